What follows belongs to an exercise in optimizing a design on an open flow for small area, a short achievable clock period and few clock cycles per item; a production flow would make more cautious choices.
In this exercise RTL edits were held to simulation tests only and were not proved equivalent to the original.
Order is by start time. A run may have started before the one above it ended, and the first run may already hold edits.
The series may have gaps, and a smaller design here may also do less where the tests do not look.

## flow/design.v

```verilog
module Trans_filter #(
    parameter WIDTH = 16,
    parameter ROWS = 4,
    parameter COLS = 4,
    parameter FRAC_WIDTH = 8
) (
    input clk,
    input rst_n,
    input enable,
    input [0:ROWS-2][0:COLS-2][WIDTH-1:0] kernel,   
    output logic [0:ROWS-1][0:COLS-1][WIDTH-1:0] F   
);
    localparam INT_WIDTH = WIDTH - FRAC_WIDTH;
    logic [0:3][0:2][WIDTH-1:0] G;
    assign G = {
        {16'h0100, 16'h0000, 16'h0000},   
        {16'h0080, 16'h0080, 16'h0080},   
        {16'h0080, 16'hFF80, 16'h0080},   
        {16'h0000, 16'h0000, 16'h0100}    
    };
    logic [0:2][0:3][WIDTH-1:0] G_T;
    assign G_T = {
        {16'h0100, 16'h0080, 16'h0080, 16'h0000},   
        {16'h0000, 16'h0080, 16'hFF80, 16'h0000},   
        {16'h0000, 16'h0080, 16'h0080, 16'h0100}    
    };
    logic signed [WIDTH-1:0] W_reg [0:ROWS-1][0:COLS-2];   
    logic enable_stage2;                                    
    logic signed [2*WIDTH-1:0] temp_stage1 [0:ROWS-1][0:COLS-2];
    logic signed [2*WIDTH-1:0] temp_stage2 [0:ROWS-1][0:COLS-1];
    always @(posedge clk or negedge rst_n) begin
        if (!rst_n) begin
            for (int i = 0; i < ROWS; i++) begin
                for (int j = 0; j < COLS-1; j++) begin
                    W_reg[i][j] <= '0;
                end
            end
            enable_stage2 <= '0;
        end
        else begin
            enable_stage2 <= enable;
            if (enable) begin
                for (int i = 0; i < 4; i++) begin
                    for (int j = 0; j < 3; j++) begin
                        temp_stage1[i][j] = $signed(G[i][0]) * $signed(kernel[0][j]) + 
                                          $signed(G[i][1]) * $signed(kernel[1][j]) + 
                                          $signed(G[i][2]) * $signed(kernel[2][j]);
                        W_reg[i][j] <= temp_stage1[i][j][WIDTH+FRAC_WIDTH-1:FRAC_WIDTH];
                    end
                end
            end
        end
    end
    always @(posedge clk or negedge rst_n) begin
        if (!rst_n) begin
            for (int i = 0; i < ROWS; i++) begin
                for (int j = 0; j < COLS; j++) begin
                    F[i][j] <= '0;
                end
            end
        end
        else if (enable_stage2) begin
            for (int i = 0; i < 4; i++) begin
                for (int j = 0; j < 4; j++) begin
                    temp_stage2[i][j] = $signed(W_reg[i][0]) * $signed(G_T[0][j]) + 
                                      $signed(W_reg[i][1]) * $signed(G_T[1][j]) + 
                                      $signed(W_reg[i][2]) * $signed(G_T[2][j]);
                    F[i][j] <= temp_stage2[i][j][WIDTH+FRAC_WIDTH-1:FRAC_WIDTH];
                end
            end
        end
    end
endmodule
module Trans_tail#(
    parameter width = 16 , parameter rows = 4 , parameter cols = 4
) (clk,rst_n,data_in,I);
    input clk,rst_n;
    input [0: rows-1][0: cols-1][width - 1:0] data_in;
    output logic [0: rows -1][0: cols-1][width - 1:0] I;
        logic  [0:rows-1][0:cols-1][width-1:0] B_T;
    assign B_T = {
            {16'sd1,16'sd0,-16'sd1,16'sd0},
            {16'sd0,16'sd1,16'sd1,16'sd0},
            {16'sd0,-16'sd1,16'sd1,16'sd0},
            {16'sd0,16'sd1,16'sd0,-16'sd1}
            };
        logic  [0:rows-1][0:cols-1][width-1:0] B;
    assign B = {
            {16'sd1,16'sd0,16'sd0,16'sd0},
            {16'sd0,16'sd1,-16'sd1,16'sd1},
            {-16'sd1,16'sd1,16'sd1,16'sd0},
            {16'sd0,16'sd0,16'sd0,-16'sd1}
            };
    logic signed [width-1:0] D_T [0:rows-1][0:cols-1] ;
    always @(posedge clk or negedge rst_n) begin
        if (!rst_n) begin
            for (int i=0; i<rows; i++) begin
                for (int j=0; j<cols; j++) begin 
                    D_T[i][j] <= 0;
                    I[i][j] <= 0;
                end
            end
        end else begin
            for (int i=0; i<rows; i++) begin
                for (int j=0; j<cols; j++) begin
                    D_T[i][j] <= B_T[i][0] * data_in[0][j] + B_T[i][1] * data_in[1][j] + B_T[i][2] * data_in[2][j] + B_T[i][3] * data_in[3][j];
                end
            end
            for (int i=0; i<rows; i++) begin
                for (int j=0; j<cols; j++) begin
                    I[i][j] <= D_T[i][0] * B[0][j] + D_T[i][1] * B[1][j] + D_T[i][2] * B[2][j] + D_T[i][3] * B[3][j];
                end
            end
        end
    end
endmodule
module Element_wise_mult #(
    parameter WIDTH = 16,
    parameter ROWS = 4,
    parameter COLS = 4,
    parameter FRAC_WIDTH = 8
)(
    input  clk,
    input  rst_n,
    input [0: ROWS-1][0: COLS-1][WIDTH-1:0] I,   
    input [0: ROWS-1][0: COLS-1][WIDTH-1:0] F,   
    output logic [0: ROWS-1][0: COLS-1][WIDTH-1:0] IF    
);
    logic [31:0] product [0:3][0:3];   
    always @(posedge clk or negedge rst_n) begin
        if (!rst_n) begin
            for (int i = 0; i < ROWS; i = i + 1) begin
                for (int j = 0; j < COLS; j = j + 1) begin
                    IF[i][j] <= 0;
                    product[i][j] <= 0;
                end
            end
        end else begin
            for (int i = 0; i < ROWS; i = i + 1) begin
                for (int j = 0; j < COLS; j = j + 1) begin
                    product[i][j] <= $signed(I[i][j]) * $signed(F[i][j]);
                    IF[i][j] <= product[i][j][WIDTH+FRAC_WIDTH-1:FRAC_WIDTH];
                end
            end
        end
    end
endmodule
module Trans_Y #(
    parameter width = 16 , parameter rows = 4 , parameter cols = 4, parameter FRAC_WIDTH = 8
) (clk,rst_n,IF,Y);
    input clk,rst_n;
    input [0: rows-1][0: cols-1][width - 1:0] IF;
    output logic [0: rows/2 -1][0: cols/2-1][width - 1:0] Y;
        logic  [0:1][0:3][width-1:0] A_T;
    assign A_T = {
            {16'sd1,16'sd1,16'sd1,16'sd0},
            {16'sd0,16'sd1,-16'sd1,-16'sd1}
            };
        logic  [0:3][0:1][width-1:0] A;
    assign A = {
            {16'sd1,16'sd0},
            {16'sd1,16'sd1},
            {16'sd1,-16'sd1},
            {16'sd0,-16'sd1}
            };
    logic signed [2*width-1:0] temp_stage1 [0:1][0:3];
    logic signed [width-1:0] IF_T [0:1][0:3] ; 
    logic signed [2*width-1:0] temp_stage2 [0:1][0:1];
    always @(posedge clk or negedge rst_n) begin
        if (!rst_n) begin
            for (int i=0; i<rows/2; i++) begin
                for (int j=0; j<cols/2; j++) begin 
                    temp_stage2[i][j] <= 0;
                    Y[i][j] <= 0;
                end
            end
            for (int i=0; i<rows/2; i++) begin
                for (int j=0; j<cols; j++) begin 
                    temp_stage1[i][j] <= 0;
                    IF_T[i][j] <= 0;
                end
            end
        end else begin
            for (int i=0; i<rows/2; i++) begin
                for (int j=0; j<cols; j++) begin
                    temp_stage1[i][j] <= $signed(A_T[i][0]) * $signed(IF[0][j]) + 
                                         $signed(A_T[i][1]) * $signed(IF[1][j]) + 
                                         $signed(A_T[i][2]) * $signed(IF[2][j]) + 
                                         $signed(A_T[i][3]) * $signed(IF[3][j]);
                    IF_T[i][j] <= temp_stage1[i][j][width-1:0];
                end
            end
            for (int i=0; i<rows/2; i++) begin
                for (int j=0; j<cols/2; j++) begin
                    temp_stage2[i][j] <= IF_T[i][0] * $signed(A[0][j]) +
                                         IF_T[i][1] * $signed(A[1][j]) +
                                         IF_T[i][2] * $signed(A[2][j]) +
                                         IF_T[i][3] * $signed(A[3][j]);
                    Y[i][j] <= temp_stage2[i][j][width-1:0];
                end
            end
        end
    end
endmodule
module winograd_tile (
    input  logic         clk,
    input  logic         rst_n,
    input  logic         in_valid,
    input  logic [255:0] tile,     
    input  logic [143:0] kernel,   
    output logic         in_ready,
    output logic         out_valid,
    output logic [63:0]  y         
);
    localparam LATENCY = 8;
    logic [0:3][0:3][15:0] d_arr;
    logic [0:2][0:2][15:0] g_arr;
    logic [0:3][0:3][15:0] F_arr;
    logic [0:3][0:3][15:0] I_arr;
    logic [0:3][0:3][15:0] IF_arr;
    logic [0:1][0:1][15:0] Y_arr;
    genvar i, j;
    generate
        for (i = 0; i < 4; i++) begin : g_d_r
            for (j = 0; j < 4; j++) begin : g_d_c
                assign d_arr[i][j] = tile[(4*i+j)*16 +: 16];
            end
        end
        for (i = 0; i < 3; i++) begin : g_g_r
            for (j = 0; j < 3; j++) begin : g_g_c
                assign g_arr[i][j] = kernel[(3*i+j)*16 +: 16];
            end
        end
        for (i = 0; i < 2; i++) begin : g_y_r
            for (j = 0; j < 2; j++) begin : g_y_c
                assign y[(2*i+j)*16 +: 16] = Y_arr[i][j];
            end
        end
    endgenerate
    Trans_filter u_filter (
        .clk(clk),
        .rst_n(rst_n),
        .enable(1'b1),
        .kernel(g_arr),
        .F(F_arr)
    );
    Trans_tail u_tail (
        .clk(clk),
        .rst_n(rst_n),
        .data_in(d_arr),
        .I(I_arr)
    );
    Element_wise_mult u_mult (
        .clk(clk),
        .rst_n(rst_n),
        .I(I_arr),
        .F(F_arr),
        .IF(IF_arr)
    );
    Trans_Y u_y (
        .clk(clk),
        .rst_n(rst_n),
        .IF(IF_arr),
        .Y(Y_arr)
    );
    logic [LATENCY-1:0] valid_pipe;
    always_ff @(posedge clk or negedge rst_n) begin
        if (!rst_n)
            valid_pipe <= '0;
        else
            valid_pipe <= {valid_pipe[LATENCY-2:0], in_valid};
    end
    assign in_ready  = 1'b1;
    assign out_valid = valid_pipe[LATENCY-1];
endmodule
```

## flow/run.sh

```bash
#!/bin/bash
# synth_recipe.tcl (not shown) runs the flow's synth.tcl, then flattens the netlist and writes it again
# the make line also repeats each setting of config.mk as NAME=value (left out here)
make -C /OpenROAD-flow-scripts/flow DESIGN_CONFIG=/design/flow/config.mk WORK_HOME=/design/flow/orfs CLKGATE_MAP_FILE= SYNTH_SCRIPT=/design/flow/synth_recipe.tcl finish
```

## flow/config.mk

```make
export PLATFORM = sky130hd
export DESIGN_NAME = winograd_tile
export DESIGN_NICKNAME = winograd_tile
export VERILOG_FILES = /design/flow/design.v
export SDC_FILE = /design/flow/constraint.sdc
export NUM_CORES = 4
export LEC_CHECK = 0
export CAP_MARGIN = 20
export CORE_MARGIN = 2
export CORE_UTILIZATION = 40
export SLEW_MARGIN = 20
```

## flow/constraint.sdc

```tcl
create_clock -name core_clock -period 10.0 [get_ports {clk}]
set_input_delay 2.0000 -clock core_clock [delete_from_list [all_inputs] [get_ports {clk}]]
set_output_delay 2.0000 -clock core_clock [all_outputs]
set_load 0.01 [all_outputs]
```

==> results of run 1 <==
## worst max-delay path, cell delays in order, from the launching register on
cell,delay (ns)
sky130_fd_sc_hd__dfrtp_1,0.89
sky130_fd_sc_hd__and2_1,0.26
sky130_fd_sc_hd__fa_1,0.42
sky130_fd_sc_hd__inv_1,0.08
sky130_fd_sc_hd__fa_1,0.43
sky130_fd_sc_hd__fa_1,0.50
sky130_fd_sc_hd__fa_1,0.55
sky130_fd_sc_hd__inv_1,0.05
sky130_fd_sc_hd__fa_1,0.48
sky130_fd_sc_hd__inv_1,0.05
sky130_fd_sc_hd__fa_1,0.47
sky130_fd_sc_hd__inv_1,0.05
sky130_fd_sc_hd__ha_1,0.19
sky130_fd_sc_hd__or3_1,0.37
sky130_fd_sc_hd__or3_1,0.31
sky130_fd_sc_hd__a31oi_1,0.20
sky130_fd_sc_hd__o21ai_0,0.14
sky130_fd_sc_hd__o2111ai_1,0.14
sky130_fd_sc_hd__nand3_1,0.19
sky130_fd_sc_hd__o41ai_1,0.51
sky130_fd_sc_hd__o21bai_1,0.18
sky130_fd_sc_hd__a21oi_1,0.21
sky130_fd_sc_hd__xnor2_1,0.08
## routing by layer
metal,track usage (%),routed length [µm],vias to the layer above
met5,0,368,-
met4,12.54,41530,58
met3,4.405,45570,916
met2,38.68,302300,4213
met1,34.00,293600,76900
li1,-,-,68230
## per-stage QoR
step | instance area, µm² | std cells | util (%) | hold WS, ns
finish | 237800 | 30160 | 43.96 | 0.3372
global route | 237700 | 30130 | 43.95 | 0.3445
CTS | 237600 | 30100 | 43.93 | 0.3316
detailed placement | 229700 | 29690 | 42.47 | 0.3347
global placement | 229700 | 29690 | 42.47 | 0.3318
floorplan | 217200 | 22500 | - | 0.3312
## cells by family (layout without fill, tap and decap cells)
family,Yosys count,count (layout)
compound gates,1837,1837
flops,1854,1854
buf+inv,5935,6331
fa+ha+maj,5424,5424
xor+xnor,1342,1342
other cells,1,57
mux,199,199
simple gates,5904,5904
## cell usage in the layout (no fill, tap or decap), types with 25 or more instances in the layout
| cell type | count |
|---|---|
| sky130_fd_sc_hd__o41ai_1 | 51 |
| sky130_fd_sc_hd__ha_1 | 2006 |
| sky130_fd_sc_hd__nor4_1 | 48 |
| sky130_fd_sc_hd__a21o_1 | 115 |
| sky130_fd_sc_hd__bufinv_16 | 26 |
| sky130_fd_sc_hd__o31ai_1 | 41 |
| sky130_fd_sc_hd__nor2b_1 | 203 |
| sky130_fd_sc_hd__a21oi_1 | 522 |
| sky130_fd_sc_hd__a2111oi_0 | 44 |
| sky130_fd_sc_hd__o21a_1 | 95 |
| sky130_fd_sc_hd__a211oi_1 | 58 |
| sky130_fd_sc_hd__o211ai_1 | 58 |
| sky130_fd_sc_hd__or3_1 | 70 |
| sky130_fd_sc_hd__a21boi_0 | 94 |
| sky130_fd_sc_hd__a211o_1 | 28 |
| sky130_fd_sc_hd__nand2b_1 | 107 |
| sky130_fd_sc_hd__buf_4 | 112 |
| sky130_fd_sc_hd__mux2_2 | 187 |
| sky130_fd_sc_hd__o21bai_1 | 81 |
| sky130_fd_sc_hd__xor2_1 | 307 |
| sky130_fd_sc_hd__xnor2_1 | 1029 |
| sky130_fd_sc_hd__clkdlybuf4s50_1 | 466 |
| sky130_fd_sc_hd__fa_1 | 3418 |
| sky130_fd_sc_hd__dfrtp_1 | 1852 |
| sky130_fd_sc_hd__o21ai_0 | 432 |
| sky130_fd_sc_hd__nor2_1 | 904 |
| sky130_fd_sc_hd__clkinv_2 | 33 |
| sky130_fd_sc_hd__diode_2 | 55 |
| sky130_fd_sc_hd__nand4_1 | 32 |
| sky130_fd_sc_hd__and2_1 | 1753 |
| sky130_fd_sc_hd__nand2_1 | 2116 |
| sky130_fd_sc_hd__nor3_1 | 255 |
| sky130_fd_sc_hd__nand3b_1 | 30 |
| sky130_fd_sc_hd__a41o_1 | 28 |
| sky130_fd_sc_hd__nor3b_1 | 25 |
| sky130_fd_sc_hd__nand3_1 | 186 |
| sky130_fd_sc_hd__clkbuf_8 | 35 |
| sky130_fd_sc_hd__inv_1 | 5317 |
| sky130_fd_sc_hd__clkbuf_16 | 229 |
| sky130_fd_sc_hd__and3_1 | 87 |
## final cells by class
class	instances	area share, %
well taps	7208	3.793
flip-flops and latches	1854	19.51
clock buffers	286	2.647
repair buffers	591	2.424
diodes	55	0.05788
clock inverters	126	0.6751
multi-input cells	14710	62.48
inverters	5328	8.411
## worst max path at each step
stage                                            from                               to  slack (ns)  cells after the start
after floorplan           u_filter.F[225]$_DFFE_PN0P_  u_mult.product[1][23]$_DFF_PN0_        3.68                     21
after global placement        u_tail.I[135]$_DFF_PN0_  u_mult.product[7][23]$_DFF_PN0_        3.22                     22
after detailed placement      u_tail.I[134]$_DFF_PN0_  u_mult.product[7][23]$_DFF_PN0_        3.16                     22
after CTS                     u_tail.I[134]$_DFF_PN0_  u_mult.product[7][23]$_DFF_PN0_        3.15                     22
after global routing          u_tail.I[134]$_DFF_PN0_  u_mult.product[7][23]$_DFF_PN0_        2.77                     22
final                         u_tail.I[134]$_DFF_PN0_  u_mult.product[7][23]$_DFF_PN0_        3.13                     22
==> impl_metrics.yaml, run 1 <==
sta:
  totalNegativeSetupSlack_ns: 0
  clk_skew_ns: 0.08738
  max-slew-margin-rel_pct: 14.67
  final.setup.worst_slack_ns: 3.125
  report.final.slew_viol_count: 0
  peak_freq_mhz: 145.5
  hold_violations: 0
  grt_setup_unrepaired: "no"
  post-route-min-period_ns: 6.875
  setup-violations-final: 0
  fin_crit_sh_pct: 68.75
  worst_slew_pin_slew_ns: 1.271
worst_hold_path:
  number_of_cells_traversed_by_the_worst_hold_path: 0
  min_path_type: "register to register"
  hold_start: "u_mult.product[0][13]$_DFF_PN0_"
  holdPathEnd: "u_mult.IF[245]$_DFF_PN0_"
outcome:
  run_status: "complete, no violations"
clock_network:
  postCtsResizedCells: 0
  clock-root-buffer: "sky130_fd_sc_hd__clkbuf_16"
  path_clk_slew_ns: 0.07
  hold_buffers: 0
  clk-insertion-delay-late_ns: 0.96
  postCtsSetupBuffers: 0
  cts_num_sinks: 1854
  cts_tree: "done"
  clock_path_buffers: 4
  cts_buffers: 224
  cts.htree.levels: 4
synthesis:
  post_synthesis_mux_area_share_pct: 1.025
  number_of_enable_flip_flop_cells_after_synthesis: 0
  synth_most_common_cell: "sky130_fd_sc_hd__inv_1"
  post_synth_inst_count: 22500
  synth-adder-area-share_pct: 43.06
  synth_top_area_share_pct: 31.51
  ys_async_rst_share_pct: 100.0
  dominant_combinational_cell_family_by_area_after_synthesis: "adder cells"
  yosys-top-cells-count: "5318 x sky130_fd_sc_hd__inv_1, 3418 x sky130_fd_sc_hd__fa_1, 2116 x sky130_fd_sc_hd__nand2_1"
  synth_compound_area_share_pct: 5.497
  netlist-cell-type-count: 84
  ys_top_cells_by_area: "sky130_fd_sc_hd__fa_1 32%, sky130_fd_sc_hd__dfrtp_1 21%, sky130_fd_sc_hd__ha_1 12%"
  synth_seq_cells: 1854
  synth_seq_area_share_pct: 21.36
  synth.avg_cell_area_um2: 9.654
  synth.largest_area_cell: "sky130_fd_sc_hd__fa_1"
  synth-simple-area-share_pct: 13.38
  synth.cell_area_um2: 217200
  synth-xor-area-share_pct: 5.412
  ys_dominant_reg_cell: "sky130_fd_sc_hd__dfrtp_1"
  yosys_warnings: 13
finish:
  drive_gt1_share_pct: 3.394
  final_nets: 28530
  layout-area-overhead-vs-synth_pct: 9.485
  layout_top_registers: "u_filter.F (256), u_mult.IF (256), u_mult.product (256)"
  multiInputGateArea_um2: 148600
  layout.area.seq_um2: 46400
  filler_cell_count: 52030
floorplan:
  core-area_um2: 540900
  die_h_um: 740.9
  dieArea_um2: 548900
  design.portCount: 469
  row_cnt: 270
  start_util_pct: 40.16
  die_w_um: 740.9
worst_setup_path:
  timing_worst_setup_path_type: "register to register"
  rrSetupSlack_ns: 3.13
  r2r.worst_path.cells: 22
  startpoint_type: "register"
  rr_startpoint: "u_tail.I[134]$_DFF_PN0_"
  crit_arrival_ns: 7.71
  end_kind: "register"
  worstPathRequired_ns: 10.84
  critical_path.reg2reg.endpoint: "u_mult.product[7][23]$_DFF_PN0_"
  crit_path_max_fanout: 16
routing:
  number_of_drc_violations_after_detailed_routing_iteration_0: 10620
  dr_total_vias: 150300
  detail_route.drc_violations: 0
  drt_first_pass_iters: 6
  final_antenna_net_count: 0
  totalWireLength_mm: 683.4
  routed_length_per_instance_um: 22.66
  detail_route.vias_per_cell: 4.984
global_routing:
  grt_overflow_total: 0
  grt_pass1_vias: 156100
  global_route.usage.total_pct: 25.05
  grt_start_max_net_pins: 169
  initial_antenna_violation_count: 148
  global_route_wire_length_before_repair_mm: 1020
place:
  place_congestion: 0.9412
  dp_hpwl_mm: 577.9
  port_buffers: 467
  detailedPlace.worstSlack_ns: 3.157
job:
  max_cap_violations: 0
Testbench counts, summed over its fixed seeds: cycles 8,064, items 8,000.
Power of run 1 is not shown: default switching activity piles up to over one toggle a cycle in this logic, so the estimate is an artifact.
==> run 2: too many edits to list; what changed since run 1 <==
flow/design.v: 275 -> 4404 lines; modules unchanged: 0
  Trans_filter_w: new, 14 lines
  Trans_filter: edited, 73 -> 16 lines
  Trans_tail: edited, 43 -> 21 lines
  booth_mul_cs: new, 558 lines, not shown
  Trans_Y: edited, 57 -> 3723 lines, shown in part
  winograd_tile: edited, 71 -> 72 lines
  removed: Element_wise_mult
==> module Trans_filter_w as of run 2 <==
module Trans_filter_w (
    input  [0:2][0:2][15:0] g,
    output [0:1][0:2][15:0] w      
);
    genvar j;
    generate
        for (j = 0; j < 3; j++) begin : g_col
            wire signed [17:0] sp = $signed(g[0][j]) + $signed(g[1][j]) + $signed(g[2][j]);
            wire signed [17:0] sm = $signed(g[0][j]) - $signed(g[1][j]) + $signed(g[2][j]);
            assign w[0][j] = sp[16:1];
            assign w[1][j] = sm[16:1];
        end
    endgenerate
endmodule
==> module Trans_filter as of run 2 <==
module Trans_filter (
    input  [0:3][0:2][15:0] W,
    output [0:3][0:3][15:0] F
);
    genvar i;
    generate
        for (i = 0; i < 4; i++) begin : g_row
            wire signed [17:0] sp = $signed(W[i][0]) + $signed(W[i][1]) + $signed(W[i][2]);
            wire signed [17:0] sm = $signed(W[i][0]) - $signed(W[i][1]) + $signed(W[i][2]);
            assign F[i][0] = W[i][0];
            assign F[i][1] = sp[16:1];
            assign F[i][2] = sm[16:1];
            assign F[i][3] = W[i][2];
        end
    endgenerate
endmodule
==> module Trans_tail as of run 2 <==
module Trans_tail (
    input  [0:3][0:3][15:0] d,
    output [0:3][0:3][15:0] I
);
    logic [0:3][0:3][15:0] D;
    genvar j, i;
    generate
        for (j = 0; j < 4; j++) begin : g_col
            assign D[0][j] = d[0][j] - d[2][j];
            assign D[1][j] = d[1][j] + d[2][j];
            assign D[2][j] = d[2][j] - d[1][j];
            assign D[3][j] = d[1][j] - d[3][j];
        end
        for (i = 0; i < 4; i++) begin : g_row
            assign I[i][0] = D[i][0] - D[i][2];
            assign I[i][1] = D[i][1] + D[i][2];
            assign I[i][2] = D[i][2] - D[i][1];
            assign I[i][3] = D[i][1] - D[i][3];
        end
    endgenerate
endmodule
==> module Trans_Y as of run 2, first 115 of 3723 lines <==
module Trans_Y (
    input  [0:3][0:3][15:0] ms,
    input  [0:3][0:3][15:0] mc,
    input  [0:3][0:3]       mcin,
    output [0:1][0:1][15:0] y
);
    wire y_1;
    wire y_2;
    wire y_3;
    wire y_4;
    wire y_5;
    wire y_6;
    wire y_7;
    wire y_8;
    wire y_9;
    wire y_10;
    wire y_11;
    wire y_12;
    wire y_13;
    wire y_14;
    wire y_15;
    wire y_16;
    wire y_17;
    wire y_18;
    wire y_19;
    wire y_20;
    wire y_21;
    wire y_22;
    wire y_23;
    wire y_24;
    wire y_25;
    wire y_26;
    wire y_27;
    wire y_28;
    wire y_29;
    wire y_30;
    wire y_31;
    wire y_32;
    wire y_33;
    wire y_34;
    wire y_35;
    wire y_36;
    wire y_37;
    wire y_38;
    wire y_39;
    wire y_40;
    wire y_41;
    wire y_42;
    wire y_43;
    wire y_44;
    wire y_45;
    wire y_46;
    wire y_47;
    wire y_48;
    wire y_49;
    wire y_50;
    wire y_51;
    wire y_52;
    wire y_53;
    wire y_54;
    wire y_55;
    wire y_56;
    wire y_57;
    wire y_58;
    wire y_59;
    wire y_60;
    wire y_61;
    wire y_62;
    wire y_63;
    wire y_64;
    wire y_65;
    wire y_66;
    wire y_67;
    wire y_68;
    wire y_69;
    wire y_70;
    wire y_71;
    wire y_72;
    wire y_73;
    wire y_74;
    wire y_75;
    wire y_76;
    wire y_77;
    wire y_78;
    wire y_79;
    wire y_80;
    wire y_81;
    wire y_82;
    wire y_83;
    wire y_84;
    wire y_85;
    wire y_86;
    wire y_87;
    wire y_88;
    wire y_89;
    wire y_90;
    wire y_91;
    wire y_92;
    wire y_93;
    wire y_94;
    wire y_95;
    wire y_96;
    wire y_97;
    wire y_98;
    wire y_99;
    wire y_100;
    wire y_101;
    wire y_102;
    wire y_103;
    wire y_104;
    wire y_105;
    wire y_106;
    wire y_107;
    wire y_108;
    wire y_109;
==> module winograd_tile as of run 2 <==
module winograd_tile (
    input  logic         clk,
    input  logic         rst_n,
    input  logic         in_valid,
    input  logic [255:0] tile,     
    input  logic [143:0] kernel,   
    output logic         in_ready,
    output logic         out_valid,
    output logic [63:0]  y         
);
    logic [0:3][0:3][15:0] d_arr;
    logic [0:2][0:2][15:0] g_arr;
    logic [0:1][0:1][15:0] y_c, y_r;
    genvar i, j;
    generate
        for (i = 0; i < 4; i++) begin : g_d_r
            for (j = 0; j < 4; j++) begin : g_d_c
                assign d_arr[i][j] = tile[(4*i+j)*16 +: 16];
            end
        end
        for (i = 0; i < 3; i++) begin : g_g_r
            for (j = 0; j < 3; j++) begin : g_g_c
                assign g_arr[i][j] = kernel[(3*i+j)*16 +: 16];
            end
        end
        for (i = 0; i < 2; i++) begin : g_y_r
            for (j = 0; j < 2; j++) begin : g_y_c
                assign y[(2*i+j)*16 +: 16] = y_r[i][j];
            end
        end
    endgenerate
    logic [0:3][0:3][15:0] I_c;
    logic [0:1][0:2][15:0] w_c;
    Trans_tail u_tail (.d(d_arr), .I(I_c));
    Trans_filter_w u_fw (.g(g_arr), .w(w_c));
    logic [0:3][0:3][15:0] I_r;
    logic [0:3][0:2][15:0] W_r;
    always_ff @(posedge clk) begin
        I_r <= I_c;
        W_r <= {g_arr[0], w_c[0], w_c[1], g_arr[2]};
    end
    logic [0:3][0:3][15:0] F_c;
    Trans_filter u_f (.W(W_r), .F(F_c));
    logic [0:3][0:3][15:0] ms_c, mc_c;
    logic [0:3][0:3]       mcin_c;
    generate
        for (i = 0; i < 4; i++) begin : g_mr
            for (j = 0; j < 4; j++) begin : g_mc
                booth_mul_cs u_mul (
                    .a(F_c[i][j]), .b(I_r[i][j]),
                    .s(ms_c[i][j]), .c(mc_c[i][j]), .cin(mcin_c[i][j])
                );
            end
        end
    endgenerate
    logic [0:3][0:3][15:0] ms_r, mc_r;
    logic [0:3][0:3]       mcin_r;
    always_ff @(posedge clk) begin
        ms_r   <= ms_c;
        mc_r   <= mc_c;
        mcin_r <= mcin_c;
    end
    Trans_Y u_y (.ms(ms_r), .mc(mc_r), .mcin(mcin_r), .y(y_c));
    always_ff @(posedge clk) y_r <= y_c;
    logic [2:0] vp;
    always_ff @(posedge clk or negedge rst_n) begin
        if (!rst_n) vp <= '0;
        else        vp <= {vp[1:0], in_valid};
    end
    assign in_ready  = 1'b1;
    assign out_valid = vp[2];
endmodule
--- a/flow/config.mk
+++ b/flow/config.mk
@@ -5,7 +5,8 @@
 export SDC_FILE = /design/flow/constraint.sdc
 export NUM_CORES = 4
 export LEC_CHECK = 0
+export ABC_AREA = 1
 export CAP_MARGIN = 20
 export CORE_MARGIN = 2
-export CORE_UTILIZATION = 40
+export CORE_UTILIZATION = 50
 export SLEW_MARGIN = 20
==> run 2 against run 1 <==
Compared with the run above:
- critical endpoint is now y_r[28]$_DFF_P_
- cell area decreased by 29%
- largest cell class unchanged
- setup slack better by 0.21 ns
- count of clock-buffer cells in the layout shrank 101
- still clean on timing, DRC and antenna
- die area fell by 43%
- core utilization grew 11 points
==> impl_metrics.yaml, run 2 <==
synthesis:
  synth_most_common_cell: "sky130_fd_sc_hd__inv_1"
  synth-xor-area-share_pct: 13.67
  netlist-cell-type-count: 63
  synth_top_area_share_pct: 29.51
  synth.cell_area_um2: 153800
  ys_top_cells_by_area: "sky130_fd_sc_hd__fa_1 30%, sky130_fd_sc_hd__dfxtp_1 13%, sky130_fd_sc_hd__xor2_1 12%"
  post_synth_inst_count: 18210
  yosys-top-cells-count: "4215 x sky130_fd_sc_hd__inv_1, 2268 x sky130_fd_sc_hd__fa_1, 2167 x sky130_fd_sc_hd__xor2_1"
  synth_seq_cells: 1039
  synth-simple-area-share_pct: 8.203
  ys_async_rst_share_pct: 0.2887
  synth.largest_area_cell: "sky130_fd_sc_hd__fa_1"
  synth.avg_cell_area_um2: 8.449
  yosys_warnings: 1
  synth_compound_area_share_pct: 12.48
  synth-adder-area-share_pct: 39.53
  dominant_combinational_cell_family_by_area_after_synthesis: "adder cells"
  post_synthesis_mux_area_share_pct: 0.006507
  ys_dominant_reg_cell: "sky130_fd_sc_hd__dfxtp_1"
  number_of_enable_flip_flop_cells_after_synthesis: 0
  synth_seq_area_share_pct: 13.53
clock_network:
  cts_tree: "done"
  cts_buffers: 142
  path_clk_slew_ns: 0.07
  clk-insertion-delay-late_ns: 0.89
  cts.htree.levels: 4
  clock-root-buffer: "sky130_fd_sc_hd__clkbuf_16"
  hold_buffers: 0
  postCtsResizedCells: 0
  postCtsSetupBuffers: 0
  cts_num_sinks: 1039
  clock_path_buffers: 4
routing:
  totalWireLength_mm: 660.3
  dr_total_vias: 128400
  detail_route.vias_per_cell: 5.666
  detail_route.drc_violations: 0
  final_antenna_net_count: 0
  routed_length_per_instance_um: 29.14
  drt_first_pass_iters: 7
  number_of_drc_violations_after_detailed_routing_iteration_0: 13680
worst_setup_path:
  cp_num_buf_inv: 2
  setup.worst_path.end: "y_r[28]$_DFF_P_"
  crit_path_max_fanout: 3
  cp_slowest_stage_delay_ns: 1.08
  crit_arrival_ns: 7.41
  r2r.worst_path.cells: 19
  timing.critical_path.cells: "fa_1 > inv_1 > fa_1 > inv_1 > fa_1 > fa_1 > fa_1 > fa_1 > fa_1 > fa_1 > nand3_1 > nand2_1 > a21boi_0 > o21ai_0 > nand2_1 > nand2_1 > a21oi_1 > o21ai_0 > xor2_1"
  worstPathRequired_ns: 10.75
  path_delay_family: "adder cells"
  rr_startpoint: "mc_r[176]$_DFF_P_"
  startpoint_type: "register"
  slowest_cell_on_the_critical_path: "sky130_fd_sc_hd__fa_1"
  timing_worst_setup_path_type: "register to register"
  rrSetupSlack_ns: 3.33
  end_kind: "register"
  critical_path.reg2reg.endpoint: "y_r[28]$_DFF_P_"
  critical_path_depth: 19
  setup.worst_path.start: "mc_r[176]$_DFF_P_"
  cpMostUsedCell: "sky130_fd_sc_hd__fa_1"
sta:
  hold_violations: 0
  fin_crit_sh_pct: 66.66
  worst_slew_pin_slew_ns: 1.198
  max-slew-margin-rel_pct: 20.13
  report.final.slew_viol_count: 0
  setup-violations-final: 0
  peak_freq_mhz: 150.0
  post-route-min-period_ns: 6.666
  totalNegativeSetupSlack_ns: 0
  clk_skew_ns: 0.06872
  grt_setup_unrepaired: "no"
floorplan:
  die_w_um: 558.7
  design.portCount: 469
  dieArea_um2: 312100
  core-area_um2: 306100
  row_cnt: 203
  die_h_um: 558.7
  start_util_pct: 50.26
place:
  port_buffers: 467
  dp_hpwl_mm: 568.6
  place_congestion: 1.074
global_routing:
  initial_antenna_violation_count: 83
  grt_overflow_total: 0
  global_route_wire_length_before_repair_mm: 926.4
  grt_start_max_net_pins: 29
  global_route.usage.total_pct: 42.17
  grt_pass1_vias: 127400
finish:
  final_nets: 22300
  drive_gt1_share_pct: 4.122
  layout.area.seq_um2: 20820
  layout_top_registers: "mc_r (256), ms_r (256), I_r (252)"
  layout.cells.most_common: "sky130_fd_sc_hd__inv_1"
  multiInputGateArea_um2: 113800
  final_util_pct: 54.91
  layout-area-overhead-vs-synth_pct: 9.248
  filler_cell_count: 29330
  layout.cells.most_common_list: "4215 x sky130_fd_sc_hd__inv_1, 2268 x sky130_fd_sc_hd__fa_1, 2158 x sky130_fd_sc_hd__xor2_1"
outcome:
  run_status: "complete, no violations"
worst_hold_path:
  min_path_type: "register to register"
  number_of_cells_traversed_by_the_worst_hold_path: 0
job:
  max_cap_violations: 0
## run 2: cell type report
type                            count  area share, %
Clock inverter                     68         0.5874
Antenna cell                       53        0.07891
Inverter                         4341          9.703
Multi-Input combinational cell  12130          67.74
Tap cell                         4100          3.052
Timing Repair Buffer              746          4.028
Clock buffer                      185          2.423
Sequential cell                  1039          12.39
## run 2: per-layer routing
metal	up-vias	share of wire (%)	GRT usage, %
li1	57270	-	-
met1	63180	39	53.54
met2	6593	41	60.19
met3	1302	12	13.69
met4	56	8.8	30.15
met5	-	0.056	0
## run 2: worst min path at each step
stage	start	end	slack, ns
after detailed placement	vp[0]$_DFF_PN0_	vp[1]$_DFF_PN0_	0.34
after CTS	vp[0]$_DFF_PN0_	vp[1]$_DFF_PN0_	0.35
after global placement	vp[0]$_DFF_PN0_	vp[1]$_DFF_PN0_	0.33
after global routing	vp[0]$_DFF_PN0_	vp[1]$_DFF_PN0_	0.37
final	vp[0]$_DFF_PN0_	vp[1]$_DFF_PN0_	0.35
after floorplan	vp[0]$_DFF_PN0_	vp[1]$_DFF_PN0_	0.33
## run 2: cell families after synthesis
logic type	count (synthesis)
XOR/XNOR	2389
adder cells (fa/ha/maj)	3499
buffers and inverters	5038
multiplexers	1
other	1
AO/OA/AOI/OAI	3174
AND/OR/NAND/NOR	3066
flip-flops	1039
## run 2: per-stage QoR
step / setup WS [ns] / hold slack (ns) / instance area [µm²] / std cells
after global placement: 3.277 / 0.3324 / 162800 / 22360
after global routing: 3.133 / 0.3737 / 168000 / 22620
after CTS: 3.436 / 0.3526 / 167900 / 22610
after detailed placement: 3.290 / 0.3371 / 162800 / 22360
after floorplan: 4.290 / 0.3312 / 153800 / 18210
final: 3.334 / 0.3515 / 168100 / 22660
Testbench counts for the RTL of run 2, summed over its fixed seeds: cycles 8,024, items 8,000.
Power of run 2 is left out for the same reason.
## Run 3: large edit since run 2, in outline
flow/design.v: 4404 -> 4426 lines; modules unchanged: 3
  Trans_tail_d: new, 14 lines
  Trans_tail: edited, 21 -> 14 lines
  Trans_T: new, 2600 lines, shown in part
  Trans_Y: edited, 3723 -> 1130 lines, not shown
  winograd_tile: edited, 72 -> 80 lines
==> module Trans_tail_d as of run 3 <==
module Trans_tail_d (
    input  [0:3][0:3][15:0] d,
    output [0:3][0:3][15:0] D
);
    genvar j;
    generate
        for (j = 0; j < 4; j++) begin : g_col
            assign D[0][j] = d[0][j] - d[2][j];
            assign D[1][j] = d[1][j] + d[2][j];
            assign D[2][j] = d[2][j] - d[1][j];
            assign D[3][j] = d[1][j] - d[3][j];
        end
    endgenerate
endmodule
==> module Trans_tail as of run 3 <==
module Trans_tail (
    input  [0:3][0:3][15:0] D,
    output [0:3][0:3][15:0] I
);
    genvar i;
    generate
        for (i = 0; i < 4; i++) begin : g_row
            assign I[i][0] = D[i][0] - D[i][2];
            assign I[i][1] = D[i][1] + D[i][2];
            assign I[i][2] = D[i][2] - D[i][1];
            assign I[i][3] = D[i][1] - D[i][3];
        end
    endgenerate
endmodule
==> module Trans_T as of run 3, first 114 of 2600 lines <==
module Trans_T (
    input  [0:3][0:3][15:0] ms,
    input  [0:3][0:3][15:0] mc,
    input  [0:3][0:3]       mcin,
    output [0:1][0:3][15:0] ts,
    output [0:1][0:3][15:0] tc
);
    wire t_1;
    wire t_2;
    wire t_3;
    wire t_4;
    wire t_5;
    wire t_6;
    wire t_7;
    wire t_8;
    wire t_9;
    wire t_10;
    wire t_11;
    wire t_12;
    wire t_13;
    wire t_14;
    wire t_15;
    wire t_16;
    wire t_17;
    wire t_18;
    wire t_19;
    wire t_20;
    wire t_21;
    wire t_22;
    wire t_23;
    wire t_24;
    wire t_25;
    wire t_26;
    wire t_27;
    wire t_28;
    wire t_29;
    wire t_30;
    wire t_31;
    wire t_32;
    wire t_33;
    wire t_34;
    wire t_35;
    wire t_36;
    wire t_37;
    wire t_38;
    wire t_39;
    wire t_40;
    wire t_41;
    wire t_42;
    wire t_43;
    wire t_44;
    wire t_45;
    wire t_46;
    wire t_47;
    wire t_48;
    wire t_49;
    wire t_50;
    wire t_51;
    wire t_52;
    wire t_53;
    wire t_54;
    wire t_55;
    wire t_56;
    wire t_57;
    wire t_58;
    wire t_59;
    wire t_60;
    wire t_61;
    wire t_62;
    wire t_63;
    wire t_64;
    wire t_65;
    wire t_66;
    wire t_67;
    wire t_68;
    wire t_69;
    wire t_70;
    wire t_71;
    wire t_72;
    wire t_73;
    wire t_74;
    wire t_75;
    wire t_76;
    wire t_77;
    wire t_78;
    wire t_79;
    wire t_80;
    wire t_81;
    wire t_82;
    wire t_83;
    wire t_84;
    wire t_85;
    wire t_86;
    wire t_87;
    wire t_88;
    wire t_89;
    wire t_90;
    wire t_91;
    wire t_92;
    wire t_93;
    wire t_94;
    wire t_95;
    wire t_96;
    wire t_97;
    wire t_98;
    wire t_99;
    wire t_100;
    wire t_101;
    wire t_102;
    wire t_103;
    wire t_104;
    wire t_105;
    wire t_106;
    wire t_107;
==> module winograd_tile as of run 3 <==
module winograd_tile (
    input  logic         clk,
    input  logic         rst_n,
    input  logic         in_valid,
    input  logic [255:0] tile,     
    input  logic [143:0] kernel,   
    output logic         in_ready,
    output logic         out_valid,
    output logic [63:0]  y         
);
    logic [0:3][0:3][15:0] d_arr;
    logic [0:2][0:2][15:0] g_arr;
    logic [0:1][0:1][15:0] y_c, y_r;
    genvar i, j;
    generate
        for (i = 0; i < 4; i++) begin : g_d_r
            for (j = 0; j < 4; j++) begin : g_d_c
                assign d_arr[i][j] = tile[(4*i+j)*16 +: 16];
            end
        end
        for (i = 0; i < 3; i++) begin : g_g_r
            for (j = 0; j < 3; j++) begin : g_g_c
                assign g_arr[i][j] = kernel[(3*i+j)*16 +: 16];
            end
        end
        for (i = 0; i < 2; i++) begin : g_y_r
            for (j = 0; j < 2; j++) begin : g_y_c
                assign y[(2*i+j)*16 +: 16] = y_r[i][j];
            end
        end
    endgenerate
    logic [0:3][0:3][15:0] D_c, D_r;
    logic [0:1][0:2][15:0] w_c;
    logic [0:3][0:2][15:0] W_r;
    Trans_tail_d u_td (.d(d_arr), .D(D_c));
    Trans_filter_w u_fw (.g(g_arr), .w(w_c));
    always_ff @(posedge clk) begin
        D_r <= D_c;
        W_r <= {g_arr[0], w_c[0], w_c[1], g_arr[2]};
    end
    logic [0:3][0:3][15:0] I_c, I_r, F_c, F_r;
    Trans_tail u_tail (.D(D_r), .I(I_c));
    Trans_filter u_f (.W(W_r), .F(F_c));
    always_ff @(posedge clk) begin
        I_r <= I_c;
        F_r <= F_c;
    end
    logic [0:3][0:3][15:0] ms_c, mc_c, ms_r, mc_r;
    logic [0:3][0:3]       mcin_c, mcin_r;
    generate
        for (i = 0; i < 4; i++) begin : g_mr
            for (j = 0; j < 4; j++) begin : g_mc
                booth_mul_cs u_mul (
                    .a(F_r[i][j]), .b(I_r[i][j]),
                    .s(ms_c[i][j]), .c(mc_c[i][j]), .cin(mcin_c[i][j])
                );
            end
        end
    endgenerate
    always_ff @(posedge clk) begin
        ms_r   <= ms_c;
        mc_r   <= mc_c;
        mcin_r <= mcin_c;
    end
    logic [0:1][0:3][15:0] ts_c, tc_c, ts_r, tc_r;
    Trans_T u_t (.ms(ms_r), .mc(mc_r), .mcin(mcin_r), .ts(ts_c), .tc(tc_c));
    always_ff @(posedge clk) begin
        ts_r <= ts_c;
        tc_r <= tc_c;
    end
    Trans_Y u_y (.ts(ts_r), .tc(tc_r), .y(y_c));
    always_ff @(posedge clk) y_r <= y_c;
    logic [4:0] vp;
    always_ff @(posedge clk or negedge rst_n) begin
        if (!rst_n) vp <= '0;
        else        vp <= {vp[3:0], in_valid};
    end
    assign in_ready  = 1'b1;
    assign out_valid = vp[4];
endmodule
removed: flow/run.sh
==> flow/flow/run.sh (new file) <==
#!/bin/bash
set -e
cd "$(dirname "$0")/.."
export SETUP_SLACK_MARGIN=6.2
bash standard.sh > standard.log 2>&1
==> flow/standard.sh (new file) <==
#!/bin/bash
# synth_recipe.tcl (not shown) runs the flow's synth.tcl, then flattens the netlist and writes it again
# the make line also repeats each setting of config.mk as NAME=value (left out here)
make -C /OpenROAD-flow-scripts/flow DESIGN_CONFIG=/design/flow/config.mk WORK_HOME=/design/flow/orfs CLKGATE_MAP_FILE= SYNTH_SCRIPT=/design/flow/synth_recipe.tcl "${@:-finish}"
==> run 3 against run 2 <==
Compared with the run above:
- first-iteration DRC count rose by 10%
- core utilization rose by 1.1 points
- count of clock-buffer cells in the layout rose by 82
- clock skew fell by 0.0019 ns
- global-route usage fell by 6.0 points
- sequential share of layout area rose by 6.4 points
- highest routed layer unchanged
- die area rose by 13%
==> impl_metrics.yaml, run 3 <==
outcome:
  run_status: "complete, no violations"
worst_setup_path:
  critical_path.reg2reg.endpoint: "F_r[239]$_DFF_P_"
  end_kind: "register"
  startpoint_type: "register"
  worstPathRequired_ns: 10.76
  setup.worst_path.start: "W_r[146]$_DFF_P_"
  crit_path_max_fanout: 4
  crit_arrival_ns: 4.60
  rrSetupSlack_ns: 6.16
  setup.worst_path.end: "F_r[239]$_DFF_P_"
  rr_startpoint: "W_r[146]$_DFF_P_"
  timing_worst_setup_path_type: "register to register"
  r2r.worst_path.cells: 10
clock_network:
  cts_num_sinks: 1802
  cts_tree: "done"
  cts_buffers: 219
  cts.htree.levels: 4
  path_clk_slew_ns: 0.06
  clock_path_buffers: 4
  clk-insertion-delay-late_ns: 0.99
  hold_buffers: 0
  clock-root-buffer: "sky130_fd_sc_hd__clkbuf_16"
finish:
  layout_top_registers: "F_r (256), mc_r (256), ms_r (256)"
  layout-area-overhead-vs-synth_pct: 11.43
  layout.cells.most_common: "sky130_fd_sc_hd__inv_1"
  final_util_pct: 56.02
  final_nets: 24070
  drive_gt1_share_pct: 7.895
  layout.cells.most_common_list: "4413 x sky130_fd_sc_hd__inv_1, 2304 x sky130_fd_sc_hd__xor2_1, 2142 x sky130_fd_sc_hd__fa_1"
sta:
  grt_setup_unrepaired: "yes"
  post-route-min-period_ns: 3.843
  totalNegativeSetupSlack_ns: 0
  worst_slew_pin_slew_ns: 1.381
  peak_freq_mhz: 260.2
  report.final.slew_viol_count: 0
  max-slew-margin-rel_pct: 7.624
  fin_crit_sh_pct: 38.43
  clk_skew_ns: 0.06685
  setup-violations-final: 0
  hold_violations: 0
global_routing:
  global_route.usage.total_pct: 36.18
  grt_pass1_vias: 132900
  global_route_wire_length_before_repair_mm: 924.9
  initial_antenna_violation_count: 145
  grt_overflow_total: 0
  grt_start_max_net_pins: 30
floorplan:
  start_util_pct: 50.28
  die_h_um: 594.5
  die_w_um: 594.5
  core-area_um2: 346700
  row_cnt: 216
  dieArea_um2: 353400
  design.portCount: 469
synthesis:
  synth_seq_cells: 1802
  synth_top_area_share_pct: 24.85
  netlist-cell-type-count: 63
  synth_seq_area_share_pct: 20.71
  synth.cell_area_um2: 174300
  synth_most_common_cell: "sky130_fd_sc_hd__inv_1"
  synth.largest_area_cell: "sky130_fd_sc_hd__fa_1"
  ys_top_cells_by_area: "sky130_fd_sc_hd__fa_1 25%, sky130_fd_sc_hd__dfxtp_1 21%, sky130_fd_sc_hd__xor2_1 12%"
  ys_dominant_reg_cell: "sky130_fd_sc_hd__dfxtp_1"
  post_synth_inst_count: 19860
  yosys-top-cells-count: "4473 x sky130_fd_sc_hd__inv_1, 2316 x sky130_fd_sc_hd__xor2_1, 2164 x sky130_fd_sc_hd__fa_1"
  ys_async_rst_share_pct: 0.2775
  number_of_enable_flip_flop_cells_after_synthesis: 0
  synth.avg_cell_area_um2: 8.780
  yosys_warnings: 1
routing:
  met1_routed_length_mm: 267.3
  totalWireLength_mm: 651.2
  dr_total_vias: 136900
  detail_route.drc_violations: 0
  dr_wl_met2_mm: 253.9
  detail_route.vias_per_cell: 5.474
  wl_met3_mm: 81.02
  number_of_drc_violations_after_detailed_routing_iteration_0: 15090
  drt_first_pass_iters: 6
  final_antenna_net_count: 0
  top_layer_used: "met5"
  routed_length_per_instance_um: 26.03
worst_hold_path:
  min_path_type: "register to register"
place:
  place_congestion: 1.040
  port_buffers: 467
  dp_hpwl_mm: 549.6
job:
  max_cap_violations: 0
[run 3: cell count changes after synthesis, sizes merged, moves of 80 or more]
cell,previous run,this run
dfxtp,1036,1797
inv,4308,4604
nand2,1916,2172
buf,284,493
clkbuf,413,210
xor2,2175,2317
ha,1231,1336
fa,2268,2164
o22ai,1528,1608
[run 3: what timing repair did]
item	in CTS	in global routing
gates resized for setup	532	399
buffers inserted	137	142
pin swaps	38	53
gates cloned	0	1
endpoints found under the setup margin	605	358
[run 3: layout make-up]
cell class	count	area (µm²)
flip-flops and latches	1802	36560
repair buffers	789	7585
clock inverters	135	1545
inverters	4629	17830
clock buffers	267	5931
fillers	31890	152500
diodes	95	237.7
multi-input cells	12720	118800
well taps	4578	5728
[run 3: worst min path at each step]
| stage | start | endpoint | cells after the start |
|---|---|---|---|
| after global placement | vp[3]$_DFF_PN0_ | vp[4]$_DFF_PN0_ | 0 |
| final | vp[3]$_DFF_PN0_ | vp[4]$_DFF_PN0_ | 0 |
| after CTS | vp[3]$_DFF_PN0_ | vp[4]$_DFF_PN0_ | 0 |
| after global routing | vp[3]$_DFF_PN0_ | vp[4]$_DFF_PN0_ | 0 |
| after floorplan | W_r[10]$_DFF_P_ | F_r[10]$_DFF_P_ | 0 |
| after detailed placement | vp[3]$_DFF_PN0_ | vp[4]$_DFF_PN0_ | 0 |
[run 3: metal layers]
metal,vias up,GRT usage (%)
met5,-,0
met4,74,22.19
met3,1095,12.58
met2,6860,49.25
met1,66200,48.91
li1,62720,-
[run 3: worst max-delay path, cell delays in order, from the launching register on]
cell and delay (ns):
sky130_fd_sc_hd__dfxtp_1 1.14, sky130_fd_sc_hd__inv_1 0.26, sky130_fd_sc_hd__fa_1 0.67, sky130_fd_sc_hd__inv_1 0.06, sky130_fd_sc_hd__ha_1 0.27, sky130_fd_sc_hd__nand3_1 0.07, sky130_fd_sc_hd__nand2_1 0.12, sky130_fd_sc_hd__nand3_1 0.10
sky130_fd_sc_hd__nand3_1 0.18, sky130_fd_sc_hd__a21oi_1 0.21, sky130_fd_sc_hd__xor2_1 0.56
[run 3: logic make-up (layout without fill, tap and decap cells)]
| logic type | count (synthesis) | count (layout) | synth area share [%] |
|---|---|---|---|
| buf+inv | 5332 | 5820 | 12.17 |
| fa+ha+maj | 3500 | 3500 | 34.44 |
| simple gates | 3332 | 3332 | 7.954 |
| compound gates | 3314 | 3314 | 11.80 |
| xor+xnor | 2574 | 2574 | 12.94 |
| flops | 1802 | 1802 | 20.71 |
| other cells | 1 | 96 | 0.002151 |
[run 3: through the flow]
stage / cells / area, µm² / setup slack [ns] / hold WS, ns
final: 25020 / 194300 / 6.157 / 0.3500
after global routing: 24940 / 194100 / 6.094 / 0.3498
after CTS: 24780 / 191500 / 6.200 / 0.3490
after detailed placement: 24240 / 181600 / 4.661 / 0.3363
after global placement: 24240 / 181600 / 4.662 / 0.3350
after floorplan: 19860 / 174600 / 6.084 / 0.3308
Testbench counts for the RTL of run 3, summed over its fixed seeds: cycles 8,040, items 8,000.
Power of run 3 is left out for the same reason.
--- run 4: outline of the changes from run 3 ---
flow/design.v: 4426 -> 10181 lines; modules unchanged: 0
  fa: new, 4 lines
  ha: new, 4 lines
  winograd_tile: edited, 80 -> 10173 lines, shown in part
  removed: Trans_filter_w, Trans_filter, Trans_tail_d, Trans_tail, booth_mul_cs, Trans_T, Trans_Y
==> module fa as of run 4 <==
module fa (input a, input b, input c, output s, output co);
    assign s  = a ^ b ^ c;
    assign co = (a & b) | (a & c) | (b & c);
endmodule
==> module ha as of run 4 <==
module ha (input a, input b, output s, output co);
    assign s  = a ^ b;
    assign co = a & b;
endmodule
==> module winograd_tile, changes in run 4, first 39 of 10154 lines <==
@@ -32,43 +32,10136 @@
     logic [0:3][0:3][15:0] D_c, D_r;
     logic [0:1][0:2][15:0] w_c;
     logic [0:3][0:2][15:0] W_r;
-    Trans_tail_d u_td (.d(d_arr), .D(D_c));
-    Trans_filter_w u_fw (.g(g_arr), .w(w_c));
+    generate
+        for (j = 0; j < 4; j++) begin : g_dt
+            assign D_c[0][j] = d_arr[0][j] - d_arr[2][j];
+            assign D_c[1][j] = d_arr[1][j] + d_arr[2][j];
+            assign D_c[2][j] = d_arr[2][j] - d_arr[1][j];
+            assign D_c[3][j] = d_arr[1][j] - d_arr[3][j];
+        end
+        for (j = 0; j < 3; j++) begin : g_w
+            wire signed [17:0] sp = $signed(g_arr[0][j]) + $signed(g_arr[1][j]) + $signed(g_arr[2][j]);
+            wire signed [17:0] sm = $signed(g_arr[0][j]) - $signed(g_arr[1][j]) + $signed(g_arr[2][j]);
+            assign w_c[0][j] = sp[16:1];
+            assign w_c[1][j] = sm[16:1];
+        end
+    endgenerate
     always_ff @(posedge clk) begin
         D_r <= D_c;
         W_r <= {g_arr[0], w_c[0], w_c[1], g_arr[2]};
     end
-    logic [0:3][0:3][15:0] I_c, I_r, F_c, F_r;
-    Trans_tail u_tail (.D(D_r), .I(I_c));
-    Trans_filter u_f (.W(W_r), .F(F_c));
+    logic [0:3][0:3][15:0] I_c, F_c, F_r;
+    generate
+        for (i = 0; i < 4; i++) begin : g_it
+            assign I_c[i][0] = D_r[i][0] - D_r[i][2];
+            assign I_c[i][1] = D_r[i][1] + D_r[i][2];
+            assign I_c[i][2] = D_r[i][2] - D_r[i][1];
+            assign I_c[i][3] = D_r[i][1] - D_r[i][3];
+        end
+        for (i = 0; i < 4; i++) begin : g_f
+            wire signed [17:0] sp = $signed(W_r[i][0]) + $signed(W_r[i][1]) + $signed(W_r[i][2]);
+            wire signed [17:0] sm = $signed(W_r[i][0]) - $signed(W_r[i][1]) + $signed(W_r[i][2]);
+            assign F_c[i][0] = W_r[i][0];
==> flow/flow/run.sh (replaced) <==
#!/bin/bash
set -e
cd "$(dirname "$0")/.."
export SETUP_SLACK_MARGIN=6.25
export BUFFER_PORTS_ARGS="-buffer_cell sky130_fd_sc_hd__buf_2"
bash standard.sh > standard.log 2>&1
--- a/flow/config.mk
+++ b/flow/config.mk
@@ -6,7 +6,7 @@
 export NUM_CORES = 4
 export LEC_CHECK = 0
 export ABC_AREA = 1
-export CAP_MARGIN = 20
+export CAP_MARGIN = 25
 export CORE_MARGIN = 2
-export CORE_UTILIZATION = 50
+export CORE_UTILIZATION = 65
 export SLEW_MARGIN = 20
==> run 4 against run 3 <==
Compared with the run above:
- still clean on timing, DRC and antenna
- register-to-register slack got worse by 0.16 ns
- synthesized area shrank 1.2%
- clock skew down 0.0093 ns
- critical path depth down 1
- non-clock buffer count is 31 higher
- cell area down 2.8%
- largest cell class unchanged
==> impl_metrics.yaml, run 4 <==
sta:
  worst_slew_pin_slew_ns: 1.313
  totalNegativeSetupSlack_ns: 0
  post-route-min-period_ns: 4.003
  hold_violations: 0
  clk_skew_ns: 0.05760
  max-slew-margin-rel_pct: 12.18
  report.final.slew_viol_count: 0
  setup-violations-final: 0
  fin_crit_sh_pct: 40.03
  grt_setup_unrepaired: "yes"
  peak_freq_mhz: 249.8
floorplan:
  die_w_um: 518.7
  core-area_um2: 263000
  row_cnt: 188
  die_h_um: 518.7
  start_util_pct: 65.47
  design.portCount: 469
  dieArea_um2: 269000
worst_setup_path:
  r2r.worst_path.cells: 9
  startpoint_type: "register"
  end_kind: "register"
  worstPathRequired_ns: 10.77
  cp_num_buf_inv: 3
  timing.critical_path.cells: "inv_1 > o22ai_1 > xor2_1 > fa_1 > inv_1 > fa_1 > fa_1 > inv_1 > fa_1"
  crit_path_max_fanout: 14
  slowest_cell_on_the_critical_path: "sky130_fd_sc_hd__dfxtp_1"
  path_delay_family: "adder cells"
  cp_slowest_stage_delay_ns: 0.61
  critical_path_depth: 9
  crit_arrival_ns: 4.78
  timing_worst_setup_path_type: "register to register"
  cpMostUsedCell: "sky130_fd_sc_hd__fa_1"
synthesis:
  synth.avg_cell_area_um2: 8.721
  post_synth_inst_count: 19740
  number_of_enable_flip_flop_cells_after_synthesis: 0
  synth_seq_area_share_pct: 20.97
  ys_dominant_reg_cell: "sky130_fd_sc_hd__dfxtp_1"
  synth.largest_area_cell: "sky130_fd_sc_hd__fa_1"
  synth_top_area_share_pct: 25.16
  netlist-cell-type-count: 53
  synth_seq_cells: 1802
  synth_most_common_cell: "sky130_fd_sc_hd__inv_1"
  synth.cell_area_um2: 172200
  yosys-top-cells-count: "4436 x sky130_fd_sc_hd__inv_1, 2309 x sky130_fd_sc_hd__xor2_1, 2164 x sky130_fd_sc_hd__fa_1"
  ys_top_cells_by_area: "sky130_fd_sc_hd__fa_1 25%, sky130_fd_sc_hd__dfxtp_1 21%, sky130_fd_sc_hd__xor2_1 12%"
  ys_async_rst_share_pct: 0.2775
  yosys_warnings: 1
finish:
  layout-area-overhead-vs-synth_pct: 9.618
  layout.cells.most_common_list: "4346 x sky130_fd_sc_hd__inv_1, 2295 x sky130_fd_sc_hd__xor2_1, 2150 x sky130_fd_sc_hd__fa_1"
  layout_top_registers: "F_r (256), mc_r (256), ms_r (256)"
  filler_cell_count: 20130
  layout.cells.most_common: "sky130_fd_sc_hd__inv_1"
  drive_gt1_share_pct: 9.444
  final_nets: 23970
worst_hold_path:
  number_of_cells_traversed_by_the_worst_hold_path: 0
  min_path_type: "register to register"
clock_network:
  cts_buffers: 203
  path_clk_slew_ns: 0.07
  clock-root-buffer: "sky130_fd_sc_hd__clkbuf_16"
  cts.htree.levels: 4
  clock_path_buffers: 4
  hold_buffers: 0
  cts_tree: "done"
  cts_num_sinks: 1802
  clk-insertion-delay-late_ns: 0.96
place:
  dp_hpwl_mm: 530.5
  port_buffers: 467
  place_congestion: 1.085
routing:
  detail_route.drc_violations: 0
  detail_route.vias_per_cell: 5.999
  number_of_drc_violations_after_detailed_routing_iteration_0: 19470
  totalWireLength_mm: 651.0
  final_antenna_net_count: 0
  routed_length_per_instance_um: 27.30
  drt_first_pass_iters: 9
  dr_total_vias: 143000
global_routing:
  grt_overflow_total: 0
  initial_antenna_violation_count: 114
  global_route.usage.total_pct: 47.28
  grt_start_max_net_pins: 46
  grt_pass1_vias: 138800
  global_route_wire_length_before_repair_mm: 923.9
job:
  max_cap_violations: 0
outcome:
  run_status: "complete, no violations"
==> run 4: cell types whose count changed after synthesis, sizes merged, moves of 21 or more <==
cell	delta
nand2	-61
clkbuf	+62
nand3	+24
a21oi	+52
inv	-84
buf	-57
nand4	-24
o21ai	+21
a211oi	-31
==> run 4: per-stage QoR <==
step                      std cells  utilization, %  hold slack [ns]  setup slack [ns]  area, µm²
after floorplan               19740               -           0.3308             6.118     172500
after global placement        23080           67.06           0.3356             5.130     176300
after detailed placement      23080           67.08           0.3355             5.187     176400
after CTS                     23540           70.49           0.3484             6.200     185400
after global routing          23770           71.70           0.3535             6.042     188600
final                         23840           71.77           0.3430             5.997     188700
==> run 4: path summary, 6_finish.rpt <==
kind	startpoint	endpoint	slack, ns
max in group asynchronous	rst_n	vp[1]$_DFF_PN0_	9.01
min reg2reg	W_r[61]$_DFF_P_	F_r[77]$_DFF_P_	0.34
min in group asynchronous	rst_n	vp[3]$_DFF_PN0_	0.87
min	W_r[61]$_DFF_P_	F_r[77]$_DFF_P_	0.34
max	F_r[73]$_DFF_P_	mc_r[68]$_DFF_P_	6.00
max reg2reg	F_r[73]$_DFF_P_	mc_r[68]$_DFF_P_	6.00
==> run 4: final cells by class <==
class,instances,area (µm²),share of cell area (%)
Timing Repair Buffer,820,5263,2.788
Sequential cell,1802,36620,19.40
Timing Repair inverter,4,27.53,0.01458
Tap cell,3515,4398,2.330
Antenna cell,91,227.7,0.1206
Clock inverter,125,1627,0.8618
Clock buffer,250,5574,2.953
Inverter,4557,17530,9.286
Multi-Input combinational cell,12680,117500,62.24
==> run 4: metal layers <==
| metal | up-vias | part of all wire, % | GRT usage, % | wire (µm) |
|---|---|---|---|---|
| met5 | - | 0.092 | 1.085 | 596 |
| met4 | 66 | 10 | 37.51 | 65920 |
| met3 | 2269 | 15 | 18.91 | 94900 |
| met2 | 9797 | 38 | 63.50 | 250200 |
| met1 | 68540 | 37 | 59.92 | 239300 |
| li1 | 62360 | - | - | - |
==> run 4: repair_timing <==
item | 4_1_cts | 5_1_grt
cloned | 1 | 5
setup buffers | 79 | 205
gates resized for setup | 448 | 433
setup endpoints to repair | 513 | 340
pin swaps | 11 | 54
==> run 4: cells by family after synthesis <==
logic type | share of synthesized area [%]
flops | 20.97
xor+xnor | 13.04
other cells | 0.002178
buf+inv | 11.89
fa+ha+maj | 34.87
simple gates | 7.818
compound gates | 11.42
Testbench counts for the RTL of run 4, summed over its fixed seeds: cycles 8,040, items 8,000.
Power of run 4 is left out for the same reason.
==> inputs of run 5 (changes only) <==
==> flow/flow/run.sh (replaced) <==
#!/bin/bash
set -e
cd "$(dirname "$0")/.."
export SETUP_SLACK_MARGIN=6.3
export BUFFER_PORTS_ARGS="-buffer_cell sky130_fd_sc_hd__buf_2"
bash standard.sh > standard.log 2>&1
--- a/flow/config.mk
+++ b/flow/config.mk
@@ -8,5 +8,5 @@
 export ABC_AREA = 1
 export CAP_MARGIN = 25
 export CORE_MARGIN = 2
-export CORE_UTILIZATION = 65
+export CORE_UTILIZATION = 50
 export SLEW_MARGIN = 20
==> run 5 against run 4 <==
Compared with the run above:
- still clean on timing, DRC and antenna
- fmax grew 7.6%
- critical path depth grew 1
- sequential cell count is the same
- synthesized cell count is the same
- first-iteration DRC count shrank 21%
- wire length grew 1.5%
- setup slack gained 0.28 ns
- sequential share of layout area shrank 0.25 points
- critical endpoint is now F_r[89]$_DFF_P_
- largest cell class unchanged
==> impl_metrics.yaml, run 5 <==
place:
  inst_count_dp: 24130
  place_congestion: 1.044
  port_buffers: 467
  dp_hpwl_mm: 556.6
floorplan:
  design.portCount: 469
  start_util_pct: 50.20
  core-area_um2: 343000
  die_w_um: 590.8
  die_h_um: 590.8
  dieArea_um2: 349100
  row_cnt: 215
sta:
  fin_crit_sh_pct: 37.20
  setup-violations-final: 0
  worst_slew_pin_slew_ns: 1.145
  post-route-min-period_ns: 3.720
  clk_skew_ns: 0.06149
  peak_freq_mhz: 268.8
  totalNegativeSetupSlack_ns: 0
  max-slew-margin-rel_pct: 23.56
  report.final.slew_viol_count: 0
  hold_violations: 0
  grt_setup_unrepaired: "yes"
finish:
  drive_gt1_share_pct: 10.33
  final_nets: 24030
  filler_cell_count: 31970
  final_util_pct: 55.83
  layout.cells.most_common: "sky130_fd_sc_hd__inv_1"
  layout-area-overhead-vs-synth_pct: 11.22
  layout_top_registers: "F_r (256), mc_r (256), ms_r (256)"
  layout.cells.most_common_list: "4317 x sky130_fd_sc_hd__inv_1, 2292 x sky130_fd_sc_hd__xor2_1, 2134 x sky130_fd_sc_hd__fa_1"
  final_cells: 24990
global_routing:
  global_route_wire_length_before_repair_mm: 932.3
  grt_pass1_vias: 132900
  grt_overflow_total: 0
  global_route.usage.total_pct: 37.30
  initial_antenna_violation_count: 125
  grt_start_max_net_pins: 31
synthesis:
  ys_dominant_reg_cell: "sky130_fd_sc_hd__dfxtp_1"
  ys_top_cells_by_area: "sky130_fd_sc_hd__fa_1 25%, sky130_fd_sc_hd__dfxtp_1 21%, sky130_fd_sc_hd__xor2_1 12%"
  synth_seq_area_share_pct: 20.97
  synth_top_area_share_pct: 25.16
  ys_async_rst_share_pct: 0.2775
  synth.largest_area_cell: "sky130_fd_sc_hd__fa_1"
  yosys-top-cells-count: "4436 x sky130_fd_sc_hd__inv_1, 2309 x sky130_fd_sc_hd__xor2_1, 2164 x sky130_fd_sc_hd__fa_1"
  synth_most_common_cell: "sky130_fd_sc_hd__inv_1"
  yosys_warnings: 1
  synth_seq_cells: 1802
  netlist-cell-type-count: 53
  post_synth_inst_count: 19740
  synth.cell_area_um2: 172200
  number_of_enable_flip_flop_cells_after_synthesis: 0
  synth.avg_cell_area_um2: 8.721
clock_network:
  cts_buffers: 214
  cts_num_sinks: 1802
  clock_path_buffers: 4
  hold_buffers: 0
  clk-insertion-delay-late_ns: 0.97
  cts.htree.levels: 4
  clock-root-buffer: "sky130_fd_sc_hd__clkbuf_16"
  cts_tree: "done"
  path_clk_slew_ns: 0.06
worst_setup_path:
  end_kind: "register"
  critical_path.reg2reg.endpoint: "F_r[89]$_DFF_P_"
  rrSetupSlack_ns: 6.28
  startpoint_type: "register"
  timing_worst_setup_path_type: "register to register"
  setup.worst_path.start: "W_r[81]$_DFF_P_"
  timing.critical_path.cells: "inv_1 > fa_1 > inv_1 > fa_1 > o21ai_1 > a21oi_1 > o21ai_2 > nand2_1 > nand2_1 > xor2_1"
  crit_path_max_fanout: 4
  rr_startpoint: "W_r[81]$_DFF_P_"
  cp_slowest_stage_delay_ns: 0.80
  slowest_cell_on_the_critical_path: "sky130_fd_sc_hd__xor2_1"
  r2r.worst_path.cells: 10
  worstPathRequired_ns: 10.76
  crit_arrival_ns: 4.48
routing:
  number_of_drc_violations_after_detailed_routing_iteration_0: 15310
  routed_length_per_instance_um: 26.44
  detail_route.drc_violations: 0
  drt_first_pass_iters: 9
  detail_route.vias_per_cell: 5.477
  final_antenna_net_count: 0
  dr_total_vias: 136900
  totalWireLength_mm: 660.8
worst_hold_path:
  min_path_type: "register to register"
  holdPathEnd: "F_r[69]$_DFF_P_"
  number_of_cells_traversed_by_the_worst_hold_path: 0
  hold_start: "W_r[53]$_DFF_P_"
outcome:
  run_status: "complete, no violations"
job:
  max_cap_violations: 0
==> run 5: worst max path at each step <==
| stage | to | cells after the start |
|---|---|---|
| 2_1_floorplan | W_r[122]$_DFF_P_ | 14 |
| 3_3_place_gp | mc_r[22]$_DFF_P_ | 10 |
| 3_5_place_dp | mc_r[198]$_DFF_P_ | 10 |
| 4_1_cts | mc_r[230]$_DFF_P_ | 10 |
| 5_1_grt | mc_r[234]$_DFF_P_ | 12 |
| 6_report | F_r[89]$_DFF_P_ | 10 |
==> run 5: worst max-delay path, delay by kind of cell, from the launching register on <==
kind | cells | cell delay, ns
xor+xnor | 1 | 0.80
simple gates | 2 | 0.17
compound gates | 3 | 0.83
buf+inv | 2 | 0.23
fa+ha+maj | 2 | 0.95
flops | 1 | 0.54
==> run 5: cell type report <==
cell class | instances | area, µm² | area share [%]
multi-input cells | 12680 | 118000 | 61.60
repair inverters | 1 | 5.005 | 0.002613
diodes | 135 | 337.8 | 0.1764
inverters | 4557 | 17630 | 9.206
clock inverters | 124 | 1602 | 0.8363
flip-flops and latches | 1802 | 36680 | 19.15
repair buffers | 868 | 5709 | 2.981
clock buffers | 269 | 5863 | 3.062
well taps | 4557 | 5702 | 2.977
==> run 5: timing repair <==
item | CTS | global route
setup endpoints to repair | 526 | 350
endpoints found under the hold margin | 0 | 0
pin swaps | 25 | 73
setup buffers | 147 | 177
gates cloned | 0 | 4
gates resized for setup | 551 | 468
==> run 5: layer usage <==
metal	wire length (µm)	track usage [%]	share of wire (%)	vias up
li1	-	-	-	62510
met5	376	0	0.057	-
met3	71290	10.32	11	1285
met1	267600	49.36	40	66240
met2	264100	52.46	40	6792
met4	57480	26.51	8.7	58
==> run 5: cell families after synthesis <==
kind of cell,after synthesis,share of synthesized area (%)
AO/OA/AOI/OAI,3313,11.42
XOR/XNOR,2564,13.04
adder cells (fa/ha/maj),3500,34.87
buffers and inverters,5265,11.89
flip-flops,1802,20.97
other,1,0.002178
AND/OR/NAND/NOR,3299,7.818
==> run 5: per-stage QoR <==
stage	area [µm²]	hold slack, ns	worst slack [ns]
floorplan	172800	0.3308	6.118
global placement	178000	0.3320	5.102
detailed placement	178000	0.3356	5.234
CTS	188100	0.3485	6.254
global route	191300	0.3534	6.212
finish	191500	0.3430	6.280
Power of run 5 is left out for the same reason.
## Run 6: large edit since run 5, in outline
flow/design.v: 10181 -> 12005 lines; modules unchanged: 2
  winograd_tile: edited, 10173 -> 11997 lines, shown in part
==> module winograd_tile, changes in run 6, first 89 of 4544 lines <==
@@ -340,84 +340,122 @@
     wire m00t_174;
     wire m00t_176;
     wire m00t_177;
+    wire m00t_178;
     wire m00t_179;
     wire m00t_180;
+    wire m00t_181;
     wire m00t_182;
     wire m00t_183;
+    wire m00t_184;
     wire m00t_185;
     wire m00t_186;
+    wire m00t_187;
     wire m00t_188;
     wire m00t_189;
+    wire m00t_190;
     wire m00t_191;
     wire m00t_192;
+    wire m00t_193;
     wire m00t_194;
     wire m00t_195;
+    wire m00t_196;
     wire m00t_197;
     wire m00t_198;
+    wire m00t_199;
     wire m00t_200;
     wire m00t_201;
+    wire m00t_202;
     wire m00t_203;
     wire m00t_204;
+    wire m00t_205;
     wire m00t_206;
     wire m00t_207;
+    wire m00t_208;
     wire m00t_209;
     wire m00t_210;
+    wire m00t_211;
     wire m00t_212;
     wire m00t_213;
+    wire m00t_214;
     wire m00t_215;
     wire m00t_216;
+    wire m00t_217;
     wire m00t_218;
     wire m00t_219;
+    wire m00t_220;
     wire m00t_221;
     wire m00t_222;
+    wire m00t_223;
     wire m00t_224;
     wire m00t_225;
+    wire m00t_226;
     wire m00t_227;
     wire m00t_228;
+    wire m00t_229;
     wire m00t_230;
     wire m00t_231;
     wire m00t_233;
     wire m00t_234;
     wire m00t_236;
     wire m00t_237;
+    wire m00t_238;
     wire m00t_239;
     wire m00t_240;
+    wire m00t_241;
     wire m00t_242;
     wire m00t_243;
+    wire m00t_244;
     wire m00t_245;
     wire m00t_246;
+    wire m00t_247;
     wire m00t_248;
     wire m00t_249;
+    wire m00t_250;
     wire m00t_251;
     wire m00t_252;
+    wire m00t_253;
     wire m00t_254;
     wire m00t_255;
+    wire m00t_256;
     wire m00t_257;
     wire m00t_258;
+    wire m00t_259;
     wire m00t_260;
     wire m00t_261;
+    wire m00t_262;
     wire m00t_263;
     wire m00t_264;
==> run 6 against run 5 <==
Compared with the run above:
- wire length increased by 5.6%
- still clean on timing, DRC and antenna
- final cell count increased by 8.2%
- synthesized cell count increased by 11%
==> impl_metrics.yaml, run 6 <==
worst_setup_path:
  startpoint_type: "register"
  worstPathRequired_ns: 10.82
  timing_worst_setup_path_type: "register to register"
  cp_slowest_stage_delay_ns: 0.77
  crit_path_max_fanout: 4
  slowest_cell_on_the_critical_path: "sky130_fd_sc_hd__dfxtp_1"
  end_kind: "register"
  crit_arrival_ns: 4.63
  timing.critical_path.cells: "inv_1 > fa_1 > ha_1 > a21o_1 > a31oi_1 > o21ai_0 > nand3_1 > nand4_1 > xor2_2"
outcome:
  run_status: "complete, no violations"
sta:
  worst_slew_pin_slew_ns: 1.264
  hold_violations: 0
  totalNegativeSetupSlack_ns: 0
  post-route-min-period_ns: 3.802
  report.final.slew_viol_count: 0
  peak_freq_mhz: 263.0
  setup-violations-final: 0
  grt_setup_unrepaired: "yes"
  fin_crit_sh_pct: 38.02
  max-slew-margin-rel_pct: 15.47
  clk_skew_ns: 0.07718
synthesis:
  ys_async_rst_share_pct: 0.2775
  synth.cell_area_um2: 176300
  synth_seq_cells: 1802
  synth_seq_area_share_pct: 20.47
  post_synth_inst_count: 21980
  synth_top_area_share_pct: 20.40
  number_of_enable_flip_flop_cells_after_synthesis: 0
  netlist-cell-type-count: 59
  synth.avg_cell_area_um2: 8.024
  synth_most_common_cell: "sky130_fd_sc_hd__inv_1"
  synth.largest_area_cell: "sky130_fd_sc_hd__dfxtp_1"
  ys_top_cells_by_area: "sky130_fd_sc_hd__dfxtp_1 20%, sky130_fd_sc_hd__fa_1 18%, sky130_fd_sc_hd__xor2_1 14%"
  yosys_warnings: 1
  ys_dominant_reg_cell: "sky130_fd_sc_hd__dfxtp_1"
  yosys-top-cells-count: "3995 x sky130_fd_sc_hd__inv_1, 3550 x sky130_fd_sc_hd__nand2_1, 2743 x sky130_fd_sc_hd__xor2_1"
global_routing:
  global_route.usage.total_pct: 38.30
  grt_pass1_vias: 142300
  global_route_wire_length_before_repair_mm: 986.2
  grt_overflow_total: 0
  grt_start_max_net_pins: 45
  initial_antenna_violation_count: 150
routing:
  drt_first_pass_iters: 7
  dr_total_vias: 149200
  number_of_drc_violations_after_detailed_routing_iteration_0: 15120
  final_antenna_net_count: 0
  totalWireLength_mm: 698.1
  detail_route.vias_per_cell: 5.515
  detail_route.drc_violations: 0
  routed_length_per_instance_um: 25.81
clock_network:
  clock_path_buffers: 4
  cts_num_sinks: 1802
  path_clk_slew_ns: 0.07
  cts.htree.levels: 4
  hold_buffers: 0
  cts_buffers: 215
  clk-insertion-delay-late_ns: 1.00
  cts_tree: "done"
  clock-root-buffer: "sky130_fd_sc_hd__clkbuf_16"
place:
  dp_hpwl_mm: 592.7
  place_congestion: 1.016
  port_buffers: 467
floorplan:
  die_w_um: 597.9
  row_cnt: 218
  dieArea_um2: 357400
  core-area_um2: 351900
  design.portCount: 469
  die_h_um: 597.9
  start_util_pct: 50.11
finish:
  layout.cells.most_common_list: "3919 x sky130_fd_sc_hd__inv_1, 3426 x sky130_fd_sc_hd__nand2_1, 2720 x sky130_fd_sc_hd__xor2_1"
  layout_top_registers: "F_r (256), mc_r (256), ms_r (256)"
  final_nets: 25450
  layout.cells.most_common: "sky130_fd_sc_hd__inv_1"
  drive_gt1_share_pct: 8.565
  layout-area-overhead-vs-synth_pct: 9.433
worst_hold_path:
  min_path_type: "register to register"
job:
  max_cap_violations: 0
run 6: metrics by stage:
| step | std cells | setup slack [ns] | instance area [µm²] | utilization, % | hold WS, ns |
|---|---|---|---|---|---|
| 2_1_floorplan | 21980 | 6.042 | 177200 | - | 0.3308 |
| 3_3_place_gp | 26450 | 5.305 | 182800 | 51.96 | 0.3361 |
| 3_5_place_dp | 26450 | 5.303 | 182900 | 51.97 | 0.3371 |
| 4_1_cts | 26870 | 6.301 | 191100 | 54.32 | 0.3476 |
| 5_1_grt | 26940 | 6.282 | 192700 | 54.76 | 0.3520 |
| 6_report | 27050 | 6.198 | 193000 | 54.84 | 0.3477 |
run 6: what timing repair did:
item	in CTS	in global routing
gates resized for setup	198	376
endpoints found under the setup margin	426	365
gates cloned	0	1
hold endpoints to repair	0	0
pin swaps	5	24
buffers inserted	23	41
run 6: layout make-up:
type	count	area, µm²
repair buffers	642	3846
diodes	133	332.8
inverters	4166	15840
fillers	33620	158900
well taps	4620	5781
flip-flops and latches	1802	36330
clock buffers	268	5879
multi-input cells	15290	123200
clock inverters	129	1702
run 6: path summary, 6_finish.rpt:
check                                  from          endpoint  slack (ns)  depth (start not counted)
min                        W_r[101]$_DFF_P_  F_r[133]$_DFF_P_        0.35                          0
min reg2reg                W_r[101]$_DFF_P_  F_r[133]$_DFF_P_        0.35                          0
max in group asynchronous             rst_n   vp[0]$_DFF_PN0_        9.01                          1
max reg2reg                 W_r[35]$_DFF_P_   F_r[31]$_DFF_P_        6.20                          9
max                         W_r[35]$_DFF_P_   F_r[31]$_DFF_P_        6.20                          9
min in group asynchronous             rst_n   vp[4]$_DFF_PN0_        0.86                          1
run 6: per-layer routing:
metal | global-route usage, % | up-vias | part of all wire, %
li1 | - | 70020 | -
met1 | 50.46 | 71410 | 42
met2 | 55.38 | 6489 | 41
met3 | 8.684 | 1215 | 9.0
met4 | 27.04 | 64 | 8.4
met5 | 0 | - | 0.059
run 6: logic make-up (layout without fill, tap and decap cells):
group                      after synthesis  count (layout)  synth area share [%]
other                                    1             134              0.002127
adders and majority gates             2956            2956                 27.69
xor gates and xnor gates              3164            3164                 15.82
and+or+nand+nor                       5422            5423                 12.74
buffers and inverters                 4882            5205                 10.75
DFF                                   1802            1802                 20.47
AOI/OAI and AO/OA                     3748            3748                 12.52
run 6: worst max-delay path, delay by kind of cell (launching register included):
kind | cells | cell delay (ns)
buffers and inverters | 1 | 0.35
DFF | 1 | 0.77
adders and majority gates | 2 | 0.91
AOI/OAI and AO/OA | 3 | 0.87
and+or+nand+nor | 2 | 0.29
xor gates and xnor gates | 1 | 0.44
Testbench counts for the RTL of run 6, summed over its fixed seeds: cycles 8,040, items 8,000.
Power of run 6 is left out for the same reason.
==> inputs of run 7 (changes only) <==
==> flow/design.v: back to that of run 4 <==
--- a/flow/config.mk
+++ b/flow/config.mk
@@ -8,5 +8,5 @@
 export ABC_AREA = 1
 export CAP_MARGIN = 25
 export CORE_MARGIN = 2
-export CORE_UTILIZATION = 50
+export CORE_UTILIZATION = 58
 export SLEW_MARGIN = 20
==> run 7 against run 6 <==
Compared with the run above:
- highest routed layer unchanged
- wire length is 7.7% lower
- critical endpoint is now I_r[213]$_DFF_P_
- synthesized area is 2.4% lower
- core utilization is 9.4 points higher
- clock skew is 0.036 ns lower
- global-route usage is 3.9 points higher
- synthesized cell count is 10% lower
- via count is 7.3% lower
- still clean
- count of clock-buffer cells in the layout is 3 lower
- die area is 16% lower
- fmax is 0.95% higher
==> impl_metrics.yaml, run 7 <==
synthesis:
  yosys_warnings: 1
  synth.largest_area_cell: "sky130_fd_sc_hd__fa_1"
  synth.cell_area_um2: 172200
  synth_top_area_share_pct: 25.16
  netlist-cell-type-count: 53
  ys_dominant_reg_cell: "sky130_fd_sc_hd__dfxtp_1"
  yosys-top-cells-count: "4436 x sky130_fd_sc_hd__inv_1, 2309 x sky130_fd_sc_hd__xor2_1, 2164 x sky130_fd_sc_hd__fa_1"
  ys_async_rst_share_pct: 0.2775
  synth.avg_cell_area_um2: 8.721
  synth_most_common_cell: "sky130_fd_sc_hd__inv_1"
  post_synth_inst_count: 19740
  synth_seq_cells: 1802
  synth_seq_area_share_pct: 20.97
  number_of_enable_flip_flop_cells_after_synthesis: 0
  ys_top_cells_by_area: "sky130_fd_sc_hd__fa_1 25%, sky130_fd_sc_hd__dfxtp_1 21%, sky130_fd_sc_hd__xor2_1 12%"
sta:
  totalNegativeSetupSlack_ns: 0
  peak_freq_mhz: 265.5
  grt_setup_unrepaired: "yes"
  hold_violations: 0
  worst_slew_pin_slew_ns: 1.195
  max-slew-margin-rel_pct: 20.08
  final.setup.worst_slack_ns: 6.233
  fin_crit_sh_pct: 37.67
  post-route-min-period_ns: 3.767
  setup-violations-final: 0
  final_hold_slack_ns: 0.3445
  report.final.slew_viol_count: 0
  clk_skew_ns: 0.04104
worst_setup_path:
  critical_path.reg2reg.endpoint: "I_r[213]$_DFF_P_"
  timing_worst_setup_path_type: "register to register"
  crit_path_max_fanout: 10
  r2r.worst_path.cells: 7
  worstPathRequired_ns: 10.72
  rrSetupSlack_ns: 6.23
  cp_slowest_stage_delay_ns: 0.78
  rr_startpoint: "D_r[225]$_DFF_P_"
  slowest_cell_on_the_critical_path: "sky130_fd_sc_hd__dfxtp_1"
  end_kind: "register"
  timing.critical_path.cells: "inv_1 > ha_1 > nand2_1 > o21ai_1 > a21oi_1 > o21ai_0 > xor2_4"
  startpoint_type: "register"
  crit_arrival_ns: 4.49
clock_network:
  clock-root-buffer: "sky130_fd_sc_hd__clkbuf_16"
  clock_path_buffers: 4
  cts_num_sinks: 1802
  cts_tree: "done"
  clk-insertion-delay-late_ns: 0.93
  path_clk_slew_ns: 0.07
  cts.htree.levels: 4
  cts_buffers: 206
  hold_buffers: 0
routing:
  final_antenna_net_count: 0
  detail_route.drc_violations: 0
  detail_route.vias_per_cell: 5.689
  routed_length_per_instance_um: 26.48
  totalWireLength_mm: 644.0
  dr_total_vias: 138400
  number_of_drc_violations_after_detailed_routing_iteration_0: 15860
  drt_first_pass_iters: 8
worst_hold_path:
  hold_start: "W_r[63]$_DFF_P_"
  holdPathEnd: "F_r[79]$_DFF_P_"
  min_path_type: "register to register"
  number_of_cells_traversed_by_the_worst_hold_path: 0
global_routing:
  m3_gr_usage_pct: 14.91
  grt_start_max_net_pins: 35
  grt_most_used_layer: "met2"
  grt_pass1_vias: 132800
  initial_antenna_violation_count: 95
  global_route_wire_length_before_repair_mm: 912.6
  global_route.usage.total_pct: 42.16
  grt_overflow_total: 0
  globalRouteMet1Util_pct: 54.98
  groute.layer.met2.usage_pct: 57.47
place:
  dp_hpwl_mm: 537.4
  port_buffers: 467
  detailedPlace.worstSlack_ns: 5.247
  place_congestion: 1.057
finish:
  filler_cell_count: 25780
  drive_gt1_share_pct: 10.22
  final_util_pct: 64.23
  layout-area-overhead-vs-synth_pct: 10.43
  final_nets: 24020
  layout_top_registers: "F_r (256), mc_r (256), ms_r (256)"
  layout.cells.most_common: "sky130_fd_sc_hd__inv_1"
  layout.cells.most_common_list: "4315 x sky130_fd_sc_hd__inv_1, 2296 x sky130_fd_sc_hd__xor2_1, 2144 x sky130_fd_sc_hd__fa_1"
floorplan:
  core-area_um2: 296000
  die_h_um: 548.9
  row_cnt: 200
  start_util_pct: 58.16
  design.portCount: 469
  die_w_um: 548.9
  dieArea_um2: 301200
outcome:
  run_status: "complete, no violations"
job:
  max_cap_violations: 0
run 7: per-stage QoR:
stage                     cells  cell area, µm²
after floorplan           19740          172800
after global placement    23500          177200
after detailed placement  23510          177200
after CTS                 23980          186500
after global routing      24250          190000
final                     24320          190100
run 7: final cells by class:
cell class                      instances  area, µm²  area share (%)
Antenna cell                           96      240.2          0.1263
Clock buffer                          265       5761           3.030
Clock inverter                        115       1431          0.7528
Inverter                             4557      17600           9.258
Multi-Input combinational cell      12680     117900           61.99
Sequential cell                      1802      36670           19.28
Tap cell                             3939       4928           2.592
Timing Repair Buffer                  868       5613           2.952
Timing Repair inverter                  4      22.52         0.01184
run 7: worst max-delay path, delay by kind of cell (launching register included):
kind / cells / cell delay, ns
AO/OA/AOI/OAI: 3 / 1.04
flip-flops: 1 / 0.78
XOR/XNOR: 1 / 0.63
AND/OR/NAND/NOR: 1 / 0.06
adder cells (fa/ha/maj): 1 / 0.46
buffers and inverters: 1 / 0.56
run 7: worst max-delay path by stage:
stage | start | endpoint | cells after the start
4_1_cts | I_r[137]$_DFF_P_ | mc_r[139]$_DFF_P_ | 11
6_report | D_r[225]$_DFF_P_ | I_r[213]$_DFF_P_ | 7
3_3_place_gp | I_r[5]$_DFF_P_ | mc_r[6]$_DFF_P_ | 10
3_5_place_dp | I_r[197]$_DFF_P_ | mc_r[198]$_DFF_P_ | 10
2_1_floorplan | kernel[65] | W_r[122]$_DFF_P_ | 14
5_1_grt | I_r[128]$_DFF_P_ | mc_r[131]$_DFF_P_ | 11
run 7: kinds of logic (layout without fill, tap and decap cells):
family	Yosys count	after routing	share of synthesized area, %
flops	1802	1802	20.97
simple gates	3299	3299	7.818
xor+xnor	2564	2564	13.04
other cells	1	97	0.002178
compound gates	3313	3313	11.42
fa+ha+maj	3500	3500	34.87
buf+inv	5265	5809	11.89
run 7: timing repair:
item / 4_1_cts / 5_1_grt
cloned: 0 / 6
setup endpoints to repair: 525 / 367
buffers inserted: 93 / 233
pin swaps: 22 / 82
gates resized for setup: 530 / 445
run 7: metal layers:
layer  wire [µm]  vias up  share of wire [%]
li1            -    62460                  -
met1      252200    66710                 39
met2      251900     7674                 39
met3       81090     1467                 13
met4       58340       62                9.1
met5         510        -              0.079
Testbench counts for the RTL of run 7, summed over its fixed seeds: cycles 8,040, items 8,000.
Power of run 7 is left out for the same reason.
==> inputs of run 8 (changes only) <==
--- a/flow/design.v
+++ b/flow/design.v
@@ -7367,7 +7367,8 @@
         mc_r   <= mc_c;
         mcin_r <= mcin_c;
     end
-    logic [0:1][0:3][15:0] ts_c, tc_c, ts_r, tc_r;
+    logic [0:1][0:3][15:0] ts_c, tc_c;
+    logic [0:1][0:1][0:2][15:0] y3_c, y3_r;
     wire t00c_1;
     wire t00c_2;
     wire t00c_4;
@@ -9320,10 +9321,6 @@
     fa u_t13c_fa242 (.a(t13c_144), .b(t13c_190), .c(t13c_192), .s(t13c_240), .co(t13c_241));
     assign ts_c[1][3] = {t13c_238, t13c_235, t13c_232, t13c_229, t13c_226, t13c_223, t13c_220, t13c_217, t13c_214, t13c_211, t13c_208, t13c_205, t13c_202, t13c_199, t13c_196, t13c_147};
     assign tc_c[1][3] = {t13c_240, t13c_237, t13c_234, t13c_231, t13c_228, t13c_225, t13c_222, t13c_219, t13c_216, t13c_213, t13c_210, t13c_207, t13c_204, t13c_201, t13c_198, t13c_195};
-    always_ff @(posedge clk) begin
-        ts_r <= ts_c;
-        tc_r <= tc_c;
-    end
     wire y00c_1;
     wire y00c_2;
     wire y00c_4;
@@ -9418,71 +9415,39 @@
     wire y00c_137;
     wire y00c_139;
     wire y00c_140;
-    wire y00c_142;
-    wire y00c_143;
-    wire y00c_145;
-    wire y00c_146;
-    wire y00c_148;
-    wire y00c_149;
-    wire y00c_151;
-    wire y00c_152;
-    wire y00c_154;
-    wire y00c_155;
-    wire y00c_157;
-    wire y00c_158;
-    wire y00c_160;
-    wire y00c_161;
-    wire y00c_163;
-    wire y00c_164;
-    wire y00c_166;
-    wire y00c_167;
-    wire y00c_169;
-    wire y00c_170;
-    wire y00c_172;
-    wire y00c_173;
-    wire y00c_175;
-    wire y00c_176;
-    wire y00c_178;
-    wire y00c_179;
-    wire y00c_181;
-    wire y00c_182;
-    wire y00c_184;
-    wire y00c_185;
-    wire y00c_187;
-    wire y00c_188;
-    fa u_y00c_fa3 (.a(tc_r[0][0][0]), .b(tc_r[0][1][0]), .c(tc_r[0][2][0]), .s(y00c_1), .co(y00c_2));
-    fa u_y00c_fa6 (.a(tc_r[0][0][1]), .b(tc_r[0][1][1]), .c(tc_r[0][2][1]), .s(y00c_4), .co(y00c_5));
-    ha u_y00c_ha9 (.a(ts_r[0][0][1]), .b(ts_r[0][1][1]), .s(y00c_7), .co(y00c_8));
-    fa u_y00c_fa12 (.a(tc_r[0][0][2]), .b(tc_r[0][1][2]), .c(tc_r[0][2][2]), .s(y00c_10), .co(y00c_11));
-    fa u_y00c_fa15 (.a(ts_r[0][0][2]), .b(ts_r[0][1][2]), .c(ts_r[0][2][2]), .s(y00c_13), .co(y00c_14));
-    fa u_y00c_fa18 (.a(tc_r[0][0][3]), .b(tc_r[0][1][3]), .c(tc_r[0][2][3]), .s(y00c_16), .co(y00c_17));
-    fa u_y00c_fa21 (.a(ts_r[0][0][3]), .b(ts_r[0][1][3]), .c(ts_r[0][2][3]), .s(y00c_19), .co(y00c_20));
-    fa u_y00c_fa24 (.a(tc_r[0][0][4]), .b(tc_r[0][1][4]), .c(tc_r[0][2][4]), .s(y00c_22), .co(y00c_23));
-    fa u_y00c_fa27 (.a(ts_r[0][0][4]), .b(ts_r[0][1][4]), .c(ts_r[0][2][4]), .s(y00c_25), .co(y00c_26));
-    fa u_y00c_fa30 (.a(tc_r[0][0][5]), .b(tc_r[0][1][5]), .c(tc_r[0][2][5]), .s(y00c_28), .co(y00c_29));
-    fa u_y00c_fa33 (.a(ts_r[0][0][5]), .b(ts_r[0][1][5]), .c(ts_r[0][2][5]), .s(y00c_31), .co(y00c_32));
-    fa u_y00c_fa36 (.a(tc_r[0][0][6]), .b(tc_r[0][1][6]), .c(tc_r[0][2][6]), .s(y00c_34), .co(y00c_35));
-    fa u_y00c_fa39 (.a(ts_r[0][0][6]), .b(ts_r[0][1][6]), .c(ts_r[0][2][6]), .s(y00c_37), .co(y00c_38));
-    fa u_y00c_fa42 (.a(tc_r[0][0][7]), .b(tc_r[0][1][7]), .c(tc_r[0][2][7]), .s(y00c_40), .co(y00c_41));
-    fa u_y00c_fa45 (.a(ts_r[0][0][7]), .b(ts_r[0][1][7]), .c(ts_r[0][2][7]), .s(y00c_43), .co(y00c_44));
-    fa u_y00c_fa48 (.a(tc_r[0][0][8]), .b(tc_r[0][1][8]), .c(tc_r[0][2][8]), .s(y00c_46), .co(y00c_47));
-    fa u_y00c_fa51 (.a(ts_r[0][0][8]), .b(ts_r[0][1][8]), .c(ts_r[0][2][8]), .s(y00c_49), .co(y00c_50));
-    fa u_y00c_fa54 (.a(tc_r[0][0][9]), .b(tc_r[0][1][9]), .c(tc_r[0][2][9]), .s(y00c_52), .co(y00c_53));
-    fa u_y00c_fa57 (.a(ts_r[0][0][9]), .b(ts_r[0][1][9]), .c(ts_r[0][2][9]), .s(y00c_55), .co(y00c_56));
-    fa u_y00c_fa60 (.a(tc_r[0][0][10]), .b(tc_r[0][1][10]), .c(tc_r[0][2][10]), .s(y00c_58), .co(y00c_59));
-    fa u_y00c_fa63 (.a(ts_r[0][0][10]), .b(ts_r[0][1][10]), .c(ts_r[0][2][10]), .s(y00c_61), .co(y00c_62));
-    fa u_y00c_fa66 (.a(tc_r[0][0][11]), .b(tc_r[0][1][11]), .c(tc_r[0][2][11]), .s(y00c_64), .co(y00c_65));
-    fa u_y00c_fa69 (.a(ts_r[0][0][11]), .b(ts_r[0][1][11]), .c(ts_r[0][2][11]), .s(y00c_67), .co(y00c_68));
-    fa u_y00c_fa72 (.a(tc_r[0][0][12]), .b(tc_r[0][1][12]), .c(tc_r[0][2][12]), .s(y00c_70), .co(y00c_71));
-    fa u_y00c_fa75 (.a(ts_r[0][0][12]), .b(ts_r[0][1][12]), .c(ts_r[0][2][12]), .s(y00c_73), .co(y00c_74));
-    fa u_y00c_fa78 (.a(tc_r[0][0][13]), .b(tc_r[0][1][13]), .c(tc_r[0][2][13]), .s(y00c_76), .co(y00c_77));
-    fa u_y00c_fa81 (.a(ts_r[0][0][13]), .b(ts_r[0][1][13]), .c(ts_r[0][2][13]), .s(y00c_79), .co(y00c_80));
-    fa u_y00c_fa84 (.a(tc_r[0][0][14]), .b(tc_r[0][1][14]), .c(tc_r[0][2][14]), .s(y00c_82), .co(y00c_83));
-    fa u_y00c_fa87 (.a(ts_r[0][0][14]), .b(ts_r[0][1][14]), .c(ts_r[0][2][14]), .s(y00c_85), .co(y00c_86));
-    fa u_y00c_fa90 (.a(tc_r[0][0][15]), .b(tc_r[0][1][15]), .c(tc_r[0][2][15]), .s(y00c_88), .co(y00c_89));
-    fa u_y00c_fa93 (.a(ts_r[0][0][15]), .b(ts_r[0][1][15]), .c(ts_r[0][2][15]), .s(y00c_91), .co(y00c_92));
-    ha u_y00c_ha96 (.a(ts_r[0][0][0]), .b(ts_r[0][1][0]), .s(y00c_94), .co(y00c_95));
-    fa u_y00c_fa99 (.a(ts_r[0][2][1]), .b(y00c_2), .c(y00c_4), .s(y00c_97), .co(y00c_98));
+    fa u_y00c_fa3 (.a(tc_c[0][0][0]), .b(tc_c[0][1][0]), .c(tc_c[0][2][0]), .s(y00c_1), .co(y00c_2));
+    fa u_y00c_fa6 (.a(tc_c[0][0][1]), .b(tc_c[0][1][1]), .c(tc_c[0][2][1]), .s(y00c_4), .co(y00c_5));
+    ha u_y00c_ha9 (.a(ts_c[0][0][1]), .b(ts_c[0][1][1]), .s(y00c_7), .co(y00c_8));
+    fa u_y00c_fa12 (.a(tc_c[0][0][2]), .b(tc_c[0][1][2]), .c(tc_c[0][2][2]), .s(y00c_10), .co(y00c_11));
+    fa u_y00c_fa15 (.a(ts_c[0][0][2]), .b(ts_c[0][1][2]), .c(ts_c[0][2][2]), .s(y00c_13), .co(y00c_14));
+    fa u_y00c_fa18 (.a(tc_c[0][0][3]), .b(tc_c[0][1][3]), .c(tc_c[0][2][3]), .s(y00c_16), .co(y00c_17));
+    fa u_y00c_fa21 (.a(ts_c[0][0][3]), .b(ts_c[0][1][3]), .c(ts_c[0][2][3]), .s(y00c_19), .co(y00c_20));
+    fa u_y00c_fa24 (.a(tc_c[0][0][4]), .b(tc_c[0][1][4]), .c(tc_c[0][2][4]), .s(y00c_22), .co(y00c_23));
+    fa u_y00c_fa27 (.a(ts_c[0][0][4]), .b(ts_c[0][1][4]), .c(ts_c[0][2][4]), .s(y00c_25), .co(y00c_26));
+    fa u_y00c_fa30 (.a(tc_c[0][0][5]), .b(tc_c[0][1][5]), .c(tc_c[0][2][5]), .s(y00c_28), .co(y00c_29));
+    fa u_y00c_fa33 (.a(ts_c[0][0][5]), .b(ts_c[0][1][5]), .c(ts_c[0][2][5]), .s(y00c_31), .co(y00c_32));
+    fa u_y00c_fa36 (.a(tc_c[0][0][6]), .b(tc_c[0][1][6]), .c(tc_c[0][2][6]), .s(y00c_34), .co(y00c_35));
+    fa u_y00c_fa39 (.a(ts_c[0][0][6]), .b(ts_c[0][1][6]), .c(ts_c[0][2][6]), .s(y00c_37), .co(y00c_38));
+    fa u_y00c_fa42 (.a(tc_c[0][0][7]), .b(tc_c[0][1][7]), .c(tc_c[0][2][7]), .s(y00c_40), .co(y00c_41));
+    fa u_y00c_fa45 (.a(ts_c[0][0][7]), .b(ts_c[0][1][7]), .c(ts_c[0][2][7]), .s(y00c_43), .co(y00c_44));
+    fa u_y00c_fa48 (.a(tc_c[0][0][8]), .b(tc_c[0][1][8]), .c(tc_c[0][2][8]), .s(y00c_46), .co(y00c_47));
+    fa u_y00c_fa51 (.a(ts_c[0][0][8]), .b(ts_c[0][1][8]), .c(ts_c[0][2][8]), .s(y00c_49), .co(y00c_50));
+    fa u_y00c_fa54 (.a(tc_c[0][0][9]), .b(tc_c[0][1][9]), .c(tc_c[0][2][9]), .s(y00c_52), .co(y00c_53));
+    fa u_y00c_fa57 (.a(ts_c[0][0][9]), .b(ts_c[0][1][9]), .c(ts_c[0][2][9]), .s(y00c_55), .co(y00c_56));
+    fa u_y00c_fa60 (.a(tc_c[0][0][10]), .b(tc_c[0][1][10]), .c(tc_c[0][2][10]), .s(y00c_58), .co(y00c_59));
+    fa u_y00c_fa63 (.a(ts_c[0][0][10]), .b(ts_c[0][1][10]), .c(ts_c[0][2][10]), .s(y00c_61), .co(y00c_62));
+    fa u_y00c_fa66 (.a(tc_c[0][0][11]), .b(tc_c[0][1][11]), .c(tc_c[0][2][11]), .s(y00c_64), .co(y00c_65));
+    fa u_y00c_fa69 (.a(ts_c[0][0][11]), .b(ts_c[0][1][11]), .c(ts_c[0][2][11]), .s(y00c_67), .co(y00c_68));
+    fa u_y00c_fa72 (.a(tc_c[0][0][12]), .b(tc_c[0][1][12]), .c(tc_c[0][2][12]), .s(y00c_70), .co(y00c_71));
+    fa u_y00c_fa75 (.a(ts_c[0][0][12]), .b(ts_c[0][1][12]), .c(ts_c[0][2][12]), .s(y00c_73), .co(y00c_74));
+    fa u_y00c_fa78 (.a(tc_c[0][0][13]), .b(tc_c[0][1][13]), .c(tc_c[0][2][13]), .s(y00c_76), .co(y00c_77));
+    fa u_y00c_fa81 (.a(ts_c[0][0][13]), .b(ts_c[0][1][13]), .c(ts_c[0][2][13]), .s(y00c_79), .co(y00c_80));
+    fa u_y00c_fa84 (.a(tc_c[0][0][14]), .b(tc_c[0][1][14]), .c(tc_c[0][2][14]), .s(y00c_82), .co(y00c_83));
+    fa u_y00c_fa87 (.a(ts_c[0][0][14]), .b(ts_c[0][1][14]), .c(ts_c[0][2][14]), .s(y00c_85), .co(y00c_86));
+    fa u_y00c_fa90 (.a(tc_c[0][0][15]), .b(tc_c[0][1][15]), .c(tc_c[0][2][15]), .s(y00c_88), .co(y00c_89));
+    fa u_y00c_fa93 (.a(ts_c[0][0][15]), .b(ts_c[0][1][15]), .c(ts_c[0][2][15]), .s(y00c_91), .co(y00c_92));
+    ha u_y00c_ha96 (.a(ts_c[0][0][0]), .b(ts_c[0][1][0]), .s(y00c_94), .co(y00c_95));
+    fa u_y00c_fa99 (.a(ts_c[0][2][1]), .b(y00c_2), .c(y00c_4), .s(y00c_97), .co(y00c_98));
     fa u_y00c_fa102 (.a(y00c_10), .b(y00c_13), .c(y00c_5), .s(y00c_100), .co(y00c_101));
     fa u_y00c_fa105 (.a(y00c_11), .b(y00c_14), .c(y00c_16), .s(y00c_103), .co(y00c_104));
     fa u_y00c_fa108 (.a(y00c_17), .b(y00c_20), .c(y00c_22), .s(y00c_106), .co(y00c_107));
@@ -9497,23 +9462,7 @@
     fa u_y00c_fa135 (.a(y00c_71), .b(y00c_74), .c(y00c_76), .s(y00c_133), .co(y00c_134));
     fa u_y00c_fa138 (.a(y00c_77), .b(y00c_80), .c(y00c_82), .s(y00c_136), .co(y00c_137));
     fa u_y00c_fa141 (.a(y00c_83), .b(y00c_86), .c(y00c_88), .s(y00c_139), .co(y00c_140));
-    ha u_y00c_ha144 (.a(ts_r[0][2][0]), .b(y00c_1), .s(y00c_142), .co(y00c_143));
-    fa u_y00c_fa147 (.a(y00c_7), .b(y00c_95), .c(y00c_97), .s(y00c_145), .co(y00c_146));
-    fa u_y00c_fa150 (.a(y00c_8), .b(y00c_100), .c(y00c_98), .s(y00c_148), .co(y00c_149));
-    fa u_y00c_fa153 (.a(y00c_19), .b(y00c_101), .c(y00c_103), .s(y00c_151), .co(y00c_152));
-    fa u_y00c_fa156 (.a(y00c_25), .b(y00c_104), .c(y00c_106), .s(y00c_154), .co(y00c_155));
-    fa u_y00c_fa159 (.a(y00c_31), .b(y00c_107), .c(y00c_109), .s(y00c_157), .co(y00c_158));
-    fa u_y00c_fa162 (.a(y00c_37), .b(y00c_110), .c(y00c_112), .s(y00c_160), .co(y00c_161));
-    fa u_y00c_fa165 (.a(y00c_43), .b(y00c_113), .c(y00c_115), .s(y00c_163), .co(y00c_164));
-    fa u_y00c_fa168 (.a(y00c_49), .b(y00c_116), .c(y00c_118), .s(y00c_166), .co(y00c_167));
-    fa u_y00c_fa171 (.a(y00c_55), .b(y00c_119), .c(y00c_121), .s(y00c_169), .co(y00c_170));
-    fa u_y00c_fa174 (.a(y00c_61), .b(y00c_122), .c(y00c_124), .s(y00c_172), .co(y00c_173));
-    fa u_y00c_fa177 (.a(y00c_67), .b(y00c_125), .c(y00c_127), .s(y00c_175), .co(y00c_176));
-    fa u_y00c_fa180 (.a(y00c_73), .b(y00c_128), .c(y00c_130), .s(y00c_178), .co(y00c_179));
-    fa u_y00c_fa183 (.a(y00c_79), .b(y00c_131), .c(y00c_133), .s(y00c_181), .co(y00c_182));
-    fa u_y00c_fa186 (.a(y00c_85), .b(y00c_134), .c(y00c_136), .s(y00c_184), .co(y00c_185));
-    fa u_y00c_fa189 (.a(y00c_91), .b(y00c_137), .c(y00c_139), .s(y00c_187), .co(y00c_188));
-    assign y_c[0][0] = {y00c_185, y00c_182, y00c_179, y00c_176, y00c_173, y00c_170, y00c_167, y00c_164, y00c_161, y00c_158, y00c_155, y00c_152, y00c_149, y00c_146, y00c_143, y00c_94} + {y00c_187, y00c_184, y00c_181, y00c_178, y00c_175, y00c_172, y00c_169, y00c_166, y00c_163, y00c_160, y00c_157, y00c_154, y00c_151, y00c_148, y00c_145, y00c_142};
+    assign y3_c[0][0] = {{y00c_91, y00c_85, y00c_79, y00c_73, y00c_67, y00c_61, y00c_55, y00c_49, y00c_43, y00c_37, y00c_31, y00c_25, y00c_19, y00c_8, y00c_7, ts_c[0][2][0]}, {y00c_137, y00c_134, y00c_131, y00c_128, y00c_125, y00c_122, y00c_119, y00c_116, y00c_113, y00c_110, y00c_107, y00c_104, y00c_101, y00c_100, y00c_95, y00c_1}, {y00c_139, y00c_136, y00c_133, y00c_130, y00c_127, y00c_124, y00c_121, y00c_118, y00c_115, y00c_112, y00c_109, y00c_106, y00c_103, y00c_98, y00c_97, y00c_94}};
     wire y01c_1;
     wire y01c_2;
     wire y01c_3;
@@ -9636,86 +9585,54 @@
     wire y01c_178;
     wire y01c_180;
     wire y01c_181;
-    wire y01c_183;
-    wire y01c_184;
-    wire y01c_186;
-    wire y01c_187;
-    wire y01c_189;
-    wire y01c_190;
-    wire y01c_192;
-    wire y01c_193;
-    wire y01c_195;
-    wire y01c_196;
-    wire y01c_198;
-    wire y01c_199;
-    wire y01c_201;
-    wire y01c_202;
-    wire y01c_204;
-    wire y01c_205;
-    wire y01c_207;
-    wire y01c_208;
-    wire y01c_210;
-    wire y01c_211;
-    wire y01c_213;
-    wire y01c_214;
-    wire y01c_216;
-    wire y01c_217;
-    wire y01c_219;
-    wire y01c_220;
-    wire y01c_222;
-    wire y01c_223;
-    wire y01c_225;
-    wire y01c_226;
-    wire y01c_228;
-    wire y01c_229;
-    assign y01c_1 = ~tc_r[0][1][2];
-    assign y01c_2 = tc_r[0][1][2];
-    ha u_y01c_ha5 (.a(tc_r[0][1][3]), .b(ts_r[0][1][3]), .s(y01c_3), .co(y01c_4));
-    ha u_y01c_ha8 (.a(tc_r[0][1][4]), .b(ts_r[0][1][4]), .s(y01c_6), .co(y01c_7));
-    ha u_y01c_ha11 (.a(tc_r[0][1][5]), .b(ts_r[0][1][5]), .s(y01c_9), .co(y01c_10));
-    ha u_y01c_ha14 (.a(tc_r[0][1][6]), .b(ts_r[0][1][6]), .s(y01c_12), .co(y01c_13));
-    ha u_y01c_ha17 (.a(tc_r[0][1][7]), .b(ts_r[0][1][7]), .s(y01c_15), .co(y01c_16));
-    ha u_y01c_ha20 (.a(tc_r[0][1][8]), .b(ts_r[0][1][8]), .s(y01c_18), .co(y01c_19));
-    ha u_y01c_ha23 (.a(tc_r[0][1][9]), .b(ts_r[0][1][9]), .s(y01c_21), .co(y01c_22));
-    ha u_y01c_ha26 (.a(tc_r[0][1][10]), .b(ts_r[0][1][10]), .s(y01c_24), .co(y01c_25));
-    ha u_y01c_ha29 (.a(tc_r[0][1][11]), .b(ts_r[0][1][11]), .s(y01c_27), .co(y01c_28));
-    ha u_y01c_ha32 (.a(tc_r[0][1][12]), .b(ts_r[0][1][12]), .s(y01c_30), .co(y01c_31));
-    ha u_y01c_ha35 (.a(tc_r[0][1][13]), .b(ts_r[0][1][13]), .s(y01c_33), .co(y01c_34));
-    ha u_y01c_ha38 (.a(tc_r[0][1][14]), .b(ts_r[0][1][14]), .s(y01c_36), .co(y01c_37));
-    ha u_y01c_ha41 (.a(tc_r[0][1][15]), .b(ts_r[0][1][15]), .s(y01c_39), .co(y01c_40));
-    fa u_y01c_fa44 (.a(tc_r[0][1][0]), .b(ts_r[0][1][0]), .c(~tc_r[0][2][0]), .s(y01c_42), .co(y01c_43));
-    fa u_y01c_fa47 (.a(tc_r[0][1][1]), .b(ts_r[0][1][1]), .c(~tc_r[0][2][1]), .s(y01c_45), .co(y01c_46));
-    ha u_y01c_ha50 (.a(~tc_r[0][3][1]), .b(~ts_r[0][2][1]), .s(y01c_48), .co(y01c_49));
-    fa u_y01c_fa53 (.a(ts_r[0][1][2]), .b(~tc_r[0][2][2]), .c(~tc_r[0][3][2]), .s(y01c_51), .co(y01c_52));
-    fa u_y01c_fa56 (.a(~ts_r[0][2][2]), .b(~ts_r[0][3][2]), .c(y01c_1), .s(y01c_54), .co(y01c_55));
-    fa u_y01c_fa59 (.a(~tc_r[0][2][3]), .b(~tc_r[0][3][3]), .c(~ts_r[0][2][3]), .s(y01c_57), .co(y01c_58));
-    fa u_y01c_fa62 (.a(~ts_r[0][3][3]), .b(y01c_2), .c(y01c_3), .s(y01c_60), .co(y01c_61));
-    fa u_y01c_fa65 (.a(~tc_r[0][2][4]), .b(~tc_r[0][3][4]), .c(~ts_r[0][2][4]), .s(y01c_63), .co(y01c_64));
-    fa u_y01c_fa68 (.a(~ts_r[0][3][4]), .b(y01c_4), .c(y01c_6), .s(y01c_66), .co(y01c_67));
-    fa u_y01c_fa71 (.a(~tc_r[0][2][5]), .b(~tc_r[0][3][5]), .c(~ts_r[0][2][5]), .s(y01c_69), .co(y01c_70));
-    fa u_y01c_fa74 (.a(~ts_r[0][3][5]), .b(y01c_7), .c(y01c_9), .s(y01c_72), .co(y01c_73));
-    fa u_y01c_fa77 (.a(~tc_r[0][2][6]), .b(~tc_r[0][3][6]), .c(~ts_r[0][2][6]), .s(y01c_75), .co(y01c_76));
-    fa u_y01c_fa80 (.a(~ts_r[0][3][6]), .b(y01c_10), .c(y01c_12), .s(y01c_78), .co(y01c_79));
-    fa u_y01c_fa83 (.a(~tc_r[0][2][7]), .b(~tc_r[0][3][7]), .c(~ts_r[0][2][7]), .s(y01c_81), .co(y01c_82));
-    fa u_y01c_fa86 (.a(~ts_r[0][3][7]), .b(y01c_13), .c(y01c_15), .s(y01c_84), .co(y01c_85));
-    fa u_y01c_fa89 (.a(~tc_r[0][2][8]), .b(~tc_r[0][3][8]), .c(~ts_r[0][2][8]), .s(y01c_87), .co(y01c_88));
-    fa u_y01c_fa92 (.a(~ts_r[0][3][8]), .b(y01c_16), .c(y01c_18), .s(y01c_90), .co(y01c_91));
-    fa u_y01c_fa95 (.a(~tc_r[0][2][9]), .b(~tc_r[0][3][9]), .c(~ts_r[0][2][9]), .s(y01c_93), .co(y01c_94));
-    fa u_y01c_fa98 (.a(~ts_r[0][3][9]), .b(y01c_19), .c(y01c_21), .s(y01c_96), .co(y01c_97));
-    fa u_y01c_fa101 (.a(~tc_r[0][2][10]), .b(~tc_r[0][3][10]), .c(~ts_r[0][2][10]), .s(y01c_99), .co(y01c_100));
-    fa u_y01c_fa104 (.a(~ts_r[0][3][10]), .b(y01c_22), .c(y01c_24), .s(y01c_102), .co(y01c_103));
-    fa u_y01c_fa107 (.a(~tc_r[0][2][11]), .b(~tc_r[0][3][11]), .c(~ts_r[0][2][11]), .s(y01c_105), .co(y01c_106));
-    fa u_y01c_fa110 (.a(~ts_r[0][3][11]), .b(y01c_25), .c(y01c_27), .s(y01c_108), .co(y01c_109));
-    fa u_y01c_fa113 (.a(~tc_r[0][2][12]), .b(~tc_r[0][3][12]), .c(~ts_r[0][2][12]), .s(y01c_111), .co(y01c_112));
-    fa u_y01c_fa116 (.a(~ts_r[0][3][12]), .b(y01c_28), .c(y01c_30), .s(y01c_114), .co(y01c_115));
-    fa u_y01c_fa119 (.a(~tc_r[0][2][13]), .b(~tc_r[0][3][13]), .c(~ts_r[0][2][13]), .s(y01c_117), .co(y01c_118));
-    fa u_y01c_fa122 (.a(~ts_r[0][3][13]), .b(y01c_31), .c(y01c_33), .s(y01c_120), .co(y01c_121));
-    fa u_y01c_fa125 (.a(~tc_r[0][2][14]), .b(~tc_r[0][3][14]), .c(~ts_r[0][2][14]), .s(y01c_123), .co(y01c_124));
-    fa u_y01c_fa128 (.a(~ts_r[0][3][14]), .b(y01c_34), .c(y01c_36), .s(y01c_126), .co(y01c_127));
-    fa u_y01c_fa131 (.a(~tc_r[0][2][15]), .b(~tc_r[0][3][15]), .c(~ts_r[0][2][15]), .s(y01c_129), .co(y01c_130));
-    fa u_y01c_fa134 (.a(~ts_r[0][3][15]), .b(y01c_37), .c(y01c_39), .s(y01c_132), .co(y01c_133));
-    ha u_y01c_ha137 (.a(~tc_r[0][3][0]), .b(~ts_r[0][2][0]), .s(y01c_135), .co(y01c_136));
-    fa u_y01c_fa140 (.a(~ts_r[0][3][1]), .b(y01c_43), .c(y01c_45), .s(y01c_138), .co(y01c_139));
+    assign y01c_1 = ~tc_c[0][1][2];
+    assign y01c_2 = tc_c[0][1][2];
+    ha u_y01c_ha5 (.a(tc_c[0][1][3]), .b(ts_c[0][1][3]), .s(y01c_3), .co(y01c_4));
+    ha u_y01c_ha8 (.a(tc_c[0][1][4]), .b(ts_c[0][1][4]), .s(y01c_6), .co(y01c_7));
+    ha u_y01c_ha11 (.a(tc_c[0][1][5]), .b(ts_c[0][1][5]), .s(y01c_9), .co(y01c_10));
+    ha u_y01c_ha14 (.a(tc_c[0][1][6]), .b(ts_c[0][1][6]), .s(y01c_12), .co(y01c_13));
+    ha u_y01c_ha17 (.a(tc_c[0][1][7]), .b(ts_c[0][1][7]), .s(y01c_15), .co(y01c_16));
+    ha u_y01c_ha20 (.a(tc_c[0][1][8]), .b(ts_c[0][1][8]), .s(y01c_18), .co(y01c_19));
+    ha u_y01c_ha23 (.a(tc_c[0][1][9]), .b(ts_c[0][1][9]), .s(y01c_21), .co(y01c_22));
+    ha u_y01c_ha26 (.a(tc_c[0][1][10]), .b(ts_c[0][1][10]), .s(y01c_24), .co(y01c_25));
+    ha u_y01c_ha29 (.a(tc_c[0][1][11]), .b(ts_c[0][1][11]), .s(y01c_27), .co(y01c_28));
+    ha u_y01c_ha32 (.a(tc_c[0][1][12]), .b(ts_c[0][1][12]), .s(y01c_30), .co(y01c_31));
+    ha u_y01c_ha35 (.a(tc_c[0][1][13]), .b(ts_c[0][1][13]), .s(y01c_33), .co(y01c_34));
+    ha u_y01c_ha38 (.a(tc_c[0][1][14]), .b(ts_c[0][1][14]), .s(y01c_36), .co(y01c_37));
+    ha u_y01c_ha41 (.a(tc_c[0][1][15]), .b(ts_c[0][1][15]), .s(y01c_39), .co(y01c_40));
+    fa u_y01c_fa44 (.a(tc_c[0][1][0]), .b(ts_c[0][1][0]), .c(~tc_c[0][2][0]), .s(y01c_42), .co(y01c_43));
+    fa u_y01c_fa47 (.a(tc_c[0][1][1]), .b(ts_c[0][1][1]), .c(~tc_c[0][2][1]), .s(y01c_45), .co(y01c_46));
+    ha u_y01c_ha50 (.a(~tc_c[0][3][1]), .b(~ts_c[0][2][1]), .s(y01c_48), .co(y01c_49));
+    fa u_y01c_fa53 (.a(ts_c[0][1][2]), .b(~tc_c[0][2][2]), .c(~tc_c[0][3][2]), .s(y01c_51), .co(y01c_52));
+    fa u_y01c_fa56 (.a(~ts_c[0][2][2]), .b(~ts_c[0][3][2]), .c(y01c_1), .s(y01c_54), .co(y01c_55));
+    fa u_y01c_fa59 (.a(~tc_c[0][2][3]), .b(~tc_c[0][3][3]), .c(~ts_c[0][2][3]), .s(y01c_57), .co(y01c_58));
+    fa u_y01c_fa62 (.a(~ts_c[0][3][3]), .b(y01c_2), .c(y01c_3), .s(y01c_60), .co(y01c_61));
+    fa u_y01c_fa65 (.a(~tc_c[0][2][4]), .b(~tc_c[0][3][4]), .c(~ts_c[0][2][4]), .s(y01c_63), .co(y01c_64));
+    fa u_y01c_fa68 (.a(~ts_c[0][3][4]), .b(y01c_4), .c(y01c_6), .s(y01c_66), .co(y01c_67));
+    fa u_y01c_fa71 (.a(~tc_c[0][2][5]), .b(~tc_c[0][3][5]), .c(~ts_c[0][2][5]), .s(y01c_69), .co(y01c_70));
+    fa u_y01c_fa74 (.a(~ts_c[0][3][5]), .b(y01c_7), .c(y01c_9), .s(y01c_72), .co(y01c_73));
+    fa u_y01c_fa77 (.a(~tc_c[0][2][6]), .b(~tc_c[0][3][6]), .c(~ts_c[0][2][6]), .s(y01c_75), .co(y01c_76));
+    fa u_y01c_fa80 (.a(~ts_c[0][3][6]), .b(y01c_10), .c(y01c_12), .s(y01c_78), .co(y01c_79));
+    fa u_y01c_fa83 (.a(~tc_c[0][2][7]), .b(~tc_c[0][3][7]), .c(~ts_c[0][2][7]), .s(y01c_81), .co(y01c_82));
+    fa u_y01c_fa86 (.a(~ts_c[0][3][7]), .b(y01c_13), .c(y01c_15), .s(y01c_84), .co(y01c_85));
+    fa u_y01c_fa89 (.a(~tc_c[0][2][8]), .b(~tc_c[0][3][8]), .c(~ts_c[0][2][8]), .s(y01c_87), .co(y01c_88));
+    fa u_y01c_fa92 (.a(~ts_c[0][3][8]), .b(y01c_16), .c(y01c_18), .s(y01c_90), .co(y01c_91));
+    fa u_y01c_fa95 (.a(~tc_c[0][2][9]), .b(~tc_c[0][3][9]), .c(~ts_c[0][2][9]), .s(y01c_93), .co(y01c_94));
+    fa u_y01c_fa98 (.a(~ts_c[0][3][9]), .b(y01c_19), .c(y01c_21), .s(y01c_96), .co(y01c_97));
+    fa u_y01c_fa101 (.a(~tc_c[0][2][10]), .b(~tc_c[0][3][10]), .c(~ts_c[0][2][10]), .s(y01c_99), .co(y01c_100));
+    fa u_y01c_fa104 (.a(~ts_c[0][3][10]), .b(y01c_22), .c(y01c_24), .s(y01c_102), .co(y01c_103));
+    fa u_y01c_fa107 (.a(~tc_c[0][2][11]), .b(~tc_c[0][3][11]), .c(~ts_c[0][2][11]), .s(y01c_105), .co(y01c_106));
+    fa u_y01c_fa110 (.a(~ts_c[0][3][11]), .b(y01c_25), .c(y01c_27), .s(y01c_108), .co(y01c_109));
+    fa u_y01c_fa113 (.a(~tc_c[0][2][12]), .b(~tc_c[0][3][12]), .c(~ts_c[0][2][12]), .s(y01c_111), .co(y01c_112));
+    fa u_y01c_fa116 (.a(~ts_c[0][3][12]), .b(y01c_28), .c(y01c_30), .s(y01c_114), .co(y01c_115));
+    fa u_y01c_fa119 (.a(~tc_c[0][2][13]), .b(~tc_c[0][3][13]), .c(~ts_c[0][2][13]), .s(y01c_117), .co(y01c_118));
+    fa u_y01c_fa122 (.a(~ts_c[0][3][13]), .b(y01c_31), .c(y01c_33), .s(y01c_120), .co(y01c_121));
+    fa u_y01c_fa125 (.a(~tc_c[0][2][14]), .b(~tc_c[0][3][14]), .c(~ts_c[0][2][14]), .s(y01c_123), .co(y01c_124));
+    fa u_y01c_fa128 (.a(~ts_c[0][3][14]), .b(y01c_34), .c(y01c_36), .s(y01c_126), .co(y01c_127));
+    fa u_y01c_fa131 (.a(~tc_c[0][2][15]), .b(~tc_c[0][3][15]), .c(~ts_c[0][2][15]), .s(y01c_129), .co(y01c_130));
+    fa u_y01c_fa134 (.a(~ts_c[0][3][15]), .b(y01c_37), .c(y01c_39), .s(y01c_132), .co(y01c_133));
+    ha u_y01c_ha137 (.a(~tc_c[0][3][0]), .b(~ts_c[0][2][0]), .s(y01c_135), .co(y01c_136));
+    fa u_y01c_fa140 (.a(~ts_c[0][3][1]), .b(y01c_43), .c(y01c_45), .s(y01c_138), .co(y01c_139));
     fa u_y01c_fa143 (.a(y01c_46), .b(y01c_49), .c(y01c_51), .s(y01c_141), .co(y01c_142));
     fa u_y01c_fa146 (.a(y01c_52), .b(y01c_57), .c(y01c_55), .s(y01c_144), .co(y01c_145));
     fa u_y01c_fa149 (.a(y01c_58), .b(y01c_63), .c(y01c_61), .s(y01c_147), .co(y01c_148));
@@ -9730,23 +9647,7 @@
     fa u_y01c_fa176 (.a(y01c_112), .b(y01c_117), .c(y01c_115), .s(y01c_174), .co(y01c_175));
     fa u_y01c_fa179 (.a(y01c_118), .b(y01c_123), .c(y01c_121), .s(y01c_177), .co(y01c_178));
     fa u_y01c_fa182 (.a(y01c_124), .b(y01c_129), .c(y01c_127), .s(y01c_180), .co(y01c_181));
-    ha u_y01c_ha185 (.a(~ts_r[0][3][0]), .b(y01c_135), .s(y01c_183), .co(y01c_184));
-    fa u_y01c_fa188 (.a(y01c_136), .b(y01c_48), .c(y01c_138), .s(y01c_186), .co(y01c_187));
-    fa u_y01c_fa191 (.a(y01c_139), .b(y01c_141), .c(y01c_54), .s(y01c_189), .co(y01c_190));
-    fa u_y01c_fa194 (.a(y01c_142), .b(y01c_60), .c(y01c_144), .s(y01c_192), .co(y01c_193));
-    fa u_y01c_fa197 (.a(y01c_66), .b(y01c_145), .c(y01c_147), .s(y01c_195), .co(y01c_196));
-    fa u_y01c_fa200 (.a(y01c_72), .b(y01c_148), .c(y01c_150), .s(y01c_198), .co(y01c_199));
-    fa u_y01c_fa203 (.a(y01c_78), .b(y01c_151), .c(y01c_153), .s(y01c_201), .co(y01c_202));
-    fa u_y01c_fa206 (.a(y01c_84), .b(y01c_154), .c(y01c_156), .s(y01c_204), .co(y01c_205));
-    fa u_y01c_fa209 (.a(y01c_90), .b(y01c_157), .c(y01c_159), .s(y01c_207), .co(y01c_208));
-    fa u_y01c_fa212 (.a(y01c_96), .b(y01c_160), .c(y01c_162), .s(y01c_210), .co(y01c_211));
-    fa u_y01c_fa215 (.a(y01c_97), .b(y01c_163), .c(y01c_165), .s(y01c_213), .co(y01c_214));
-    fa u_y01c_fa218 (.a(y01c_108), .b(y01c_166), .c(y01c_168), .s(y01c_216), .co(y01c_217));
-    fa u_y01c_fa221 (.a(y01c_114), .b(y01c_169), .c(y01c_171), .s(y01c_219), .co(y01c_220));
-    fa u_y01c_fa224 (.a(y01c_120), .b(y01c_172), .c(y01c_174), .s(y01c_222), .co(y01c_223));
-    fa u_y01c_fa227 (.a(y01c_126), .b(y01c_175), .c(y01c_177), .s(y01c_225), .co(y01c_226));
-    fa u_y01c_fa230 (.a(y01c_132), .b(y01c_178), .c(y01c_180), .s(y01c_228), .co(y01c_229));
-    assign y_c[0][1] = {y01c_226, y01c_223, y01c_220, y01c_217, y01c_214, y01c_211, y01c_208, y01c_205, y01c_202, y01c_199, y01c_196, y01c_193, y01c_190, y01c_187, y01c_184, y01c_42} + {y01c_228, y01c_225, y01c_222, y01c_219, y01c_216, y01c_213, y01c_210, y01c_207, y01c_204, y01c_201, y01c_198, y01c_195, y01c_192, y01c_189, y01c_186, y01c_183};
+    assign y3_c[0][1] = {{y01c_132, y01c_126, y01c_120, y01c_114, y01c_108, y01c_97, y01c_96, y01c_90, y01c_84, y01c_78, y01c_72, y01c_66, y01c_142, y01c_139, y01c_136, ~ts_c[0][3][0]}, {y01c_178, y01c_175, y01c_172, y01c_169, y01c_166, y01c_163, y01c_160, y01c_157, y01c_154, y01c_151, y01c_148, y01c_145, y01c_60, y01c_141, y01c_48, y01c_135}, {y01c_180, y01c_177, y01c_174, y01c_171, y01c_168, y01c_165, y01c_162, y01c_159, y01c_156, y01c_153, y01c_150, y01c_147, y01c_144, y01c_54, y01c_138, y01c_42}};
     wire y10c_1;
     wire y10c_2;
     wire y10c_4;
@@ -9841,71 +9742,39 @@
     wire y10c_137;
     wire y10c_139;
     wire y10c_140;
-    wire y10c_142;
-    wire y10c_143;
-    wire y10c_145;
-    wire y10c_146;
-    wire y10c_148;
-    wire y10c_149;
-    wire y10c_151;
-    wire y10c_152;
-    wire y10c_154;
-    wire y10c_155;
-    wire y10c_157;
-    wire y10c_158;
-    wire y10c_160;
-    wire y10c_161;
-    wire y10c_163;
-    wire y10c_164;
-    wire y10c_166;
-    wire y10c_167;
-    wire y10c_169;
-    wire y10c_170;
-    wire y10c_172;
-    wire y10c_173;
-    wire y10c_175;
-    wire y10c_176;
-    wire y10c_178;
-    wire y10c_179;
-    wire y10c_181;
-    wire y10c_182;
-    wire y10c_184;
-    wire y10c_185;
-    wire y10c_187;
-    wire y10c_188;
-    fa u_y10c_fa3 (.a(tc_r[1][0][0]), .b(tc_r[1][1][0]), .c(tc_r[1][2][0]), .s(y10c_1), .co(y10c_2));
-    fa u_y10c_fa6 (.a(tc_r[1][0][1]), .b(tc_r[1][1][1]), .c(tc_r[1][2][1]), .s(y10c_4), .co(y10c_5));
-    ha u_y10c_ha9 (.a(ts_r[1][0][1]), .b(ts_r[1][1][1]), .s(y10c_7), .co(y10c_8));
-    fa u_y10c_fa12 (.a(tc_r[1][0][2]), .b(tc_r[1][1][2]), .c(tc_r[1][2][2]), .s(y10c_10), .co(y10c_11));
-    fa u_y10c_fa15 (.a(ts_r[1][0][2]), .b(ts_r[1][1][2]), .c(ts_r[1][2][2]), .s(y10c_13), .co(y10c_14));
-    fa u_y10c_fa18 (.a(tc_r[1][0][3]), .b(tc_r[1][1][3]), .c(tc_r[1][2][3]), .s(y10c_16), .co(y10c_17));
-    fa u_y10c_fa21 (.a(ts_r[1][0][3]), .b(ts_r[1][1][3]), .c(ts_r[1][2][3]), .s(y10c_19), .co(y10c_20));
-    fa u_y10c_fa24 (.a(tc_r[1][0][4]), .b(tc_r[1][1][4]), .c(tc_r[1][2][4]), .s(y10c_22), .co(y10c_23));
-    fa u_y10c_fa27 (.a(ts_r[1][0][4]), .b(ts_r[1][1][4]), .c(ts_r[1][2][4]), .s(y10c_25), .co(y10c_26));
-    fa u_y10c_fa30 (.a(tc_r[1][0][5]), .b(tc_r[1][1][5]), .c(tc_r[1][2][5]), .s(y10c_28), .co(y10c_29));
-    fa u_y10c_fa33 (.a(ts_r[1][0][5]), .b(ts_r[1][1][5]), .c(ts_r[1][2][5]), .s(y10c_31), .co(y10c_32));
-    fa u_y10c_fa36 (.a(tc_r[1][0][6]), .b(tc_r[1][1][6]), .c(tc_r[1][2][6]), .s(y10c_34), .co(y10c_35));
-    fa u_y10c_fa39 (.a(ts_r[1][0][6]), .b(ts_r[1][1][6]), .c(ts_r[1][2][6]), .s(y10c_37), .co(y10c_38));
-    fa u_y10c_fa42 (.a(tc_r[1][0][7]), .b(tc_r[1][1][7]), .c(tc_r[1][2][7]), .s(y10c_40), .co(y10c_41));
-    fa u_y10c_fa45 (.a(ts_r[1][0][7]), .b(ts_r[1][1][7]), .c(ts_r[1][2][7]), .s(y10c_43), .co(y10c_44));
-    fa u_y10c_fa48 (.a(tc_r[1][0][8]), .b(tc_r[1][1][8]), .c(tc_r[1][2][8]), .s(y10c_46), .co(y10c_47));
-    fa u_y10c_fa51 (.a(ts_r[1][0][8]), .b(ts_r[1][1][8]), .c(ts_r[1][2][8]), .s(y10c_49), .co(y10c_50));
-    fa u_y10c_fa54 (.a(tc_r[1][0][9]), .b(tc_r[1][1][9]), .c(tc_r[1][2][9]), .s(y10c_52), .co(y10c_53));
-    fa u_y10c_fa57 (.a(ts_r[1][0][9]), .b(ts_r[1][1][9]), .c(ts_r[1][2][9]), .s(y10c_55), .co(y10c_56));
-    fa u_y10c_fa60 (.a(tc_r[1][0][10]), .b(tc_r[1][1][10]), .c(tc_r[1][2][10]), .s(y10c_58), .co(y10c_59));
-    fa u_y10c_fa63 (.a(ts_r[1][0][10]), .b(ts_r[1][1][10]), .c(ts_r[1][2][10]), .s(y10c_61), .co(y10c_62));
-    fa u_y10c_fa66 (.a(tc_r[1][0][11]), .b(tc_r[1][1][11]), .c(tc_r[1][2][11]), .s(y10c_64), .co(y10c_65));
-    fa u_y10c_fa69 (.a(ts_r[1][0][11]), .b(ts_r[1][1][11]), .c(ts_r[1][2][11]), .s(y10c_67), .co(y10c_68));
-    fa u_y10c_fa72 (.a(tc_r[1][0][12]), .b(tc_r[1][1][12]), .c(tc_r[1][2][12]), .s(y10c_70), .co(y10c_71));
-    fa u_y10c_fa75 (.a(ts_r[1][0][12]), .b(ts_r[1][1][12]), .c(ts_r[1][2][12]), .s(y10c_73), .co(y10c_74));
-    fa u_y10c_fa78 (.a(tc_r[1][0][13]), .b(tc_r[1][1][13]), .c(tc_r[1][2][13]), .s(y10c_76), .co(y10c_77));
-    fa u_y10c_fa81 (.a(ts_r[1][0][13]), .b(ts_r[1][1][13]), .c(ts_r[1][2][13]), .s(y10c_79), .co(y10c_80));
-    fa u_y10c_fa84 (.a(tc_r[1][0][14]), .b(tc_r[1][1][14]), .c(tc_r[1][2][14]), .s(y10c_82), .co(y10c_83));
-    fa u_y10c_fa87 (.a(ts_r[1][0][14]), .b(ts_r[1][1][14]), .c(ts_r[1][2][14]), .s(y10c_85), .co(y10c_86));
-    fa u_y10c_fa90 (.a(tc_r[1][0][15]), .b(tc_r[1][1][15]), .c(tc_r[1][2][15]), .s(y10c_88), .co(y10c_89));
-    fa u_y10c_fa93 (.a(ts_r[1][0][15]), .b(ts_r[1][1][15]), .c(ts_r[1][2][15]), .s(y10c_91), .co(y10c_92));
-    ha u_y10c_ha96 (.a(ts_r[1][0][0]), .b(ts_r[1][1][0]), .s(y10c_94), .co(y10c_95));
-    fa u_y10c_fa99 (.a(ts_r[1][2][1]), .b(y10c_2), .c(y10c_4), .s(y10c_97), .co(y10c_98));
+    fa u_y10c_fa3 (.a(tc_c[1][0][0]), .b(tc_c[1][1][0]), .c(tc_c[1][2][0]), .s(y10c_1), .co(y10c_2));
+    fa u_y10c_fa6 (.a(tc_c[1][0][1]), .b(tc_c[1][1][1]), .c(tc_c[1][2][1]), .s(y10c_4), .co(y10c_5));
+    ha u_y10c_ha9 (.a(ts_c[1][0][1]), .b(ts_c[1][1][1]), .s(y10c_7), .co(y10c_8));
+    fa u_y10c_fa12 (.a(tc_c[1][0][2]), .b(tc_c[1][1][2]), .c(tc_c[1][2][2]), .s(y10c_10), .co(y10c_11));
+    fa u_y10c_fa15 (.a(ts_c[1][0][2]), .b(ts_c[1][1][2]), .c(ts_c[1][2][2]), .s(y10c_13), .co(y10c_14));
+    fa u_y10c_fa18 (.a(tc_c[1][0][3]), .b(tc_c[1][1][3]), .c(tc_c[1][2][3]), .s(y10c_16), .co(y10c_17));
+    fa u_y10c_fa21 (.a(ts_c[1][0][3]), .b(ts_c[1][1][3]), .c(ts_c[1][2][3]), .s(y10c_19), .co(y10c_20));
+    fa u_y10c_fa24 (.a(tc_c[1][0][4]), .b(tc_c[1][1][4]), .c(tc_c[1][2][4]), .s(y10c_22), .co(y10c_23));
+    fa u_y10c_fa27 (.a(ts_c[1][0][4]), .b(ts_c[1][1][4]), .c(ts_c[1][2][4]), .s(y10c_25), .co(y10c_26));
+    fa u_y10c_fa30 (.a(tc_c[1][0][5]), .b(tc_c[1][1][5]), .c(tc_c[1][2][5]), .s(y10c_28), .co(y10c_29));
+    fa u_y10c_fa33 (.a(ts_c[1][0][5]), .b(ts_c[1][1][5]), .c(ts_c[1][2][5]), .s(y10c_31), .co(y10c_32));
+    fa u_y10c_fa36 (.a(tc_c[1][0][6]), .b(tc_c[1][1][6]), .c(tc_c[1][2][6]), .s(y10c_34), .co(y10c_35));
+    fa u_y10c_fa39 (.a(ts_c[1][0][6]), .b(ts_c[1][1][6]), .c(ts_c[1][2][6]), .s(y10c_37), .co(y10c_38));
+    fa u_y10c_fa42 (.a(tc_c[1][0][7]), .b(tc_c[1][1][7]), .c(tc_c[1][2][7]), .s(y10c_40), .co(y10c_41));
+    fa u_y10c_fa45 (.a(ts_c[1][0][7]), .b(ts_c[1][1][7]), .c(ts_c[1][2][7]), .s(y10c_43), .co(y10c_44));
+    fa u_y10c_fa48 (.a(tc_c[1][0][8]), .b(tc_c[1][1][8]), .c(tc_c[1][2][8]), .s(y10c_46), .co(y10c_47));
+    fa u_y10c_fa51 (.a(ts_c[1][0][8]), .b(ts_c[1][1][8]), .c(ts_c[1][2][8]), .s(y10c_49), .co(y10c_50));
+    fa u_y10c_fa54 (.a(tc_c[1][0][9]), .b(tc_c[1][1][9]), .c(tc_c[1][2][9]), .s(y10c_52), .co(y10c_53));
+    fa u_y10c_fa57 (.a(ts_c[1][0][9]), .b(ts_c[1][1][9]), .c(ts_c[1][2][9]), .s(y10c_55), .co(y10c_56));
+    fa u_y10c_fa60 (.a(tc_c[1][0][10]), .b(tc_c[1][1][10]), .c(tc_c[1][2][10]), .s(y10c_58), .co(y10c_59));
+    fa u_y10c_fa63 (.a(ts_c[1][0][10]), .b(ts_c[1][1][10]), .c(ts_c[1][2][10]), .s(y10c_61), .co(y10c_62));
+    fa u_y10c_fa66 (.a(tc_c[1][0][11]), .b(tc_c[1][1][11]), .c(tc_c[1][2][11]), .s(y10c_64), .co(y10c_65));
+    fa u_y10c_fa69 (.a(ts_c[1][0][11]), .b(ts_c[1][1][11]), .c(ts_c[1][2][11]), .s(y10c_67), .co(y10c_68));
+    fa u_y10c_fa72 (.a(tc_c[1][0][12]), .b(tc_c[1][1][12]), .c(tc_c[1][2][12]), .s(y10c_70), .co(y10c_71));
+    fa u_y10c_fa75 (.a(ts_c[1][0][12]), .b(ts_c[1][1][12]), .c(ts_c[1][2][12]), .s(y10c_73), .co(y10c_74));
+    fa u_y10c_fa78 (.a(tc_c[1][0][13]), .b(tc_c[1][1][13]), .c(tc_c[1][2][13]), .s(y10c_76), .co(y10c_77));
+    fa u_y10c_fa81 (.a(ts_c[1][0][13]), .b(ts_c[1][1][13]), .c(ts_c[1][2][13]), .s(y10c_79), .co(y10c_80));
+    fa u_y10c_fa84 (.a(tc_c[1][0][14]), .b(tc_c[1][1][14]), .c(tc_c[1][2][14]), .s(y10c_82), .co(y10c_83));
+    fa u_y10c_fa87 (.a(ts_c[1][0][14]), .b(ts_c[1][1][14]), .c(ts_c[1][2][14]), .s(y10c_85), .co(y10c_86));
+    fa u_y10c_fa90 (.a(tc_c[1][0][15]), .b(tc_c[1][1][15]), .c(tc_c[1][2][15]), .s(y10c_88), .co(y10c_89));
+    fa u_y10c_fa93 (.a(ts_c[1][0][15]), .b(ts_c[1][1][15]), .c(ts_c[1][2][15]), .s(y10c_91), .co(y10c_92));
+    ha u_y10c_ha96 (.a(ts_c[1][0][0]), .b(ts_c[1][1][0]), .s(y10c_94), .co(y10c_95));
+    fa u_y10c_fa99 (.a(ts_c[1][2][1]), .b(y10c_2), .c(y10c_4), .s(y10c_97), .co(y10c_98));
     fa u_y10c_fa102 (.a(y10c_10), .b(y10c_13), .c(y10c_5), .s(y10c_100), .co(y10c_101));
     fa u_y10c_fa105 (.a(y10c_11), .b(y10c_14), .c(y10c_16), .s(y10c_103), .co(y10c_104));
     fa u_y10c_fa108 (.a(y10c_17), .b(y10c_20), .c(y10c_22), .s(y10c_106), .co(y10c_107));
@@ -9920,23 +9789,7 @@
     fa u_y10c_fa135 (.a(y10c_71), .b(y10c_74), .c(y10c_76), .s(y10c_133), .co(y10c_134));
     fa u_y10c_fa138 (.a(y10c_77), .b(y10c_80), .c(y10c_82), .s(y10c_136), .co(y10c_137));
     fa u_y10c_fa141 (.a(y10c_83), .b(y10c_86), .c(y10c_88), .s(y10c_139), .co(y10c_140));
-    ha u_y10c_ha144 (.a(ts_r[1][2][0]), .b(y10c_1), .s(y10c_142), .co(y10c_143));
-    fa u_y10c_fa147 (.a(y10c_7), .b(y10c_95), .c(y10c_97), .s(y10c_145), .co(y10c_146));
-    fa u_y10c_fa150 (.a(y10c_8), .b(y10c_100), .c(y10c_98), .s(y10c_148), .co(y10c_149));
-    fa u_y10c_fa153 (.a(y10c_19), .b(y10c_101), .c(y10c_103), .s(y10c_151), .co(y10c_152));
-    fa u_y10c_fa156 (.a(y10c_25), .b(y10c_104), .c(y10c_106), .s(y10c_154), .co(y10c_155));
-    fa u_y10c_fa159 (.a(y10c_31), .b(y10c_107), .c(y10c_109), .s(y10c_157), .co(y10c_158));
-    fa u_y10c_fa162 (.a(y10c_37), .b(y10c_110), .c(y10c_112), .s(y10c_160), .co(y10c_161));
-    fa u_y10c_fa165 (.a(y10c_43), .b(y10c_113), .c(y10c_115), .s(y10c_163), .co(y10c_164));
-    fa u_y10c_fa168 (.a(y10c_49), .b(y10c_116), .c(y10c_118), .s(y10c_166), .co(y10c_167));
-    fa u_y10c_fa171 (.a(y10c_55), .b(y10c_119), .c(y10c_121), .s(y10c_169), .co(y10c_170));
-    fa u_y10c_fa174 (.a(y10c_61), .b(y10c_122), .c(y10c_124), .s(y10c_172), .co(y10c_173));
-    fa u_y10c_fa177 (.a(y10c_67), .b(y10c_125), .c(y10c_127), .s(y10c_175), .co(y10c_176));
-    fa u_y10c_fa180 (.a(y10c_73), .b(y10c_128), .c(y10c_130), .s(y10c_178), .co(y10c_179));
-    fa u_y10c_fa183 (.a(y10c_79), .b(y10c_131), .c(y10c_133), .s(y10c_181), .co(y10c_182));
-    fa u_y10c_fa186 (.a(y10c_85), .b(y10c_134), .c(y10c_136), .s(y10c_184), .co(y10c_185));
-    fa u_y10c_fa189 (.a(y10c_91), .b(y10c_137), .c(y10c_139), .s(y10c_187), .co(y10c_188));
-    assign y_c[1][0] = {y10c_185, y10c_182, y10c_179, y10c_176, y10c_173, y10c_170, y10c_167, y10c_164, y10c_161, y10c_158, y10c_155, y10c_152, y10c_149, y10c_146, y10c_143, y10c_94} + {y10c_187, y10c_184, y10c_181, y10c_178, y10c_175, y10c_172, y10c_169, y10c_166, y10c_163, y10c_160, y10c_157, y10c_154, y10c_151, y10c_148, y10c_145, y10c_142};
+    assign y3_c[1][0] = {{y10c_91, y10c_85, y10c_79, y10c_73, y10c_67, y10c_61, y10c_55, y10c_49, y10c_43, y10c_37, y10c_31, y10c_25, y10c_19, y10c_8, y10c_7, ts_c[1][2][0]}, {y10c_137, y10c_134, y10c_131, y10c_128, y10c_125, y10c_122, y10c_119, y10c_116, y10c_113, y10c_110, y10c_107, y10c_104, y10c_101, y10c_100, y10c_95, y10c_1}, {y10c_139, y10c_136, y10c_133, y10c_130, y10c_127, y10c_124, y10c_121, y10c_118, y10c_115, y10c_112, y10c_109, y10c_106, y10c_103, y10c_98, y10c_97, y10c_94}};
     wire y11c_1;
     wire y11c_2;
     wire y11c_3;
@@ -10059,86 +9912,54 @@
     wire y11c_178;
     wire y11c_180;
     wire y11c_181;
-    wire y11c_183;
-    wire y11c_184;
-    wire y11c_186;
-    wire y11c_187;
-    wire y11c_189;
-    wire y11c_190;
-    wire y11c_192;
-    wire y11c_193;
-    wire y11c_195;
-    wire y11c_196;
-    wire y11c_198;
-    wire y11c_199;
-    wire y11c_201;
-    wire y11c_202;
-    wire y11c_204;
-    wire y11c_205;
-    wire y11c_207;
-    wire y11c_208;
-    wire y11c_210;
-    wire y11c_211;
-    wire y11c_213;
-    wire y11c_214;
-    wire y11c_216;
-    wire y11c_217;
-    wire y11c_219;
-    wire y11c_220;
-    wire y11c_222;
-    wire y11c_223;
-    wire y11c_225;
-    wire y11c_226;
-    wire y11c_228;
-    wire y11c_229;
-    assign y11c_1 = ~tc_r[1][1][2];
-    assign y11c_2 = tc_r[1][1][2];
-    ha u_y11c_ha5 (.a(tc_r[1][1][3]), .b(ts_r[1][1][3]), .s(y11c_3), .co(y11c_4));
-    ha u_y11c_ha8 (.a(tc_r[1][1][4]), .b(ts_r[1][1][4]), .s(y11c_6), .co(y11c_7));
-    ha u_y11c_ha11 (.a(tc_r[1][1][5]), .b(ts_r[1][1][5]), .s(y11c_9), .co(y11c_10));
-    ha u_y11c_ha14 (.a(tc_r[1][1][6]), .b(ts_r[1][1][6]), .s(y11c_12), .co(y11c_13));
-    ha u_y11c_ha17 (.a(tc_r[1][1][7]), .b(ts_r[1][1][7]), .s(y11c_15), .co(y11c_16));
-    ha u_y11c_ha20 (.a(tc_r[1][1][8]), .b(ts_r[1][1][8]), .s(y11c_18), .co(y11c_19));
-    ha u_y11c_ha23 (.a(tc_r[1][1][9]), .b(ts_r[1][1][9]), .s(y11c_21), .co(y11c_22));
-    ha u_y11c_ha26 (.a(tc_r[1][1][10]), .b(ts_r[1][1][10]), .s(y11c_24), .co(y11c_25));
-    ha u_y11c_ha29 (.a(tc_r[1][1][11]), .b(ts_r[1][1][11]), .s(y11c_27), .co(y11c_28));
-    ha u_y11c_ha32 (.a(tc_r[1][1][12]), .b(ts_r[1][1][12]), .s(y11c_30), .co(y11c_31));
-    ha u_y11c_ha35 (.a(tc_r[1][1][13]), .b(ts_r[1][1][13]), .s(y11c_33), .co(y11c_34));
-    ha u_y11c_ha38 (.a(tc_r[1][1][14]), .b(ts_r[1][1][14]), .s(y11c_36), .co(y11c_37));
-    ha u_y11c_ha41 (.a(tc_r[1][1][15]), .b(ts_r[1][1][15]), .s(y11c_39), .co(y11c_40));
-    fa u_y11c_fa44 (.a(tc_r[1][1][0]), .b(ts_r[1][1][0]), .c(~tc_r[1][2][0]), .s(y11c_42), .co(y11c_43));
-    fa u_y11c_fa47 (.a(tc_r[1][1][1]), .b(ts_r[1][1][1]), .c(~tc_r[1][2][1]), .s(y11c_45), .co(y11c_46));
-    ha u_y11c_ha50 (.a(~tc_r[1][3][1]), .b(~ts_r[1][2][1]), .s(y11c_48), .co(y11c_49));
-    fa u_y11c_fa53 (.a(ts_r[1][1][2]), .b(~tc_r[1][2][2]), .c(~tc_r[1][3][2]), .s(y11c_51), .co(y11c_52));
-    fa u_y11c_fa56 (.a(~ts_r[1][2][2]), .b(~ts_r[1][3][2]), .c(y11c_1), .s(y11c_54), .co(y11c_55));
-    fa u_y11c_fa59 (.a(~tc_r[1][2][3]), .b(~tc_r[1][3][3]), .c(~ts_r[1][2][3]), .s(y11c_57), .co(y11c_58));
-    fa u_y11c_fa62 (.a(~ts_r[1][3][3]), .b(y11c_2), .c(y11c_3), .s(y11c_60), .co(y11c_61));
-    fa u_y11c_fa65 (.a(~tc_r[1][2][4]), .b(~tc_r[1][3][4]), .c(~ts_r[1][2][4]), .s(y11c_63), .co(y11c_64));
-    fa u_y11c_fa68 (.a(~ts_r[1][3][4]), .b(y11c_4), .c(y11c_6), .s(y11c_66), .co(y11c_67));
-    fa u_y11c_fa71 (.a(~tc_r[1][2][5]), .b(~tc_r[1][3][5]), .c(~ts_r[1][2][5]), .s(y11c_69), .co(y11c_70));
-    fa u_y11c_fa74 (.a(~ts_r[1][3][5]), .b(y11c_7), .c(y11c_9), .s(y11c_72), .co(y11c_73));
-    fa u_y11c_fa77 (.a(~tc_r[1][2][6]), .b(~tc_r[1][3][6]), .c(~ts_r[1][2][6]), .s(y11c_75), .co(y11c_76));
-    fa u_y11c_fa80 (.a(~ts_r[1][3][6]), .b(y11c_10), .c(y11c_12), .s(y11c_78), .co(y11c_79));
-    fa u_y11c_fa83 (.a(~tc_r[1][2][7]), .b(~tc_r[1][3][7]), .c(~ts_r[1][2][7]), .s(y11c_81), .co(y11c_82));
-    fa u_y11c_fa86 (.a(~ts_r[1][3][7]), .b(y11c_13), .c(y11c_15), .s(y11c_84), .co(y11c_85));
-    fa u_y11c_fa89 (.a(~tc_r[1][2][8]), .b(~tc_r[1][3][8]), .c(~ts_r[1][2][8]), .s(y11c_87), .co(y11c_88));
-    fa u_y11c_fa92 (.a(~ts_r[1][3][8]), .b(y11c_16), .c(y11c_18), .s(y11c_90), .co(y11c_91));
-    fa u_y11c_fa95 (.a(~tc_r[1][2][9]), .b(~tc_r[1][3][9]), .c(~ts_r[1][2][9]), .s(y11c_93), .co(y11c_94));
-    fa u_y11c_fa98 (.a(~ts_r[1][3][9]), .b(y11c_19), .c(y11c_21), .s(y11c_96), .co(y11c_97));
-    fa u_y11c_fa101 (.a(~tc_r[1][2][10]), .b(~tc_r[1][3][10]), .c(~ts_r[1][2][10]), .s(y11c_99), .co(y11c_100));
-    fa u_y11c_fa104 (.a(~ts_r[1][3][10]), .b(y11c_22), .c(y11c_24), .s(y11c_102), .co(y11c_103));
-    fa u_y11c_fa107 (.a(~tc_r[1][2][11]), .b(~tc_r[1][3][11]), .c(~ts_r[1][2][11]), .s(y11c_105), .co(y11c_106));
-    fa u_y11c_fa110 (.a(~ts_r[1][3][11]), .b(y11c_25), .c(y11c_27), .s(y11c_108), .co(y11c_109));
-    fa u_y11c_fa113 (.a(~tc_r[1][2][12]), .b(~tc_r[1][3][12]), .c(~ts_r[1][2][12]), .s(y11c_111), .co(y11c_112));
-    fa u_y11c_fa116 (.a(~ts_r[1][3][12]), .b(y11c_28), .c(y11c_30), .s(y11c_114), .co(y11c_115));
-    fa u_y11c_fa119 (.a(~tc_r[1][2][13]), .b(~tc_r[1][3][13]), .c(~ts_r[1][2][13]), .s(y11c_117), .co(y11c_118));
-    fa u_y11c_fa122 (.a(~ts_r[1][3][13]), .b(y11c_31), .c(y11c_33), .s(y11c_120), .co(y11c_121));
-    fa u_y11c_fa125 (.a(~tc_r[1][2][14]), .b(~tc_r[1][3][14]), .c(~ts_r[1][2][14]), .s(y11c_123), .co(y11c_124));
-    fa u_y11c_fa128 (.a(~ts_r[1][3][14]), .b(y11c_34), .c(y11c_36), .s(y11c_126), .co(y11c_127));
-    fa u_y11c_fa131 (.a(~tc_r[1][2][15]), .b(~tc_r[1][3][15]), .c(~ts_r[1][2][15]), .s(y11c_129), .co(y11c_130));
-    fa u_y11c_fa134 (.a(~ts_r[1][3][15]), .b(y11c_37), .c(y11c_39), .s(y11c_132), .co(y11c_133));
-    ha u_y11c_ha137 (.a(~tc_r[1][3][0]), .b(~ts_r[1][2][0]), .s(y11c_135), .co(y11c_136));
-    fa u_y11c_fa140 (.a(~ts_r[1][3][1]), .b(y11c_43), .c(y11c_45), .s(y11c_138), .co(y11c_139));
+    assign y11c_1 = ~tc_c[1][1][2];
+    assign y11c_2 = tc_c[1][1][2];
+    ha u_y11c_ha5 (.a(tc_c[1][1][3]), .b(ts_c[1][1][3]), .s(y11c_3), .co(y11c_4));
+    ha u_y11c_ha8 (.a(tc_c[1][1][4]), .b(ts_c[1][1][4]), .s(y11c_6), .co(y11c_7));
+    ha u_y11c_ha11 (.a(tc_c[1][1][5]), .b(ts_c[1][1][5]), .s(y11c_9), .co(y11c_10));
+    ha u_y11c_ha14 (.a(tc_c[1][1][6]), .b(ts_c[1][1][6]), .s(y11c_12), .co(y11c_13));
+    ha u_y11c_ha17 (.a(tc_c[1][1][7]), .b(ts_c[1][1][7]), .s(y11c_15), .co(y11c_16));
+    ha u_y11c_ha20 (.a(tc_c[1][1][8]), .b(ts_c[1][1][8]), .s(y11c_18), .co(y11c_19));
+    ha u_y11c_ha23 (.a(tc_c[1][1][9]), .b(ts_c[1][1][9]), .s(y11c_21), .co(y11c_22));
+    ha u_y11c_ha26 (.a(tc_c[1][1][10]), .b(ts_c[1][1][10]), .s(y11c_24), .co(y11c_25));
+    ha u_y11c_ha29 (.a(tc_c[1][1][11]), .b(ts_c[1][1][11]), .s(y11c_27), .co(y11c_28));
+    ha u_y11c_ha32 (.a(tc_c[1][1][12]), .b(ts_c[1][1][12]), .s(y11c_30), .co(y11c_31));
+    ha u_y11c_ha35 (.a(tc_c[1][1][13]), .b(ts_c[1][1][13]), .s(y11c_33), .co(y11c_34));
+    ha u_y11c_ha38 (.a(tc_c[1][1][14]), .b(ts_c[1][1][14]), .s(y11c_36), .co(y11c_37));
+    ha u_y11c_ha41 (.a(tc_c[1][1][15]), .b(ts_c[1][1][15]), .s(y11c_39), .co(y11c_40));
+    fa u_y11c_fa44 (.a(tc_c[1][1][0]), .b(ts_c[1][1][0]), .c(~tc_c[1][2][0]), .s(y11c_42), .co(y11c_43));
+    fa u_y11c_fa47 (.a(tc_c[1][1][1]), .b(ts_c[1][1][1]), .c(~tc_c[1][2][1]), .s(y11c_45), .co(y11c_46));
+    ha u_y11c_ha50 (.a(~tc_c[1][3][1]), .b(~ts_c[1][2][1]), .s(y11c_48), .co(y11c_49));
+    fa u_y11c_fa53 (.a(ts_c[1][1][2]), .b(~tc_c[1][2][2]), .c(~tc_c[1][3][2]), .s(y11c_51), .co(y11c_52));
+    fa u_y11c_fa56 (.a(~ts_c[1][2][2]), .b(~ts_c[1][3][2]), .c(y11c_1), .s(y11c_54), .co(y11c_55));
+    fa u_y11c_fa59 (.a(~tc_c[1][2][3]), .b(~tc_c[1][3][3]), .c(~ts_c[1][2][3]), .s(y11c_57), .co(y11c_58));
+    fa u_y11c_fa62 (.a(~ts_c[1][3][3]), .b(y11c_2), .c(y11c_3), .s(y11c_60), .co(y11c_61));
+    fa u_y11c_fa65 (.a(~tc_c[1][2][4]), .b(~tc_c[1][3][4]), .c(~ts_c[1][2][4]), .s(y11c_63), .co(y11c_64));
+    fa u_y11c_fa68 (.a(~ts_c[1][3][4]), .b(y11c_4), .c(y11c_6), .s(y11c_66), .co(y11c_67));
+    fa u_y11c_fa71 (.a(~tc_c[1][2][5]), .b(~tc_c[1][3][5]), .c(~ts_c[1][2][5]), .s(y11c_69), .co(y11c_70));
+    fa u_y11c_fa74 (.a(~ts_c[1][3][5]), .b(y11c_7), .c(y11c_9), .s(y11c_72), .co(y11c_73));
+    fa u_y11c_fa77 (.a(~tc_c[1][2][6]), .b(~tc_c[1][3][6]), .c(~ts_c[1][2][6]), .s(y11c_75), .co(y11c_76));
+    fa u_y11c_fa80 (.a(~ts_c[1][3][6]), .b(y11c_10), .c(y11c_12), .s(y11c_78), .co(y11c_79));
+    fa u_y11c_fa83 (.a(~tc_c[1][2][7]), .b(~tc_c[1][3][7]), .c(~ts_c[1][2][7]), .s(y11c_81), .co(y11c_82));
+    fa u_y11c_fa86 (.a(~ts_c[1][3][7]), .b(y11c_13), .c(y11c_15), .s(y11c_84), .co(y11c_85));
+    fa u_y11c_fa89 (.a(~tc_c[1][2][8]), .b(~tc_c[1][3][8]), .c(~ts_c[1][2][8]), .s(y11c_87), .co(y11c_88));
+    fa u_y11c_fa92 (.a(~ts_c[1][3][8]), .b(y11c_16), .c(y11c_18), .s(y11c_90), .co(y11c_91));
+    fa u_y11c_fa95 (.a(~tc_c[1][2][9]), .b(~tc_c[1][3][9]), .c(~ts_c[1][2][9]), .s(y11c_93), .co(y11c_94));
+    fa u_y11c_fa98 (.a(~ts_c[1][3][9]), .b(y11c_19), .c(y11c_21), .s(y11c_96), .co(y11c_97));
+    fa u_y11c_fa101 (.a(~tc_c[1][2][10]), .b(~tc_c[1][3][10]), .c(~ts_c[1][2][10]), .s(y11c_99), .co(y11c_100));
+    fa u_y11c_fa104 (.a(~ts_c[1][3][10]), .b(y11c_22), .c(y11c_24), .s(y11c_102), .co(y11c_103));
+    fa u_y11c_fa107 (.a(~tc_c[1][2][11]), .b(~tc_c[1][3][11]), .c(~ts_c[1][2][11]), .s(y11c_105), .co(y11c_106));
+    fa u_y11c_fa110 (.a(~ts_c[1][3][11]), .b(y11c_25), .c(y11c_27), .s(y11c_108), .co(y11c_109));
+    fa u_y11c_fa113 (.a(~tc_c[1][2][12]), .b(~tc_c[1][3][12]), .c(~ts_c[1][2][12]), .s(y11c_111), .co(y11c_112));
+    fa u_y11c_fa116 (.a(~ts_c[1][3][12]), .b(y11c_28), .c(y11c_30), .s(y11c_114), .co(y11c_115));
+    fa u_y11c_fa119 (.a(~tc_c[1][2][13]), .b(~tc_c[1][3][13]), .c(~ts_c[1][2][13]), .s(y11c_117), .co(y11c_118));
+    fa u_y11c_fa122 (.a(~ts_c[1][3][13]), .b(y11c_31), .c(y11c_33), .s(y11c_120), .co(y11c_121));
+    fa u_y11c_fa125 (.a(~tc_c[1][2][14]), .b(~tc_c[1][3][14]), .c(~ts_c[1][2][14]), .s(y11c_123), .co(y11c_124));
+    fa u_y11c_fa128 (.a(~ts_c[1][3][14]), .b(y11c_34), .c(y11c_36), .s(y11c_126), .co(y11c_127));
+    fa u_y11c_fa131 (.a(~tc_c[1][2][15]), .b(~tc_c[1][3][15]), .c(~ts_c[1][2][15]), .s(y11c_129), .co(y11c_130));
+    fa u_y11c_fa134 (.a(~ts_c[1][3][15]), .b(y11c_37), .c(y11c_39), .s(y11c_132), .co(y11c_133));
+    ha u_y11c_ha137 (.a(~tc_c[1][3][0]), .b(~ts_c[1][2][0]), .s(y11c_135), .co(y11c_136));
+    fa u_y11c_fa140 (.a(~ts_c[1][3][1]), .b(y11c_43), .c(y11c_45), .s(y11c_138), .co(y11c_139));
     fa u_y11c_fa143 (.a(y11c_46), .b(y11c_49), .c(y11c_51), .s(y11c_141), .co(y11c_142));
     fa u_y11c_fa146 (.a(y11c_52), .b(y11c_57), .c(y11c_55), .s(y11c_144), .co(y11c_145));
     fa u_y11c_fa149 (.a(y11c_58), .b(y11c_63), .c(y11c_61), .s(y11c_147), .co(y11c_148));
@@ -10153,23 +9974,15 @@
     fa u_y11c_fa176 (.a(y11c_112), .b(y11c_117), .c(y11c_115), .s(y11c_174), .co(y11c_175));
     fa u_y11c_fa179 (.a(y11c_118), .b(y11c_123), .c(y11c_121), .s(y11c_177), .co(y11c_178));
     fa u_y11c_fa182 (.a(y11c_124), .b(y11c_129), .c(y11c_127), .s(y11c_180), .co(y11c_181));
-    ha u_y11c_ha185 (.a(~ts_r[1][3][0]), .b(y11c_135), .s(y11c_183), .co(y11c_184));
-    fa u_y11c_fa188 (.a(y11c_136), .b(y11c_48), .c(y11c_138), .s(y11c_186), .co(y11c_187));
-    fa u_y11c_fa191 (.a(y11c_139), .b(y11c_141), .c(y11c_54), .s(y11c_189), .co(y11c_190));
-    fa u_y11c_fa194 (.a(y11c_142), .b(y11c_60), .c(y11c_144), .s(y11c_192), .co(y11c_193));
-    fa u_y11c_fa197 (.a(y11c_66), .b(y11c_145), .c(y11c_147), .s(y11c_195), .co(y11c_196));
-    fa u_y11c_fa200 (.a(y11c_72), .b(y11c_148), .c(y11c_150), .s(y11c_198), .co(y11c_199));
-    fa u_y11c_fa203 (.a(y11c_78), .b(y11c_151), .c(y11c_153), .s(y11c_201), .co(y11c_202));
-    fa u_y11c_fa206 (.a(y11c_84), .b(y11c_154), .c(y11c_156), .s(y11c_204), .co(y11c_205));
-    fa u_y11c_fa209 (.a(y11c_90), .b(y11c_157), .c(y11c_159), .s(y11c_207), .co(y11c_208));
-    fa u_y11c_fa212 (.a(y11c_96), .b(y11c_160), .c(y11c_162), .s(y11c_210), .co(y11c_211));
-    fa u_y11c_fa215 (.a(y11c_97), .b(y11c_163), .c(y11c_165), .s(y11c_213), .co(y11c_214));
-    fa u_y11c_fa218 (.a(y11c_108), .b(y11c_166), .c(y11c_168), .s(y11c_216), .co(y11c_217));
-    fa u_y11c_fa221 (.a(y11c_114), .b(y11c_169), .c(y11c_171), .s(y11c_219), .co(y11c_220));
-    fa u_y11c_fa224 (.a(y11c_120), .b(y11c_172), .c(y11c_174), .s(y11c_222), .co(y11c_223));
-    fa u_y11c_fa227 (.a(y11c_126), .b(y11c_175), .c(y11c_177), .s(y11c_225), .co(y11c_226));
-    fa u_y11c_fa230 (.a(y11c_132), .b(y11c_178), .c(y11c_180), .s(y11c_228), .co(y11c_229));
-    assign y_c[1][1] = {y11c_226, y11c_223, y11c_220, y11c_217, y11c_214, y11c_211, y11c_208, y11c_205, y11c_202, y11c_199, y11c_196, y11c_193, y11c_190, y11c_187, y11c_184, y11c_42} + {y11c_228, y11c_225, y11c_222, y11c_219, y11c_216, y11c_213, y11c_210, y11c_207, y11c_204, y11c_201, y11c_198, y11c_195, y11c_192, y11c_189, y11c_186, y11c_183};
+    assign y3_c[1][1] = {{y11c_132, y11c_126, y11c_120, y11c_114, y11c_108, y11c_97, y11c_96, y11c_90, y11c_84, y11c_78, y11c_72, y11c_66, y11c_142, y11c_139, y11c_136, ~ts_c[1][3][0]}, {y11c_178, y11c_175, y11c_172, y11c_169, y11c_166, y11c_163, y11c_160, y11c_157, y11c_154, y11c_151, y11c_148, y11c_145, y11c_60, y11c_141, y11c_48, y11c_135}, {y11c_180, y11c_177, y11c_174, y11c_171, y11c_168, y11c_165, y11c_162, y11c_159, y11c_156, y11c_153, y11c_150, y11c_147, y11c_144, y11c_54, y11c_138, y11c_42}};
+    always_ff @(posedge clk) y3_r <= y3_c;
+    generate
+        for (i = 0; i < 2; i++) begin : g_yr
+            for (j = 0; j < 2; j++) begin : g_yc
+                assign y_c[i][j] = y3_r[i][j][0] + y3_r[i][j][1] + y3_r[i][j][2];
+            end
+        end
+    endgenerate
     always_ff @(posedge clk) y_r <= y_c;
     logic [4:0] vp;
     always_ff @(posedge clk or negedge rst_n) begin
--- a/flow/config.mk
+++ b/flow/config.mk
@@ -8,5 +8,5 @@
 export ABC_AREA = 1
 export CAP_MARGIN = 25
 export CORE_MARGIN = 2
-export CORE_UTILIZATION = 58
+export CORE_UTILIZATION = 50
 export SLEW_MARGIN = 20
==> run 8 against run 7 <==
Compared with the run above:
- still clean on timing, DRC and antenna
- final cell count up 3.3%
- critical path depth increased by 9
- cell area grew 0.72%
- core utilization down 8.3 points
- sequential cell count fell by 64
- highest routed layer unchanged
==> impl_metrics.yaml, run 8 <==
outcome:
  run_status: "complete, no violations"
sta:
  setup-violations-final: 0
  clk_skew_ns: 0.07452
  totalNegativeSetupSlack_ns: 0
  final_hold_slack_ns: 0.3411
  fin_crit_sh_pct: 37.95
  post-route-min-period_ns: 3.795
  peak_freq_mhz: 263.5
  report.final.slew_viol_count: 0
  hold_violations: 0
  max-slew-margin-rel_pct: 8.783
  grt_setup_unrepaired: "yes"
  worst_slew_pin_slew_ns: 1.364
clock_network:
  clock-root-buffer: "sky130_fd_sc_hd__clkbuf_16"
  cts.htree.levels: 4
  cts_buffers: 211
  cts_tree: "done"
  clock_path_buffers: 4
  hold_buffers: 0
  clk-insertion-delay-late_ns: 0.96
  path_clk_slew_ns: 0.07
  cts_num_sinks: 1738
routing:
  routed_length_per_instance_um: 26.09
  number_of_drc_violations_after_detailed_routing_iteration_0: 14540
  totalWireLength_mm: 655.5
  drt_first_pass_iters: 6
  detail_route.vias_per_cell: 5.486
  detail_route.drc_violations: 0
  dr_total_vias: 137800
  final_antenna_net_count: 0
finish:
  drive_gt1_share_pct: 11.32
  layout.cells.most_common_list: "4391 x sky130_fd_sc_hd__inv_1, 2300 x sky130_fd_sc_hd__xor2_1, 2121 x sky130_fd_sc_hd__nand2_1"
  post-route-cell-area_um2: 191500
  layout-area-overhead-vs-synth_pct: 11.51
  final_nets: 24200
  layout_top_registers: "F_r (256), mc_r (256), ms_r (256)"
  layout.cells.most_common: "sky130_fd_sc_hd__inv_1"
synthesis:
  synth_most_common_cell: "sky130_fd_sc_hd__inv_1"
  number_of_enable_flip_flop_cells_after_synthesis: 0
  ys_dominant_reg_cell: "sky130_fd_sc_hd__dfxtp_1"
  synth_seq_area_share_pct: 20.27
  ys_top_cells_by_area: "sky130_fd_sc_hd__fa_1 25%, sky130_fd_sc_hd__dfxtp_1 20%, sky130_fd_sc_hd__xor2_1 12%"
  synth.largest_area_cell: "sky130_fd_sc_hd__fa_1"
  ys_async_rst_share_pct: 0.2877
  yosys-top-cells-count: "4528 x sky130_fd_sc_hd__inv_1, 2318 x sky130_fd_sc_hd__xor2_1, 2259 x sky130_fd_sc_hd__nand2_1"
  synth_top_area_share_pct: 25.27
  synth.cell_area_um2: 171700
  synth.avg_cell_area_um2: 8.622
  synth_seq_cells: 1738
  netlist-cell-type-count: 55
  post_synth_inst_count: 19920
  yosys_warnings: 1
place:
  place_congestion: 1.061
  port_buffers: 467
  post_dp_cell_area_um2: 177800
  dp_hpwl_mm: 555.3
global_routing:
  grt_overflow_total: 0
  grt_pass1_vias: 132800
  initial_antenna_violation_count: 97
  grt_start_max_net_pins: 32
  global_route_wire_length_before_repair_mm: 923.3
  global_route.usage.total_pct: 36.95
floorplan:
  die_h_um: 590.1
  dieArea_um2: 348200
  core-area_um2: 342400
  row_cnt: 215
  start_util_pct: 50.15
  design.portCount: 469
  die_w_um: 590.1
worst_setup_path:
  end_kind: "register"
  r2r.worst_path.cells: 16
  timing.critical_path.cells: "ha_4 > inv_2 > fa_2 > fa_1 > fa_1 > inv_2 > ha_4 > inv_2 > fa_2 > xnor2_4 > xnor2_2 > xor2_1 > nand2_2 > nand2_1 > nand3_1 > nand2_1"
  worstPathRequired_ns: 10.91
  timing_worst_setup_path_type: "register to register"
  cp_slowest_stage_delay_ns: 0.57
  cpMostUsedCell: "sky130_fd_sc_hd__inv_2"
  crit_arrival_ns: 4.70
  startpoint_type: "register"
  slowest_cell_on_the_critical_path: "sky130_fd_sc_hd__fa_1"
  crit_path_max_fanout: 2
worst_hold_path:
  number_of_cells_traversed_by_the_worst_hold_path: 0
  min_path_type: "register to register"
job:
  max_cap_violations: 0
[run 8: stage by stage]
step	util, %	setup WS [ns]	cells
3_3_place_gp	51.87	5.311	24300
2_1_floorplan	-	6.061	19920
6_report	55.92	6.205	25120
4_1_cts	54.82	6.121	24810
5_1_grt	55.86	6.136	25040
3_5_place_dp	51.92	5.180	24310
[run 8: cell type report]
cell class,instances,area (µm²)
timing repair inverter,4,28.78
timing repair buffer,882,5811
multi-input combinational,12800,118800
sequential,1738,35500
clock buffer,251,5693
tap,4557,5702
antenna,89,222.7
fill,31710,150900
inverter,4659,17990
clock inverter,140,1714
[run 8: critical path: cells and delay by family, from the launching register on]
family,cells,cell delay [ns]
adders and majority gates,6,2.28
xor gates and xnor gates,3,0.58
DFF,1,0.37
and+or+nand+nor,4,0.36
buffers and inverters,3,0.15
[run 8: kinds of logic after synthesis]
kind of cell	after synthesis	share of synthesized area [%]
buffers and inverters	5379	12.19
AND/OR/NAND/NOR	3506	8.383
other	1	0.002183
XOR/XNOR	2518	12.84
AO/OA/AOI/OAI	3282	11.37
flip-flops	1738	20.27
adder cells (fa/ha/maj)	3496	34.95
[run 8: per-layer routing]
layer,share of wire [%],global-route usage (%),vias to the layer above
li1,-,-,63000
met1,40,48.32,66870
met2,41,52.39,6606
met3,11,10.05,1293
met4,8.8,27.07,48
met5,0.050,0,-
[run 8: worst paths after layout]
path	start	end	slack, ns
max reg2reg	ms_r[173]$_DFF_P_	y3_r[15]$_DFF_P_	6.20
min reg2reg	W_r[108]$_DFF_P_	F_r[140]$_DFF_P_	0.34
max in group asynchronous	rst_n	vp[4]$_DFF_PN0_	9.01
min in group asynchronous	rst_n	vp[0]$_DFF_PN0_	0.86
min	W_r[108]$_DFF_P_	F_r[140]$_DFF_P_	0.34
max	ms_r[173]$_DFF_P_	y3_r[15]$_DFF_P_	6.20
[run 8: what timing repair did]
action                     4_1_cts  5_1_grt
pin swaps                       62      160
gates cloned                     1        4
gates resized for setup        643      527
buffers inserted               108      217
setup endpoints to repair      592      385
Testbench counts for the RTL of run 8, summed over its fixed seeds: cycles 8,040, items 8,000.
Power of run 8 is left out for the same reason.
==> inputs of run 9 (changes only) <==
==> flow/design.v: back to that of run 4 <==
==> flow/flow/run.sh (replaced) <==
#!/bin/bash
# The standard layout (standard.sh), with three changes to how it is made
# (constraints and synthesis are unchanged):
#  1. After the standard synthesis, flow/invpush.py removes inverters around
#     the full-adder cells (FA(~a,~b,~c) = ~FA(a,b,c)); registers and ports
#     are untouched, only inverters are added or removed.
#  2. Timing repair is asked to leave more setup slack than the 10 ns clock
#     needs, so that it speeds up the critical paths.
#  3. Every port is still buffered, with a plain buf_2 instead of the delay
#     cell that buffer_ports picks by default.
set -euo pipefail
cd "$(dirname "$0")/.."
export SETUP_SLACK_MARGIN=6.3
export BUFFER_PORTS_ARGS="-buffer_cell sky130_fd_sc_hd__buf_2"
R="$(pwd)/orfs/results/sky130hd/winograd_tile/base"
bash standard.sh synth > synth.log 2>&1
cp "$R/1_2_yosys.v" ./1_2_yosys_standard.v
python3 flow/invpush.py ./1_2_yosys_standard.v "$R/1_2_yosys.v" > invpush.log 2>&1
rm -f "$R/1_synth.odb" "$R/1_synth.sdc"
bash standard.sh > standard.log 2>&1
==> flow/flow/invpush.py (new file) <==
#!/usr/bin/env python3
"""Removes inverters around full-adder cells of a flat netlist.

A full adder with all three inputs inverted gives both outputs inverted:
FA(~a,~b,~c) = (~s, ~co).  Where most of an fa cell's inputs come through
inverters, the cell is flipped: it takes the inverters' inputs instead, and
inverters that only served to undo its outputs are dropped; any pin that still
needs the other polarity gets an inverter.  Registers and ports are untouched.
Usage: invpush.py IN.v OUT.v"""
import re, sys

src = open(sys.argv[1]).read()
cell_re = re.compile(r'^  (sky130_fd_sc_hd__\w+) (\S+ ?) \(\n(.*?)\n  \);\n', re.S | re.M)
pin_re = re.compile(r'\.(\w+)\((.*?)\)(?:,|$)', re.M)
first = cell_re.search(src)
header = src[:first.start()]
tail_start = None
cells = {}
order = []
pos = first.start()
for m in cell_re.finditer(src):
    assert m.start() == pos, "unexpected netlist text at %d" % pos
    pos = m.end()
    typ, name, body = m.group(1), m.group(2).strip(), m.group(3)
    pins = {}
    for line in body.split('\n'):
        pm = re.match(r'\s*\.(\w+)\((.*)\),?\s*$', line)
        assert pm, line
        pins[pm.group(1)] = pm.group(2).strip()
    cells[name] = [typ, pins]
    order.append(name)
footer = src[pos:]
assert footer.strip() == 'endmodule', footer[:200]

ports = set()
for m in re.finditer(r'^\s*(input|output)\s+(?:\[(\d+):(\d+)\]\s+)?(\S+);', header, re.M):
    if m.group(2):
        for i in range(int(m.group(3)), int(m.group(2)) + 1):
            ports.add(f"{m.group(4)}[{i}]")
    else:
        ports.add(m.group(4))

OUTPINS = {'X', 'Y', 'Q', 'Q_N', 'SUM', 'COUT', 'HI', 'LO'}
def is_inv(t): return re.match(r'sky130_fd_sc_hd__(clk)?inv_\d+$', t) is not None
def is_fa(t): return re.match(r'sky130_fd_sc_hd__fa_\d+$', t) is not None
def is_const(n): return "'" in n

driver, sinks = {}, {}
def add_sink(n, c, p): sinks.setdefault(n, []).append((c, p))
def del_sink(n, c, p): sinks[n].remove((c, p))
for name in order:
    typ, pins = cells[name]
    for p, n in pins.items():
        if p in OUTPINS: driver[n] = (name, p)
        else: add_sink(n, name, p)

counter = [0]
new_wires = []
def fresh_net():
    counter[0] += 1
    n = f"_ipn{counter[0]}_"
    new_wires.append(n)
    return n
def fresh_cell():
    counter[0] += 1
    return f"_ipc{counter[0]}_"

def inv_driver(n):
    d = driver.get(n)
    if d and is_inv(cells[d[0]][0]): return d[0]
    return None
def inv_sink(n):
    for (c, p) in sinks.get(n, []):
        if c in cells and is_inv(cells[c][0]) and cells[c][1]['Y'] not in ports:
            return c
    return None

def gain(f):
    typ, pins = cells[f]
    g = 0
    ins = [pins['A'], pins['B'], pins['CIN']]
    if any(is_const(n) for n in ins): return -99
    for n in ins:
        i = inv_driver(n)
        if i is not None:
            if len(sinks[n]) == 1 and n not in ports: g += 1
        elif inv_sink(n) is None:
            g -= 1
    for p in ('SUM', 'COUT'):
        n = pins[p]
        other = 0
        for (c, q) in sinks.get(n, []):
            if is_inv(cells[c][0]) and cells[c][1]['Y'] not in ports: g += 1
            else: other += 1
        if other or n in ports: g -= 1
    return g

def new_inv(a, y):
    c = fresh_cell()
    cells[c] = ['sky130_fd_sc_hd__inv_1', {'A': a, 'Y': y}]
    order.append(c)
    add_sink(a, c, 'A')
    driver[y] = (c, 'Y')
    return c

def remove_cell(c):
    typ, pins = cells[c]
    for p, n in pins.items():
        if p in OUTPINS: driver.pop(n, None)
        else: del_sink(n, c, p)
    del cells[c]

def reconnect(c, p, n_new):
    n_old = cells[c][1][p]
    del_sink(n_old, c, p)
    cells[c][1][p] = n_new
    add_sink(n_new, c, p)

def flip(f):
    typ, pins = cells[f]
    for p in ('A', 'B', 'CIN'):
        n = pins[p]
        i = inv_driver(n)
        if i is not None:
            x = cells[i][1]['A']
            reconnect(f, p, x)
            if not sinks[n] and n not in ports:
                remove_cell(i)
        else:
            j = inv_sink(n)
            if j is not None:
                reconnect(f, p, cells[j][1]['Y'])
            else:
                y = fresh_net()
                new_inv(n, y)
                reconnect(f, p, y)
    for p in ('SUM', 'COUT'):
        n = pins[p]
        m = fresh_net()
        driver.pop(n, None)
        pins[p] = m
        driver[m] = (f, p)
        for (c, q) in list(sinks.get(n, [])):
            if c in cells and is_inv(cells[c][0]) and cells[c][1]['Y'] not in ports:
                o = cells[c][1]['Y']
                remove_cell(c)
                for (c2, q2) in list(sinks.get(o, [])):
                    reconnect(c2, q2, m)
        if sinks.get(n) or n in ports:
            new_inv(m, n)

before = sum(1 for c in cells.values() if is_inv(c[0]))
for it in range(20):
    changed = 0
    for f in list(order):
        if f in cells and is_fa(cells[f][0]) and gain(f) > 0:
            flip(f)
            changed += 1
    if not changed: break
after = sum(1 for c in cells.values() if is_inv(c[0]))
print(f"invpush: inverters {before} -> {after}", file=sys.stderr)

def fmt(n): return n + ' ' if n.startswith('\\') else n
out = [header]
for w in new_wires:
    if w in driver or w in sinks:
        out.append(f"  wire {w};\n")
for name in order:
    if name not in cells: continue
    typ, pins = cells[name]
    body = ",\n".join(f"    .{p}({fmt(n)})" for p, n in pins.items())
    out.append(f"  {typ} {fmt(name)} (\n{body}\n  );\n")
out.append(footer)
open(sys.argv[2], 'w').write("".join(out))
--- a/flow/config.mk
+++ b/flow/config.mk
@@ -8,5 +8,5 @@
 export ABC_AREA = 1
 export CAP_MARGIN = 25
 export CORE_MARGIN = 2
-export CORE_UTILIZATION = 50
+export CORE_UTILIZATION = 58
 export SLEW_MARGIN = 20
==> run 9 against run 8 <==
Compared with the run above:
- still clean
- core utilization increased by 8.6 points
- clock skew up 0.015 ns
- sequential cell count increased by 64
- wire length fell by 2.7%
- critical path depth shrank 3
- synthesized area decreased by 3.2%
- synthesized cell count fell by 8.8%
- setup slack improved by 0.095 ns
- die area shrank 16%
- first-iteration DRC count grew 10%
- hold slack improved by 0.010 ns
- via count down 3.6%
==> impl_metrics.yaml, run 9 <==
floorplan:
  die_w_um: 539.4
  start_util_pct: 58.30
  row_cnt: 196
  dieArea_um2: 291000
  core-area_um2: 285200
  die_h_um: 539.4
  design.portCount: 469
worst_setup_path:
  critical_path.reg2reg.endpoint: "mc_r[255]$_DFF_P_"
  startpoint_type: "register"
  rr_startpoint: "I_r[249]$_DFF_P_"
  worstPathRequired_ns: 10.74
  crit_path_max_fanout: 8
  rrSetupSlack_ns: 6.30
  setup.worst_path.start: "I_r[249]$_DFF_P_"
  end_kind: "register"
  r2r.worst_path.cells: 13
  timing_worst_setup_path_type: "register to register"
  timing.critical_path.cells: "buf_12 > nor2_4 > inv_1 > o21ai_4 > clkinvlp_2 > o22ai_1 > xor2_1 > fa_1 > fa_1 > xor2_1 > xnor2_1 > nand3b_1 > nand2_1"
  slowest_cell_on_the_critical_path: "sky130_fd_sc_hd__fa_1"
  crit_arrival_ns: 4.44
  cp_slowest_stage_delay_ns: 0.46
finish:
  final_nets: 22460
  filler_cell_count: 24150
  drive_gt1_share_pct: 10.78
  layout-area-overhead-vs-synth_pct: 10.74
  layout_top_registers: "F_r (256), mc_r (256), ms_r (256)"
  layout.cells.most_common_list: "2763 x sky130_fd_sc_hd__inv_1, 2290 x sky130_fd_sc_hd__xor2_1, 2142 x sky130_fd_sc_hd__fa_1"
  final_cells: 22610
  layout.cells.most_common: "sky130_fd_sc_hd__inv_1"
place:
  port_buffers: 467
  place_congestion: 1.067
  dp_hpwl_mm: 537.1
  inst_count_dp: 21800
global_routing:
  grt_overflow_total: 0
  global_route_wire_length_before_repair_mm: 898.3
  grt_start_max_net_pins: 60
  global_route.usage.total_pct: 43.07
  initial_antenna_violation_count: 119
  grt_pass1_vias: 128100
routing:
  detail_route.drc_violations: 0
  number_of_drc_violations_after_detailed_routing_iteration_0: 16010
  drt_first_pass_iters: 7
  totalWireLength_mm: 637.7
  routed_length_per_instance_um: 28.20
  detail_route.vias_per_cell: 5.875
  dr_total_vias: 132900
  final_antenna_net_count: 0
sta:
  clk_skew_ns: 0.08985
  totalNegativeSetupSlack_ns: 0
  grt_setup_unrepaired: "yes"
  worst_slew_pin_slew_ns: 1.256
  max-slew-margin-rel_pct: 16.01
  fin_crit_sh_pct: 37.00
  post-route-min-period_ns: 3.700
  setup-violations-final: 0
  peak_freq_mhz: 270.2
  report.final.slew_viol_count: 0
  final_hold_slack_ns: 0.3513
  hold_violations: 0
worst_hold_path:
  holdPathEnd: "vp[1]$_DFF_PN0_"
  min_path_type: "register to register"
  number_of_cells_traversed_by_the_worst_hold_path: 0
  hold_start: "vp[0]$_DFF_PN0_"
job:
  max_cap_violations: 0
synthesis:
  synth.cell_area_um2: 166300
  post_synth_inst_count: 18170
  synth.avg_cell_area_um2: 9.151
  yosys_warnings: 1
outcome:
  run_status: "complete, no violations"
clock_network:
  cts_num_sinks: 1802
  cts.htree.levels: 4
  hold_buffers: 0
  clock_path_buffers: 4
  clk-insertion-delay-late_ns: 0.98
  path_clk_slew_ns: 0.06
  cts_tree: "done"
  cts_buffers: 206
  clock-root-buffer: "sky130_fd_sc_hd__clkbuf_16"
==> run 9: layout make-up <==
cell class	instances	area (µm²)	area share [%]
clock buffer	256	5647	3.067
inverter	2982	11690	6.350
sequential	1802	36640	19.90
antenna	130	325.3	0.1767
clock inverter	117	1625	0.8827
timing repair inverter	4	22.52	0.01223
timing repair buffer	884	5851	3.177
multi-input combinational	12680	117600	63.88
tap	3762	4707	2.556
==> run 9: timing repair <==
action / CTS / global route
gates cloned: 1 / 3
pin swaps: 20 / 87
setup buffers: 123 / 184
endpoints found under the setup margin: 517 / 326
resized for setup: 522 / 441
endpoints found under the hold margin: 0 / 0
==> run 9: worst max-delay path by stage <==
stage | endpoint | slack, ns | cells after the start
after floorplan | W_r[122]$_DFF_P_ | 6.18 | 12
after global placement | mc_r[11]$_DFF_P_ | 5.21 | 9
after detailed placement | mc_r[107]$_DFF_P_ | 5.27 | 9
after CTS | mc_r[107]$_DFF_P_ | 6.30 | 12
after global routing | mc_r[251]$_DFF_P_ | 6.20 | 12
final | mc_r[255]$_DFF_P_ | 6.30 | 13
==> run 9: per-layer routing <==
metal	vias to the layer above	track usage (%)	share of wire (%)
met2	7435	58.56	39
met3	1429	17.35	13
met4	62	30.53	8.6
met5	-	0	0.064
met1	64550	55.24	39
li1	59380	-	-
==> run 9: stage by stage <==
stage	setup WS [ns]	util (%)	area (µm²)
floorplan	6.182	-	166600
global placement	5.206	59.99	171100
detailed placement	5.270	60.01	171100
CTS	6.300	63.38	180800
global route	6.205	64.46	183800
finish	6.300	64.56	184100
==> run 9: worst max-delay path: cells and delay by family, from the launching register on <==
kind / cells / cell delay, ns
adder cells (fa/ha/maj): 2 / 0.91
buffers and inverters: 3 / 0.70
AND/OR/NAND/NOR: 3 / 0.42
flip-flops: 1 / 0.32
XOR/XNOR: 3 / 0.63
AO/OA/AOI/OAI: 2 / 0.54
Testbench counts for the RTL of run 9, summed over its fixed seeds: cycles 8,040, items 8,000.
Power of run 9 is left out for the same reason.
==> inputs of run 10 (changes only) <==
--- a/flow/flow/run.sh
+++ b/flow/flow/run.sh
@@ -3,7 +3,9 @@
 # (constraints and synthesis are unchanged):
 #  1. After the standard synthesis, flow/invpush.py removes inverters around
 #     the full-adder cells (FA(~a,~b,~c) = ~FA(a,b,c)); registers and ports
-#     are untouched, only inverters are added or removed.
+#     are untouched, only inverters are added or removed; a gate followed
+#     by an inverter becomes the complementary gate (xor2 <-> xnor2,
+#     nand2 -> and2, nor2 -> or2).
 #  2. Timing repair is asked to leave more setup slack than the 10 ns clock
 #     needs, so that it speeds up the critical paths.
 #  3. Every port is still buffered, with a plain buf_2 instead of the delay
--- a/flow/flow/invpush.py
+++ b/flow/flow/invpush.py
@@ -5,7 +5,9 @@
 FA(~a,~b,~c) = (~s, ~co).  Where most of an fa cell's inputs come through
 inverters, the cell is flipped: it takes the inverters' inputs instead, and
 inverters that only served to undo its outputs are dropped; any pin that still
-needs the other polarity gets an inverter.  Registers and ports are untouched.
+needs the other polarity gets an inverter.  Registers and ports are untouched.  Then a gate driving only an inverter
+becomes the complementary gate (xor2/xnor2, nand2 -> and2, nor2 -> or2),
+and inverter pairs are removed.
 Usage: invpush.py IN.v OUT.v"""
 import re, sys
 
@@ -157,6 +159,39 @@
             flip(f)
             changed += 1
     if not changed: break
+# Peepholes: gate + inverter -> complementary gate; inverter pairs.
+SWAP = {
+    'sky130_fd_sc_hd__xor2_1': ('sky130_fd_sc_hd__xnor2_1', 'X', 'Y'),
+    'sky130_fd_sc_hd__xnor2_1': ('sky130_fd_sc_hd__xor2_1', 'Y', 'X'),
+    'sky130_fd_sc_hd__nand2_1': ('sky130_fd_sc_hd__and2_1', 'Y', 'X'),
+    'sky130_fd_sc_hd__nor2_1': ('sky130_fd_sc_hd__or2_1', 'Y', 'X'),
+}
+peep = 0
+for i in list(order):
+    if i not in cells or not is_inv(cells[i][0]): continue
+    n, o = cells[i][1]['A'], cells[i][1]['Y']
+    if n in ports or o in ports: continue
+    d = driver.get(n)
+    if d is None or len(sinks.get(n, [])) != 1: continue
+    dc = d[0]
+    if cells[dc][0] in SWAP:
+        nt, op, np_ = SWAP[cells[dc][0]]
+        remove_cell(i)
+        pins = cells[dc][1]
+        driver.pop(n, None)
+        del pins[op]
+        pins[np_] = o
+        cells[dc][0] = nt
+        driver[o] = (dc, np_)
+        peep += 1
+    elif is_inv(cells[dc][0]) and cells[dc][1]['A'] not in ports:
+        x = cells[dc][1]['A']
+        remove_cell(i)
+        for (c2, q2) in list(sinks.get(o, [])):
+            reconnect(c2, q2, x)
+        if not sinks.get(n): remove_cell(dc)
+        peep += 1
+print(f"invpush: peepholes {peep}", file=sys.stderr)
 after = sum(1 for c in cells.values() if is_inv(c[0]))
 print(f"invpush: inverters {before} -> {after}", file=sys.stderr)
 
==> run 10 against run 9 <==
Compared with the run above:
- still clean
- synthesized area shrank 0.26%
- clock skew decreased by 0.041 ns
- register-to-register slack lost 0.03 ns
- global-route usage up 0.72 points
- wire length rose by 1.5%
- sequential cell count is the same
- non-clock buffer count shrank 28
- die area down 0.25%
- hold slack got worse by 0.012 ns
- sequential share of layout area about the same
- critical endpoint is now mc_r[217]$_DFF_P_
==> impl_metrics.yaml, run 10 <==
outcome:
  run_status: "complete, no violations"
worst_setup_path:
  worstPathRequired_ns: 10.80
  startpoint_type: "register"
  crit_path_max_fanout: 7
  timing_worst_setup_path_type: "register to register"
  end_kind: "register"
  cp_slowest_stage_delay_ns: 0.56
  timing.critical_path.cells: "buf_12 > nor2_2 > nor2_4 > clkinvlp_4 > o22ai_2 > xor2_1 > fa_2 > fa_2 > fa_1 > fa_1 > inv_1"
  slowest_cell_on_the_critical_path: "sky130_fd_sc_hd__fa_1"
  crit_arrival_ns: 4.53
sta:
  grt_setup_unrepaired: "yes"
  clk_skew_ns: 0.04848
  totalNegativeSetupSlack_ns: 0
  setup-violations-final: 0
  hold_violations: 0
  report.final.slew_viol_count: 0
  fin_crit_sh_pct: 37.26
  peak_freq_mhz: 268.4
  max-slew-margin-rel_pct: 14.55
  worst_slew_pin_slew_ns: 1.281
  post-route-min-period_ns: 3.726
finish:
  final_nets: 22260
  drive_gt1_share_pct: 10.93
  layout.area.seq_um2: 36640
  multiInputGateArea_um2: 118200
  layout-area-overhead-vs-synth_pct: 11.01
  filler_cell_count: 23930
  layout_top_registers: "F_r (256), mc_r (256), ms_r (256)"
  layout.cells.most_common_list: "2605 x sky130_fd_sc_hd__inv_1, 2205 x sky130_fd_sc_hd__xor2_1, 2127 x sky130_fd_sc_hd__fa_1"
  layout.cells.most_common: "sky130_fd_sc_hd__inv_1"
job:
  max_cap_violations: 0
routing:
  number_of_drc_violations_after_detailed_routing_iteration_0: 15940
  dr_total_vias: 132700
  final_antenna_net_count: 0
  detail_route.vias_per_cell: 5.919
  routed_length_per_instance_um: 28.87
  totalWireLength_mm: 647.4
  drt_first_pass_iters: 7
  detail_route.drc_violations: 0
clock_network:
  cts_buffers: 210
  cts_num_sinks: 1802
  clk-insertion-delay-late_ns: 0.94
  clock-root-buffer: "sky130_fd_sc_hd__clkbuf_16"
  cts_tree: "done"
  path_clk_slew_ns: 0.07
  hold_buffers: 0
  cts.htree.levels: 4
  clock_path_buffers: 4
floorplan:
  row_cnt: 196
  die_h_um: 538.7
  core-area_um2: 284700
  dieArea_um2: 290200
  design.portCount: 469
  start_util_pct: 58.25
  die_w_um: 538.7
synthesis:
  synth.avg_cell_area_um2: 9.219
  yosys_warnings: 1
  synth.cell_area_um2: 165800
  post_synth_inst_count: 17990
global_routing:
  global_route.usage.total_pct: 43.78
  grt_start_max_net_pins: 60
  initial_antenna_violation_count: 127
  global_route_wire_length_before_repair_mm: 908.5
  grt_overflow_total: 0
  grt_pass1_vias: 127700
place:
  place_congestion: 1.096
  dp_hpwl_mm: 544.8
  port_buffers: 467
worst_hold_path:
  min_path_type: "register to register"
==> run 10: repair_timing <==
action / CTS / global route
setup buffers: 96 / 198
pin swaps: 20 / 109
gates resized for setup: 537 / 462
endpoints found under the setup margin: 520 / 343
gates cloned: 0 / 5
==> run 10: layout make-up <==
class,count,area share [%]
Inverter,2803,5.943
Antenna cell,129,0.1753
Clock buffer,250,3.085
Timing Repair Buffer,856,3.092
Tap cell,3762,2.557
Clock inverter,139,1.025
Sequential cell,1802,19.90
Timing Repair inverter,4,0.01087
Multi-Input combinational cell,12680,64.21
==> run 10: stage by stage <==
step                      cell area, µm²  setup WS (ns)  hold WS, ns  instances  utilization [%]
after detailed placement          170700          5.330       0.3387      21600            59.94
after global routing              183800          6.205       0.3595      22310            64.56
final                             184100          6.274       0.3392      22420            64.66
after global placement            170600          5.312       0.3332      21600            59.93
after floorplan                   166200          6.182       0.3308      17990                -
after CTS                         180400          6.231       0.3422      22090            63.38
==> run 10: layer usage <==
metal,global-route usage [%],wire (µm),share of wire (%),up-vias
li1,-,-,-,59030
met1,55.98,246900,38,64440
met2,60.09,255000,39,7715
met3,18.65,92000,14,1451
met4,28.72,52990,8.2,78
met5,0,542,0.084,-
==> run 10: final timing paths <==
kind	from	to	slack (ns)	depth (start not counted)
setup / recovery	I_r[217]$_DFF_P_	mc_r[217]$_DFF_P_	6.27	11
hold / removal	vp[1]$_DFF_PN0_	vp[2]$_DFF_PN0_	0.34	0
setup reg to reg	I_r[217]$_DFF_P_	mc_r[217]$_DFF_P_	6.27	11
hold reg to reg	vp[1]$_DFF_PN0_	vp[2]$_DFF_PN0_	0.34	0
max in group asynchronous	rst_n	vp[0]$_DFF_PN0_	8.97	1
min in group asynchronous	rst_n	vp[2]$_DFF_PN0_	0.89	1
==> run 10: worst max-delay path: cells and delay by family, from the launching register on <==
| family | cells | cell delay, ns |
|---|---|---|
| adders and majority gates | 4 | 1.94 |
| buffers and inverters | 3 | 0.49 |
| DFF | 1 | 0.37 |
| and+or+nand+nor | 2 | 0.30 |
| AOI/OAI and AO/OA | 1 | 0.25 |
| xor gates and xnor gates | 1 | 0.22 |
Power of run 10 is left out for the same reason.
==> inputs of run 11 (changes only) <==
--- a/flow/flow/run.sh
+++ b/flow/flow/run.sh
@@ -3,9 +3,10 @@
 # (constraints and synthesis are unchanged):
 #  1. After the standard synthesis, flow/invpush.py removes inverters around
 #     the full-adder cells (FA(~a,~b,~c) = ~FA(a,b,c)); registers and ports
-#     are untouched, only inverters are added or removed; a gate followed
+#     are untouched; then a gate followed
 #     by an inverter becomes the complementary gate (xor2 <-> xnor2,
-#     nand2 -> and2, nor2 -> or2).
+#     nand2 -> and2, nor2 -> or2), and half adders fed through
+#     inverters become xor2/nor2 or xnor2/nor2b pairs.
 #  2. Timing repair is asked to leave more setup slack than the 10 ns clock
 #     needs, so that it speeds up the critical paths.
 #  3. Every port is still buffered, with a plain buf_2 instead of the delay
--- a/flow/flow/invpush.py
+++ b/flow/flow/invpush.py
@@ -7,7 +7,8 @@
 inverters that only served to undo its outputs are dropped; any pin that still
 needs the other polarity gets an inverter.  Registers and ports are untouched.  Then a gate driving only an inverter
 becomes the complementary gate (xor2/xnor2, nand2 -> and2, nor2 -> or2),
-and inverter pairs are removed.
+and inverter pairs are removed.  Half adders fed through inverters become
+xor2/nor2 or xnor2/nor2b pairs.
 Usage: invpush.py IN.v OUT.v"""
 import re, sys
 
@@ -191,7 +192,44 @@
             reconnect(c2, q2, x)
         if not sinks.get(n): remove_cell(dc)
         peep += 1
-print(f"invpush: peepholes {peep}", file=sys.stderr)
+# Half adders fed through inverters: HA(~a,~b) = (xor2(a,b), nor2(a,b));
+# HA(a,~b) = (xnor2(a,b), nor2b(A=b, B_N=a)).
+def single_inv(n):
+    i = inv_driver(n)
+    if i is None or n in ports or len(sinks.get(n, [])) != 1: return None
+    if cells[i][1]['A'] in ports: return None
+    return i
+def is_ha(t): return t == 'sky130_fd_sc_hd__ha_1'
+def add_cell(typ, pins):
+    c = fresh_cell()
+    cells[c] = [typ, pins]
+    order.append(c)
+    for p, n in pins.items():
+        if p in OUTPINS: driver[n] = (c, p)
+        else: add_sink(n, c, p)
+hap = 0
+for h in list(order):
+    if h not in cells or not is_ha(cells[h][0]): continue
+    pins = cells[h][1]
+    a, b, so, co = pins['A'], pins['B'], pins['SUM'], pins['COUT']
+    if is_const(a) or is_const(b) or a == b: continue
+    ia, ib = single_inv(a), single_inv(b)
+    if ia is None and ib is None: continue
+    remove_cell(h)
+    if ia is not None and ib is not None:
+        xa, xb = cells[ia][1]['A'], cells[ib][1]['A']
+        remove_cell(ia); remove_cell(ib)
+        add_cell('sky130_fd_sc_hd__xor2_1', {'A': xa, 'B': xb, 'X': so})
+        add_cell('sky130_fd_sc_hd__nor2_1', {'A': xa, 'B': xb, 'Y': co})
+    else:
+        if ia is not None:   # make b the inverted one
+            a, b, ia, ib = b, a, None, ia
+        xb = cells[ib][1]['A']
+        remove_cell(ib)
+        add_cell('sky130_fd_sc_hd__xnor2_1', {'A': a, 'B': xb, 'Y': so})
+        add_cell('sky130_fd_sc_hd__nor2b_1', {'A': xb, 'B_N': a, 'Y': co})
+    hap += 1
+print(f"invpush: peepholes {peep}, half adders {hap}", file=sys.stderr)
 after = sum(1 for c in cells.values() if is_inv(c[0]))
 print(f"invpush: inverters {before} -> {after}", file=sys.stderr)
 
==> run 11 against run 10 <==
Compared with the run above:
- die area shrank 0.33%
- global-route usage down 0.43 points
- final cell count decreased by 0.15%
- wire length fell by 1.6%
- synthesized cell count fell by 0.13%
- hold slack better by 0.0034 ns
- register-to-register slack gained 0.06 ns
- setup slack better by 0.060 ns
- first-iteration DRC count shrank 0.12%
- synthesized area down 0.33%
- critical endpoint is now mc_r[233]$_DFF_P_
==> impl_metrics.yaml, run 11 <==
outcome:
  run_status: "complete, no violations"
clock_network:
  cts_tree: "done"
  cts_buffers: 205
  cts.htree.levels: 4
  path_clk_slew_ns: 0.07
  clock-root-buffer: "sky130_fd_sc_hd__clkbuf_16"
  clock_path_buffers: 4
  clk-insertion-delay-late_ns: 0.95
  cts_num_sinks: 1802
sta:
  worst_slew_pin_slew_ns: 1.272
  grt_setup_unrepaired: "yes"
  max-slew-margin-rel_pct: 14.91
  peak_freq_mhz: 272.8
  totalNegativeSetupSlack_ns: 0
  report.final.slew_viol_count: 0
  fin_crit_sh_pct: 36.66
  hold_violations: 0
  post-route-min-period_ns: 3.666
  clk_skew_ns: 0.06902
  setup-violations-final: 0
worst_setup_path:
  crit_path_max_fanout: 10
  startpoint_type: "register"
  worstPathRequired_ns: 10.79
  rr_startpoint: "I_r[233]$_DFF_P_"
  setup.worst_path.end: "mc_r[233]$_DFF_P_"
  r2r.worst_path.cells: 11
  critical_path.reg2reg.endpoint: "mc_r[233]$_DFF_P_"
  rrSetupSlack_ns: 6.33
  end_kind: "register"
  timing_worst_setup_path_type: "register to register"
  setup.worst_path.start: "I_r[233]$_DFF_P_"
  crit_arrival_ns: 4.46
routing:
  drt_first_pass_iters: 8
  final_antenna_net_count: 0
  detail_route.drc_violations: 0
  routed_length_per_instance_um: 28.44
  detail_route.vias_per_cell: 5.919
  totalWireLength_mm: 636.8
  dr_total_vias: 132500
  number_of_drc_violations_after_detailed_routing_iteration_0: 15920
synthesis:
  synth.cell_area_um2: 165300
  synth.avg_cell_area_um2: 9.200
  yosys_warnings: 1
  post_synth_inst_count: 17970
floorplan:
  row_cnt: 196
  core-area_um2: 284200
  die_w_um: 537.8
  die_h_um: 537.8
  design.portCount: 469
  dieArea_um2: 289300
  start_util_pct: 58.16
global_routing:
  global_route.usage.total_pct: 43.35
  grt_overflow_total: 0
  initial_antenna_violation_count: 143
  grt_start_max_net_pins: 45
  grt_pass1_vias: 126600
  global_route_wire_length_before_repair_mm: 891.8
finish:
  post-route-cell-area_um2: 182000
  layout-area-overhead-vs-synth_pct: 10.13
  final_nets: 21870
  layout.cells.most_common_list: "2257 x sky130_fd_sc_hd__inv_1, 2241 x sky130_fd_sc_hd__xor2_1, 2147 x sky130_fd_sc_hd__fa_1"
  layout_top_registers: "F_r (256), mc_r (256), ms_r (256)"
  final_util_pct: 64.05
  layout.cells.most_common: "sky130_fd_sc_hd__inv_1"
  drive_gt1_share_pct: 10.05
worst_hold_path:
  number_of_cells_traversed_by_the_worst_hold_path: 0
  min_path_type: "register to register"
place:
  dp_hpwl_mm: 531.9
  post_dp_cell_area_um2: 169900
  port_buffers: 467
  place_congestion: 1.106
job:
  max_cap_violations: 0
-- run 11: cell count changes in the layout (fill, tap and decap cells not counted), sizes merged, moves of 2 or more --
cell and change:
xor2 +23, diode +37, nor2 +23, inv -350, ha -326, clkinvlp +2, buf -33, clkinv -18
nor2b +303, clkbuf +15, xnor2 +303, bufinv -13
-- run 11: cell type report --
cell class / instances / area [µm²]
clock inverters: 110 / 1299
well taps: 3762 / 4707
multi-input cells: 13000 / 118400
repair inverters: 3 / 17.52
fillers: 24360 / 102200
clock buffers: 266 / 5794
repair buffers: 822 / 5184
flip-flops and latches: 1802 / 36570
diodes: 166 / 415.4
inverters: 2454 / 9633
-- run 11: worst min path at each step --
stage	end	slack, ns	startpoint
finish	F_r[127]$_DFF_P_	0.34	W_r[95]$_DFF_P_
CTS	F_r[127]$_DFF_P_	0.34	W_r[95]$_DFF_P_
detailed placement	vp[2]$_DFF_PN0_	0.33	vp[1]$_DFF_PN0_
global route	F_r[127]$_DFF_P_	0.35	W_r[95]$_DFF_P_
global placement	vp[2]$_DFF_PN0_	0.33	vp[1]$_DFF_PN0_
floorplan	F_r[127]$_DFF_P_	0.33	W_r[95]$_DFF_P_
-- run 11: worst max-delay path, cell delays in order, from the launching register on --
cell and delay (ns):
sky130_fd_sc_hd__dfxtp_1 0.31, sky130_fd_sc_hd__buf_6 0.16, sky130_fd_sc_hd__or2_4 0.28, sky130_fd_sc_hd__o21ai_4 0.19
sky130_fd_sc_hd__clkinvlp_4 0.22, sky130_fd_sc_hd__o22ai_2 0.16, sky130_fd_sc_hd__xor2_1 0.21, sky130_fd_sc_hd__fa_1 0.47
sky130_fd_sc_hd__fa_1 0.47, sky130_fd_sc_hd__fa_1 0.50, sky130_fd_sc_hd__fa_1 0.54, sky130_fd_sc_hd__inv_1 0.03
-- run 11: stage by stage --
step / hold WS, ns / std cells / setup slack, ns
detailed placement: 0.3347 / 21580 / 5.240
finish: 0.3426 / 22390 / 6.334
CTS: 0.3411 / 22040 / 6.292
floorplan: 0.3308 / 17970 / 6.195
global placement: 0.3328 / 21560 / 5.274
global route: 0.3450 / 22240 / 6.224
-- run 11: what timing repair did --
action / in CTS / in global routing
endpoints found under the setup margin: 514 / 316
resized for setup: 468 / 353
buffers inserted: 79 / 179
pin swaps: 12 / 63
hold buffers: 0 / 0
gates cloned: 1 / 3
-- run 11: metal layers --
layer | vias to the layer above | global-route usage, % | routed length, µm
met1 | 64190 | 53.91 | 239500
met5 | - | 0 | 440
met2 | 7764 | 59.07 | 249700
met4 | 66 | 37.86 | 69170
li1 | 58900 | - | -
met3 | 1608 | 15.76 | 78050
Power of run 11 is left out for the same reason.
==> inputs of run 12 (changes only) <==
--- a/flow/flow/run.sh
+++ b/flow/flow/run.sh
@@ -13,7 +13,7 @@
 #     cell that buffer_ports picks by default.
 set -euo pipefail
 cd "$(dirname "$0")/.."
-export SETUP_SLACK_MARGIN=6.3
+export SETUP_SLACK_MARGIN=6.35
 export BUFFER_PORTS_ARGS="-buffer_cell sky130_fd_sc_hd__buf_2"
 R="$(pwd)/orfs/results/sky130hd/winograd_tile/base"
 bash standard.sh synth > synth.log 2>&1
==> run 12 against run 11 <==
Compared with the run above:
- still clean
- synthesized area is the same
- fmax grew 1.3%
- clock skew shrank 0.0079 ns
- non-clock buffer count grew 83
- count of clock-buffer cells in the layout shrank 9
- global-route usage is essentially flat
- critical path type unchanged
- critical endpoint is now mc_r[235]$_DFF_P_
==> impl_metrics.yaml, run 12 <==
sta:
  clk_skew_ns: 0.06107
  final_hold_slack_ns: 0.3582
  fin_crit_sh_pct: 36.17
  worst_slew_pin_slew_ns: 1.255
  hold_violations: 0
  report.final.slew_viol_count: 0
  max-slew-margin-rel_pct: 16.07
  peak_freq_mhz: 276.5
  totalNegativeSetupSlack_ns: 0
  post-route-min-period_ns: 3.617
  grt_setup_unrepaired: "yes"
  setup-violations-final: 0
synthesis:
  synth.cell_area_um2: 165300
  yosys_warnings: 1
  synth.avg_cell_area_um2: 9.200
  post_synth_inst_count: 17970
clock_network:
  path_clk_slew_ns: 0.07
  hold_buffers: 0
  cts_tree: "done"
  clock_path_buffers: 4
  clock-root-buffer: "sky130_fd_sc_hd__clkbuf_16"
  cts.htree.levels: 4
  cts_num_sinks: 1802
  cts_buffers: 208
  clk-insertion-delay-late_ns: 0.95
worst_setup_path:
  timing.critical_path.cells: "or2_4 > o21ai_4 > clkinvlp_4 > o22ai_2 > xor2_1 > fa_1 > fa_1 > fa_1 > fa_1 > inv_1"
  r2r.worst_path.cells: 10
  startpoint_type: "register"
  cp_num_buf_inv: 2
  setup.worst_path.start: "I_r[233]$_DFF_P_"
  crit_path_max_fanout: 7
  timing_worst_setup_path_type: "register to register"
  cpMostUsedCell: "sky130_fd_sc_hd__fa_1"
  rr_startpoint: "I_r[233]$_DFF_P_"
  crit_arrival_ns: 4.45
  cp_slowest_stage_delay_ns: 0.54
  rrSetupSlack_ns: 6.38
  critical_path.reg2reg.endpoint: "mc_r[235]$_DFF_P_"
  path_delay_family: "adder cells"
  end_kind: "register"
  slowest_cell_on_the_critical_path: "sky130_fd_sc_hd__fa_1"
  worstPathRequired_ns: 10.83
finish:
  layout-area-overhead-vs-synth_pct: 11.14
  filler_cell_count: 24070
  layout.area.seq_um2: 36640
  layout_top_registers: "F_r (256), mc_r (256), ms_r (256)"
  multiInputGateArea_um2: 119000
  layout.cells.most_common_list: "2249 x sky130_fd_sc_hd__inv_1, 2227 x sky130_fd_sc_hd__xor2_1, 2136 x sky130_fd_sc_hd__fa_1"
  drive_gt1_share_pct: 11.14
  layout.cells.most_common: "sky130_fd_sc_hd__inv_1"
  final_nets: 21950
worst_hold_path:
  number_of_cells_traversed_by_the_worst_hold_path: 0
  min_path_type: "register to register"
  holdPathEnd: "vp[3]$_DFF_PN0_"
  hold_start: "vp[2]$_DFF_PN0_"
routing:
  detail_route.drc_violations: 0
  drt_first_pass_iters: 8
  totalWireLength_mm: 638.0
  routed_length_per_instance_um: 28.41
  detail_route.vias_per_cell: 5.929
  dr_total_vias: 133100
  number_of_drc_violations_after_detailed_routing_iteration_0: 15290
  final_antenna_net_count: 0
global_routing:
  grt_pass1_vias: 127800
  initial_antenna_violation_count: 131
  grt_start_max_net_pins: 45
  global_route.usage.total_pct: 43.32
  global_route_wire_length_before_repair_mm: 895.1
  grt_overflow_total: 0
outcome:
  run_status: "complete, no violations"
floorplan:
  dieArea_um2: 289300
  core-area_um2: 284200
  design.portCount: 469
  row_cnt: 196
  start_util_pct: 58.16
  die_h_um: 537.8
  die_w_um: 537.8
place:
  dp_hpwl_mm: 530.8
  port_buffers: 467
  place_congestion: 1.036
job:
  max_cap_violations: 0
-- run 12: worst max-delay path by stage --
stage               depth (start not counted)                 to  slack (ns)
finish                                     10  mc_r[235]$_DFF_P_        6.38
detailed placement                          9   mc_r[29]$_DFF_P_        5.20
global placement                            9   mc_r[29]$_DFF_P_        5.19
global route                               17  mc_r[239]$_DFF_P_        6.26
CTS                                        10   mc_r[29]$_DFF_P_        6.33
floorplan                                  12   W_r[122]$_DFF_P_        6.19
-- run 12: routing by layer --
metal  part of all wire [%]  global-route usage (%)  vias to the layer above
met5                  0.075                       0                        -
met4                    9.9                   34.84                       70
met3                     12                   14.43                     1505
met2                     41                   61.01                     7704
met1                     37                   54.18                    64800
li1                       -                       -                    59060
-- run 12: worst register-to-register path: stages, from the launching register on --
cell and delay, ns:
sky130_fd_sc_hd__dfxtp_4 0.37, sky130_fd_sc_hd__or2_4 0.27, sky130_fd_sc_hd__o21ai_4 0.20, sky130_fd_sc_hd__clkinvlp_4 0.29, sky130_fd_sc_hd__o22ai_2 0.18, sky130_fd_sc_hd__xor2_1 0.18
sky130_fd_sc_hd__fa_1 0.48, sky130_fd_sc_hd__fa_1 0.47, sky130_fd_sc_hd__fa_1 0.50, sky130_fd_sc_hd__fa_1 0.55, sky130_fd_sc_hd__inv_1 0.04
-- run 12: per-stage QoR --
| stage | cell area [µm²] | setup slack, ns | util (%) | cells |
|---|---|---|---|---|
| 2_1_floorplan | 165700 | 6.195 | - | 17970 |
| 3_3_place_gp | 170100 | 5.189 | 59.83 | 21580 |
| 3_5_place_dp | 170100 | 5.204 | 59.85 | 21590 |
| 4_1_cts | 179700 | 6.335 | 63.23 | 22070 |
| 5_1_grt | 183500 | 6.263 | 64.55 | 22360 |
| 6_report | 183700 | 6.383 | 64.63 | 22460 |
-- run 12: timing repair --
item | CTS | global route
pin swaps | 19 | 96
buffers inserted | 94 | 237
cloned | 1 | 3
endpoints found under the setup margin | 526 | 339
gates resized for setup | 543 | 432
-- run 12: layout make-up --
type | instances | share of cell area, %
tap | 3762 | 2.562
timing repair inverter | 2 | 0.005449
multi-input combinational | 13000 | 64.76
clock inverter | 129 | 0.9733
sequential | 1802 | 19.95
antenna | 140 | 0.1907
clock buffer | 257 | 3.092
timing repair buffer | 905 | 3.205
inverter | 2454 | 5.270
Power of run 12 is left out for the same reason.
==> inputs of run 13 (changes only) <==
--- a/flow/flow/run.sh
+++ b/flow/flow/run.sh
@@ -13,7 +13,7 @@
 #     cell that buffer_ports picks by default.
 set -euo pipefail
 cd "$(dirname "$0")/.."
-export SETUP_SLACK_MARGIN=6.35
+export SETUP_SLACK_MARGIN=6.3
 export BUFFER_PORTS_ARGS="-buffer_cell sky130_fd_sc_hd__buf_2"
 R="$(pwd)/orfs/results/sky130hd/winograd_tile/base"
 bash standard.sh synth > synth.log 2>&1
--- a/flow/config.mk
+++ b/flow/config.mk
@@ -8,5 +8,5 @@
 export ABC_AREA = 1
 export CAP_MARGIN = 25
 export CORE_MARGIN = 2
-export CORE_UTILIZATION = 58
+export CORE_UTILIZATION = 54
 export SLEW_MARGIN = 20
==> run 13 against run 12 <==
Compared with the run above:
- fmax down 1.8%
- clock skew down 0.0090 ns
- register-to-register slack lost 0.04 ns
- critical path depth shrank 1
- wire length grew 1.6%
- hold slack worse by 0.0090 ns
- critical path type is now primary input to register
- sequential cell count is the same
- highest routed layer unchanged
- synthesized cell count did not move
- via count down 1.1%
==> impl_metrics.yaml, run 13 <==
worst_hold_path:
  min_path_type: "register to register"
  holdPathEnd: "vp[2]$_DFF_PN0_"
  hold_start: "vp[1]$_DFF_PN0_"
  number_of_cells_traversed_by_the_worst_hold_path: 0
global_routing:
  global_route_wire_length_before_repair_mm: 908.9
  grt_start_max_net_pins: 31
  grt_overflow_total: 0
  global_route.usage.total_pct: 41.26
  initial_antenna_violation_count: 134
  grt_pass1_vias: 126500
worst_setup_path:
  startpoint_type: "primary input"
  worstPathRequired_ns: 10.81
  timing_worst_setup_path_type: "primary input to register"
  r2r.worst_path.cells: 13
  rrSetupSlack_ns: 6.34
  crit_path_max_fanout: 4
  critical_path.reg2reg.endpoint: "mc_r[25]$_DFF_P_"
  slowest_cell_on_the_critical_path: "sky130_fd_sc_hd__fa_2"
  timing.critical_path.cells: "buf_2 > fa_2 > xnor2_2 > nand2_1 > o21ai_0 > nand3_1 > nand4_1 > a21oi_1 > xor2_1"
  end_kind: "register"
  crit_arrival_ns: 4.49
  cp_slowest_stage_delay_ns: 0.60
  rr_startpoint: "I_r[25]$_DFF_P_"
job:
  max_cap_violations: 0
place:
  place_congestion: 1.045
  dp_hpwl_mm: 545.3
  port_buffers: 467
finish:
  final_nets: 21900
  layout.cells.most_common_list: "2254 x sky130_fd_sc_hd__inv_1, 2227 x sky130_fd_sc_hd__xor2_1, 2139 x sky130_fd_sc_hd__fa_1"
  layout.cells.most_common: "sky130_fd_sc_hd__inv_1"
  filler_cell_count: 27210
  drive_gt1_share_pct: 10.37
  layout-area-overhead-vs-synth_pct: 10.77
  layout_top_registers: "F_r (256), mc_r (256), ms_r (256)"
sta:
  worst_slew_pin_slew_ns: 1.261
  peak_freq_mhz: 271.6
  totalNegativeSetupSlack_ns: 0
  post-route-min-period_ns: 3.682
  clk_skew_ns: 0.05205
  fin_crit_sh_pct: 36.82
  hold_violations: 0
  report.final.slew_viol_count: 0
  setup-violations-final: 0
  grt_setup_unrepaired: "yes"
  max-slew-margin-rel_pct: 15.92
synthesis:
  synth.cell_area_um2: 165300
  synth.avg_cell_area_um2: 9.200
  yosys_warnings: 1
  post_synth_inst_count: 17970
floorplan:
  die_h_um: 557.3
  row_cnt: 203
  design.portCount: 469
  start_util_pct: 54.14
  core-area_um2: 305300
  die_w_um: 557.3
  dieArea_um2: 310500
clock_network:
  hold_buffers: 0
  clock-root-buffer: "sky130_fd_sc_hd__clkbuf_16"
  path_clk_slew_ns: 0.06
  clock_path_buffers: 4
  cts.htree.levels: 4
  cts_num_sinks: 1802
  cts_tree: "done"
  cts_buffers: 208
  clk-insertion-delay-late_ns: 0.95
routing:
  final_antenna_net_count: 0
  number_of_drc_violations_after_detailed_routing_iteration_0: 14040
  detail_route.vias_per_cell: 5.768
  routed_length_per_instance_um: 28.41
  detail_route.drc_violations: 0
  drt_first_pass_iters: 7
  totalWireLength_mm: 648.4
  dr_total_vias: 131600
outcome:
  run_status: "complete, no violations"
[run 13: cell count changes in the layout (fill, tap and decap cells not counted), moves of 17 or more]
cell                       before   now
sky130_fd_sc_hd__dfxtp_1     1613  1649
sky130_fd_sc_hd__diode_2      140   238
sky130_fd_sc_hd__dfxtp_2       59    39
sky130_fd_sc_hd__ha_1         980   997
sky130_fd_sc_hd__clkinv_2      22    39
sky130_fd_sc_hd__buf_4        404   344
[run 13: critical path: cells and delay by family]
kind | cells | cell delay (ns)
buffers and inverters | 1 | 0.44
xor gates and xnor gates | 2 | 0.40
and+or+nand+nor | 3 | 0.50
AOI/OAI and AO/OA | 2 | 0.53
adders and majority gates | 1 | 0.60
[run 13: through the flow]
step	instance area, µm²	utilization, %	setup WS [ns]	std cells	hold WS (ns)
4_1_cts	179500	58.81	6.260	22390	0.3511
3_3_place_gp	170400	55.81	5.241	21920	0.3349
2_1_floorplan	165500	-	6.195	17970	0.3308
3_5_place_dp	170500	55.85	5.250	21930	0.3387
6_report	183100	59.97	6.318	22820	0.3491
5_1_grt	182600	59.82	6.198	22630	0.3580
[run 13: timing repair]
| action | in CTS | in global routing |
|---|---|---|
| gates cloned | 2 | 5 |
| setup buffers | 84 | 181 |
| resized for setup | 459 | 421 |
| endpoints found under the setup margin | 516 | 338 |
| pin swaps | 14 | 79 |
[run 13: worst max path at each step]
| stage | from | end | slack, ns | depth (start not counted) |
|---|---|---|---|---|
| 2_1_floorplan | kernel[113] | W_r[122]$_DFF_P_ | 6.19 | 12 |
| 3_3_place_gp | I_r[197]$_DFF_P_ | mc_r[203]$_DFF_P_ | 5.24 | 9 |
| 3_5_place_dp | I_r[117]$_DFF_P_ | mc_r[123]$_DFF_P_ | 5.25 | 9 |
| 4_1_cts | I_r[121]$_DFF_P_ | mc_r[123]$_DFF_P_ | 6.26 | 11 |
| 5_1_grt | I_r[231]$_DFF_P_ | mc_r[239]$_DFF_P_ | 6.20 | 16 |
| 6_report | kernel[34] | W_r[62]$_DFF_P_ | 6.32 | 9 |
[run 13: metal layers]
layer | part of all wire, % | track usage, %
met4 | 10 | 33.79
met2 | 41 | 58.15
met3 | 11 | 13.47
met5 | 0.086 | 0
met1 | 38 | 51.40
[run 13: cell type report]
type,count,area [µm²],area share [%]
Clock buffer,251,5682,3.103
Timing Repair Buffer,843,5418,2.959
Clock inverter,122,1463,0.7989
Multi-Input combinational cell,13000,118600,64.75
Inverter,2454,9657,5.274
Timing Repair inverter,5,30.03,0.01640
Tap cell,4100,5130,2.802
Sequential cell,1802,36560,19.97
Antenna cell,238,595.6,0.3253
Power of run 13 is left out for the same reason.
==> inputs of run 14 (changes only) <==
--- a/flow/flow/run.sh
+++ b/flow/flow/run.sh
@@ -13,7 +13,7 @@
 #     cell that buffer_ports picks by default.
 set -euo pipefail
 cd "$(dirname "$0")/.."
-export SETUP_SLACK_MARGIN=6.3
+export SETUP_SLACK_MARGIN=6.4
 export BUFFER_PORTS_ARGS="-buffer_cell sky130_fd_sc_hd__buf_2"
 R="$(pwd)/orfs/results/sky130hd/winograd_tile/base"
 bash standard.sh synth > synth.log 2>&1
--- a/flow/config.mk
+++ b/flow/config.mk
@@ -8,5 +8,5 @@
 export ABC_AREA = 1
 export CAP_MARGIN = 25
 export CORE_MARGIN = 2
-export CORE_UTILIZATION = 54
+export CORE_UTILIZATION = 58
 export SLEW_MARGIN = 20
==> run 14 against run 13 <==
Compared with the run above:
- first-iteration DRC count grew 9.6%
- clock skew grew 0.035 ns
- sequential cell count is the same
- global-route usage grew 1.9 points
- largest cell class unchanged
- synthesized area is the same
- die area shrank 6.8%
- still clean on timing, DRC and antenna
- synthesized cell count is the same
- critical path depth shrank 1
==> impl_metrics.yaml, run 14 <==
routing:
  met1_routed_length_mm: 238.9
  detail_route.drc_violations: 0
  detail_route.vias_per_cell: 5.885
  wl_met3_mm: 76.51
  final_antenna_net_count: 0
  dr_total_vias: 132400
  dr_wl_met2_mm: 254.9
  top_layer_used: "met5"
  drt_first_pass_iters: 8
  totalWireLength_mm: 635.5
  routed_length_per_instance_um: 28.24
  number_of_drc_violations_after_detailed_routing_iteration_0: 15380
global_routing:
  global_route.usage.total_pct: 43.14
  initial_antenna_violation_count: 128
  grt_start_max_net_pins: 31
  grt_pass1_vias: 125600
  grt_overflow_total: 0
  global_route_wire_length_before_repair_mm: 888.5
finish:
  layout_top_registers: "F_r (256), mc_r (256), ms_r (256)"
  layout.cells.most_common_list: "2249 x sky130_fd_sc_hd__inv_1, 2219 x sky130_fd_sc_hd__xor2_1, 2121 x sky130_fd_sc_hd__fa_1"
  filler_cell_count: 23940
  final_nets: 22000
  layout.area.seq_um2: 36640
  final_cells: 22500
  drive_gt1_share_pct: 11.83
  layout.cells.most_common: "sky130_fd_sc_hd__inv_1"
  post-route-cell-area_um2: 184500
  layout-area-overhead-vs-synth_pct: 11.63
  multiInputGateArea_um2: 119500
worst_setup_path:
  critical_path.reg2reg.endpoint: "I_r[169]$_DFF_P_"
  timing_worst_setup_path_type: "register to register"
  rrSetupSlack_ns: 6.36
  end_kind: "register"
  worstPathRequired_ns: 10.70
  r2r.worst_path.cells: 8
  rr_startpoint: "D_r[161]$_DFF_P_"
  crit_arrival_ns: 4.34
  crit_path_max_fanout: 4
  startpoint_type: "register"
clock_network:
  clock-root-buffer: "sky130_fd_sc_hd__clkbuf_16"
  cts_num_sinks: 1802
  hold_buffers: 0
  clk-insertion-delay-late_ns: 0.96
  cts_tree: "done"
  clock_path_buffers: 4
  cts_buffers: 207
  path_clk_slew_ns: 0.06
  cts.htree.levels: 4
place:
  detailedPlace.worstSlack_ns: 5.303
  dp_hpwl_mm: 529.5
  inst_count_dp: 21590
  post_dp_cell_area_um2: 170300
  port_buffers: 467
  place_congestion: 1.063
sta:
  post-route-min-period_ns: 3.644
  fin_crit_sh_pct: 36.44
  hold_violations: 0
  grt_setup_unrepaired: "yes"
  max-slew-margin-rel_pct: 17.28
  report.final.slew_viol_count: 0
  setup-violations-final: 0
  worst_slew_pin_slew_ns: 1.237
  clk_skew_ns: 0.08676
  final.setup.worst_slack_ns: 6.356
  totalNegativeSetupSlack_ns: 0
  peak_freq_mhz: 274.5
worst_hold_path:
  min_path_type: "register to register"
  holdPathEnd: "vp[4]$_DFF_PN0_"
  number_of_cells_traversed_by_the_worst_hold_path: 0
  hold_start: "vp[3]$_DFF_PN0_"
floorplan:
  dieArea_um2: 289300
  start_util_pct: 58.16
  design.portCount: 469
  die_w_um: 537.8
  row_cnt: 196
  die_h_um: 537.8
  core-area_um2: 284200
outcome:
  run_status: "complete, no violations"
synthesis:
  yosys_warnings: 1
  synth.cell_area_um2: 165300
  synth.avg_cell_area_um2: 9.200
  post_synth_inst_count: 17970
job:
  max_cap_violations: 0
[run 14: routing by layer]
layer | up-vias | track usage (%)
met5 | - | 0
met4 | 66 | 35.52
met3 | 1488 | 15.26
met2 | 7482 | 59.88
met1 | 64220 | 53.82
li1 | 59170 | -
[run 14: repair_timing]
item / in CTS / in global routing
gates cloned: 4 / 4
endpoints found under the setup margin: 524 / 343
buffers inserted: 114 / 256
pin swaps: 24 / 126
gates resized for setup: 572 / 524
[run 14: cell type report]
type                            instances  share of cell area, %
Timing Repair Buffer                  949                  3.429
Clock inverter                        128                 0.8510
Sequential cell                      1802                  19.86
Clock buffer                          251                  3.067
Antenna cell                          145                 0.1967
Tap cell                             3762                  2.551
Inverter                             2454                  5.291
Timing Repair inverter                  4                0.01221
Multi-Input combinational cell      13010                  64.75
[run 14: per-stage QoR]
| step | util, % | hold WS, ns |
|---|---|---|
| global placement | 59.91 | 0.3399 |
| floorplan | - | 0.3308 |
| finish | 64.92 | 0.3517 |
| global route | 64.80 | 0.3577 |
| detailed placement | 59.92 | 0.3364 |
| CTS | 63.33 | 0.3556 |
[run 14: worst max-delay path, stage by stage (launching register included)]
cell                      delay [ns]
sky130_fd_sc_hd__dfxtp_1        0.82
sky130_fd_sc_hd__inv_1          0.56
sky130_fd_sc_hd__ha_1           0.46
sky130_fd_sc_hd__nor2_1         0.04
sky130_fd_sc_hd__nand2_1        0.09
sky130_fd_sc_hd__nand2_1        0.16
sky130_fd_sc_hd__a31o_2         0.28
sky130_fd_sc_hd__a21oi_1        0.16
sky130_fd_sc_hd__xor2_1         0.82
[run 14: how the worst max path moves through the flow]
stage | startpoint | to | depth (start not counted)
floorplan | kernel[113] | W_r[122]$_DFF_P_ | 12
global placement | I_r[85]$_DFF_P_ | mc_r[91]$_DFF_P_ | 9
detailed placement | I_r[21]$_DFF_P_ | mc_r[27]$_DFF_P_ | 9
CTS | I_r[233]$_DFF_P_ | mc_r[234]$_DFF_P_ | 12
global route | I_r[153]$_DFF_P_ | mc_r[155]$_DFF_P_ | 11
finish | D_r[161]$_DFF_P_ | I_r[169]$_DFF_P_ | 8
Power of run 14 is left out for the same reason.

==> port drivers added, routing unchanged <==
The flow's constraints put no driver on any port. The routed layouts listed below were extracted and timed again, unchanged, in two steps. Step 1 sets driving cells, clkbuf_16 on the clock port and buf_2 on the other inputs (assumed; they add their load-dependent delay and slew). Step 2 adds t to the input delays and takes it off the output delays; t is the mean of the earliest and latest rising clock arrival at the registers after step 1. Input paths then give back, and output paths get back, about the clock's delay inside the block. a / b / c = ideal / step 1 / step 2; a / b = the first two.
| run | t, ns | setup slack, ns | latest minus earliest clock arrival (ns) | worst slew at a driven data input, ns | pins driven straight from the clock port |
|---|---|---|---|---|---|
| run 1 | 1.042 | 3.125 / 3.125 / 3.125 | 0.106 / 0.106 | 0.25 | 1 |
| run 2 | 0.979 | 3.334 / 3.334 / 3.276 | 0.069 / 0.070 | 0.21 | 1 |
| run 3 | 1.062 | 6.157 / 6.157 / 5.104 | 0.069 / 0.069 | 0.33 | 1 |
| run 4 | 1.051 | 5.997 / 5.997 / 5.410 | 0.070 / 0.070 | 0.22 | 1 |
| run 5 | 1.067 | 6.280 / 6.280 / 5.394 | 0.070 / 0.070 | 0.25 | 1 |
| run 6 | 1.079 | 6.198 / 6.198 / 5.419 | 0.086 / 0.086 | 0.19 | 1 |
| run 7 | 1.028 | 6.233 / 6.233 / 5.367 | 0.045 / 0.044 | 0.18 | 1 |
| run 8 | 1.038 | 6.204 / 6.204 / 5.386 | 0.083 / 0.083 | 0.23 | 1 |
| run 9 | 1.051 | 6.300 / 6.300 / 5.308 | 0.095 / 0.094 | 0.42 | 1 |
| run 10 | 1.034 | 6.274 / 6.274 / 5.461 | 0.051 / 0.051 | 0.29 | 1 |
| run 11 | 1.038 | 6.334 / 6.334 / 5.441 | 0.070 / 0.071 | 0.33 | 1 |
| run 12 | 1.032 | 6.383 / 6.383 / 5.433 | 0.064 / 0.065 | 0.45 | 1 |
| run 13 | 1.042 | 6.318 / 6.342 / 5.319 | 0.062 / 0.062 | 0.52 | 1 |
| run 14 | 1.036 | 6.356 / 6.356 / 5.553 | 0.097 / 0.097 | 0.23 | 1 |
After both steps every run listed still meets setup and hold. For run 3, which loses most, drivers alone change the setup slack by 0.000 ns; drivers and shift together by -1.053 ns.
